This is an optimization exercise on Yosys and OpenROAD, whose aim is small area and a short achievable clock period, not a production implementation.
The RTL was checked by simulation tests, not by an equivalence proof against the original design.
Runs are listed by start time; runs that overlapped did not see each other's results, and the first one shown may already differ from the original design.
The series may have gaps, and a smaller design here may also do less where the tests do not look.
No activity file was given, so power comes from the tool's default toggle rates.

==> design/flow/design.v <==
`default_nettype none
`default_nettype none
`default_nettype none
module alu
  ( 
   alu_data_out, alu_flags_out,
   alu_data0_in, alu_data1_in, alu_op, alu_flags_in, alu_size
   );
   parameter
     F_Z = 3, F_N = 2, F_H = 1, F_C = 0;
   output reg [7:0] alu_data_out;
   output reg [3:0] alu_flags_out;
   input [7:0]      alu_data0_in, alu_data1_in;
   input [4:0]      alu_op;
   input [3:0]      alu_flags_in;
   input [1:0]      alu_size;
   reg [8:0]        intermediate_result1, intermediate_result2;
   reg [4:0]        result_low;
   reg [4:0]        result_high;
   wire [2:0]       bit_index;
   reg              carry;
   assign bit_index = alu_data0_in[5:3];
   always @(*) begin
      alu_flags_out = 4'd0;
      carry = 1'b0;
      result_low = 5'd0;
      result_high = 5'd0;
      intermediate_result1 = 9'd0;
      intermediate_result2 = 9'd0;
      case (alu_op)
        5'd0, 5'd1: begin
           carry = (alu_op == 5'd1) ? alu_flags_in[F_C] : 1'b0;
           result_low = {1'b0, alu_data1_in[3:0]} + {1'b0, alu_data0_in[3:0]} + 
                        {4'b0, carry};
           alu_flags_out[F_H] = result_low[4];
           result_high = {1'b0, alu_data1_in[7:4]} + 
                         {1'b0, alu_data0_in[7:4]} + 
                         result_low[4];
           alu_flags_out[F_C] = result_high[4];
           alu_data_out = {result_high[3:0], result_low[3:0]};
           if (alu_size == 2'd1) begin
              alu_flags_out[F_Z] = alu_flags_in[F_Z];
           end else if (alu_size == 2'd2) begin
              alu_flags_out[F_Z] = 1'b0;
           end else begin
              alu_flags_out[F_Z] = (alu_data_out == 8'd0) ? 1'b1 : 1'b0;
           end
        end
        5'd2, 5'd3: begin
           alu_flags_out[F_N] = 1'b1;
           carry = (alu_op == 5'd3) ? alu_flags_in[F_C] : 1'b0;
           result_low = {1'b0, alu_data1_in[3:0]} + 
                        ~({1'b0, alu_data0_in[3:0]} + 
                          {4'b0, carry}) + 5'b1;
           alu_flags_out[F_H] = result_low[4];
           result_high = {1'b0, alu_data1_in[7:4]} + 
                         ~({1'b0, alu_data0_in[7:4]}) +
                         {4'b0, ~result_low[4]};
           alu_flags_out[F_C] = result_high[4];
           alu_data_out = {result_high[3:0], result_low[3:0]};
           alu_flags_out[F_Z] = (alu_data_out == 8'd0) ? 1'b1 : 1'b0;
        end
        5'd4: begin
           alu_flags_out[F_H] = 1'b1;
           alu_data_out = alu_data1_in & alu_data0_in;
           alu_flags_out[F_Z] = (alu_data_out == 8'd0) ? 1'b1 : 1'b0;
        end
        5'd5: begin
           alu_data_out = alu_data1_in | alu_data0_in;
           alu_flags_out[F_Z] = (alu_data_out == 8'd0) ? 1'b1 : 1'b0;
        end
        5'd6: begin
           alu_data_out = alu_data1_in ^ alu_data0_in;
           alu_flags_out[F_Z] = (alu_data_out == 8'd0) ? 1'b1 : 1'b0;
        end
        5'd8: begin
           alu_flags_out[F_C] = alu_flags_in[F_C];
           result_low = {1'b0, alu_data1_in[3:0]} + 5'd1;
           alu_flags_out[F_H] = result_low[4];
           result_high = {1'b0, alu_data1_in[7:4]} + result_low[4];
           alu_data_out = {result_high[3:0], result_low[3:0]};
           if (alu_size == 2'd1) begin
              alu_flags_out = alu_flags_in;
           end else begin
              alu_flags_out[F_Z] = (alu_data_out == 8'd0) ? 1'b1 : 1'b0;
           end
        end  
        5'd7: begin
           alu_flags_out[F_C] = alu_flags_in[F_C];
           result_low = {1'b0, alu_data1_in[3:0]} + 
                        ~({1'b0, 4'd1}) + 5'b1;
           alu_flags_out[F_H] = result_low[4];
           result_high = {1'b0, alu_data1_in[7:4]} + 
                         ~({1'b0, 4'd0}) +
                         {4'b0, ~result_low[4]};
           alu_flags_out[F_N] = 1'b1;
           alu_data_out = {result_high[3:0], result_low[3:0]};
           if (alu_size == 2'd1) begin
              alu_flags_out = alu_flags_in;
           end else begin
              alu_flags_out[F_Z] = (alu_data_out == 8'd0) ? 1'b1 : 1'b0;
           end
        end  
        5'd9: begin
           if (~alu_flags_in[F_N]) begin
              if (alu_flags_in[F_H] | 
                  ((alu_data1_in & 8'h0f) > 8'h9)) begin
                 intermediate_result1 = {1'b0, alu_data1_in} + 9'h6;
              end
              else begin
                 intermediate_result1 = {1'b0, alu_data1_in};
              end
              if (alu_flags_in[F_C] | (intermediate_result1 > 9'h9f)) begin
                 intermediate_result2 = intermediate_result1 + 9'h60;
              end
              else begin
                 intermediate_result2 = intermediate_result1;
              end
           end
           else begin
              if (alu_flags_in[F_H]) begin
                 intermediate_result1 = {1'b0, (alu_data1_in - 8'h6)};
              end
              else begin
                 intermediate_result1 = {1'b0, alu_data1_in};
              end
              if (alu_flags_in[F_C]) begin
                 intermediate_result2 = intermediate_result1 - 9'h60;
              end
              else begin
                 intermediate_result2 = intermediate_result1;
              end
           end  
           alu_data_out = intermediate_result2[7:0];
           alu_flags_out[F_N] = alu_flags_in[F_N];
           alu_flags_out[F_H] = 1'b0;
           alu_flags_out[F_C] = intermediate_result2[8] ? 1'b1 : 
                                alu_flags_in[F_C];
           alu_flags_out[F_Z] = (intermediate_result2[7:0] == 8'd0) ? 
                                1'b1 : 1'b0;
        end
        5'd10: begin
           alu_flags_out[F_Z] = alu_flags_in[F_Z];
           alu_flags_out[F_N] = 1'b1;
           alu_flags_out[F_H] = 1'b1;
           alu_flags_out[F_C] = alu_flags_in[F_C];
           alu_data_out = ~alu_data1_in;
        end
        5'd11: begin
           alu_flags_out[F_Z] = alu_flags_in[F_Z];
           alu_flags_out[F_C] = ~alu_flags_in[F_C];
           alu_data_out = alu_data0_in;
        end
        5'd12: begin
           alu_flags_out[F_Z] = alu_flags_in[F_Z];
           alu_flags_out[F_C] = 1'b1;
           alu_data_out = alu_data0_in;
        end
        5'd13: begin
           alu_data_out[0] = alu_data1_in[7];
           alu_data_out[7:1] = alu_data1_in[6:0];
           alu_flags_out[F_C] = alu_data1_in[7];
           if (alu_size == 2'd2) begin
              alu_flags_out[F_Z] = 1'b0;
           end else begin
              alu_flags_out[F_Z] = (alu_data_out == 8'd0) ? 1'b1 : 1'b0;
           end
        end
        5'd14: begin
           alu_data_out[0] = alu_flags_in[F_C];
           alu_data_out[7:1] = alu_data1_in[6:0];
           alu_flags_out[F_C] = alu_data1_in[7];
           if (alu_size == 2'd2) begin
              alu_flags_out[F_Z] = 1'b0;
           end else begin
              alu_flags_out[F_Z] = (alu_data_out == 8'd0) ? 1'b1 : 1'b0;
           end
        end
        5'd15: begin
           alu_data_out[7] = alu_data1_in[0];
           alu_data_out[6:0] = alu_data1_in[7:1];
           alu_flags_out[F_C] = alu_data1_in[0];
           if (alu_size == 2'd2) begin
              alu_flags_out[F_Z] = 1'b0;
           end else begin
              alu_flags_out[F_Z] = (alu_data_out == 8'd0) ? 1'b1 : 1'b0;
           end
        end
        5'd16: begin
           alu_data_out[7] = alu_flags_in[F_C];
           alu_data_out[6:0] = alu_data1_in[7:1];
           alu_flags_out[F_C] = alu_data1_in[0];
           if (alu_size == 2'd2) begin
              alu_flags_out[F_Z] = 1'b0;
           end else begin
              alu_flags_out[F_Z] = (alu_data_out == 8'd0) ? 1'b1 : 1'b0;
           end
        end
        5'd17: begin
           alu_data_out[7:1] = alu_data1_in[6:0];
           alu_data_out[0] = 1'b0;
           alu_flags_out[F_C] = alu_data1_in[7];
           alu_flags_out[F_Z] = (alu_data_out == 8'd0) ? 1'b1 : 1'b0;
        end
        5'd18: begin
           alu_data_out[7] = alu_data1_in[7];
           alu_data_out[6:0] = alu_data1_in[7:1];
           alu_flags_out[F_C] = alu_data1_in[0];
           alu_flags_out[F_Z] = (alu_data_out == 8'd0) ? 1'b1 : 1'b0;
        end
        5'd19: begin
           alu_data_out[7] = 1'b0;
           alu_data_out[6:0] = alu_data1_in[7:1];
           alu_flags_out[F_C] = alu_data1_in[0];
           alu_flags_out[F_Z] = (alu_data_out == 8'd0) ? 1'b1 : 1'b0;
        end
        5'd20: begin
           alu_data_out = alu_data0_in;
           alu_flags_out = alu_flags_in;
        end
        5'd21: begin
           alu_data_out = alu_data1_in;
           alu_flags_out = alu_flags_in;
        end
        5'd22: begin
           alu_data_out = alu_data0_in;
           alu_flags_out = alu_data0_in[7:4];
        end
        5'd23: begin
           alu_flags_out[F_C] = alu_flags_in[F_C];
           alu_flags_out[F_H] = 1'b1;
           alu_flags_out[F_N] = 1'b0;
           alu_flags_out[F_Z] = ~alu_data1_in[bit_index];
           alu_data_out = alu_data0_in;
        end
        5'd24: begin
           alu_flags_out = alu_flags_in;
           alu_data_out = alu_data1_in;
           alu_data_out[bit_index] = 1'b1;
        end
        5'd25: begin
           alu_flags_out = alu_flags_in;
           alu_data_out = alu_data1_in;
           alu_data_out[bit_index] = 1'b0;
        end
        5'd26: begin
           alu_flags_out[F_Z] = (alu_data_out == 8'd0) ? 1'd1: 1'd0;
           alu_flags_out[F_H] = 1'b0;
           alu_flags_out[F_C] = 1'b0;
           alu_flags_out[F_N] = 1'b0;
           alu_data_out = {alu_data1_in[3:0], alu_data1_in[7:4]};
        end
        default: begin
           alu_data_out = alu_data0_in;
           alu_flags_out = alu_flags_in;
        end
      endcase
   end
endmodule  
`default_nettype none
`default_nettype none
module regfile( 
   regs_data, regfile_data_out,
   regfile_data_in, regfile_rn_in, regfile_rn_out, regfile_we,
   regfile_change16, regfile_inc, regfile_jp_hl, reset, clock, halt
   );
   output wire [79:0] regs_data;
   output wire [15:0] regfile_data_out;
   input [7:0]        regfile_data_in;
   input [4:0]        regfile_rn_in, regfile_rn_out;
   input              regfile_we, regfile_change16, regfile_inc, regfile_jp_hl;
   input              reset, clock;
   input              halt;
   reg [15:0]         mem[0:4];
   integer            i;
   wire [2:0]         ri_in, ri_out;
   wire               full_in, hi_in, full_out, hi_out;
   wire [7:0]         data_out8;
   assign regs_data[79:64] = mem[0];
   assign regs_data[63:48] = mem[1];
   assign regs_data[47:32] = mem[2];
   assign regs_data[31:16] = mem[3];
   assign regs_data[15:0] = mem[4];
   assign full_out = regfile_rn_out[4];
   assign hi_out = regfile_rn_out[3];
   assign ri_out = regfile_rn_out[2:0];
   assign full_in = regfile_rn_in[4];
   assign hi_in = regfile_rn_in[3];
   assign ri_in = regfile_rn_in[2:0];
   always @(posedge clock or posedge reset) begin
      if (reset) begin
         mem[0] <= 16'h0013;  
         mem[1] <= 16'h00D8;  
         mem[2] <= 16'h014D;  
         mem[3] <= 16'hFFFE;  
         mem[4] <= 16'h0100;  
      end
      else if (regfile_we) begin
         if (regfile_jp_hl) begin
            mem[4] <= mem[2];
         end else if (full_in & regfile_change16 & regfile_inc) begin
            mem[ri_in] <= mem[ri_in] + 16'd1;
         end else if (full_in & regfile_change16 & ~regfile_inc) begin
            mem[ri_in] <= mem[ri_in] - 16'd1;
         end else if (hi_in) begin
            mem[ri_in][15:8] <= regfile_data_in;
         end else begin
            mem[ri_in][7:0] <= regfile_data_in;
         end
      end
   end
   assign data_out8 = (hi_out) ? mem[ri_out][15:8] : mem[ri_out][7:0];
   assign regfile_data_out = (full_out) ? mem[ri_out] : {8'd0, data_out8};
endmodule  
`default_nettype none
`default_nettype none
module decode( 
   regfile_rn_in, regfile_rn_out, regfile_we, regfile_change16,
   regfile_inc, regfile_jp_hl, addr_buf_load, addr_buf_write,
   data_buf_load, data_buf_write, addr_buf_load_ext,
   addr_buf_write_ext, data_buf_load_ext, data_buf_write_ext,
   inst_reg_load, A_load, F_load, temp1_load, temp0_load, IF_load_l,
   IME_set, IME_reset, regfile_data_gate, A_data_gate, F_data_gate,
   alu_data_gate, regfile_addr_gate, interrupt_data_gate,
   alu_data1_in_sel, alu_data0_in_sel, addr_ff00_sel, alu_op,
   alu_size, halt, debug_halt,
   bp_step, bp_continue, bp_pc, instruction, taken, interrupt,
   IME_data, clock, reset, ext_halt
   );
   parameter
     F_Z = 3, F_N = 2, F_H = 1, F_C = 0;
   output wire [4:0]  regfile_rn_in, regfile_rn_out;
   output wire        regfile_we;
   output wire        regfile_change16, regfile_inc;
   output reg         regfile_jp_hl;
   output reg         addr_buf_load, addr_buf_write;
   output reg         data_buf_load, data_buf_write;
   output reg         addr_buf_load_ext, addr_buf_write_ext;
   output reg         data_buf_load_ext, data_buf_write_ext;
   output reg         inst_reg_load, A_load, F_load, temp1_load, temp0_load;
   output reg         IF_load_l, IME_set, IME_reset;
   output reg         regfile_data_gate, A_data_gate, F_data_gate;
   output reg         alu_data_gate;
   output reg         regfile_addr_gate, interrupt_data_gate;
   output reg [1:0]   alu_data1_in_sel, alu_data0_in_sel;
   output reg         addr_ff00_sel;
   output reg [4:0]   alu_op;
   output reg [1:0]   alu_size;
   output reg         halt;
   output reg         debug_halt;        
   input              bp_step, bp_continue, bp_pc;
   input [7:0]        instruction;
   input              taken, interrupt, IME_data;
   input              clock, reset;
   input              ext_halt;
   reg                 next_debug_halt;
   reg                step_inst, next_step_inst;
   reg                step_pressed, next_step_pressed;
   reg                continue_pressed, next_continue_pressed;
   reg                cb, next_cb;
   reg                branch_taken, next_branch_taken;
   reg [4:0]          cycle, next_cycle;
   reg [3:0]          m_cycles;
   wire [2:0]         m_cycle;
   wire [1:0]         t_cycle;
   reg                halted;
   reg                interrupt_handle, next_interrupt_handle;
   assign m_cycle = cycle[4:2];
   assign t_cycle = cycle[1:0];
   reg [4:0]          rn_in, rn_out;
   reg [2:0]          nin_rn_in, nin_rn_out;
   reg                rn16_in, rn16_out, rn16_in_lo, rn16_in_hi, rn16_out_lo;
   reg                rn16_out_hi;
   wire [4:0]         rn_in_inter;
   rn_decode rgf_in_decoder(.rgf_rn_out(regfile_rn_in),
                            .rgf_rn_in(rn_in_inter),
                            .rn(nin_rn_in),
                            .rn16(rn16_in),
                            .hi(rn16_in_hi),
                            .lo(rn16_in_lo));
   rn_decode rgf_out_decoder(.rgf_rn_out(regfile_rn_out),
                             .rgf_rn_in(rn_out),
                             .rn(nin_rn_out),
                             .rn16(rn16_out),
                             .hi(rn16_out_hi),
                             .lo(rn16_out_lo));
   reg                regfile_change16_l, regfile_inc_l, regfile_inc_pc;
   reg                regfile_we_l;
   assign rn_in_inter = (regfile_inc_pc) ? 5'b10_100 : rn_in;
   assign regfile_we = regfile_inc_pc | regfile_we_l;
   assign regfile_change16 = regfile_inc_pc | regfile_change16_l;
   assign regfile_inc = regfile_inc_pc | regfile_inc_l;
   wire [5:0]         next_cycle_high;
   assign next_cycle_high = {1'b0, cycle} + 6'b1;
   always @(posedge clock or posedge reset) begin
      if (reset) begin
         cycle <= 5'd0;
         cb <= 1'b0;
         branch_taken <= 1'b0;
         halted <= 1'd0;
         interrupt_handle <= 1'b0;
         debug_halt <= 1'b0;
         step_inst <= 1'b0;
         step_pressed <= 1'b0;
         continue_pressed <= 1'b0;
      end else if (ext_halt) begin
      end else begin
         cycle <= next_cycle;
         cb <= next_cb;
         branch_taken <= next_branch_taken;
         interrupt_handle <= next_interrupt_handle;
         halted <= halt;
         debug_halt <= next_debug_halt;
         step_inst <= next_step_inst;
         step_pressed <= next_step_pressed;
         continue_pressed <= next_continue_pressed;
      end
   end
   always @(*) begin
      {regfile_we_l, regfile_change16_l, regfile_inc_l, regfile_inc_pc} = 4'd0;
      regfile_jp_hl = 1'd0;
      {addr_buf_load, addr_buf_write} = 2'd0;
      {data_buf_load, data_buf_write} = 2'd0;
      {addr_buf_load_ext, addr_buf_write_ext} = 2'd0;
      {data_buf_load_ext, data_buf_write_ext} = 2'd0;
      {inst_reg_load, A_load, F_load, temp1_load, temp0_load} = 5'd0;
      {regfile_data_gate, A_data_gate, F_data_gate, alu_data_gate} = 4'd0;
      regfile_addr_gate = 1'd0;
      alu_data1_in_sel = 2'd0;
      {alu_data0_in_sel, addr_ff00_sel} = 2'd0;
      alu_op = 5'd0;
      alu_size = 2'd0;
      next_cb = cb;
      m_cycles = 4'd1;
      next_interrupt_handle = interrupt_handle;
      next_branch_taken = branch_taken;
      rn_in = 5'b11_111;
      rn_out = 5'b11_111;
      nin_rn_in = 3'd0;
      nin_rn_out = 3'd0;
      {rn16_in, rn16_out} = 2'd0;
      {rn16_in_hi, rn16_in_lo, rn16_out_hi, rn16_out_lo} = 4'd0;
      {IF_load_l, interrupt_data_gate, IME_set, IME_reset} = 4'd0;
      halt = halted;
      next_step_pressed = step_pressed | bp_step;
      next_continue_pressed = continue_pressed | bp_continue;
      next_debug_halt = debug_halt;
      next_step_inst = step_inst;
      if (cycle == 5'd0 & bp_pc & ~debug_halt & ~ext_halt) begin
         m_cycles = 4'd1;
         next_debug_halt = 1'b1;
      end else if (ext_halt | ( debug_halt & ~step_inst)) begin
         m_cycles = 4'd1;
      end else if (~debug_halt & interrupt & IME_data & cycle == 5'd0) begin
         m_cycles = 4'd5;
         next_interrupt_handle = 1'b1;
         if (halted) begin
            halt = 1'b0;
         end
         IME_reset = 1'b1;
         regfile_we_l = 1'b1;
         regfile_change16_l = 1'b1;
         regfile_inc_l = 1'b0;
         rn_in = 5'b10_011;
         interrupt_data_gate = 1'b1;
         temp1_load = 1'b1;
      end else if (interrupt_handle) begin
         m_cycles = 4'd5;
         case (cycle)
           5'd1: begin
              rn_out = 5'b01_100;
              regfile_data_gate = 1'b1;
              data_buf_load = 1'b1;
           end
           5'd2: begin
              rn_out = 5'b10_011;
              regfile_addr_gate = 1'b1;
              addr_buf_load = 1'b1;
           end
           5'd3: begin
              addr_buf_write_ext = 1'b1;
              data_buf_write_ext = 1'b1;
              rn_in = 5'b10_011;
              regfile_we_l = 1'b1;
              regfile_change16_l = 1'b1;
              regfile_inc_l = 1'b0;
           end
           5'd4: begin
              rn_out = 5'b00_100;
              regfile_data_gate = 1'b1;
              data_buf_load = 1'b1;
           end
           5'd5: begin
              rn_out = 5'b10_011;
              regfile_addr_gate = 1'b1;
              addr_buf_load = 1'b1;
           end
           5'd6: begin
              addr_buf_write_ext = 1'b1;
              data_buf_write_ext = 1'b1;
              alu_data1_in_sel = 2'd3;
              alu_op = 5'd21;
              alu_data_gate = 1'b1;
              data_buf_load = 1'b1;
              temp0_load = 1'b1;
           end
           5'd7: begin
              alu_data1_in_sel = 2'd3;
              alu_data0_in_sel = 2'd1;
              alu_op = 5'd6;
              alu_data_gate = 1'b1;
              temp1_load = 1'b1;
           end
           5'd8: begin
              alu_data1_in_sel = 2'd3;
              alu_op = 5'd21;
              alu_data_gate = 1'b1;
              regfile_we_l = 1'b1;
              rn_in = 5'b01_100;
           end
           5'd9: begin
              data_buf_write = 1'b1;
              regfile_we_l = 1'b1;
              rn_in = 5'b00_100;
              IF_load_l = 1'b1;
           end
         endcase
      end else if ((halted) & ~(~IME_data & interrupt)) begin
         m_cycles = 4'd1;
         halt = 1'b1;
      end else if (cycle == 5'd0) begin
         m_cycles = 4'd1;
         rn_out = 5'b10_100;
         regfile_addr_gate = 1'b1;
         addr_buf_load = 1'b1;
      end else if (cycle == 5'd1) begin
         m_cycles = 4'd1;
         if (halted & ~IME_data & interrupt) begin
            halt = 1'b0;
         end else begin
            regfile_inc_pc = 1'b1;
         end
         addr_buf_write_ext = 1'b1;
         data_buf_load_ext = 1'b1;
      end else if (cycle == 5'd2) begin
         m_cycles = 4'd1;
         data_buf_write = 1'b1;
         inst_reg_load = 1'b1;
         rn_out = 5'b10_100;
         regfile_addr_gate = 1'b1;
         addr_buf_load = 1'b1;
      end else if ((cycle == 5'd3) && (instruction == 8'hCB)) begin
         m_cycles = 4'd2;
         next_cb = 1'b1;
         regfile_inc_pc = 1'b1;
         addr_buf_write_ext = 1'b1;
         data_buf_load_ext = 1'b1;
      end else if ((cycle == 5'd4) && (cb)) begin
         m_cycles = 4'd2;
         data_buf_write = 1'b1;
         inst_reg_load = 1'b1;
      end
      else if (~cb) begin
         casex (instruction)
           8'b0: begin
              m_cycles = 4'd1;
           end
           8'b01_110_110: begin
              halt = 1'b1;
           end
           8'b01_xxx_xxx: begin
              if (instruction[2:0] == 3'b110) begin
                 m_cycles = 4'd2;
                 case (cycle)
                   5'd3: begin
                      rn_out = 5'b10_010;
                      regfile_addr_gate = 1'b1;
                      addr_buf_load = 1'b1;
                   end
                   5'd4: begin
                      addr_buf_write_ext = 1'b1;
                      data_buf_load_ext = 1'b1;
                   end
                   5'd5: begin
                      data_buf_write = 1'b1;
                      nin_rn_in = instruction[5:3];
                      if (nin_rn_in == 3'b111) begin
                         A_load = 1'b1;
                         alu_op = 5'd20;
                      end else begin
                         regfile_we_l = 1'b1;
                      end
                   end
                 endcase
              end else if (instruction[5:3] == 3'b110) begin
                 m_cycles = 4'd2;
                 case (cycle)
                   5'd3: begin
                      rn_out = 5'b10_010;
                      regfile_addr_gate = 1'b1;
                      addr_buf_load = 1'b1;
                   end
                   5'd4: begin
                      nin_rn_out = instruction[2:0];
                      if (nin_rn_out == 3'b111) begin
                         A_data_gate = 1'b1;
                      end else begin
                         regfile_data_gate = 1'b1;
                      end
                      data_buf_load = 1'b1;
                   end
                   5'd5: begin
                      addr_buf_write_ext = 1'b1;
                      data_buf_write_ext = 1'b1;
                   end
                 endcase
              end else begin
                 m_cycles = 4'd1;
                 if (cycle == 5'd3) begin
                    nin_rn_in = instruction[5:3];
                    nin_rn_out = instruction[2:0];
                    if (nin_rn_in == 3'b111) begin
                       A_load = 1'b1;
                       alu_op = 5'd20;
                    end else begin
                       regfile_we_l = 1'b1;
                    end
                    if (nin_rn_out == 3'b111) begin
                       A_data_gate = 1'b1;
                    end else begin
                       regfile_data_gate = 1'b1;
                    end
                 end
              end
           end  
           8'b00_xxx_110: begin
              if (instruction[5:3] == 3'b110) begin
                 m_cycles = 4'd3;
                 case (cycle)
                   5'd3: begin
                      regfile_inc_pc = 1'b1;
                      addr_buf_write_ext = 1'b1;
                      data_buf_load_ext = 1'b1;
                      regfile_addr_gate = 1'b1;
                      rn_out = 5'b10_010;
                      addr_buf_load = 1'b1;
                   end
                   5'd4: begin
                      addr_buf_write_ext = 1'b1;
                      data_buf_write_ext = 1'b1;
                   end
                 endcase
              end else begin
                 m_cycles = 4'd2;
                 case (cycle)
                   5'd3: begin
                      rn_out = 5'b10_100;
                      regfile_addr_gate = 1'b1;
                      addr_buf_load = 1'b1;
                   end
                   5'd4: begin
                      regfile_inc_pc = 1'b1;
                      addr_buf_write_ext = 1'b1;
                      data_buf_load_ext = 1'b1;
                   end
                   5'd5: begin
                      data_buf_write = 1'b1;
                      nin_rn_in = instruction[5:3];
                      if (nin_rn_in == 3'b111) begin
                         A_load = 1'b1;
                         alu_op = 5'd20;
                      end else begin
                         regfile_we_l = 1'b1;
                      end
                   end
                 endcase
              end
           end  
           8'b00_001_010: begin
              m_cycles = 4'd2;
              case (cycle)
                5'd3: begin
                   regfile_addr_gate = 1'b1;
                   rn_out = 5'b10_000;
                   addr_buf_load = 1'b1;
                end
                5'd4: begin
                   data_buf_load_ext = 1'b1;
                   addr_buf_write_ext = 1'b1;
                end
                5'd5: begin
                   data_buf_write = 1'b1;
                   A_load = 1'b1;
                   alu_op = 5'd20;
                end
              endcase
           end
           8'b00_011_010: begin
              m_cycles = 4'd2;
              case (cycle)
                5'd3: begin
                   regfile_addr_gate = 1'b1;
                   rn_out = 5'b10_001;
                   addr_buf_load = 1'b1;
                end
                5'd4: begin
                   data_buf_load_ext = 1'b1;
                   addr_buf_write_ext = 1'b1;
                end
                5'd5: begin
                   data_buf_write = 1'b1;
                   A_load = 1'b1;
                   alu_op = 5'd20;
                end
              endcase
           end
           8'b11_110_010: begin
              m_cycles = 4'd2;
              case (cycle)
                5'd3: begin
                   rn_out = 5'b00_000;
                   addr_ff00_sel = 1'b1;
                   regfile_addr_gate = 1'b1;
                   addr_buf_load = 1'b1;
                end
                5'd4: begin
                   addr_buf_write_ext = 1'b1;
                   data_buf_load_ext = 1'b1;
                end
                5'd5: begin
                   data_buf_write = 1'b1;
                   A_load = 1'b1;
                   alu_op = 5'd20;
                end
              endcase
           end
           8'b11_100_010: begin
              m_cycles = 4'd2;
              case (cycle)
                5'd3: begin
                   rn_out = 5'b00_000;
                   addr_ff00_sel = 1'b1;
                   regfile_addr_gate = 1'b1;
                   addr_buf_load = 1'b1;
                end
                5'd4: begin
                   A_data_gate = 1'b1;
                   data_buf_load = 1'b1;
                end
                5'd5: begin
                   addr_buf_write_ext = 1'b1;
                   data_buf_write_ext = 1'b1;
                end
              endcase
           end
           8'b11_110_000, 8'b11_100_000: begin
              m_cycles = 4'd3;
              case (cycle)
                5'd3: begin
                   addr_buf_write_ext = 1'b1;
                   data_buf_load_ext = 1'b1;
                   rn_out = 5'b00_000;
                   regfile_data_gate = 1'b1;
                   temp0_load = 1'b1;
                end
                5'd4: begin
                   rn_in = 5'b00_000;
                   regfile_we_l = 1'b1;
                   data_buf_write = 1'b1;
                end
                5'd5: begin
                   rn_out = 5'b00_000;
                   regfile_addr_gate = 1'b1;
                   addr_buf_load = 1'b1;
                   addr_ff00_sel = 1'b1;
                   rn_in = 5'b00_000;
                   regfile_we_l = 1'b1;
                   alu_data0_in_sel = 2'd1;
                   alu_op = 5'd20;
                   alu_data_gate = 1'b1;
                end  
                5'd6: begin
                   if (instruction[4]) begin
                      addr_buf_write_ext = 1'b1;
                      data_buf_load_ext = 1'b1;
                   end else begin
                      A_data_gate = 1'b1;
                      data_buf_load = 1'b1;
                   end
                   regfile_inc_pc = 1'b1;
                end
                5'd7: begin
                   if (instruction[4]) begin
                      data_buf_write = 1'b1;
                      alu_op = 5'd20;
                      A_load = 1'b1;
                   end else begin
                      addr_buf_write_ext = 1'b1;
                      data_buf_write_ext = 1'b1;
                   end
                end
              endcase
           end
           8'b11_111_010, 8'b11_101_010: begin
              m_cycles = 4'd4;
              case (cycle)
                5'd3: begin
                   addr_buf_write_ext = 1'b1;
                   data_buf_load_ext = 1'b1;
                   regfile_inc_pc = 1'b1;
                end
                5'd4: begin
                   rn_out = 5'b10_100;
                   regfile_addr_gate = 1'b1;
                   addr_buf_load = 1'b1;
                   data_buf_write = 1'b1;
                   temp0_load = 1'b1;
                end
                5'd5: begin
                   addr_buf_write_ext = 1'b1;
                   data_buf_load_ext = 1'b1;
                   regfile_inc_pc = 1'b1;
                end
                5'd6: begin
                   data_buf_write = 1'b1;
                   temp1_load = 1'b1;
                end
                5'd7: begin
                   rn_out = 5'b00_000;
                   regfile_data_gate = 1'b1;
                   data_buf_load = 1'b1;
                end
                5'd8: begin
                   alu_data0_in_sel = 2'd1;
                   alu_op = 5'd20;
                   alu_data_gate = 1'b1;
                   rn_in = 5'b00_000;
                   regfile_we_l = 1'b1;
                end
                5'd9: begin
                   rn_out = 5'b01_000;
                   regfile_data_gate = 1'b1;
                   temp0_load = 1'b1;
                end
                5'd10: begin
                   alu_data1_in_sel = 2'd3;
                   alu_op = 5'd21;
                   alu_data_gate = 1'd1;
                   rn_in = 5'b01_000;
                   regfile_we_l = 1'b1;
                end
                5'd11: begin
                   rn_out = 5'b10_000;
                   regfile_addr_gate = 1'b1;
                   addr_buf_load = 1'b1;
                   data_buf_write = 1'b1;
                   rn_in = 5'b00_000;
                   regfile_we_l = 1'b1;
                end
                5'd12: begin
                   alu_data0_in_sel = 2'd1;
                   alu_op = 5'd20;
                   alu_data_gate = 1'b1;
                   rn_in = 5'b01_000;
                   regfile_we_l = 1'b1;
                   if (instruction[4]) begin
                      addr_buf_write_ext = 1'b1;
                      data_buf_load_ext = 1'b1;
                   end
                end
                5'd13: begin
                   if (instruction[4]) begin
                      data_buf_write = 1'b1;
                      alu_op = 5'd20;
                      A_load = 1'b1;
                   end else begin
                      A_data_gate = 1'b1;
                      data_buf_load = 1'b1;
                   end
                end  
                5'd14: begin
                   if (~instruction[4]) begin
                      addr_buf_write_ext = 1'b1;
                      data_buf_write_ext = 1'b1;
                   end
                end
              endcase
           end
           8'b00_101_010, 8'b00_111_010: begin
              m_cycles = 4'd2;
              case (cycle)
                5'd3: begin
                   regfile_addr_gate = 1'b1;
                   rn_out = 5'b10_010;
                   addr_buf_load = 1'b1;
                end
                5'd4: begin
                   data_buf_load_ext = 1'b1;
                   addr_buf_write_ext = 1'b1;
                   regfile_we_l = 1'b1;
                   regfile_change16_l = 1'b1;
                   if (instruction[4]) begin
                      regfile_inc_l = 1'b0;
                   end else begin
                      regfile_inc_l = 1'b1;
                   end
                   rn_in = 5'b10_010;
                end
                5'd5: begin
                   A_load = 1'b1;
                   alu_op = 5'd20;
                   data_buf_write = 1'b1;
                end
              endcase
           end
           8'b00_000_010: begin
              m_cycles = 4'd2;
              case (cycle)
                5'd3: begin
                   rn_out = 5'b10_000;
                   regfile_addr_gate = 1'b1;
                   addr_buf_load = 1'b1;
                end
                5'd4: begin
                   A_data_gate = 1'b1;
                   data_buf_load = 1'b1;
                end
                5'd5: begin
                   data_buf_write_ext = 1'b1;
                   addr_buf_write_ext = 1'b1;
                end
              endcase
           end
           8'b00_010_010: begin
              m_cycles = 4'd2;
              case (cycle)
                5'd3: begin
                   rn_out = 5'b10_001;
                   regfile_addr_gate = 1'b1;
                   addr_buf_load = 1'b1;
                end
                5'd4: begin
                   A_data_gate = 1'b1;
                   data_buf_load = 1'b1;
                end
                5'd5: begin
                   data_buf_write_ext = 1'b1;
                   addr_buf_write_ext = 1'b1;
                end
              endcase
           end  
           8'b00_100_010, 8'b00_110_010: begin
              m_cycles = 4'd2;
              case (cycle)
                5'd3: begin
                   rn_out = 5'b10_010;
                   regfile_addr_gate = 1'b1;
                   addr_buf_load = 1'b1;
                   A_data_gate = 1'b1;
                   data_buf_load = 1'b1;
                end
                5'd4: begin
                   data_buf_write_ext = 1'b1;
                   addr_buf_write_ext = 1'b1;
                   regfile_we_l = 1'b1;
                   regfile_change16_l = 1'b1;
                   if (instruction[4]) begin
                      regfile_inc_l = 1'b0;
                   end else begin
                      regfile_inc_l = 1'b1;
                   end
                   rn_in = 5'b10_010;
                end
              endcase
           end
           8'b00_xx0_001: begin
              m_cycles = 4'd3;
              case (cycle)
                5'd3: begin
                   addr_buf_write_ext = 1'b1;
                   data_buf_load_ext = 1'b1;
                   regfile_inc_pc = 1'b1;
                end
                5'd4: begin
                   regfile_we_l = 1'b1;
                   nin_rn_in = instruction[5:4];
                   rn16_in = 1'b1;
                   rn16_in_lo = 1'b1;
                   data_buf_write = 1'b1;
                   regfile_addr_gate = 1'b1;
                   rn_out = 5'b10_100;
                   addr_buf_load = 1'b1;
                end
                5'd5: begin
                   addr_buf_write_ext = 1'b1;
                   data_buf_load_ext = 1'b1;
                   regfile_inc_pc = 1'b1;
                end
                5'd6: begin
                   data_buf_write = 1'b1;
                   regfile_we_l = 1'b1;
                   nin_rn_in = instruction[5:4];
                   rn16_in = 1'b1;
                   rn16_in_hi = 1'b1;
                end
              endcase
           end
           8'b11_111_001: begin
              m_cycles = 4'd2;
              case (cycle)
                5'd3: begin
                   regfile_data_gate = 1'b1;
                   regfile_we_l = 1'b1;
                   rn_in = 5'b01_011;
                   rn_out = 5'b01_010;
                end
                5'd4: begin
                   regfile_data_gate = 1'b1;
                   regfile_we_l = 1'b1;
                   rn_in = 5'b00_011;
                   rn_out = 5'b00_010;
                end
              endcase
           end
           8'b11_xx0_101: begin
              m_cycles = 4'd4;
              case (cycle)
                5'd3: begin
                   regfile_we_l = 1'b1;
                   regfile_change16_l = 1'b1;
                   rn_in = 5'b10_011;
                   if (instruction[5:4] == 2'b11) begin
                      A_data_gate = 1'b1;
                   end else begin
                      regfile_data_gate = 1'b1;
                      nin_rn_out = instruction[5:4];
                      rn16_out = 1'b1;
                      rn16_out_hi = 1'b1;
                   end
                   data_buf_load = 1'b1;
                end
                5'd4: begin
                   rn_out = 5'b10_011;
                   regfile_addr_gate = 1'b1;
                   addr_buf_load = 1'b1;
                   regfile_we_l = 1'b1;
                   regfile_change16_l = 1'b1;
                   rn_in = 5'b10_011;
                end
                5'd5: begin
                   addr_buf_write_ext = 1'b1;
                   data_buf_write_ext = 1'b1;
                   addr_buf_load = 1'b1;
                   rn_out = 5'b10_011;
                   regfile_addr_gate = 1'b1;
                end
                5'd6: begin
                   if (instruction[5:4] == 2'b11) begin
                      F_data_gate = 1'b1;
                   end else begin
                      regfile_data_gate = 1'b1;
                      nin_rn_out = instruction[5:4];
                      rn16_out = 1'b1;
                      rn16_out_lo = 1'b1;
                   end
                   data_buf_load = 1'b1;
                end
                5'd7: begin
                   addr_buf_write_ext = 1'b1;
                   data_buf_write_ext = 1'b1;
                end
              endcase
           end
           8'b11_xx0_001: begin
              m_cycles = 4'd3;
              case (cycle)
                5'd3: begin
                   rn_out = 5'b10_011;
                   regfile_addr_gate = 1'b1;
                   addr_buf_load = 1'b1;
                   rn_in = 5'b10_011;
                   regfile_we_l = 1'b1;
                   regfile_change16_l = 1'b1;
                   regfile_inc_l = 1'b1;
                end
                5'd4: begin
                   data_buf_load_ext = 1'b1;
                   addr_buf_write_ext = 1'b1;
                   rn_out = 5'b10_011;
                   regfile_addr_gate = 1'b1;
                   addr_buf_load = 1'b1;
                   rn_in = 5'b10_011;
                   regfile_we_l = 1'b1;
                   regfile_change16_l = 1'b1;
                   regfile_inc_l = 1'b1;
                end  
                5'd5: begin
                   data_buf_write = 1'b1;
                   if (instruction[5:4] == 2'b11) begin
                      alu_data0_in_sel = 2'd0;
                      alu_op = 5'd22;
                      F_load = 1'b1;
                   end else begin
                      nin_rn_in = instruction[5:4];
                      rn16_in = 1'b1;
                      rn16_in_lo = 1'b1;
                      regfile_we_l = 1'b1;
                   end
                   data_buf_load_ext = 1'b1;
                   addr_buf_write_ext = 1'b1;
                end
                5'd6: begin
                   data_buf_write = 1'b1;
                   if (instruction[5:4] == 2'b11) begin
                      alu_data0_in_sel = 2'd0;
                      alu_op = 5'd20;
                      A_load = 1'b1;
                   end else begin
                      nin_rn_in = instruction[5:4];
                      rn16_in = 1'b1;
                      rn16_in_hi = 1'b1;
                      regfile_we_l = 1'b1;
                   end
                end
              endcase
           end  
           8'b11_111_000: begin
              m_cycles = 4'd3;
              case (cycle)
                5'd3: begin
                   addr_buf_write_ext = 1'b1;
                   data_buf_load_ext = 1'b1;
                   regfile_inc_pc = 1'b1;
                end
                5'd4: begin
                   data_buf_write = 1'b1;
                   temp0_load = 1'b1;
                end
                5'd5: begin
                   rn_out = 5'b00_011;
                   regfile_data_gate = 1'b1;
                   temp1_load = 1'b1;
                end
                5'd6: begin
                   alu_data1_in_sel = 2'd3;
                   alu_data0_in_sel = 2'd1;
                   alu_op = 5'd0;
                   alu_data_gate = 1'b1;
                   F_load = 1'b1;
                   alu_size = 2'd2;
                   rn_in = 5'b00_010;
                   regfile_we_l = 1'b1;
                end
                5'd7: begin
                   rn_out = 5'b01_011;
                   regfile_data_gate = 1'b1;
                   temp1_load = 1'b1;
                end
                5'd8: begin
                   alu_data1_in_sel = 2'd3;
                   alu_data0_in_sel = 2'd3;
                   alu_op = 5'd1;
                   alu_data_gate = 1'b1;
                   alu_size = 2'd1;
                   rn_in = 5'b01_010;
                   regfile_we_l = 1'b1;
                end
              endcase
           end
           8'b00_001_000: begin
              m_cycles = 4'd5;
              case (cycle)
                5'd3: begin
                   regfile_data_gate = 1'b1;
                   temp0_load = 1'b1;
                   rn_out = 5'b00_000;
                   addr_buf_write_ext = 1'b1;
                   data_buf_load_ext = 1'b1;
                   regfile_inc_pc = 1'b1;
                end
                5'd4: begin
                   regfile_data_gate = 1'b1;
                   temp1_load = 1'b1;
                   rn_out = 5'b01_000;
                end
                5'd5: begin
                   regfile_we_l = 1'b1;
                   rn_in = 5'b00_000;
                   data_buf_write = 1'b1;
                end
                5'd6: begin
                   addr_buf_load = 1'b1;
                   regfile_addr_gate = 1'b1;
                   rn_out = 5'b10_100;
                   regfile_inc_pc = 1'b1;
                end
                5'd7: begin
                   addr_buf_write_ext = 1'b1;
                   data_buf_load_ext = 1'b1;
                end
                5'd8: begin
                   data_buf_write = 1'b1;
                   regfile_we_l = 1'b1;
                   rn_in = 5'b01_000;
                end
                5'd9: begin
                   regfile_addr_gate = 1'b1;
                   addr_buf_load = 1'b1;
                   rn_out = 5'b10_000;
                end
                5'd10: begin
                   regfile_data_gate = 1'b1;
                   data_buf_load = 1'b1;
                   rn_out = 5'b00_011;
                   regfile_we_l = 1'b1;
                   regfile_change16_l = 1'b1;
                   regfile_inc_l = 1'b1;
                   rn_in = 5'b10_000;
                end  
                5'd11: begin
                   data_buf_write_ext = 1'b1;
                   addr_buf_write_ext = 1'b1;
                   addr_buf_load = 1'b1;
                   regfile_addr_gate = 1'b1;
                   rn_out = 5'b10_000;
                end
                5'd12: begin
                   regfile_data_gate = 1'b1;
                   data_buf_load = 1'b1;
                   rn_out = 5'b01_011;
                end
                5'd13: begin
                   data_buf_write_ext = 1'b1;
                   addr_buf_write_ext = 1'b1;
                   alu_data_gate = 1'b1;
                   alu_op = 5'd21;
                   alu_data1_in_sel = 2'd3;
                   regfile_we_l = 1'b1;
                   rn_in = 5'b01_000;
                end
                5'd14: begin
                   alu_data_gate = 1'b1;
                   alu_op = 5'd20;
                   alu_data0_in_sel = 2'd1;
                   regfile_we_l = 1'b1;
                   rn_in = 5'b00_000;
                end
              endcase
           end
           8'b10_xxx_xxx: begin
              if (instruction[2:0] == 3'b110) begin
                 m_cycles = 4'd2;
                 case (cycle)
                   5'd3: begin
                      rn_out = 5'b10_010;
                      regfile_addr_gate = 1'b1;
                      addr_buf_load = 1'b1;
                   end
                   5'd4: begin
                      addr_buf_write_ext = 1'b1;
                      data_buf_load_ext = 1'b1;
                   end
                   5'd5: begin
                      data_buf_write = 1'b1;
                      if (instruction[5:3] != 3'b111) begin
                         A_load = 1'b1;
                      end
                      F_load = 1'b1;
                      case (instruction[5:3])
                        3'b000: alu_op = 5'd0;
                        3'b001: alu_op = 5'd1;
                        3'b010: alu_op = 5'd2;
                        3'b011: alu_op = 5'd3;
                        3'b100: alu_op = 5'd4;
                        3'b110: alu_op = 5'd5;
                        3'b101: alu_op = 5'd6;
                        3'b111: alu_op = 5'd2;
                      endcase  
                   end
                 endcase
              end else begin
                 m_cycles = 4'd1;
                 if (cycle == 5'd3) begin
                    nin_rn_out = instruction[2:0];
                    if (nin_rn_out == 3'b111) begin
                       A_data_gate = 1'b1;
                    end else begin
                       regfile_data_gate = 1'b1;
                    end
                    if (instruction[5:3] != 3'b111) begin
                       A_load = 1'b1;
                    end
                    F_load = 1'b1;
                    case (instruction[5:3])
                      3'b000: alu_op = 5'd0;
                      3'b001: alu_op = 5'd1;
                      3'b010: alu_op = 5'd2;
                      3'b011: alu_op = 5'd3;
                      3'b100: alu_op = 5'd4;
                      3'b110: alu_op = 5'd5;
                      3'b101: alu_op = 5'd6;
                      3'b111: alu_op = 5'd2;
                    endcase  
                 end
              end
           end
           8'b11_xxx_110: begin
              m_cycles = 4'd2;
              case (cycle)
                5'd3: begin
                   addr_buf_write_ext = 1'b1;
                   data_buf_load_ext = 1'b1;
                   regfile_inc_pc = 1'b1;
                end
                5'd4: begin
                   data_buf_write = 1'b1;
                   if (instruction[5:3] != 3'b111) begin
                      A_load = 1'b1;
                   end
                   F_load = 1'b1;
                   case (instruction[5:3])
                     3'b000: alu_op = 5'd0;
                     3'b001: alu_op = 5'd1;
                     3'b010: alu_op = 5'd2;
                     3'b011: alu_op = 5'd3;
                     3'b100: alu_op = 5'd4;
                     3'b110: alu_op = 5'd5;
                     3'b101: alu_op = 5'd6;
                     3'b111: alu_op = 5'd2;
                   endcase  
                end
              endcase  
           end
           8'b00_xxx_10x: begin
              if (instruction[5:3] == 3'b110) begin
                 m_cycles = 4'd3;
                 case (cycle)
                   5'd3: begin
                      rn_out = 5'b10_010;
                      regfile_addr_gate = 1'b1;
                      addr_buf_load = 1'b1;
                   end
                   5'd4: begin
                      addr_buf_write_ext = 1'b1;
                      data_buf_load_ext = 1'b1;
                   end
                   5'd5: begin
                      data_buf_write = 1'b1;
                      temp1_load = 1'b1;
                   end
                   5'd6: begin
                      alu_data1_in_sel = 2'd3;
                      if (instruction[0]) begin
                         alu_op = 5'd7;
                      end else begin
                         alu_op = 5'd8;
                      end
                      F_load = 1'b1;
                      alu_data_gate = 1'b1;
                      data_buf_load = 1'b1;
                   end
                   5'd7: begin
                      addr_buf_write_ext = 1'b1;
                      data_buf_write_ext = 1'b1;
                   end
                 endcase
              end else begin
                 m_cycles = 4'd1;
                 case (cycle)
                   5'd3: begin
                      nin_rn_in = instruction[5:3];
                      nin_rn_out = instruction[5:3];
                      if (instruction[5:3] == 3'b111) begin
                         A_load = 1'b1;
                         alu_data1_in_sel = 2'd0;
                      end else begin
                         regfile_we_l = 1'b1;
                         alu_data1_in_sel = 2'd2;
                         alu_data_gate = 1'b1;
                      end
                      if (instruction[0]) begin
                         alu_op = 5'd7;
                      end else begin
                         alu_op = 5'd8;
                      end
                      F_load = 1'b1;
                   end
                 endcase  
              end
           end
           8'b00_xx1_001: begin
              m_cycles = 4'd2;
              case (cycle)
                5'd3: begin
                   nin_rn_out = instruction[5:4];
                   rn16_out = 1'b1;
                   rn16_out_lo = 1'b1;
                   regfile_data_gate = 1'b1;
                   temp1_load = 1'b1;
                end
                5'd4: begin
                   rn_out = 5'b00_010;
                   regfile_data_gate = 1'b1;
                   temp0_load = 1'b1;
                end
                5'd5: begin
                   alu_data0_in_sel = 2'd1;
                   alu_data1_in_sel = 2'd3;
                   alu_op = 5'd0;
                   alu_size = 2'd1;
                   F_load = 1'b1;
                   alu_data_gate = 1'b1;
                   regfile_we_l = 1'b1;
                   rn_in = 5'b00_010;
                end
                5'd6: begin
                   nin_rn_out = instruction[5:4];
                   rn16_out = 1'b1;
                   rn16_out_hi = 1'b1;
                   regfile_data_gate = 1'b1;
                   temp0_load = 1'b1;
                end
                5'd7: begin
                   rn_out = 5'b01_010;
                   alu_data0_in_sel = 2'd1;
                   alu_data1_in_sel = 2'd2;
                   alu_op = 5'd1;
                   alu_size = 2'd1;
                   F_load = 1'b1;
                   alu_data_gate = 1'b1;
                   regfile_we_l = 1'b1;
                   rn_in = 5'b01_010;
                end
              endcase
           end
           8'b11_101_000: begin
              m_cycles = 4'd4;
              case (cycle)
                5'd3: begin
                   addr_buf_write_ext = 1'b1;
                   data_buf_load_ext = 1'b1;
                   regfile_inc_pc = 1'b1;
                end
                5'd4: begin
                   data_buf_write = 1'b1;
                   temp0_load = 1'b1;
                end
                5'd5: begin
                   rn_out = 5'b00_011;
                   regfile_data_gate = 1'b1;
                   temp1_load = 1'b1;
                end
                5'd6: begin
                   alu_data1_in_sel = 2'd3;
                   alu_data0_in_sel = 2'd1;
                   alu_op = 5'd0;
                   F_load = 1'b1;
                   alu_size = 2'd2;
                   alu_data_gate = 1'b1;
                   rn_in = 5'b00_011;
                   regfile_we_l = 1'b1;
                end
                5'd7: begin
                   rn_out = 5'b01_011;
                   regfile_data_gate = 1'b1;
                   temp1_load = 1'b1;
                end
                5'd8: begin
                   alu_data1_in_sel = 2'd3;
                   alu_data0_in_sel = 2'd3;
                   alu_op = 5'd1;
                   alu_size = 2'd1;
                   alu_data_gate = 1'b1;
                   rn_in = 5'b01_011;
                   regfile_we_l = 1'b1;
                end
              endcase
           end
           8'b00_xx0_011, 8'b00_xx1_011: begin
              m_cycles = 4'd2;
              case (cycle)
                5'd3: begin
                   regfile_we_l = 1'b1;
                   regfile_change16_l = 1'b1;
                   if (instruction[3]) begin
                      regfile_inc_l = 1'b0;
                   end else begin
                      regfile_inc_l = 1'b1;
                   end
                   rn16_in = 1'b1;
                   nin_rn_in = instruction[5:4];
                end
              endcase
           end
           8'b00_000_111, 8'b00_010_111, 8'b00_001_111, 8'b00_011_111: begin
              m_cycles = 4'd1;
              case (cycle)
                5'd3: begin
                   case (instruction[4:3])
                     2'b00: alu_op = 5'd13;
                     2'b01: alu_op = 5'd15;
                     2'b10: alu_op = 5'd14;
                     2'b11: alu_op = 5'd16;
                   endcase  
                   alu_data1_in_sel = 2'd0;
                   alu_size = 2'd2;
                   A_load = 1'b1;
                   F_load = 1'b1;
                end  
              endcase
           end
           8'b11_000_011, 8'b11_0xx_010: begin
              if (instruction[0] | taken | branch_taken) begin
                 m_cycles = 4'd3;
                 case (cycle)
                   5'd3: begin
                      next_branch_taken = 1'b1;
                      regfile_inc_pc = 1'b1;
                      addr_buf_write_ext = 1'b1;
                      data_buf_load_ext = 1'b1;
                   end
                   5'd4: begin
                      data_buf_write = 1'b1;
                      temp0_load = 1'b1;
                      rn_out = 5'b10_100;
                      regfile_addr_gate = 1'b1;
                      addr_buf_load = 1'b1;
                   end
                   5'd5: begin
                      addr_buf_write_ext = 1'b1;
                      data_buf_load_ext = 1'b1;
                      A_data_gate = 1'b1;
                      temp1_load = 1'b1;
                   end
                   5'd6: begin
                      A_load = 1'b1;
                      alu_op = 5'd20;
                      alu_data0_in_sel = 2'd1;
                      data_buf_write = 1'b1;
                      regfile_we_l = 1'b1;
                      rn_in = 5'b01_100;
                   end
                   5'd7: begin
                      A_data_gate = 1'b1;
                      regfile_we_l = 1'b1;
                      rn_in = 5'b00_100;
                      A_load = 1'b1;
                      alu_data1_in_sel = 2'd3;
                      alu_op = 5'd21;
                   end
                 endcase  
              end else begin  
                 m_cycles = 4'd2;
                 case (cycle)
                   5'd3: begin
                      regfile_inc_pc = 1'b1;
                   end
                   5'd4: begin
                      regfile_inc_pc = 1'b1;
                   end
                 endcase
              end
           end
           8'b00_011_000, 8'b00_1xx_000: begin
              if ((~instruction[5]) | taken | branch_taken) begin
                 m_cycles = 4'd3;
                 case (cycle)
                   5'd3: begin
                      next_branch_taken = 1'b1;
                      data_buf_load_ext = 1'b1;
                      addr_buf_write_ext = 1'b1;
                      regfile_inc_pc = 1'b1;
                   end
                   5'd4: begin
                      data_buf_write = 1'b1;
                      temp0_load = 1'b1;
                   end
                   5'd5: begin
                      F_data_gate = 1'b1;
                      data_buf_load = 1'b1;
                   end
                   5'd6: begin
                      rn_out = 5'b00_100;
                      regfile_data_gate = 1'b1;
                      temp1_load = 1'b1;                   
                   end
                   5'd7: begin
                      alu_data1_in_sel = 2'd3;
                      alu_data0_in_sel = 2'd1;
                      alu_op = 5'd0;
                      F_load = 1'b1;
                      alu_data_gate = 1'b1;
                      regfile_we_l = 1'b1;
                      rn_in = 5'b00_100;
                   end
                   5'd8: begin
                      rn_out = 5'b01_100;
                      regfile_data_gate = 1'b1;
                      temp1_load = 1'b1;
                   end
                   5'd9: begin
                      alu_data1_in_sel = 2'd3;
                      alu_data0_in_sel = 2'd3;
                      alu_op = 5'd1;
                      rn_in = 5'b01_100;
                      alu_data_gate = 1'b1;
                      regfile_we_l = 1'b1;
                   end
                   5'd10: begin
                      data_buf_write = 1'b1;
                      alu_data0_in_sel = 2'd0;
                      alu_op = 5'd22;
                      F_load = 1'b1;
                   end
                 endcase  
              end else begin  
                 m_cycles = 4'd2;
                 case (cycle)
                   5'd3: begin
                      regfile_inc_pc = 1'b1;
                   end
                 endcase
              end
           end
           8'b11_101_001: begin
              m_cycles = 4'd1;
              if (cycle == 5'd3) begin
                 regfile_we_l = 1'b1;
                 regfile_jp_hl = 1'b1;
              end
           end
           8'b11_001_101, 8'b11_0xx_100: begin
              if (instruction[0] | taken | branch_taken) begin
                 m_cycles = 4'd6;
                 case (cycle)
                   5'd3: begin
                      next_branch_taken = 1'b1;
                      regfile_inc_pc = 1'b1;
                      data_buf_load_ext = 1'b1;
                      addr_buf_write_ext = 1'b1;
                   end
                   5'd4: begin
                      rn_out = 5'b10_100;
                      regfile_addr_gate = 1'b1;
                      addr_buf_load = 1'b1;
                      data_buf_write = 1'b1;
                      temp0_load = 1'b1;
                   end
                   5'd5: begin
                      regfile_inc_pc = 1'b1;
                      data_buf_load_ext = 1'b1;
                      addr_buf_write_ext = 1'b1;
                   end
                   5'd6: begin
                      data_buf_write = 1'b1;
                      temp1_load = 1'b1;
                      regfile_we_l = 1'b1;
                      regfile_change16_l = 1'b1;
                      rn_in = 5'b10_011;
                   end
                   5'd7: begin
                      regfile_we_l = 1'b1;
                      regfile_change16_l = 1'b1;
                      rn_in = 5'b10_011;
                      addr_buf_load = 1'b1;
                      regfile_addr_gate = 1'b1;
                      rn_out = 5'b10_011;
                   end
                   5'd8: begin
                      data_buf_load = 1'b1;
                      regfile_data_gate = 1'b1;
                      rn_out = 5'b01_100;
                   end
                   5'd9: begin
                      addr_buf_write_ext = 1'b1;
                      data_buf_write_ext = 1'b1;
                   end
                   5'd10: begin
                      data_buf_load = 1'b1;
                      regfile_data_gate = 1'b1;
                      rn_out = 5'b00_100;
                   end
                   5'd11: begin
                      addr_buf_load = 1'b1;
                      regfile_addr_gate = 1'b1;
                      rn_out = 5'b10_011;
                   end
                   5'd12: begin
                      addr_buf_write_ext = 1'b1;
                      data_buf_write_ext = 1'b1;
                   end
                   5'd13: begin
                      alu_data1_in_sel = 2'd3;
                      alu_op = 5'd21;
                      alu_data_gate = 1'b1;
                      regfile_we_l = 1'b1;
                      rn_in = 5'b01_100;
                   end
                   5'd14: begin
                      alu_data0_in_sel = 2'd1;
                      alu_op = 5'd20;
                      alu_data_gate = 1'b1;
                      regfile_we_l = 1'b1;
                      rn_in = 5'b00_100;
                   end
                 endcase  
              end else begin  
                 m_cycles = 4'd3;
                 case (cycle)
                   5'd3: begin
                      regfile_inc_pc = 1'b1;
                   end
                   5'd4: begin
                      regfile_inc_pc = 1'b1;
                   end
                 endcase
              end
           end  
           8'b11_001_001, 8'b11_011_001, 8'b11_0xx_000: begin
              if (instruction[0] | taken | branch_taken) begin
                 if(instruction != 8'b11_001_001 && instruction != 8'b11_011_001)
                   m_cycles = 4'd5;
                 else
                   m_cycles = 4'd4;
                 case (cycle)
                   5'd3: begin
                      next_branch_taken = 1'b1;
                      rn_out = 5'b10_011;
                      regfile_addr_gate = 1'b1;
                      addr_buf_load = 1'b1;
                      rn_in = 5'b10_011;
                      regfile_change16_l = 1'b1;
                      regfile_inc_l = 1'b1;
                      regfile_we_l = 1'b1;
                   end
                   5'd4: begin
                      addr_buf_write_ext = 1'b1;
                      data_buf_load_ext = 1'b1;
                      rn_out = 5'b10_011;
                      regfile_addr_gate = 1'b1;
                      addr_buf_load = 1'b1;
                   end
                   5'd5: begin
                      data_buf_write = 1'b1;
                      regfile_we_l = 1'b1;
                      rn_in = 5'b00_100;
                      addr_buf_write_ext = 1'b1;
                      data_buf_load_ext = 1'b1;
                   end
                   5'd6: begin
                      data_buf_write = 1'b1;
                      regfile_we_l = 1'b1;
                      rn_in = 5'b01_100;
                   end
                   5'd7: begin
                      rn_in = 5'b10_011;
                      regfile_change16_l = 1'b1;
                      regfile_inc_l = 1'b1;
                      regfile_we_l = 1'b1;
                      if (instruction[0] & instruction[4]) begin
                         IME_set = 1'b1;
                      end
                   end
                 endcase  
              end else begin
                 m_cycles = 4'd2;
              end
           end
           8'b11_xxx_111: begin
              m_cycles = 4'd4;
              case (cycle)
                5'd3: begin
                   regfile_we_l = 1'b1;
                   regfile_change16_l = 1'b1;
                   rn_in = 5'b10_011;
                   data_buf_write = 1'b1;
                   temp1_load = 1'b1;
                end
                5'd4: begin
                   regfile_addr_gate = 1'b1;
                   rn_out = 5'b10_011;
                   addr_buf_load = 1'b1;
                   regfile_we_l = 1'b1;
                   rn_in = 5'b10_011;
                   regfile_change16_l = 1'b1;
                   alu_data0_in_sel = 2'd2;
                   alu_op = 5'd20;
                   alu_data_gate = 1'b1;
                   temp1_load = 1'b1;
                end
                5'd5: begin
                   data_buf_load = 1'b1;
                   rn_out = 5'b01_100;
                   regfile_data_gate = 1'b1;
                end
                5'd6: begin
                   data_buf_write_ext = 1'b1;
                   addr_buf_write_ext = 1'b1;
                   data_buf_load = 1'b1;
                   rn_out = 5'b00_100;
                   regfile_data_gate = 1'b1;
                end
                5'd7: begin
                   addr_buf_load = 1'b1;
                   regfile_addr_gate = 1'b1;
                   rn_out = 5'b10_011;
                   rn_in = 5'b00_100;
                   alu_data1_in_sel = 2'd3;
                   alu_op = 5'd21;
                   alu_data_gate = 1'b1;
                   regfile_we_l = 1'b1;
                end
                5'd8: begin
                   alu_data_gate = 1'b1;
                   alu_op = 5'd21;
                   alu_data1_in_sel = 2'd3;
                   temp0_load = 1'b1;
                   addr_buf_write_ext = 1'b1;
                   data_buf_write_ext = 1'b1;
                end
                5'd9: begin
                   alu_data_gate = 1'b1;
                   alu_op = 5'd6;
                   alu_data1_in_sel = 2'd3;
                   alu_data0_in_sel = 2'd1;
                   temp1_load = 1'b1;
                end
                5'd10: begin
                   regfile_we_l = 1'b1;
                   rn_in = 5'b01_100;
                   alu_op = 5'd21;
                   alu_data1_in_sel = 2'd3;
                   alu_data_gate = 1'b1;
                end
              endcase
           end  
           8'b00_100_111: begin
              m_cycles = 4'd1;
              case(cycle)
                5'd3: begin
                   alu_data1_in_sel = 2'd0;
                   alu_op = 5'd9;
                   A_load = 1'b1;
                   F_load = 1'b1;
                end
              endcase
           end
           8'b00_101_111: begin
              m_cycles = 4'd1;
              case(cycle)
                5'd3: begin
                   alu_data1_in_sel = 2'd0;
                   alu_op = 5'd10;
                   A_load = 1'b1;
                   F_load = 1'b1;
                end
              endcase
           end
           8'b00_111_111: begin
              m_cycles = 4'd1;
              case(cycle)
                5'd3: begin
                   alu_op = 5'd11;
                   F_load = 1'b1;
                end
              endcase
           end
           8'b00_110_111: begin
              m_cycles = 4'd1;
              case(cycle)
                5'd3: begin
                   alu_op = 5'd12;
                   F_load = 1'b1;
                end
              endcase
           end
           8'b11_110_011: begin
              m_cycles = 4'd1;
              case(cycle)
                 5'd3: begin
                    IME_reset = 1'b1;
                 end
              endcase
           end
           8'b11_111_011: begin
              m_cycles = 4'd1;
              case(cycle)
                 5'd3: begin
                    IME_set = 1'b1;
                 end
              endcase
           end
         endcase  
      end else begin
         casex (instruction)
           8'b00_xxx_xxx: begin
              case (instruction[5:3])
                3'b000: alu_op = 5'd13;
                3'b001: alu_op = 5'd15;
                3'b010: alu_op = 5'd14;
                3'b011: alu_op = 5'd16;
                3'b100: alu_op = 5'd17;
                3'b101: alu_op = 5'd18;
                3'b110: alu_op = 5'd26;
                3'b111: alu_op = 5'd19;
              endcase
              if (instruction[2:0] == 3'b110) begin
                 m_cycles = 4'd4;
                 case (cycle)
                   5'd5: begin
                      rn_out = 5'b10_010;
                      regfile_addr_gate = 1'b1;
                      addr_buf_load = 1'b1;
                   end
                   5'd6: begin
                      addr_buf_write_ext = 1'b1;
                      data_buf_load_ext = 1'b1;
                   end
                   5'd7: begin
                      data_buf_write = 1'b1;
                      temp1_load = 1'b1;
                   end
                   5'd8: begin
                      alu_data1_in_sel = 2'd3;
                      alu_data_gate = 1'b1;
                      data_buf_load = 1'b1;
                      F_load = 1'b1;
                   end
                   5'd9: begin
                      addr_buf_write_ext = 1'b1;
                      data_buf_write_ext = 1'b1;
                   end
                 endcase
              end else begin
                 m_cycles = 4'd2;
                 case (cycle)
                   5'd5: begin
                      if (instruction[2:0] == 3'b111) begin
                         A_data_gate = 1'b1;
                      end else begin
                         nin_rn_out = instruction[2:0];
                         regfile_data_gate = 1'b1;
                      end
                      temp1_load = 1'b1;
                   end
                   5'd6: begin
                      alu_data1_in_sel = 2'd3;
                      if (instruction[2:0] == 3'b111) begin
                         A_load = 1'b1;
                      end else begin
                         alu_data_gate = 1'b1;
                         nin_rn_in = instruction[2:0];
                         regfile_we_l = 1'b1;
                      end
                      F_load = 1'b1;
                   end
                 endcase
              end
           end
           8'b01_xxx_xxx, 8'b11_xxx_xxx, 8'b10_xxx_xxx: begin
              if (instruction[2:0] == 3'b110) begin
                 m_cycles = 4'd3;
                 case (cycle)
                   5'd5: begin
                      data_buf_write = 1'b1;
                      temp0_load = 1'b1;
                   end
                   5'd6: begin
                      rn_out = 5'b10_010;
                      regfile_addr_gate = 1'b1;
                      addr_buf_load = 1'b1;
                   end
                   5'd7: begin
                      addr_buf_write_ext = 1'b1;
                      data_buf_load_ext = 1'b1;
                   end
                   5'd8: begin
                      data_buf_write = 1'b1;
                      temp1_load = 1'b1;
                   end
                   5'd9: begin
                      alu_data1_in_sel = 2'd3;
                      alu_data0_in_sel = 2'd1;
                      if (instruction[7:6] == 2'b01) begin
                         alu_op = 5'd23;
                         F_load = 1'b1;
                      end else begin
                         alu_data_gate = 1'b1;
                         data_buf_load = 1'b1;
                         if (instruction[7:6] == 2'b11) begin
                            alu_op = 5'd24;
                         end else begin
                            alu_op = 5'd25;
                         end
                      end
                   end  
                   5'd10: begin
                      if (instruction[7:6] != 2'b01) begin
                         addr_buf_write_ext = 1'b1;
                         data_buf_write_ext = 1'b1;
                      end
                   end
                 endcase
              end else begin
                 m_cycles = 4'd2;
                 case (cycle)
                   5'd5: begin
                      data_buf_write = 1'b1;
                      temp0_load = 1'b1;
                   end
                   5'd6: begin
                      nin_rn_out = instruction[2:0];
                      if (nin_rn_out == 3'b111) begin
                         A_data_gate = 1'b1;
                      end else begin
                         regfile_data_gate = 1'b1;
                      end
                      temp1_load = 1'b1;
                   end
                   5'd7: begin
                      alu_data0_in_sel = 2'd1;
                      alu_data1_in_sel = 2'd3;
                      nin_rn_in = instruction[2:0];
                      if (instruction[7:6] == 2'b01) begin
                         alu_op = 5'd23;
                         F_load = 1'b1;
                      end else begin
                         if (nin_rn_in == 3'b111) begin
                            A_load = 1'b1;
                         end else begin
                            regfile_we_l = 1'b1;
                         end
                         alu_data_gate = 1'b1;
                         if (instruction[7:6] == 2'b11) begin
                            alu_op = 5'd24;
                         end else begin
                            alu_op = 5'd25;
                         end
                      end
                   end
                 endcase
              end  
           end  
         endcase  
      end  
      if (next_cycle_high[5:2] == m_cycles) begin
         next_cycle = 5'b0;
         next_cb = 1'b0;
         next_interrupt_handle = 1'b0;
         next_branch_taken = 1'b0;
         if (step_pressed | bp_step) begin
            next_step_inst = 1'b1;
         end else begin
            next_step_inst = 1'b0;
         end
         if (continue_pressed | bp_continue) begin
            next_debug_halt = 1'b0;
         end else begin
            next_debug_halt = debug_halt;
         end
         next_step_pressed = 1'b0;
         next_continue_pressed = 1'b0;
      end else begin
         next_cycle = next_cycle_high[4:0];
      end
   end
endmodule  
`default_nettype none
`default_nettype none
module gb80_cpu(
   F_data, A_data, instruction, IF_data,
   IE_data, regs_data, mem_we_l, mem_re_l, halt, debug_halt,
   cpu_addr_out, data_out,
   data_in,
   IF_in, IE_in, IF_load, IE_load, cpu_mem_disable, clock, reset,
   bp_addr, bp_step, bp_continue, ext_halt
   );
   output wire [15:0] cpu_addr_out;
   output wire [7:0]  data_out;
   input [7:0]        data_in;
   output wire [7:0] F_data;
   output wire [7:0] A_data, instruction;
   output wire [79:0] regs_data;
   output wire [4:0] IF_data, IE_data;
   output wire  mem_we_l, mem_re_l;
   output wire  halt;
   output wire  debug_halt;
   input [4:0]  IF_in, IE_in;
   input        IF_load, IE_load;
   input        cpu_mem_disable;
   input        clock, reset, ext_halt;
   input [15:0] bp_addr;
   input        bp_step, bp_continue;
   parameter
     F_Z = 3, F_N = 2, F_H = 1, F_C = 0,
     I_HILO = 4, I_SERIAL = 3, I_TIMA = 2, I_LCDC = 1, I_VBLANK = 0;
   wire [15:0]  addr_bus;
   wire [7:0]   data_bus;
   wire         bp_pc;
   assign bp_pc = regs_data[15:0] == bp_addr;
   wire        addr_buf_load_ext, addr_buf_write_ext;
   wire        data_buf_load_ext, data_buf_write_ext;
   wire [7:0]   data_ext_out, data_ext_in;
   wire [15:0]  addr_ext_out, addr_ext_in;
	assign cpu_addr_out = addr_ext_out; 
   wire         high_mem = (16'hff80 <= addr_ext_out) & 
                (addr_ext_out <= 16'hfffe); 
   wire [7:0]   high_mem_data, high_mem_rdata;
   wire [15:0]  high_mem_addr;
   assign high_mem_addr = addr_ext_out - 16'hff80;
   assign high_mem_data = (data_buf_write_ext & high_mem) ? data_ext_out :
                          high_mem_rdata;
   assign data_ext_in = (high_mem) ? high_mem_data :
                        (cpu_mem_disable) ? 8'h0 : data_in;
   assign addr_ext_in = 16'h0;
   assign data_out = data_ext_out;
   hram #(127) high_mmmod(.rdata(high_mem_rdata),
                          .wdata(high_mem_data),
                          .addr(high_mem_addr[6:0]),
                          .mem_we(addr_buf_write_ext & high_mem & ~ext_halt),
                          .reset(reset),
                          .clock(clock));
   wire [7:0]    temp1_data, temp0_data;
   wire [4:0]   IF_in_l, IE_in_l;
   wire         IME_data;
   wire         IE_load_l;
   reg [4:0]   interrupt_mask;  
   reg [2:0]   interrupt_sel;  
   reg [3:0]   interrupt_addr_bits;  
   wire         IF_load_l;  
   wire         interrupt_data_gate;  
   wire         interrupt;  
   assign interrupt = ~((IF_data & IE_data) == 5'd0);
   assign IF_in_l = (IF_load_l) ? IF_in | (IF_data & interrupt_mask) : IF_in;
   assign IE_load_l = (~mem_we_l) ? addr_ext_out == 16'hffff : 1'b0;
   assign IE_in_l = (IE_load_l) ? data_ext_out[4:0] : IE_in;
   always @(*) begin
      casex (IF_data & IE_data)
        5'bxx_xx1: begin
           interrupt_sel = 3'd0;
           interrupt_mask = 5'b11_110;
        end
        5'bxx_x10: begin
           interrupt_sel = 3'd1;
           interrupt_mask = 5'b11_101;
        end
        5'bxx_100: begin
           interrupt_sel = 3'd2;
           interrupt_mask = 5'b11_011;
        end
        5'bx1_000: begin
           interrupt_sel = 3'd3;
           interrupt_mask = 5'b10_111;
        end
        5'b10_000: begin
           interrupt_sel = 3'd4;
           interrupt_mask = 5'b01_111;
        end
        5'b00_000: begin
           interrupt_sel = 3'd0;
           interrupt_mask = 5'b11_111;
        end
      endcase  
      case (interrupt_sel)
        3'd0: interrupt_addr_bits = 4'b1000;
        3'd1: interrupt_addr_bits = 4'b1001;
        3'd2: interrupt_addr_bits = 4'b1010;
        3'd3: interrupt_addr_bits = 4'b1011;
        3'd4: interrupt_addr_bits = 4'b1100;
        default: interrupt_addr_bits = 4'd0;
      endcase  
   end
   wire [7:0]   alu_data_out;
   reg [7:0]    alu_data1_in, alu_data0_in;
   wire [3:0]   alu_flags_in, alu_flags_out;
   assign alu_flags_in = F_data[7:4];
   wire [15:0]  regfile_data_out, regfile_data_addr;
   wire [7:0]   regfile_data_in;
   wire        addr_buf_load, addr_buf_write;
   wire        data_buf_load, data_buf_write;
   assign mem_we_l = ~(data_buf_write_ext & ~high_mem & ~cpu_mem_disable & ~ext_halt);
   assign mem_re_l = ~(data_buf_load_ext & ~high_mem & ~cpu_mem_disable & ~ext_halt);
   wire        inst_reg_load, A_load, F_load, temp1_load, temp0_load;
   wire        IME_set, IME_reset;
   wire        regfile_data_gate, A_data_gate, F_data_gate, regfile_addr_gate;
   wire        alu_data_gate;
   wire [1:0]  alu_data1_in_sel, alu_data0_in_sel;
   wire        addr_ff00_sel;
   wire [4:0]  alu_op;
   wire [1:0]  alu_size;
   wire [4:0]  regfile_rn_in, regfile_rn_out;
   wire        regfile_we, regfile_change16, regfile_inc, regfile_jp_hl;
   reg         taken;
   wire [3:0]  flags;
   assign flags = F_data[7:4];
   always @(*) begin
      case (instruction[4:3])
        2'b00: taken = ~flags[F_Z];
        2'b01: taken = flags[F_Z];
        2'b10: taken = ~flags[F_C];
        2'b11: taken = flags[F_C];
      endcase
   end
   assign regfile_data_addr = (addr_ff00_sel) ? {8'hff, regfile_data_out[7:0]} :
                              regfile_data_out;
   always @(*) begin
      case (alu_data0_in_sel)
         2'd0: alu_data0_in = data_bus_src;
         2'd1: alu_data0_in = temp0_data;
         2'd2: alu_data0_in = {2'd0, instruction[5:3], 3'd0};
         2'd3: alu_data0_in = (temp0_data[7]) ? 8'hff : 8'h00;
      endcase
   end
   always @(*) begin
      case (alu_data1_in_sel)
        2'd0: alu_data1_in = A_data;
        2'd1: alu_data1_in = data_bus_src;
        2'd2: alu_data1_in = regfile_data_out;
        2'd3: alu_data1_in = temp1_data;
      endcase
   end
   assign regfile_data_in = data_bus;
   nobus_buffer #(8, 0) data_buf(.bus_in(data_bus),
                                 .bus_out(data_buf_q),
                                 .bus_ext_out(data_ext_out),
                                 .bus_ext_in(data_ext_in),
                                 .bus_read(data_buf_load & ~ext_halt),
                                 .bus_write(data_buf_write),
                                 .bus_ext_read(data_buf_load_ext & ~ext_halt),
                                 .clock(clock),
                                 .reset(reset));
   nobus_buffer #(16, 0) addr_buf(.bus_in(addr_bus),
                                  .bus_out(addr_buf_q),
                                  .bus_ext_out(addr_ext_out),
                                  .bus_ext_in(addr_ext_in),
                                  .bus_read(addr_buf_load & ~ext_halt),
                                  .bus_write(addr_buf_write),
                                  .bus_ext_read(addr_buf_load_ext & ~ext_halt),
                                  .clock(clock),
                                  .reset(reset));
   register #(8, 0) inst_reg(.q(instruction),
                             .d(data_bus),
                             .load(inst_reg_load & ~ext_halt),
                             .clock(clock),
                             .reset(reset));
   register #(8, 8'h11) A_reg(.q(A_data),
                          .d(alu_data_out),
                          .load(A_load & ~ext_halt),
                          .clock(clock),
                          .reset(reset));
   register #(8, 8'hB0) F_reg(.q(F_data),
                          .d({alu_flags_out, 4'b0}),
                          .load(F_load & ~ext_halt),
                          .clock(clock),
                          .reset(reset));
   register #(8, 0) temp1_reg(.q(temp1_data),
                              .d(data_bus),
                              .load(temp1_load & ~ext_halt),
                              .clock(clock),
                              .reset(reset));
   register #(8, 0) temp0_reg(.q(temp0_data),
                              .d(data_bus),
                              .load(temp0_load & ~ext_halt),
                              .clock(clock),
                              .reset(reset));
   register #(5, 0) IF_reg(.q(IF_data),
                           .d(IF_in_l),
                           .load(IF_load_l | IF_load),
                           .clock(clock),
                           .reset(reset));
   register #(5, 0) IE_reg(.q(IE_data),
                           .d(IE_in_l),
                           .load((IE_load_l | IE_load) & ~ext_halt),
                           .clock(clock),
                           .reset(reset));
   register #(1, 1) IME_reg(.q(IME_data),
                            .d(IME_set),
                            .load((IME_set | IME_reset) & ~ext_halt),
                            .clock(clock),
                            .reset(reset));
   wire [7:0]   data_buf_q;
   wire [15:0]  addr_buf_q;
   wire [7:0]   data_bus_src;
   assign data_bus_src = ({8{data_buf_write}} & data_buf_q) |
                         ({8{regfile_data_gate}} & regfile_data_out[7:0]) |
                         ({8{A_data_gate}} & A_data) |
                         ({8{F_data_gate}} & F_data) |
                         ({8{interrupt_data_gate}} &
                          {1'd0, interrupt_addr_bits, 3'd0});
   assign data_bus = data_bus_src | ({8{alu_data_gate}} & alu_data_out);
   assign addr_bus = ({16{addr_buf_write}} & addr_buf_q) |
                     ({16{regfile_addr_gate}} & regfile_data_addr[15:0]);
   alu gb80_alu( 
                .alu_data_out           (alu_data_out[7:0]),
                .alu_flags_out          (alu_flags_out[3:0]),
                .alu_data0_in           (alu_data0_in[7:0]),
                .alu_data1_in           (alu_data1_in[7:0]),
                .alu_op                 (alu_op[4:0]),
                .alu_flags_in           (alu_flags_in[3:0]),
                .alu_size               (alu_size[1:0]));
   regfile gb80_regfile( 
                        .regs_data      (regs_data[79:0]),
                        .regfile_data_out(regfile_data_out[15:0]),
                        .regfile_data_in(regfile_data_in[7:0]),
                        .regfile_rn_in  (regfile_rn_in[4:0]),
                        .regfile_rn_out (regfile_rn_out[4:0]),
                        .regfile_we     (regfile_we & ~ext_halt),
                        .regfile_change16(regfile_change16),
                        .regfile_inc    (regfile_inc),
                        .regfile_jp_hl  (regfile_jp_hl),
                        .reset          (reset),
                        .clock          (clock),
                        .halt           (halt));
   decode gb80_decode( 
                      .regfile_rn_in    (regfile_rn_in[4:0]),
                      .regfile_rn_out   (regfile_rn_out[4:0]),
                      .regfile_we       (regfile_we),
                      .regfile_change16 (regfile_change16),
                      .regfile_inc      (regfile_inc),
                      .regfile_jp_hl    (regfile_jp_hl),
                      .addr_buf_load    (addr_buf_load),
                      .addr_buf_write   (addr_buf_write),
                      .data_buf_load    (data_buf_load),
                      .data_buf_write   (data_buf_write),
                      .addr_buf_load_ext(addr_buf_load_ext),
                      .addr_buf_write_ext(addr_buf_write_ext),
                      .data_buf_load_ext(data_buf_load_ext),
                      .data_buf_write_ext(data_buf_write_ext),
                      .inst_reg_load    (inst_reg_load),
                      .A_load           (A_load),
                      .F_load           (F_load),
                      .temp1_load       (temp1_load),
                      .temp0_load       (temp0_load),
                      .IF_load_l        (IF_load_l),
                      .IME_set          (IME_set),
                      .IME_reset        (IME_reset),
                      .regfile_data_gate(regfile_data_gate),
                      .A_data_gate      (A_data_gate),
                      .F_data_gate      (F_data_gate),
                      .alu_data_gate    (alu_data_gate),
                      .regfile_addr_gate(regfile_addr_gate),
                      .interrupt_data_gate(interrupt_data_gate),
                      .alu_data1_in_sel (alu_data1_in_sel[1:0]),
                      .alu_data0_in_sel (alu_data0_in_sel[1:0]),
                      .addr_ff00_sel    (addr_ff00_sel),
                      .alu_op           (alu_op[4:0]),
                      .alu_size         (alu_size[1:0]),
                      .halt             (halt),
                      .ext_halt         (ext_halt),
                      .debug_halt       (debug_halt),
                      .bp_step          (bp_step),
                      .bp_continue      (bp_continue),
                      .bp_pc            (bp_pc), 
                      .instruction      (instruction[7:0]),
                      .taken            (taken),
                      .interrupt        (interrupt),
                      .IME_data         (IME_data),
                      .clock            (clock),
                      .reset            (reset));
endmodule  
module rn_decode( 
   rgf_rn_out,
   rgf_rn_in, rn, rn16, lo, hi
   );
   output reg [4:0]   rgf_rn_out;
   input [4:0]        rgf_rn_in;
   input [2:0]        rn;
   input              rn16, lo, hi;
   always @(*) begin
      if (rgf_rn_in == 5'b11_111) begin
         if (~rn16) begin
            case (rn)
              3'b000: rgf_rn_out = 5'b01_000;
              3'b001: rgf_rn_out = 5'b00_000;
              3'b010: rgf_rn_out = 5'b01_001;
              3'b011: rgf_rn_out = 5'b00_001;
              3'b100: rgf_rn_out = 5'b01_010;
              3'b101: rgf_rn_out = 5'b00_010;
              default: rgf_rn_out = 5'b01_000;
            endcase
         end else if (hi) begin
            case (rn)
              3'b000: rgf_rn_out = 5'b01_000;
              3'b001: rgf_rn_out = 5'b01_001;
              3'b010: rgf_rn_out = 5'b01_010;
              3'b011: rgf_rn_out = 5'b01_011;
              default: rgf_rn_out = 5'b01_000;
            endcase
         end else if (lo) begin
            case (rn)
              3'b000: rgf_rn_out = 5'b00_000;
              3'b001: rgf_rn_out = 5'b00_001;
              3'b010: rgf_rn_out = 5'b00_010;
              3'b011: rgf_rn_out = 5'b00_011;
              default: rgf_rn_out = 5'b01_000;
            endcase
         end else begin
            case(rn)
              3'b000: rgf_rn_out = 5'b10_000;
              3'b001: rgf_rn_out = 5'b10_001;
              3'b010: rgf_rn_out = 5'b10_010;
              3'b011: rgf_rn_out = 5'b10_011;
              default: rgf_rn_out = 5'b01_000;
            endcase
         end
      end else begin
         rgf_rn_out = rgf_rn_in;
      end
   end
endmodule  
module register( 
   q,
   d, load, clock, reset
   );
   parameter
     width = 8,
     reset_value = 0;
   output reg [(width - 1):0] q;
   input [(width - 1):0]      d;
   input                      load;
   input                      clock, reset;
   always @(posedge clock or posedge reset) begin
      if (reset) begin
         q <= reset_value;
      end
      else if (load) begin
         q <= d;
      end
   end
endmodule  
module nobus_buffer(
   bus_out, bus_ext_out,
   bus_in, bus_ext_in, bus_read, bus_write, bus_ext_read, clock, reset
   );
   parameter
     width = 8,
     reset_value = 0;
   input [width-1:0]         bus_in;
   output wire [width-1:0]   bus_out;
   output wire [(width-1):0] bus_ext_out;
   input [(width-1):0]       bus_ext_in;
   input                     bus_read, bus_write, bus_ext_read;
   input                     clock, reset;
   reg [(width - 1):0] q;
   assign bus_out = q;
   assign bus_ext_out = q;
   always @(posedge clock or posedge reset) begin
      if (reset) begin
         q <= reset_value;
      end
      else if (bus_read) begin
         q <= bus_in;
      end
      else if (bus_ext_read) begin
         q <= bus_ext_in;
      end
   end
endmodule
module hram(
   rdata,
   wdata, addr, mem_we, reset, clock
   );
   parameter size = 127;  
   output wire [7:0] rdata;
   input [7:0]       wdata;
   input [6:0]       addr;
   input             mem_we;
   input             reset, clock;
   reg [7:0]         data[0:size-1];
   integer           i;
   always @(posedge clock or posedge reset) begin
      if (reset) begin
         for (i = 0; i < size; i = i + 1) begin
            data[i] <= 8'hee;
         end
      end else if (mem_we && addr < size) begin
         data[addr] <= wdata;
      end
   end
   assign rdata = (addr < size) ? data[addr] : 8'h00;
endmodule
==> design/flow/run.sh <==
#!/bin/bash
# synth_recipe.tcl (not shown) runs the flow's synth.tcl, then flattens the netlist and writes it again
# the make line also repeats each setting of config.mk as NAME=value (left out here)
make -C /OpenROAD-flow-scripts/flow DESIGN_CONFIG=/design/flow/config.mk WORK_HOME=/design/flow/orfs CLKGATE_MAP_FILE= SYNTH_SCRIPT=/design/flow/synth_recipe.tcl finish
==> design/flow/config.mk <==
export PLATFORM = sky130hd
export DESIGN_NAME = gb80_cpu
export DESIGN_NICKNAME = gb80_cpu
export VERILOG_FILES = /design/flow/design.v
export SDC_FILE = /design/flow/constraint.sdc
export NUM_CORES = 4
export LEC_CHECK = 0
export CAP_MARGIN = 20
export CORE_MARGIN = 2
export CORE_UTILIZATION = 40
export PLACE_DENSITY = 0.55
export SLEW_MARGIN = 20
==> design/flow/constraint.sdc <==
create_clock -name core_clock -period 10.0 [get_ports {clock}]
set_input_delay 2.0000 -clock core_clock [delete_from_list [all_inputs] [get_ports {clock}]]
set_output_delay 2.0000 -clock core_clock [all_outputs]
set_load 0.01 [all_outputs]
==> results of run 1 <==
## worst max-delay path, delay by kind of cell (launching register included)
| family | cells | cell delay, ns |
|---|---|---|
| AO/OA/AOI/OAI | 16 | 4.00 |
| adder cells (fa/ha/maj) | 6 | 1.91 |
| multiplexers | 1 | 0.32 |
| buffers and inverters | 10 | 1.66 |
| XOR/XNOR | 1 | 0.12 |
| flip-flops | 1 | 0.46 |
| AND/OR/NAND/NOR | 8 | 1.18 |
## Yosys cell counts (29+ instances only)
master,n,share of area (%)
a221oi_1,159,2.2
clkbuf_1,366,2.2
a22oi_1,246,2.9
nand2_1,1420,8.4
inv_1,70,0.41
nand3_1,126,0.99
a31oi_1,45,0.44
dfstp_2,796,33
dfrtp_1,384,15
nand4_1,124,1.2
nor3_1,104,0.82
nor4_1,77,0.76
mux2_2,97,1.7
nor2_1,379,2.2
o31ai_1,29,0.34
a22o_1,175,2.4
ha_1,60,1.2
o22ai_1,40,0.39
a211oi_1,36,0.42
a21o_1,34,0.40
a21oi_1,190,1.5
buf_2,49,0.39
xnor2_1,36,0.50
o211ai_1,36,0.42
mux2i_1,53,0.83
o21ai_0,1184,9.3
## repair_timing
| item | 4_1_cts | 5_1_grt |
|---|---|---|
| setup endpoints to repair | 32 | 52 |
| endpoints found under the hold margin | 0 | 0 |
| buffers inserted | 0 | 5 |
| resized for setup | 3 | 34 |
| pin swaps | 0 | 15 |
| hold buffers | 0 | 0 |
## final cells by class
cell class | count | share of cell area (%)
tap | 2072 | 3.33
inverter | 84 | 0.417
sequential | 1180 | 39.3
clock inverter | 46 | 0.729
timing repair buffer | 1016 | 10.8
clock buffer | 202 | 5.02
antenna | 8 | 0.0257
multi-input combinational | 5315 | 40.4
## cell usage in the layout, fill, tap and decap left out, types with 25 or more instances in the layout
cell and count:
a22oi_1 245, nand2_1 1418, nor2_2 37, or3_1 28
a22o_1 175, o21ai_0 1183, dfrtp_1 383, o211ai_1 36
nor2_1 342, clkdlybuf4s50_1 179, o31ai_1 28, a21oi_1 187
mux2i_1 45, nand4_1 124, dfstp_2 796, o22ai_1 39
ha_1 60, mux2_2 95, a221oi_1 154, nand3_1 126
inv_1 69, a31oi_1 44, buf_4 804, clkbuf_8 27
clkbuf_16 135, xnor2_1 35, xor2_1 25, nor4_1 72
clkbuf_1 40, a211oi_1 33, a21o_1 34, nor3_1 102
## how the worst max path moves through the flow
stage                               to  depth (start not counted)     startpoint  slack [ns]
2_1_floorplan               A_reg.q[1]                          1          reset       -7.65
3_3_place_gp   gb80_regfile.mem[1][13]                         37    bp_addr[11]       -1.05
3_5_place_dp    gb80_regfile.mem[0][6]                         37    bp_addr[11]       -1.02
4_1_cts        gb80_regfile.mem[0][13]                         39     bp_addr[4]        0.04
5_1_grt         gb80_regfile.mem[1][5]                         38     bp_addr[4]       0.001
6_report        gb80_regfile.mem[0][6]                         42  inst_reg.q[6]        0.21
## state kept, by name, summed over array words and instances, names as in the netlist
name                          cells
gb80_regfile.mem                 80
gb80_decode.interrupt_handle      1
inst_reg.q                        8
gb80_decode.step_inst             1
temp1_reg.q                       8
gb80_decode.cycle                 5
gb80_decode.step_pressed          1
IME_reg.q                         1
IE_reg.q                          5
gb80_decode.cb                    1
gb80_decode.halted                1
gb80_decode.branch_taken          1
gb80_decode.debug_halt            1
addr_buf.q                       16
data_buf.q                        8
gb80_decode.continue_pressed      1
A_reg.q                           8
IF_reg.q                          5
F_reg.q                           4
high_mmmod.data                1016
temp0_reg.q                       8
## kinds of logic after synthesis
logic type,Yosys count
AO/OA/AOI/OAI,2524
AND/OR/NAND/NOR,2504
flip-flops,1180
buffers and inverters,542
multiplexers,150
adder cells (fa/ha/maj),67
XOR/XNOR,66
other,1
## layer usage
metal	track usage, %	up-vias	wire length [um]
met4	19.3	12	19800
met1	64.7	33493	159000
met5	0.922	-	508
met2	60.4	4861	146000
met3	19.8	945	55900
li1	-	27361	-
## per-stage QoR
step,std cells,cell area [um^2]
6_report,9923,77800
5_1_grt,9916,77700
4_1_cts,9903,77400
3_5_place_dp,9655,72900
3_3_place_gp,9652,72900
2_1_floorplan,7037,63700
## report_power, final
part	switching [W]	internal, W	total [W]
clock	0.00224	0.00282	0.00506
combinational	0.00505	0.00296	0.00801
sequential	0.000363	0.00495	0.00531
total	0.00764	0.0107	0.0184
==> out/metrics.cfg, run 1 <==
[grt]
grt_usage_pct=45.9
grt_pass1_wl_um=519000
overflow=0
grt_pass1_vias=61618
antenna_found_initial=23
grt_max_degree=160

[logic_synthesis]
syn_avg_cell_area_um2=9.05
synthMuxAreaShare_pct=2.55
async_flop_share_pct=100
yosysSeqAreaShare_pct=47.9
synth_cell_type_count=134
syn_area_um2=63700
synth_compound_area_share_pct=25.9
syn_inst=7034
synth_fa_ha_area_share_pct=1.40
yosys.area_share.simple_pct=17.7
synth-xor-area-share_pct=0.943
ys.flop_type=dfstp_2
ys_ff_latch=1180
yosysWarnings=15
synth_top_family_by_area=compound AO/OA/AOI/OAI gates
synth_edf_count=0

[timing]
tightest_slew_ns=1.29
fin_skew_ns=0.0783
timing.setup.tns_ns=0
fin_crit_ns=9.79
hold_ws_ns=0.476
setup_viol=0
fin_crit_sh_pct=97.9
hold_viol_final=0
slew_headroom_pct=14.0
worst_slack_ns=0.213
rsz0062_at_grt=false
drv_slew=0
fmax_mhz=102

[drt]
post_drt_wl_per_cell_um=38.4
drc_errors=0
viasPerCell=6.72
drt_iter0_markers=10472
drtPass1Iterations=9
ant_nets=0
vias=66672
wirelength_um=381000

[floorplan]
ios=184
fp.coreArea_um2=158000
die_w_um=403
die_h_um=403
rows=146
die_area_um2=162000
initial_core_util_pct=40.2

[setup_path]
startpoint_type=flip-flop
cp_max_fo=12
arrival_ns=10.47
worst_path_most_repeated_cell=buf_4
reg2reg_slack_ns=0.21
regToRegStartpoint=inst_reg.q[6]
criticalPathCategory=reg2reg
required_ns=10.69
rr_endpoint=gb80_regfile.mem[0][6]
critPathSlowestCell=o41ai_1
rr_worst_depth=42
crit_path_end_kind=flip-flop
cpPeakStageDelay_ns=0.67

[pwr]
power.density_nw_per_um2=236
total_power_w=0.0184
p_leak_nw=30.0
max-vdd-ir-drop_uv=179

[clock_network]
path_clk_slew_ns=0.07
cts_sinks=1180
clkLatencyLatePin_ns=0.82
cts_root_buf=clkbuf_16
clk_path_buf_depth=3
cts_tree=done
htree_num_levels=4
numCtsBuffers=134

[final_layout]
multiInputGateArea_um2=31400
nets=7840
layout-area-overhead-vs-synth_pct=22.1
final_layout_size_suffix_gt1_share_pct=27.4
fillers=15243
final_util_pct=49.2
seq_area_um2=30500

[placed_design]
hpwl_um=286000
gp_congestion=1.10
place_ws_ns=-1.02
port-buffer-count=179

[run_status]
status=no timing/DRC/antenna violations

[min_path]
hold_start=high_mmmod.data[85][6]
min_path_cells=2
hp-class=reg2reg
hold_end=high_mmmod.data[85][6]

[flow_run]
drv_cap=0

==> run 2: changes to the inputs <==
--- a/design/flow/design.v
+++ b/design/flow/design.v
@@ -323,7 +323,7 @@
    IME_set, IME_reset, regfile_data_gate, A_data_gate, F_data_gate,
    alu_data_gate, regfile_addr_gate, interrupt_data_gate,
    alu_data1_in_sel, alu_data0_in_sel, addr_ff00_sel, alu_op,
-   alu_size, halt, debug_halt,
+   alu_size, halt, debug_halt, bp_hit,
    bp_step, bp_continue, bp_pc, instruction, taken, interrupt,
    IME_data, clock, reset, ext_halt
    );
@@ -346,8 +346,9 @@
    output reg         addr_ff00_sel;
    output reg [4:0]   alu_op;
    output reg [1:0]   alu_size;
-   output reg         halt;
-   output reg         debug_halt;        
+   output wire        halt;
+   output reg         debug_halt;
+   output wire        bp_hit;        
    input              bp_step, bp_continue, bp_pc;
    input [7:0]        instruction;
    input              taken, interrupt, IME_data;
@@ -390,6 +391,9 @@
    assign regfile_we = regfile_inc_pc | regfile_we_l;
    assign regfile_change16 = regfile_inc_pc | regfile_change16_l;
    assign regfile_inc = regfile_inc_pc | regfile_inc_l;
+   reg                halt_d;
+   assign halt = ext_halt ? halted : halt_d;
+   assign bp_hit = (cycle == 5'd0) & bp_pc & ~debug_halt;
    wire [5:0]         next_cycle_high;
    assign next_cycle_high = {1'b0, cycle} + 6'b1;
    always @(posedge clock or posedge reset) begin
@@ -409,7 +413,7 @@
          cb <= next_cb;
          branch_taken <= next_branch_taken;
          interrupt_handle <= next_interrupt_handle;
-         halted <= halt;
+         halted <= halt_d;
          debug_halt <= next_debug_halt;
          step_inst <= next_step_inst;
          step_pressed <= next_step_pressed;
@@ -441,21 +445,18 @@
       {rn16_in, rn16_out} = 2'd0;
       {rn16_in_hi, rn16_in_lo, rn16_out_hi, rn16_out_lo} = 4'd0;
       {IF_load_l, interrupt_data_gate, IME_set, IME_reset} = 4'd0;
-      halt = halted;
+      halt_d = halted;
       next_step_pressed = step_pressed | bp_step;
       next_continue_pressed = continue_pressed | bp_continue;
       next_debug_halt = debug_halt;
       next_step_inst = step_inst;
-      if (cycle == 5'd0 & bp_pc & ~debug_halt & ~ext_halt) begin
-         m_cycles = 4'd1;
-         next_debug_halt = 1'b1;
-      end else if (ext_halt | ( debug_halt & ~step_inst)) begin
+      if (debug_halt & ~step_inst) begin
          m_cycles = 4'd1;
       end else if (~debug_halt & interrupt & IME_data & cycle == 5'd0) begin
          m_cycles = 4'd5;
          next_interrupt_handle = 1'b1;
          if (halted) begin
-            halt = 1'b0;
+            halt_d = 1'b0;
          end
          IME_reset = 1'b1;
          regfile_we_l = 1'b1;
@@ -527,7 +528,7 @@
          endcase
       end else if ((halted) & ~(~IME_data & interrupt)) begin
          m_cycles = 4'd1;
-         halt = 1'b1;
+         halt_d = 1'b1;
       end else if (cycle == 5'd0) begin
          m_cycles = 4'd1;
          rn_out = 5'b10_100;
@@ -536,7 +537,7 @@
       end else if (cycle == 5'd1) begin
          m_cycles = 4'd1;
          if (halted & ~IME_data & interrupt) begin
-            halt = 1'b0;
+            halt_d = 1'b0;
          end else begin
             regfile_inc_pc = 1'b1;
          end
@@ -566,7 +567,7 @@
               m_cycles = 4'd1;
            end
            8'b01_110_110: begin
-              halt = 1'b1;
+              halt_d = 1'b1;
            end
            8'b01_xxx_xxx: begin
               if (instruction[2:0] == 3'b110) begin
@@ -2043,6 +2044,14 @@
            end  
          endcase  
       end  
+      if (bp_hit) begin
+         m_cycles = 4'd1;
+         next_debug_halt = 1'b1;
+         next_interrupt_handle = interrupt_handle;
+         next_branch_taken = branch_taken;
+         next_cb = cb;
+         halt_d = halted;
+      end
       if (next_cycle_high[5:2] == m_cycles) begin
          next_cycle = 5'b0;
          next_cb = 1'b0;
@@ -2105,19 +2114,18 @@
 	assign cpu_addr_out = addr_ext_out; 
    wire         high_mem = (16'hff80 <= addr_ext_out) & 
                 (addr_ext_out <= 16'hfffe); 
-   wire [7:0]   high_mem_data, high_mem_rdata;
-   wire [15:0]  high_mem_addr;
-   assign high_mem_addr = addr_ext_out - 16'hff80;
-   assign high_mem_data = (data_buf_write_ext & high_mem) ? data_ext_out :
-                          high_mem_rdata;
-   assign data_ext_in = (high_mem) ? high_mem_data :
+   wire         bp_hit;
+   wire         kill = ext_halt | bp_hit;
+   wire [7:0]   high_mem_rdata;
+   assign data_ext_in = (high_mem) ? high_mem_rdata :
                         (cpu_mem_disable) ? 8'h0 : data_in;
    assign addr_ext_in = 16'h0;
    assign data_out = data_ext_out;
    hram #(127) high_mmmod(.rdata(high_mem_rdata),
-                          .wdata(high_mem_data),
-                          .addr(high_mem_addr[6:0]),
-                          .mem_we(addr_buf_write_ext & high_mem & ~ext_halt),
+                          .wdata(data_ext_out),
+                          .addr(addr_ext_out[6:0]),
+                          .mem_we(addr_buf_write_ext & data_buf_write_ext &
+                                  high_mem & ~kill),
                           .reset(reset),
                           .clock(clock));
    wire [7:0]    temp1_data, temp0_data;
@@ -2131,7 +2139,7 @@
    wire         interrupt_data_gate;  
    wire         interrupt;  
    assign interrupt = ~((IF_data & IE_data) == 5'd0);
-   assign IF_in_l = (IF_load_l) ? IF_in | (IF_data & interrupt_mask) : IF_in;
+   assign IF_in_l = (IF_load_l & ~kill) ? IF_in | (IF_data & interrupt_mask) : IF_in;
    assign IE_load_l = (~mem_we_l) ? addr_ext_out == 16'hffff : 1'b0;
    assign IE_in_l = (IE_load_l) ? data_ext_out[4:0] : IE_in;
    always @(*) begin
@@ -2178,8 +2186,8 @@
    wire [7:0]   regfile_data_in;
    wire        addr_buf_load, addr_buf_write;
    wire        data_buf_load, data_buf_write;
-   assign mem_we_l = ~(data_buf_write_ext & ~high_mem & ~cpu_mem_disable & ~ext_halt);
-   assign mem_re_l = ~(data_buf_load_ext & ~high_mem & ~cpu_mem_disable & ~ext_halt);
+   assign mem_we_l = ~(data_buf_write_ext & ~high_mem & ~cpu_mem_disable & ~kill);
+   assign mem_re_l = ~(data_buf_load_ext & ~high_mem & ~cpu_mem_disable & ~kill);
    wire        inst_reg_load, A_load, F_load, temp1_load, temp0_load;
    wire        IME_set, IME_reset;
    wire        regfile_data_gate, A_data_gate, F_data_gate, regfile_addr_gate;
@@ -2224,48 +2232,48 @@
                                  .bus_out(data_buf_q),
                                  .bus_ext_out(data_ext_out),
                                  .bus_ext_in(data_ext_in),
-                                 .bus_read(data_buf_load & ~ext_halt),
+                                 .bus_read(data_buf_load & ~kill),
                                  .bus_write(data_buf_write),
-                                 .bus_ext_read(data_buf_load_ext & ~ext_halt),
+                                 .bus_ext_read(data_buf_load_ext & ~kill),
                                  .clock(clock),
                                  .reset(reset));
    nobus_buffer #(16, 0) addr_buf(.bus_in(addr_bus),
                                   .bus_out(addr_buf_q),
                                   .bus_ext_out(addr_ext_out),
                                   .bus_ext_in(addr_ext_in),
-                                  .bus_read(addr_buf_load & ~ext_halt),
+                                  .bus_read(addr_buf_load & ~kill),
                                   .bus_write(addr_buf_write),
-                                  .bus_ext_read(addr_buf_load_ext & ~ext_halt),
+                                  .bus_ext_read(addr_buf_load_ext & ~kill),
                                   .clock(clock),
                                   .reset(reset));
    register #(8, 0) inst_reg(.q(instruction),
                              .d(data_bus),
-                             .load(inst_reg_load & ~ext_halt),
+                             .load(inst_reg_load & ~kill),
                              .clock(clock),
                              .reset(reset));
    register #(8, 8'h11) A_reg(.q(A_data),
                           .d(alu_data_out),
-                          .load(A_load & ~ext_halt),
+                          .load(A_load & ~kill),
                           .clock(clock),
                           .reset(reset));
    register #(8, 8'hB0) F_reg(.q(F_data),
                           .d({alu_flags_out, 4'b0}),
-                          .load(F_load & ~ext_halt),
+                          .load(F_load & ~kill),
                           .clock(clock),
                           .reset(reset));
    register #(8, 0) temp1_reg(.q(temp1_data),
                               .d(data_bus),
-                              .load(temp1_load & ~ext_halt),
+                              .load(temp1_load & ~kill),
                               .clock(clock),
                               .reset(reset));
    register #(8, 0) temp0_reg(.q(temp0_data),
                               .d(data_bus),
-                              .load(temp0_load & ~ext_halt),
+                              .load(temp0_load & ~kill),
                               .clock(clock),
                               .reset(reset));
    register #(5, 0) IF_reg(.q(IF_data),
                            .d(IF_in_l),
-                           .load(IF_load_l | IF_load),
+                           .load((IF_load_l & ~kill) | IF_load),
                            .clock(clock),
                            .reset(reset));
    register #(5, 0) IE_reg(.q(IE_data),
@@ -2275,7 +2283,7 @@
                            .reset(reset));
    register #(1, 1) IME_reg(.q(IME_data),
                             .d(IME_set),
-                            .load((IME_set | IME_reset) & ~ext_halt),
+                            .load((IME_set | IME_reset) & ~kill),
                             .clock(clock),
                             .reset(reset));
    wire [7:0]   data_buf_q;
@@ -2304,7 +2312,7 @@
                         .regfile_data_in(regfile_data_in[7:0]),
                         .regfile_rn_in  (regfile_rn_in[4:0]),
                         .regfile_rn_out (regfile_rn_out[4:0]),
-                        .regfile_we     (regfile_we & ~ext_halt),
+                        .regfile_we     (regfile_we & ~kill),
                         .regfile_change16(regfile_change16),
                         .regfile_inc    (regfile_inc),
                         .regfile_jp_hl  (regfile_jp_hl),
@@ -2348,6 +2356,7 @@
                       .halt             (halt),
                       .ext_halt         (ext_halt),
                       .debug_halt       (debug_halt),
+                      .bp_hit           (bp_hit),
                       .bp_step          (bp_step),
                       .bp_continue      (bp_continue),
                       .bp_pc            (bp_pc), 
@@ -2467,15 +2476,18 @@
    input             mem_we;
    input             reset, clock;
    reg [7:0]         data[0:size-1];
-   integer           i;
+   reg [size-1:0]    written;
+   always @(posedge clock) begin
+      if (mem_we) begin
+         data[addr] <= wdata;
+      end
+   end
    always @(posedge clock or posedge reset) begin
       if (reset) begin
-         for (i = 0; i < size; i = i + 1) begin
-            data[i] <= 8'hee;
-         end
-      end else if (mem_we && addr < size) begin
-         data[addr] <= wdata;
+         written <= {size{1'b0}};
+      end else if (mem_we) begin
+         written[addr] <= 1'b1;
       end
    end
-   assign rdata = (addr < size) ? data[addr] : 8'h00;
+   assign rdata = written[addr] ? data[addr] : 8'hee;
 endmodule
--- a/design/flow/config.mk
+++ b/design/flow/config.mk
@@ -9,4 +9,5 @@
 export CORE_MARGIN = 2
 export CORE_UTILIZATION = 40
 export PLACE_DENSITY = 0.55
+export SETUP_SLACK_MARGIN = 1.5
 export SLEW_MARGIN = 20
==> run 2 against run 1 <==
Combinational power up 49%. Power up 32%. Critical path depth down 5. Final cell count down 20%. First-iteration DRC count down 42%. Highest routed layer unchanged. Critical path type unchanged. Largest cell class is now registers. Via count down 22%.
==> out/metrics.cfg, run 2 <==
[grt]
grt_pass1_wl_um=412000
grt_usage_pct=36.0
grt_max_degree=118
grt_pass1_vias=50533
overflow=0
antenna_found_initial=13

[final_layout]
fillers=14232
largest_registers=high_mmmod.data (1016), high_mmmod.written (127), gb80_regfile.mem (80)
nets=5862
final_layout_size_suffix_gt1_share_pct=20.2
largest_reg_flops=1016
layout-area-overhead-vs-synth_pct=20.7
largest_register=high_mmmod.data
final_area_um2=76700
final_cell_mix=edfxtp_1, buf_4, a22oi_1
layout_commonest_cell=edfxtp_1
final_util_pct=48.5

[setup_path]
crit_path_end_kind=flip-flop
cp_max_fo=19
required_ns=10.67
crit_buf_inv=5
cpPeakStageDelay_ns=0.67
critical-path-top-delay-family=compound AO/OA/AOI/OAI gates
worst_path_most_repeated_cell=a21oi_2
criticalPathCategory=reg2reg
reg2reg_slack_ns=1.16
arrival_ns=9.51
startpoint_type=flip-flop
critPathSlowestCell=or4_4

[min_path]
hp-class=reg2reg

[clock_network]
cts_sinks=1307
cts_tree=done
clk_path_buf_depth=3
htree_num_levels=4
numCtsBuffers=143
path_clk_slew_ns=0.07
cts_root_buf=clkbuf_16
clkLatencyLatePin_ns=0.82
holdBufCountCts=0

[drt]
viasPerCell=6.59
vias=52327
drc_errors=0
post_drt_wl_per_cell_um=37.4
ant_nets=0
wirelength_um=297000
drt_iter0_markers=6069
drtPass1Iterations=6

[floorplan]
fp.coreArea_um2=158000
initial_core_util_pct=40.2
rows=146
die_h_um=402
die_area_um2=162000
die_w_um=402
ios=184

[placed_design]
gp_congestion=1.04
hpwl_um=208000
port-buffer-count=179
placed_area_um2=70000

[pwr]
p_int_w=0.0135
clkPwrFrac_pct=22.1
seq_power_share_pct=29.0
combPwrFrac_pct=48.9
max-vdd-ir-drop_uv=260
p_leak_nw=26.6
power.density_nw_per_um2=316
swShare_pct=44.3
p_sw_w=0.0108

[timing]
hold_ws_ns=0.468
slew_headroom_pct=15.7
tightest_slew_ns=1.26
fin_crit_ns=8.84
fmax_mhz=113
timing.setup.tns_ns=0
drv_slew=0
setup_viol=0
hold_viol_final=0
fin_crit_sh_pct=88.4
rsz0062_at_grt=true
fin_skew_ns=0.0709

[run_status]
status=no timing/DRC/antenna violations

[logic_synthesis]
syn_avg_cell_area_um2=12.0
synth_cell_type_count=131
syn_area_um2=63500
synthTopCellsByCount=edfxtp_1, a22oi_1, nand2_1, nor2_1, dfrtp_1
yosysTopAreaCell=edfxtp_1
ys_ff_latch=1307
syn_inst=5289
yosysSeqAreaShare_pct=59.6
ys.flop_type=edfxtp_1
synth_edf_count=1016
synth_top_area_share_pct=48.0
async_flop_share_pct=22.3
synthTopCellsByArea=edfxtp_1, dfrtp_1, a22oi_1, nand2_1, nor2_1
synth_most_common_cell=edfxtp_1
yosysWarnings=14

[flow_run]
drv_cap=0

-- run 2: cell count changes after synthesis, sizes merged, moves of 127 or more --
cell / previous run / this run
dfstp: 796 / 34
dfrtp: 384 / 257
nand2: 1423 / 393
edfxtp: 0 / 1016
o21ai: 1203 / 251
a22oi: 249 / 398
-- run 2: stage by stage --
stage,total power (W),cells,setup WS [ns]
3_3_place_gp,0.0178,7583,-0.0925
6_report,0.0242,7943,1.16
5_1_grt,0.0249,7939,0.946
4_1_cts,0.0236,7919,1.28
2_1_floorplan,0.0124,5292,1.50
3_5_place_dp,0.0177,7585,0.00461
-- run 2: cells by family after synthesis --
kind of cell               Yosys count  synth area share [%]
other                                1               0.00591
DFF                               1307                  59.6
xor gates and xnor gates            71                  1.00
muxes                              172                  3.02
and+or+nand+nor                   1396                  10.9
adders and majority gates           71                  1.48
AOI/OAI and AO/OA                 1798                  21.0
buffers and inverters              473                  3.06
-- run 2: area by class of cell --
class / instances / area (um^2) / area share [%]
sequential: 1307 / 37900 / 49.4
multi-input combinational: 3512 / 25000 / 32.6
timing repair buffer: 693 / 6100 / 7.95
clock buffer: 178 / 3830 / 5.00
tap: 2072 / 2590 / 3.38
clock inverter: 84 / 887 / 1.16
inverter: 92 / 353 / 0.460
antenna: 5 / 12.5 / 0.0163
-- run 2: final timing paths --
check                                  startpoint                       to  cells after the start
hold / removal             high_mmmod.written[53]   high_mmmod.written[53]                      1
setup reg to reg                    inst_reg.q[3]  gb80_regfile.mem[2][14]                     37
max in group asynchronous                   reset            data_buf.q[1]                      4
setup / recovery                    inst_reg.q[3]  gb80_regfile.mem[2][14]                     37
hold reg to reg            high_mmmod.written[53]   high_mmmod.written[53]                      1
min in group asynchronous                   reset     gb80_decode.cycle[0]                      2
-- run 2: power by group through the flow --
| stage | Sequential (W) | Combinational (W) | Clock (W) |
|---|---|---|---|
| after floorplan | 0.00715 | 0.00524 | 0 |
| after global placement | 0.00713 | 0.0107 | 0 |
| after detailed placement | 0.00714 | 0.0106 | 0 |
| after CTS | 0.00701 | 0.0112 | 0.00540 |
| after global routing | 0.00703 | 0.0122 | 0.00562 |
| final | 0.00704 | 0.0119 | 0.00535 |
-- run 2: layer usage --
layer  up-vias  track usage (%)  share of wire, %
li1      21945                -                 -
met1     26819             45.1                38
met2      2760             58.2                47
met3       789             6.41               7.4
met4        14             21.9               7.1
met5         -                0             0.031
-- run 2: repair_timing --
action,4_1_cts,5_1_grt
cloned,2,0
pin swaps,67,26
buffers inserted,70,18
endpoints found under the setup margin,91,82
resized for setup,166,111
==> run 3: changes to the inputs <==
--- a/design/flow/design.v
+++ b/design/flow/design.v
@@ -15,50 +15,66 @@
    input [3:0]      alu_flags_in;
    input [1:0]      alu_size;
    reg [8:0]        intermediate_result1, intermediate_result2;
-   reg [4:0]        result_low;
-   reg [4:0]        result_high;
    wire [2:0]       bit_index;
-   reg              carry;
    assign bit_index = alu_data0_in[5:3];
+   wire             op_add = (alu_op == 5'd0) | (alu_op == 5'd1);
+   wire             op_sub = (alu_op == 5'd2) | (alu_op == 5'd3);
+   wire             op_carry = (alu_op == 5'd1) | (alu_op == 5'd3);
+   wire             op_inc = (alu_op == 5'd8);
+   wire             op_dec = (alu_op == 5'd7);
+   wire             sub = op_sub | op_dec;
+   wire [7:0]       add_b = op_inc ? 8'h00 : op_dec ? 8'hff :
+                    (sub ? ~alu_data0_in : alu_data0_in);
+   wire             add_cin = op_inc ? 1'b1 : op_dec ? 1'b0 :
+                    (op_carry ? alu_flags_in[F_C] : 1'b0) ^ sub;
+   wire [7:0]       add_a = alu_data1_in;
+   wire [7:0]       g = add_a & add_b;
+   wire [7:0]       p = add_a | add_b;
+   wire [7:0]       x = add_a ^ add_b;
+   wire [8:0]       c;
+   assign c[0] = add_cin;
+   genvar           i, j;
+   generate
+      for (i = 0; i < 8; i = i + 1) begin : carry
+         wire [i:0] terms;
+         for (j = 0; j <= i; j = j + 1) begin : term
+            if (j == i) begin : last
+               assign terms[j] = g[j];
+            end else begin : chain
+               assign terms[j] = g[j] & (&p[i:j+1]);
+            end
+         end
+         assign c[i+1] = (|terms) | (add_cin & (&p[i:0]));
+      end
+   endgenerate
+   wire [7:0]       sum = x ^ c[7:0];
+   wire             half = c[4] ^ sub;
+   wire             full = c[8] ^ sub;
+   wire             sum_zero = (sum == 8'd0);
    always @(*) begin
       alu_flags_out = 4'd0;
-      carry = 1'b0;
-      result_low = 5'd0;
-      result_high = 5'd0;
+      alu_data_out = alu_data0_in;
       intermediate_result1 = 9'd0;
       intermediate_result2 = 9'd0;
       case (alu_op)
         5'd0, 5'd1: begin
-           carry = (alu_op == 5'd1) ? alu_flags_in[F_C] : 1'b0;
-           result_low = {1'b0, alu_data1_in[3:0]} + {1'b0, alu_data0_in[3:0]} + 
-                        {4'b0, carry};
-           alu_flags_out[F_H] = result_low[4];
-           result_high = {1'b0, alu_data1_in[7:4]} + 
-                         {1'b0, alu_data0_in[7:4]} + 
-                         result_low[4];
-           alu_flags_out[F_C] = result_high[4];
-           alu_data_out = {result_high[3:0], result_low[3:0]};
+           alu_flags_out[F_H] = half;
+           alu_flags_out[F_C] = full;
+           alu_data_out = sum;
            if (alu_size == 2'd1) begin
               alu_flags_out[F_Z] = alu_flags_in[F_Z];
            end else if (alu_size == 2'd2) begin
               alu_flags_out[F_Z] = 1'b0;
            end else begin
-              alu_flags_out[F_Z] = (alu_data_out == 8'd0) ? 1'b1 : 1'b0;
+              alu_flags_out[F_Z] = sum_zero;
            end
         end
         5'd2, 5'd3: begin
            alu_flags_out[F_N] = 1'b1;
-           carry = (alu_op == 5'd3) ? alu_flags_in[F_C] : 1'b0;
-           result_low = {1'b0, alu_data1_in[3:0]} + 
-                        ~({1'b0, alu_data0_in[3:0]} + 
-                          {4'b0, carry}) + 5'b1;
-           alu_flags_out[F_H] = result_low[4];
-           result_high = {1'b0, alu_data1_in[7:4]} + 
-                         ~({1'b0, alu_data0_in[7:4]}) +
-                         {4'b0, ~result_low[4]};
-           alu_flags_out[F_C] = result_high[4];
-           alu_data_out = {result_high[3:0], result_low[3:0]};
-           alu_flags_out[F_Z] = (alu_data_out == 8'd0) ? 1'b1 : 1'b0;
+           alu_flags_out[F_H] = half;
+           alu_flags_out[F_C] = full;
+           alu_data_out = sum;
+           alu_flags_out[F_Z] = sum_zero;
         end
         5'd4: begin
            alu_flags_out[F_H] = 1'b1;
@@ -74,31 +90,24 @@
            alu_flags_out[F_Z] = (alu_data_out == 8'd0) ? 1'b1 : 1'b0;
         end
         5'd8: begin
-           alu_flags_out[F_C] = alu_flags_in[F_C];
-           result_low = {1'b0, alu_data1_in[3:0]} + 5'd1;
-           alu_flags_out[F_H] = result_low[4];
-           result_high = {1'b0, alu_data1_in[7:4]} + result_low[4];
-           alu_data_out = {result_high[3:0], result_low[3:0]};
+           alu_data_out = sum;
            if (alu_size == 2'd1) begin
               alu_flags_out = alu_flags_in;
            end else begin
-              alu_flags_out[F_Z] = (alu_data_out == 8'd0) ? 1'b1 : 1'b0;
+              alu_flags_out[F_C] = alu_flags_in[F_C];
+              alu_flags_out[F_H] = half;
+              alu_flags_out[F_Z] = sum_zero;
            end
         end  
         5'd7: begin
-           alu_flags_out[F_C] = alu_flags_in[F_C];
-           result_low = {1'b0, alu_data1_in[3:0]} + 
-                        ~({1'b0, 4'd1}) + 5'b1;
-           alu_flags_out[F_H] = result_low[4];
-           result_high = {1'b0, alu_data1_in[7:4]} + 
-                         ~({1'b0, 4'd0}) +
-                         {4'b0, ~result_low[4]};
-           alu_flags_out[F_N] = 1'b1;
-           alu_data_out = {result_high[3:0], result_low[3:0]};
+           alu_data_out = sum;
            if (alu_size == 2'd1) begin
               alu_flags_out = alu_flags_in;
            end else begin
-              alu_flags_out[F_Z] = (alu_data_out == 8'd0) ? 1'b1 : 1'b0;
+              alu_flags_out[F_C] = alu_flags_in[F_C];
+              alu_flags_out[F_H] = half;
+              alu_flags_out[F_N] = 1'b1;
+              alu_flags_out[F_Z] = sum_zero;
            end
         end  
         5'd9: begin
@@ -244,11 +253,11 @@
            alu_data_out[bit_index] = 1'b0;
         end
         5'd26: begin
+           alu_data_out = {alu_data1_in[3:0], alu_data1_in[7:4]};
            alu_flags_out[F_Z] = (alu_data_out == 8'd0) ? 1'd1: 1'd0;
            alu_flags_out[F_H] = 1'b0;
            alu_flags_out[F_C] = 1'b0;
            alu_flags_out[F_N] = 1'b0;
-           alu_data_out = {alu_data1_in[3:0], alu_data1_in[7:4]};
         end
         default: begin
            alu_data_out = alu_data0_in;
@@ -324,8 +333,211 @@
    alu_data_gate, regfile_addr_gate, interrupt_data_gate,
    alu_data1_in_sel, alu_data0_in_sel, addr_ff00_sel, alu_op,
    alu_size, halt, debug_halt, bp_hit,
-   bp_step, bp_continue, bp_pc, instruction, taken, interrupt,
-   IME_data, clock, reset, ext_halt
+   bp_step, bp_continue, bp_pc, instruction, next_instruction, flags,
+   interrupt, IME_data, clock, reset, ext_halt
+   );
+   output wire [4:0]  regfile_rn_in, regfile_rn_out;
+   output wire        regfile_we;
+   output wire        regfile_change16, regfile_inc;
+   output wire        regfile_jp_hl;
+   output wire        addr_buf_load, addr_buf_write;
+   output wire        data_buf_load, data_buf_write;
+   output wire        addr_buf_load_ext, addr_buf_write_ext;
+   output wire        data_buf_load_ext, data_buf_write_ext;
+   output wire        inst_reg_load, A_load, F_load, temp1_load, temp0_load;
+   output wire        IF_load_l, IME_set, IME_reset;
+   output wire        regfile_data_gate, A_data_gate, F_data_gate;
+   output wire        alu_data_gate;
+   output wire        regfile_addr_gate, interrupt_data_gate;
+   output wire [1:0]  alu_data1_in_sel, alu_data0_in_sel;
+   output wire        addr_ff00_sel;
+   output wire [4:0]  alu_op;
+   output wire [1:0]  alu_size;
+   output wire        halt;
+   output reg         debug_halt;
+   output wire        bp_hit;
+   input              bp_step, bp_continue, bp_pc;
+   input [7:0]        instruction;
+   input [7:0]        next_instruction;
+   input [3:0]        flags;
+   input              interrupt, IME_data;
+   input              clock, reset;
+   input              ext_halt;
+   reg                step_inst, step_pressed, continue_pressed;
+   reg                cb, branch_taken, halted, interrupt_handle;
+   reg [4:0]          cycle;
+   localparam CW_W = 55;
+   reg [CW_W-1:0]     cw;
+   wire [4:0]         cw_rn_in, cw_rn_out;
+   wire               cw_we, cw_change16, cw_inc, cw_jp_hl;
+   wire               cw_addr_buf_load, cw_addr_buf_write;
+   wire               cw_data_buf_load, cw_data_buf_write;
+   wire               cw_addr_buf_load_ext, cw_addr_buf_write_ext;
+   wire               cw_data_buf_load_ext, cw_data_buf_write_ext;
+   wire               cw_inst_reg_load, cw_A_load, cw_F_load;
+   wire               cw_temp1_load, cw_temp0_load;
+   wire               cw_IF_load_l, cw_IME_set, cw_IME_reset;
+   wire               cw_regfile_data_gate, cw_A_data_gate, cw_F_data_gate;
+   wire               cw_alu_data_gate, cw_regfile_addr_gate;
+   wire               cw_interrupt_data_gate;
+   wire [1:0]         cw_alu_data1_in_sel, cw_alu_data0_in_sel;
+   wire               cw_addr_ff00_sel;
+   wire [4:0]         cw_alu_op;
+   wire [1:0]         cw_alu_size;
+   wire [3:0]         cw_m_cycles;
+   wire               cw_set_cb, cw_set_bt, cw_halt_set;
+   assign {cw_rn_in, cw_rn_out, cw_we, cw_change16, cw_inc, cw_jp_hl, cw_addr_buf_load, cw_addr_buf_write, cw_data_buf_load, cw_data_buf_write, cw_addr_buf_load_ext, cw_addr_buf_write_ext, cw_data_buf_load_ext, cw_data_buf_write_ext, cw_inst_reg_load, cw_A_load, cw_F_load, cw_temp1_load, cw_temp0_load, cw_IF_load_l, cw_IME_set, cw_IME_reset, cw_regfile_data_gate, cw_A_data_gate, cw_F_data_gate, cw_alu_data_gate, cw_regfile_addr_gate, cw_interrupt_data_gate, cw_alu_data1_in_sel, cw_alu_data0_in_sel, cw_addr_ff00_sel, cw_alu_op, cw_alu_size, cw_m_cycles, cw_set_cb, cw_set_bt, cw_halt_set} = cw;
+   wire               stall = debug_halt & ~step_inst;
+   wire               int_entry = ~debug_halt & interrupt & IME_data &
+                                  (cycle == 5'd0);
+   wire               idle = ~stall & ~int_entry & ~interrupt_handle &
+                             halted & ~(~IME_data & interrupt);
+   wire               run = ~stall & ~int_entry & ~idle;
+   wire               halt_bug = run & ~interrupt_handle & (cycle == 5'd1) &
+                                 halted & ~IME_data & interrupt;
+   assign bp_hit = (cycle == 5'd0) & bp_pc & ~debug_halt;
+   assign regfile_rn_in = cw_rn_in;
+   assign regfile_rn_out = cw_rn_out;
+   assign regfile_we = (run & cw_we & ~halt_bug) | int_entry;
+   assign regfile_change16 = cw_change16;
+   assign regfile_inc = cw_inc;
+   assign regfile_jp_hl = cw_jp_hl;
+   assign addr_buf_load = run & cw_addr_buf_load;
+   assign addr_buf_write = cw_addr_buf_write;
+   assign data_buf_load = run & cw_data_buf_load;
+   assign data_buf_write = cw_data_buf_write;
+   assign addr_buf_load_ext = run & cw_addr_buf_load_ext;
+   assign addr_buf_write_ext = run & cw_addr_buf_write_ext;
+   assign data_buf_load_ext = run & cw_data_buf_load_ext;
+   assign data_buf_write_ext = run & cw_data_buf_write_ext;
+   assign inst_reg_load = run & cw_inst_reg_load;
+   assign A_load = run & cw_A_load;
+   assign F_load = run & cw_F_load;
+   assign temp1_load = (run & cw_temp1_load) | int_entry;
+   assign temp0_load = run & cw_temp0_load;
+   assign IF_load_l = run & cw_IF_load_l;
+   assign IME_set = run & cw_IME_set;
+   assign IME_reset = (run & cw_IME_reset) | int_entry;
+   assign regfile_data_gate = cw_regfile_data_gate;
+   assign A_data_gate = cw_A_data_gate;
+   assign F_data_gate = cw_F_data_gate;
+   assign alu_data_gate = cw_alu_data_gate;
+   assign regfile_addr_gate = cw_regfile_addr_gate;
+   assign interrupt_data_gate = cw_interrupt_data_gate;
+   assign alu_data1_in_sel = cw_alu_data1_in_sel;
+   assign alu_data0_in_sel = cw_alu_data0_in_sel;
+   assign addr_ff00_sel = cw_addr_ff00_sel;
+   assign alu_op = cw_alu_op;
+   assign alu_size = cw_alu_size;
+   wire               halt_d = (halted & ~int_entry & ~halt_bug) |
+                               (run & cw_halt_set);
+   assign halt = (ext_halt | bp_hit) ? halted : halt_d;
+   wire [3:0]         m_cycles = (stall | idle) ? 4'd1 : cw_m_cycles;
+   wire [5:0]         next_cycle_high = {1'b0, cycle} + 6'b1;
+   wire               last = next_cycle_high[5:2] == m_cycles;
+   wire [4:0]         next_cycle = last ? 5'd0 : next_cycle_high[4:0];
+   wire               next_cb = ~last & (cb | (run & cw_set_cb));
+   wire               next_branch_taken = ~last &
+                                          (branch_taken | (run & cw_set_bt));
+   wire               next_interrupt_handle = ~last & interrupt_handle;
+   wire               entering = int_entry & ~bp_hit;
+   wire [7:0]         next_inst = (run & cw_inst_reg_load) ? next_instruction :
+                      instruction;
+   always @(posedge clock or posedge reset) begin
+      if (reset) begin
+         cycle <= 5'd0;
+         cb <= 1'b0;
+         branch_taken <= 1'b0;
+         halted <= 1'd0;
+         interrupt_handle <= 1'b0;
+         debug_halt <= 1'b0;
+         step_inst <= 1'b0;
+         step_pressed <= 1'b0;
+         continue_pressed <= 1'b0;
+      end else if (ext_halt) begin
+      end else begin
+         cycle <= next_cycle;
+         cb <= next_cb;
+         branch_taken <= next_branch_taken;
+         interrupt_handle <= next_interrupt_handle | entering;
+         halted <= halt;
+         if (last) begin
+            step_inst <= step_pressed | bp_step;
+            debug_halt <= (continue_pressed | bp_continue) ? 1'b0 : debug_halt;
+            step_pressed <= 1'b0;
+            continue_pressed <= 1'b0;
+         end else begin
+            debug_halt <= debug_halt | bp_hit;
+            step_pressed <= step_pressed | bp_step;
+            continue_pressed <= continue_pressed | bp_continue;
+         end
+      end
+   end
+   wire [CW_W-1:0]    cw_next, cw_int1, cw_reset;
+   ucode ucode_next(
+      .regfile_rn_in(cw_next[54:50]),
+      .regfile_rn_out(cw_next[49:45]),
+      .regfile_we(cw_next[44]),
+      .regfile_change16(cw_next[43]),
+      .regfile_inc(cw_next[42]),
+      .regfile_jp_hl(cw_next[41]),
+      .addr_buf_load(cw_next[40]),
+      .addr_buf_write(cw_next[39]),
+      .data_buf_load(cw_next[38]),
+      .data_buf_write(cw_next[37]),
+      .addr_buf_load_ext(cw_next[36]),
+      .addr_buf_write_ext(cw_next[35]),
+      .data_buf_load_ext(cw_next[34]),
+      .data_buf_write_ext(cw_next[33]),
+      .inst_reg_load(cw_next[32]),
+      .A_load(cw_next[31]),
+      .F_load(cw_next[30]),
+      .temp1_load(cw_next[29]),
+      .temp0_load(cw_next[28]),
+      .IF_load_l(cw_next[27]),
+      .IME_set(cw_next[26]),
+      .IME_reset(cw_next[25]),
+      .regfile_data_gate(cw_next[24]),
+      .A_data_gate(cw_next[23]),
+      .F_data_gate(cw_next[22]),
+      .alu_data_gate(cw_next[21]),
+      .regfile_addr_gate(cw_next[20]),
+      .interrupt_data_gate(cw_next[19]),
+      .alu_data1_in_sel(cw_next[18:17]),
+      .alu_data0_in_sel(cw_next[16:15]),
+      .addr_ff00_sel(cw_next[14]),
+      .alu_op(cw_next[13:9]),
+      .alu_size(cw_next[8:7]),
+      .m_cycles(cw_next[6:3]),
+      .set_cb(cw_next[2]),
+      .set_bt(cw_next[1]),
+      .halt_set(cw_next[0]),
+      .regfile_inc_pc(),
+      .cycle(next_cycle), .instruction(next_inst), .cb(next_cb),
+      .branch_taken(next_branch_taken),
+      .interrupt_handle(next_interrupt_handle),
+      .flags(flags));
+   localparam [CW_W-1:0] CW_INT1 = 55'h21804001000028;
+   localparam [CW_W-1:0] CW_RESET = 55'h4e890000180008;
+   always @(posedge clock or posedge reset) begin
+      if (reset) begin
+         cw <= CW_RESET;
+      end else if (~ext_halt) begin
+         cw <= entering ? CW_INT1 : cw_next;
+      end
+   end
+endmodule  
+module ucode(
+   regfile_rn_in, regfile_rn_out, regfile_we, regfile_change16,
+   regfile_inc, regfile_jp_hl, addr_buf_load, addr_buf_write,
+   data_buf_load, data_buf_write, addr_buf_load_ext,
+   addr_buf_write_ext, data_buf_load_ext, data_buf_write_ext,
+   inst_reg_load, A_load, F_load, temp1_load, temp0_load, IF_load_l,
+   IME_set, IME_reset, regfile_data_gate, A_data_gate, F_data_gate,
+   alu_data_gate, regfile_addr_gate, interrupt_data_gate,
+   alu_data1_in_sel, alu_data0_in_sel, addr_ff00_sel, alu_op,
+   alu_size, m_cycles, set_cb, set_bt, halt_set, regfile_inc_pc,
+   cycle, instruction, cb, branch_taken, interrupt_handle, flags
    );
    parameter
      F_Z = 3, F_N = 2, F_H = 1, F_C = 0;
@@ -346,28 +558,22 @@
    output reg         addr_ff00_sel;
    output reg [4:0]   alu_op;
    output reg [1:0]   alu_size;
-   output wire        halt;
-   output reg         debug_halt;
-   output wire        bp_hit;        
-   input              bp_step, bp_continue, bp_pc;
+   output reg [3:0]   m_cycles;
+   output reg         set_cb, set_bt, halt_set;
+   output reg         regfile_inc_pc;
+   input [4:0]        cycle;
    input [7:0]        instruction;
-   input              taken, interrupt, IME_data;
-   input              clock, reset;
-   input              ext_halt;
-   reg                 next_debug_halt;
-   reg                step_inst, next_step_inst;
-   reg                step_pressed, next_step_pressed;
-   reg                continue_pressed, next_continue_pressed;
-   reg                cb, next_cb;
-   reg                branch_taken, next_branch_taken;
-   reg [4:0]          cycle, next_cycle;
-   reg [3:0]          m_cycles;
-   wire [2:0]         m_cycle;
-   wire [1:0]         t_cycle;
-   reg                halted;
-   reg                interrupt_handle, next_interrupt_handle;
-   assign m_cycle = cycle[4:2];
-   assign t_cycle = cycle[1:0];
+   input              cb, branch_taken, interrupt_handle;
+   input [3:0]        flags;
+   reg                taken;
+   always @(*) begin
+      case (instruction[4:3])
+        2'b00: taken = ~flags[F_Z];
+        2'b01: taken = flags[F_Z];
+        2'b10: taken = ~flags[F_C];
+        2'b11: taken = flags[F_C];
+      endcase
+   end
    reg [4:0]          rn_in, rn_out;
    reg [2:0]          nin_rn_in, nin_rn_out;
    reg                rn16_in, rn16_out, rn16_in_lo, rn16_in_hi, rn16_out_lo;
@@ -385,41 +591,12 @@
                              .rn16(rn16_out),
                              .hi(rn16_out_hi),
                              .lo(rn16_out_lo));
-   reg                regfile_change16_l, regfile_inc_l, regfile_inc_pc;
+   reg                regfile_change16_l, regfile_inc_l;
    reg                regfile_we_l;
    assign rn_in_inter = (regfile_inc_pc) ? 5'b10_100 : rn_in;
    assign regfile_we = regfile_inc_pc | regfile_we_l;
    assign regfile_change16 = regfile_inc_pc | regfile_change16_l;
    assign regfile_inc = regfile_inc_pc | regfile_inc_l;
-   reg                halt_d;
-   assign halt = ext_halt ? halted : halt_d;
-   assign bp_hit = (cycle == 5'd0) & bp_pc & ~debug_halt;
-   wire [5:0]         next_cycle_high;
-   assign next_cycle_high = {1'b0, cycle} + 6'b1;
-   always @(posedge clock or posedge reset) begin
-      if (reset) begin
-         cycle <= 5'd0;
-         cb <= 1'b0;
-         branch_taken <= 1'b0;
-         halted <= 1'd0;
-         interrupt_handle <= 1'b0;
-         debug_halt <= 1'b0;
-         step_inst <= 1'b0;
-         step_pressed <= 1'b0;
-         continue_pressed <= 1'b0;
-      end else if (ext_halt) begin
-      end else begin
-         cycle <= next_cycle;
-         cb <= next_cb;
-         branch_taken <= next_branch_taken;
-         interrupt_handle <= next_interrupt_handle;
-         halted <= halt_d;
-         debug_halt <= next_debug_halt;
-         step_inst <= next_step_inst;
-         step_pressed <= next_step_pressed;
-         continue_pressed <= next_continue_pressed;
-      end
-   end
    always @(*) begin
       {regfile_we_l, regfile_change16_l, regfile_inc_l, regfile_inc_pc} = 4'd0;
       regfile_jp_hl = 1'd0;
@@ -434,10 +611,9 @@
       {alu_data0_in_sel, addr_ff00_sel} = 2'd0;
       alu_op = 5'd0;
       alu_size = 2'd0;
-      next_cb = cb;
+      set_cb = 1'b0;
       m_cycles = 4'd1;
-      next_interrupt_handle = interrupt_handle;
-      next_branch_taken = branch_taken;
+      set_bt = 1'b0;
       rn_in = 5'b11_111;
       rn_out = 5'b11_111;
       nin_rn_in = 3'd0;
@@ -445,27 +621,8 @@
       {rn16_in, rn16_out} = 2'd0;
       {rn16_in_hi, rn16_in_lo, rn16_out_hi, rn16_out_lo} = 4'd0;
       {IF_load_l, interrupt_data_gate, IME_set, IME_reset} = 4'd0;
-      halt_d = halted;
-      next_step_pressed = step_pressed | bp_step;
-      next_continue_pressed = continue_pressed | bp_continue;
-      next_debug_halt = debug_halt;
-      next_step_inst = step_inst;
-      if (debug_halt & ~step_inst) begin
-         m_cycles = 4'd1;
-      end else if (~debug_halt & interrupt & IME_data & cycle == 5'd0) begin
-         m_cycles = 4'd5;
-         next_interrupt_handle = 1'b1;
-         if (halted) begin
-            halt_d = 1'b0;
-         end
-         IME_reset = 1'b1;
-         regfile_we_l = 1'b1;
-         regfile_change16_l = 1'b1;
-         regfile_inc_l = 1'b0;
-         rn_in = 5'b10_011;
-         interrupt_data_gate = 1'b1;
-         temp1_load = 1'b1;
-      end else if (interrupt_handle) begin
+      halt_set = 1'b0;
+      if (interrupt_handle) begin
          m_cycles = 4'd5;
          case (cycle)
            5'd1: begin
@@ -526,21 +683,18 @@
               IF_load_l = 1'b1;
            end
          endcase
-      end else if ((halted) & ~(~IME_data & interrupt)) begin
-         m_cycles = 4'd1;
-         halt_d = 1'b1;
       end else if (cycle == 5'd0) begin
          m_cycles = 4'd1;
          rn_out = 5'b10_100;
          regfile_addr_gate = 1'b1;
          addr_buf_load = 1'b1;
+         regfile_change16_l = 1'b1;
+         regfile_inc_l = 1'b0;
+         rn_in = 5'b10_011;
+         interrupt_data_gate = 1'b1;
       end else if (cycle == 5'd1) begin
          m_cycles = 4'd1;
-         if (halted & ~IME_data & interrupt) begin
-            halt_d = 1'b0;
-         end else begin
-            regfile_inc_pc = 1'b1;
-         end
+         regfile_inc_pc = 1'b1;
          addr_buf_write_ext = 1'b1;
          data_buf_load_ext = 1'b1;
       end else if (cycle == 5'd2) begin
@@ -552,7 +706,7 @@
          addr_buf_load = 1'b1;
       end else if ((cycle == 5'd3) && (instruction == 8'hCB)) begin
          m_cycles = 4'd2;
-         next_cb = 1'b1;
+         set_cb = 1'b1;
          regfile_inc_pc = 1'b1;
          addr_buf_write_ext = 1'b1;
          data_buf_load_ext = 1'b1;
@@ -567,7 +721,7 @@
               m_cycles = 4'd1;
            end
            8'b01_110_110: begin
-              halt_d = 1'b1;
+              halt_set = 1'b1;
            end
            8'b01_xxx_xxx: begin
               if (instruction[2:0] == 3'b110) begin
@@ -1515,7 +1669,7 @@
                  m_cycles = 4'd3;
                  case (cycle)
                    5'd3: begin
-                      next_branch_taken = 1'b1;
+                      set_bt = 1'b1;
                       regfile_inc_pc = 1'b1;
                       addr_buf_write_ext = 1'b1;
                       data_buf_load_ext = 1'b1;
@@ -1567,7 +1721,7 @@
                  m_cycles = 4'd3;
                  case (cycle)
                    5'd3: begin
-                      next_branch_taken = 1'b1;
+                      set_bt = 1'b1;
                       data_buf_load_ext = 1'b1;
                       addr_buf_write_ext = 1'b1;
                       regfile_inc_pc = 1'b1;
@@ -1635,7 +1789,7 @@
                  m_cycles = 4'd6;
                  case (cycle)
                    5'd3: begin
-                      next_branch_taken = 1'b1;
+                      set_bt = 1'b1;
                       regfile_inc_pc = 1'b1;
                       data_buf_load_ext = 1'b1;
                       addr_buf_write_ext = 1'b1;
@@ -1725,7 +1879,7 @@
                    m_cycles = 4'd4;
                  case (cycle)
                    5'd3: begin
-                      next_branch_taken = 1'b1;
+                      set_bt = 1'b1;
                       rn_out = 5'b10_011;
                       regfile_addr_gate = 1'b1;
                       addr_buf_load = 1'b1;
@@ -2044,34 +2198,6 @@
            end  
          endcase  
       end  
-      if (bp_hit) begin
-         m_cycles = 4'd1;
-         next_debug_halt = 1'b1;
-         next_interrupt_handle = interrupt_handle;
-         next_branch_taken = branch_taken;
-         next_cb = cb;
-         halt_d = halted;
-      end
-      if (next_cycle_high[5:2] == m_cycles) begin
-         next_cycle = 5'b0;
-         next_cb = 1'b0;
-         next_interrupt_handle = 1'b0;
-         next_branch_taken = 1'b0;
-         if (step_pressed | bp_step) begin
-            next_step_inst = 1'b1;
-         end else begin
-            next_step_inst = 1'b0;
-         end
-         if (continue_pressed | bp_continue) begin
-            next_debug_halt = 1'b0;
-         end else begin
-            next_debug_halt = debug_halt;
-         end
-         next_step_pressed = 1'b0;
-         next_continue_pressed = 1'b0;
-      end else begin
-         next_cycle = next_cycle_high[4:0];
-      end
    end
 endmodule  
 `default_nettype none
@@ -2198,17 +2324,6 @@
    wire [1:0]  alu_size;
    wire [4:0]  regfile_rn_in, regfile_rn_out;
    wire        regfile_we, regfile_change16, regfile_inc, regfile_jp_hl;
-   reg         taken;
-   wire [3:0]  flags;
-   assign flags = F_data[7:4];
-   always @(*) begin
-      case (instruction[4:3])
-        2'b00: taken = ~flags[F_Z];
-        2'b01: taken = flags[F_Z];
-        2'b10: taken = ~flags[F_C];
-        2'b11: taken = flags[F_C];
-      endcase
-   end
    assign regfile_data_addr = (addr_ff00_sel) ? {8'hff, regfile_data_out[7:0]} :
                               regfile_data_out;
    always @(*) begin
@@ -2361,7 +2476,8 @@
                       .bp_continue      (bp_continue),
                       .bp_pc            (bp_pc), 
                       .instruction      (instruction[7:0]),
-                      .taken            (taken),
+                      .next_instruction (data_buf_q),
+                      .flags            (F_data[7:4]),
                       .interrupt        (interrupt),
                       .IME_data         (IME_data),
                       .clock            (clock),
--- a/design/flow/config.mk
+++ b/design/flow/config.mk
@@ -9,5 +9,5 @@
 export CORE_MARGIN = 2
 export CORE_UTILIZATION = 40
 export PLACE_DENSITY = 0.55
-export SETUP_SLACK_MARGIN = 1.5
+export SETUP_SLACK_MARGIN = 4.5
 export SLEW_MARGIN = 20
==> run 3 against run 2 <==
Largest cell class unchanged. Final area up 1.1%. Utilization down 0.92 points. Critical path depth down 27. Worst hold slack worse by 0.012 ns. Sequential share of layout area up 1.1 points. Synthesized cell count up 7.1%. Clock-buffer cell count up 31. Clock power up 2%. First-iteration DRC count up 20%. Sequential power up 9.7%. Non-clock buffer count down 213. Wire length down 8.0%. Highest routed layer unchanged.
==> out/metrics.cfg, run 3 <==
[run_status]
status=no timing/DRC/antenna violations

[drt]
viasPerCell=6.56
vias=53769
wirelength_um=273000
drt_iter0_markers=7259
drc_errors=0
drtPass1Iterations=9
ant_nets=0
post_drt_wl_per_cell_um=33.4

[setup_path]
required_ns=8.00
arrival_ns=3.76
criticalPathCategory=in2out
crit_path_end_kind=output port
cp_max_fo=6
startpoint_type=primary input

[timing]
rsz0062_at_grt=true
tightest_slew_ns=1.20
timing.setup.tns_ns=0
fin_crit_sh_pct=57.6
slew_headroom_pct=19.1
fin_crit_ns=5.76
worst_slack_ns=4.24
setup_viol=0
hold_viol_final=0
fin_skew_ns=0.0584
drv_slew=0
fmax_mhz=174

[logic_synthesis]
synth_cell_type_count=123
synth_top_family_by_area=compound AO/OA/AOI/OAI gates
yosysSeqAreaShare_pct=59.7
syn_inst=5664
synth_top_area_share_pct=46.6
synth_fa_ha_area_share_pct=1.25
yosysTopAreaCell=edfxtp_1
synth_edf_count=1016
synth_most_common_cell=edfxtp_1
async_flop_share_pct=25.2
synthTopCellsByCount=edfxtp_1, nor2_1, a22oi_1, nand2_1, o21ai_0
syn_avg_cell_area_um2=11.6
ys.flop_type=edfxtp_1
yosysWarnings=15
synth_compound_area_share_pct=21.1
synthTopCellsByArea=edfxtp_1, dfrtp_1, a22oi_1, nor2_1, nand2_1
syn_area_um2=65500
ys_ff_latch=1358
yosys.area_share.simple_pct=11.4
synth-xor-area-share_pct=0.962
synthMuxAreaShare_pct=2.62

[floorplan]
fp.coreArea_um2=163000
ios=184
die_h_um=409
initial_core_util_pct=40.3
rows=148
die_area_um2=167000
die_w_um=409

[grt]
grt_pass1_wl_um=387000
antenna_found_initial=5
grt_pass1_vias=50901
grt_max_degree=128
overflow=0
grt_usage_pct=31.7

[clock_network]
htree_num_levels=4
path_clk_slew_ns=0.06
cts_tree=done
cts_root_buf=clkbuf_16
clk_path_buf_depth=3
cts_sinks=1358
numCtsBuffers=148
clkLatencyLatePin_ns=0.81

[min_path]
hp-class=reg2reg

[final_layout]
final_util_pct=47.6
fillers=14673
final_layout_size_suffix_gt1_share_pct=16.2
largest_registers=high_mmmod.data (1016), high_mmmod.written (127), gb80_regfile.mem (80)
nets=6010
largest_register=high_mmmod.data
final_cell_mix=edfxtp_1, a22oi_1, nor2_1
largest_reg_flops=1016
final_area_um2=77500
layout-area-overhead-vs-synth_pct=18.2
layout_commonest_cell=edfxtp_1
layout.cells.non_filler=8195

[placed_design]
gp_congestion=1.06
port-buffer-count=179
hpwl_um=182000
placed_area_um2=70000
place_ws_ns=2.03
placedCellCount=7792

[pwr]
max-vdd-ir-drop_uv=362
power.density_nw_per_um2=341
p_leak_nw=26.7

[flow_run]
drv_cap=0

-- run 3: power by group --
part,switching (W),internal [W],leakage [nW],total [W]
Combinational,0.00893,0.00428,10.7,0.0132
Sequential,0.000773,0.00694,13.6,0.00772
Clock,0.00233,0.00313,2.35,0.00545
-- run 3: critical path: stages --
cell,delay [ns]
clkdlybuf4s15_1,0.18
xor2_1,0.19
nor4_4,0.47
nand3_2,0.20
o21ai_4,0.20
nor2_4,0.07
buf_12,0.16
nand2_8,0.08
nand2_4,0.06
buf_6,0.13
-- run 3: area by class of cell --
cell class | count | area, um^2 | area share [%]
clock inverter | 55 | 601 | 0.775
timing repair buffer | 480 | 4380 | 5.65
sequential | 1358 | 39200 | 50.6
clock buffer | 209 | 4210 | 5.43
tap | 2175 | 2720 | 3.51
inverter | 88 | 369 | 0.476
multi-input combinational | 3827 | 26000 | 33.6
antenna | 3 | 7.51 | 0.00969
-- run 3: final timing paths --
check	from	slack, ns	cells past startpoint	to
min reg2reg	high_mmmod.written[77]	0.46	1	high_mmmod.written[77]
max reg2reg	gb80_decode.cw[47]	4.48	22	data_buf.q[6]
max	bp_addr[1]	4.24	10	halt
min in group asynchronous	reset	1.73	2	high_mmmod.written[22]
max in group asynchronous	reset	6.07	4	gb80_decode.cycle[3]
min	high_mmmod.written[77]	0.46	1	high_mmmod.written[77]
-- run 3: repair_timing --
action                                  in CTS  in global routing
hold endpoints to repair                     0                  0
endpoints found under the setup margin    1048                118
hold buffers                                 0                  0
pin swaps                                   56                 69
resized for setup                          268                148
cloned                                       4                  2
buffers inserted                            70                 60
-- run 3: stage by stage --
step / total power [W] / hold WS [ns]
final: 0.0264 / 0.455
after floorplan: 0.0140 / 0.422
after global routing: 0.0272 / 0.467
after detailed placement: 0.0191 / 0.444
after CTS: 0.0253 / 0.456
after global placement: 0.0192 / 0.438
-- run 3: routing by layer --
metal	up-vias	track usage [%]	share of wire, %
met1	27211	45.5	42
met4	8	10.9	3.8
met5	-	0	0.022
li1	22675	-	-
met3	565	7.80	10
met2	3310	46.6	43
-- run 3: kinds of logic after synthesis --
kind of cell | Yosys count
and+or+nand+nor | 1590
other | 1
DFF | 1358
adders and majority gates | 65
muxes | 150
buffers and inverters | 483
AOI/OAI and AO/OA | 1949
xor gates and xnor gates | 68
==> run 4: changes to the inputs <==
--- a/design/flow/design.v
+++ b/design/flow/design.v
@@ -2605,5 +2605,30 @@
          written[addr] <= 1'b1;
       end
    end
-   assign rdata = written[addr] ? data[addr] : 8'hee;
+   wire [3:0]        lsel;
+   wire [31:0]       hsel;
+   genvar            k;
+   generate
+      for (k = 0; k < 4; k = k + 1) begin : ldec
+         assign lsel[k] = (addr[1:0] == k);
+      end
+      for (k = 0; k < 32; k = k + 1) begin : hdec
+         assign hsel[k] = (addr[6:2] == k);
+      end
+   endgenerate
+   reg [8:0]         grp, rd;
+   integer           h, l;
+   always @(*) begin
+      rd = 9'd0;
+      for (h = 0; h < 32; h = h + 1) begin
+         grp = 9'd0;
+         for (l = 0; l < 4; l = l + 1) begin
+            if (h * 4 + l < size) begin
+               grp = grp | ({9{lsel[l]}} & {written[h*4+l], data[h*4+l]});
+            end
+         end
+         rd = rd | ({9{hsel[h]}} & grp);
+      end
+   end
+   assign rdata = rd[8] ? rd[7:0] : 8'hee;
 endmodule
--- a/design/flow/config.mk
+++ b/design/flow/config.mk
@@ -7,7 +7,8 @@
 export LEC_CHECK = 0
 export CAP_MARGIN = 20
 export CORE_MARGIN = 2
-export CORE_UTILIZATION = 40
-export PLACE_DENSITY = 0.55
+export CORE_UTILIZATION = 55
+export CTS_BUF_LIST = sky130_fd_sc_hd__clkbuf_4 sky130_fd_sc_hd__clkbuf_8
+export PLACE_DENSITY = 0.65
 export SETUP_SLACK_MARGIN = 4.5
 export SLEW_MARGIN = 20
==> run 4 against run 3 <==
Register-to-register slack got worse by 0.51 ns. Sequential power increased by 0.8%. Non-clock buffer count increased by 128. Sequential share of layout area decreased by 1.7 points. Largest cell class unchanged. First-iteration DRC count increased by 36%. Highest routed layer unchanged. Worst setup slack got worse by 0.33 ns. Still clean. Critical path depth unchanged. Worst hold slack improved by 0.0034 ns. Final area increased by 3.5%.
==> out/metrics.cfg, run 4 <==
[run_status]
status=no timing/DRC/antenna violations

[setup_path]
crit_buf_inv=3
arrival_ns=4.08
cp_max_fo=3
worst_path_most_repeated_cell=or3_4
criticalPathCategory=in2out
required_ns=8.00
path_cells=buf_8 -> xnor2_4 -> nand4_1 -> or3_4 -> or3_4 -> nor2_4 -> nor3_4 -> buf_6 -> a22o_1 -> buf_2
critical-path-top-delay-family=simple AND/OR/NAND/NOR gates
critPathSlowestCell=or3_4
startpoint_type=primary input
crit_path_end_kind=output port
cpPeakStageDelay_ns=0.44

[logic_synthesis]
yosysSeqAreaShare_pct=59.0
synth_most_common_cell=edfxtp_1
syn_inst=5644
syn_area_um2=66300
yosysWarnings=15
synth_edf_count=1016
synth_top_area_share_pct=46.0
synthTopCellsByCount=edfxtp_1, nand2_1, nor2_1, clkbuf_1, a22o_1
ys.flop_type=edfxtp_1
synthTopCellsByArea=edfxtp_1, dfrtp_1, a22o_1, a221oi_1, nand2_1
yosysTopAreaCell=edfxtp_1
syn_avg_cell_area_um2=11.7
synth_cell_type_count=119
async_flop_share_pct=25.2
ys_ff_latch=1358

[flow_run]
drv_cap=0

[floorplan]
rows=127
die_area_um2=123000
die_w_um=351
ios=184
initial_core_util_pct=55.4
fp.coreArea_um2=120000
die_h_um=351

[grt]
grt_pass1_vias=53181
grt_usage_pct=43.3
antenna_found_initial=11
grt_max_degree=152
overflow=0
grt_pass1_wl_um=384000
grt_util_met2_pct=60.8
grt_util_met1_pct=60.6
met3_usage_pct=16.0
grt-busiest-layer=met2

[final_layout]
final_layout_size_suffix_gt1_share_pct=23.2
final_cell_mix=edfxtp_1, nand2_1, nor2_1
layout_commonest_cell=edfxtp_1
nets=6189
layout-area-overhead-vs-synth_pct=20.9
largest_reg_flops=1016
largest_registers=high_mmmod.data (1016), high_mmmod.written (127), gb80_regfile.mem (80)
layout.cells.non_filler=7870
largest_register=high_mmmod.data

[drt]
ant_nets=0
post_drt_wl_per_cell_um=34.8
viasPerCell=7.29
wirelength_um=274000
vias=57370
drtPass1Iterations=9
drc_errors=0
drt_iter0_markers=9850

[clock_network]
cts_root_buf=clkbuf_8
clkLatencyLatePin_ns=0.97
path_clk_slew_ns=0.06
clk_path_buf_depth=3
htree_num_levels=4
holdBufCountCts=0
numCtsBuffers=210
cts_tree=done
cts_sinks=1358

[placed_design]
hpwl_um=182000
gp_congestion=1.07
place_ws_ns=1.87
port-buffer-count=179
placedCellCount=7184

[pwr]
p_leak_nw=28.3
power.density_nw_per_um2=360
max-vdd-ir-drop_uv=237

[timing]
hold_viol_final=0
tightest_slew_ns=1.34
setup_viol=0
fin_crit_sh_pct=60.8
timing.setup.tns_ns=0
fin_crit_ns=6.08
fmax_mhz=164
slew_headroom_pct=10.6
drv_slew=0
rsz0062_at_grt=true
fin_skew_ns=0.0785
worst_slack_ns=3.92

[min_path]
hp-class=reg2reg

[run 4: where the power goes]
part / total (W) / switching [W] / internal (W)
clock: 0.00485 / 0.00232 / 0.00252
combinational: 0.0162 / 0.0106 / 0.00566
sequential: 0.00778 / 0.000746 / 0.00704
total: 0.0289 / 0.0136 / 0.0152
[run 4: metrics by stage]
| step | total power, W | hold slack (ns) | area, um^2 | utilization (%) |
|---|---|---|---|---|
| after global placement | 0.0202 | 0.438 | 70000 | 58.5 |
| after global routing | 0.0295 | 0.470 | 80100 | 67.0 |
| after floorplan | 0.0150 | 0.428 | 66700 | - |
| final | 0.0289 | 0.459 | 80100 | 67.0 |
| after CTS | 0.0267 | 0.460 | 77900 | 65.1 |
| after detailed placement | 0.0202 | 0.446 | 70000 | 58.5 |
[run 4: final timing paths]
check	startpoint	end	slack [ns]	cells after the start
max reg2reg	gb80_decode.cycle[3]	gb80_decode.cw[17]	3.97	26
min	high_mmmod.written[8]	high_mmmod.written[8]	0.46	1
min in group asynchronous	reset	high_mmmod.written[59]	1.46	2
max	bp_addr[3]	halt	3.92	10
max in group asynchronous	reset	gb80_decode.cw[46]	6.55	4
min reg2reg	high_mmmod.written[8]	high_mmmod.written[8]	0.46	1
[run 4: cell families (layout without fill, tap and decap cells)]
family | Yosys count | in the layout | synth area share (%)
adders and majority gates | 66 | 66 | 1.26
other | 1 | 8 | 0.00566
xor gates and xnor gates | 69 | 69 | 0.933
and+or+nand+nor | 1544 | 1544 | 11.2
AOI/OAI and AO/OA | 1964 | 1966 | 22.0
DFF | 1358 | 1358 | 59.0
buffers and inverters | 487 | 1092 | 3.03
muxes | 155 | 155 | 2.55
[run 4: per-layer routing]
layer	share of wire, %	vias to the layer above
li1	-	23420
met1	38	28309
met2	42	4695
met3	15	932
met4	5.2	14
met5	0.047	-
[run 4: worst register-to-register path: stages, from the launching register on]
cell and delay [ns]:
dfrtp_2 0.43, buf_12 0.13, or4b_4 0.55, buf_6 0.16, a311oi_4 0.33, buf_4 0.19
a2111o_2 0.25, buf_6 0.14, buf_6 0.09, mux2i_4 0.29, inv_4 0.08, ha_4 0.17
mux2_2 0.27, a211oi_2 0.27, a21oi_4 0.10, a221oi_4 0.24, buf_12 0.18, o31ai_4 0.09
o21ai_4 0.19, buf_4 0.14, buf_6 0.10, a21oi_1 0.06, a31oi_1 0.26, o22ai_2 0.18
nand4b_1 0.31, a221o_1 0.40, a221o_1 0.32
[run 4: repair_timing]
item                                     CTS  global route
pin swaps                                111           152
gates resized for setup                  442           357
cloned                                     6             0
endpoints found under the setup margin  1242           692
hold endpoints to repair                   0             0
setup buffers                            209            81
[run 4: final cells by class]
class                      count  area, um^2
fill                        8809       39500
antenna                        4        10.0
timing repair buffer         608        5600
tap                         1612        2020
sequential                  1358       39200
clock inverter                99         880
clock buffer                 286        3540
inverter                      99         418
multi-input combinational   3804       28500
==> run 5: changes to the inputs <==
--- a/design/flow/design.v
+++ b/design/flow/design.v
@@ -429,9 +429,9 @@
    assign addr_ff00_sel = cw_addr_ff00_sel;
    assign alu_op = cw_alu_op;
    assign alu_size = cw_alu_size;
-   wire               halt_d = (halted & ~int_entry & ~halt_bug) |
-                               (run & cw_halt_set);
-   assign halt = (ext_halt | bp_hit) ? halted : halt_d;
+   assign halt = ext_halt ? halted :
+                 ((halted & ~(int_entry & ~bp_pc) & ~halt_bug) |
+                  (run & cw_halt_set));
    wire [3:0]         m_cycles = (stall | idle) ? 4'd1 : cw_m_cycles;
    wire [5:0]         next_cycle_high = {1'b0, cycle} + 6'b1;
    wire               last = next_cycle_high[5:2] == m_cycles;
@@ -2251,7 +2251,7 @@
                           .wdata(data_ext_out),
                           .addr(addr_ext_out[6:0]),
                           .mem_we(addr_buf_write_ext & data_buf_write_ext &
-                                  high_mem & ~kill),
+                                  high_mem & ~ext_halt),
                           .reset(reset),
                           .clock(clock));
    wire [7:0]    temp1_data, temp0_data;
@@ -2265,7 +2265,7 @@
    wire         interrupt_data_gate;  
    wire         interrupt;  
    assign interrupt = ~((IF_data & IE_data) == 5'd0);
-   assign IF_in_l = (IF_load_l & ~kill) ? IF_in | (IF_data & interrupt_mask) : IF_in;
+   assign IF_in_l = (IF_load_l & ~ext_halt) ? IF_in | (IF_data & interrupt_mask) : IF_in;
    assign IE_load_l = (~mem_we_l) ? addr_ext_out == 16'hffff : 1'b0;
    assign IE_in_l = (IE_load_l) ? data_ext_out[4:0] : IE_in;
    always @(*) begin
@@ -2312,8 +2312,8 @@
    wire [7:0]   regfile_data_in;
    wire        addr_buf_load, addr_buf_write;
    wire        data_buf_load, data_buf_write;
-   assign mem_we_l = ~(data_buf_write_ext & ~high_mem & ~cpu_mem_disable & ~kill);
-   assign mem_re_l = ~(data_buf_load_ext & ~high_mem & ~cpu_mem_disable & ~kill);
+   assign mem_we_l = ~(data_buf_write_ext & ~high_mem & ~cpu_mem_disable & ~ext_halt);
+   assign mem_re_l = ~(data_buf_load_ext & ~high_mem & ~cpu_mem_disable & ~ext_halt);
    wire        inst_reg_load, A_load, F_load, temp1_load, temp0_load;
    wire        IME_set, IME_reset;
    wire        regfile_data_gate, A_data_gate, F_data_gate, regfile_addr_gate;
@@ -2347,9 +2347,9 @@
                                  .bus_out(data_buf_q),
                                  .bus_ext_out(data_ext_out),
                                  .bus_ext_in(data_ext_in),
-                                 .bus_read(data_buf_load & ~kill),
+                                 .bus_read(data_buf_load & ~ext_halt),
                                  .bus_write(data_buf_write),
-                                 .bus_ext_read(data_buf_load_ext & ~kill),
+                                 .bus_ext_read(data_buf_load_ext & ~ext_halt),
                                  .clock(clock),
                                  .reset(reset));
    nobus_buffer #(16, 0) addr_buf(.bus_in(addr_bus),
@@ -2358,22 +2358,22 @@
                                   .bus_ext_in(addr_ext_in),
                                   .bus_read(addr_buf_load & ~kill),
                                   .bus_write(addr_buf_write),
-                                  .bus_ext_read(addr_buf_load_ext & ~kill),
+                                  .bus_ext_read(addr_buf_load_ext & ~ext_halt),
                                   .clock(clock),
                                   .reset(reset));
    register #(8, 0) inst_reg(.q(instruction),
                              .d(data_bus),
-                             .load(inst_reg_load & ~kill),
+                             .load(inst_reg_load & ~ext_halt),
                              .clock(clock),
                              .reset(reset));
    register #(8, 8'h11) A_reg(.q(A_data),
                           .d(alu_data_out),
-                          .load(A_load & ~kill),
+                          .load(A_load & ~ext_halt),
                           .clock(clock),
                           .reset(reset));
    register #(8, 8'hB0) F_reg(.q(F_data),
                           .d({alu_flags_out, 4'b0}),
-                          .load(F_load & ~kill),
+                          .load(F_load & ~ext_halt),
                           .clock(clock),
                           .reset(reset));
    register #(8, 0) temp1_reg(.q(temp1_data),
@@ -2383,12 +2383,12 @@
                               .reset(reset));
    register #(8, 0) temp0_reg(.q(temp0_data),
                               .d(data_bus),
-                              .load(temp0_load & ~kill),
+                              .load(temp0_load & ~ext_halt),
                               .clock(clock),
                               .reset(reset));
    register #(5, 0) IF_reg(.q(IF_data),
                            .d(IF_in_l),
-                           .load((IF_load_l & ~kill) | IF_load),
+                           .load((IF_load_l & ~ext_halt) | IF_load),
                            .clock(clock),
                            .reset(reset));
    register #(5, 0) IE_reg(.q(IE_data),
@@ -2605,30 +2605,5 @@
          written[addr] <= 1'b1;
       end
    end
-   wire [3:0]        lsel;
-   wire [31:0]       hsel;
-   genvar            k;
-   generate
-      for (k = 0; k < 4; k = k + 1) begin : ldec
-         assign lsel[k] = (addr[1:0] == k);
-      end
-      for (k = 0; k < 32; k = k + 1) begin : hdec
-         assign hsel[k] = (addr[6:2] == k);
-      end
-   endgenerate
-   reg [8:0]         grp, rd;
-   integer           h, l;
-   always @(*) begin
-      rd = 9'd0;
-      for (h = 0; h < 32; h = h + 1) begin
-         grp = 9'd0;
-         for (l = 0; l < 4; l = l + 1) begin
-            if (h * 4 + l < size) begin
-               grp = grp | ({9{lsel[l]}} & {written[h*4+l], data[h*4+l]});
-            end
-         end
-         rd = rd | ({9{hsel[h]}} & grp);
-      end
-   end
-   assign rdata = rd[8] ? rd[7:0] : 8'hee;
+   assign rdata = written[addr] ? data[addr] : 8'hee;
 endmodule
==> design/flow/config.mk (replaced) <==
export PLATFORM = sky130hd
export DESIGN_NAME = gb80_cpu
export DESIGN_NICKNAME = gb80_cpu
export VERILOG_FILES = /design/flow/design.v
export SDC_FILE = /design/flow/constraint.sdc
export NUM_CORES = 4
export LEC_CHECK = 0
export CAP_MARGIN = 20
export CORE_MARGIN = 2
export CORE_UTILIZATION = 40
export PLACE_DENSITY = 0.55
export SETUP_SLACK_MARGIN = 4.5
export SLEW_MARGIN = 20
==> run 5 against run 4 <==
Final cell count rose by 5.5%. Clock power up 9.7%. Fmax is 10% higher. Still clean. Non-clock buffer count is 52 lower. Flip-flop and latch count did not move.
==> out/metrics.cfg, run 5 <==
[pwr]
p_leak_nw=27.3
max-vdd-ir-drop_uv=243
power.density_nw_per_um2=356

[clock_network]
cts_root_buf=clkbuf_16
numCtsBuffers=147
htree_num_levels=4
cts_sinks=1358
clk_path_buf_depth=3
cts_tree=done
clkLatencyLatePin_ns=0.82
path_clk_slew_ns=0.05

[flow_run]
drv_cap=0

[timing]
fmax_mhz=181
drv_slew=0
timing.setup.tns_ns=0
setup_viol=0
tightest_slew_ns=1.27
fin_crit_sh_pct=55.2
hold_viol_final=0
rsz0062_at_grt=true
fin_skew_ns=0.0556
hold_ws_ns=0.455
worst_slack_ns=4.48
slew_headroom_pct=15.3
fin_crit_ns=5.52

[logic_synthesis]
ys_ff_latch=1358
yosysTopAreaCell=edfxtp_1
yosysWarnings=15
syn_area_um2=65800
synthTopCellsByArea=edfxtp_1, dfrtp_1, a22oi_1, nor2_1, nand2_1
yosysSeqAreaShare_pct=59.5
synthTopCellsByCount=edfxtp_1, nor2_1, nand2_1, a22oi_1, a21oi_1
synth_top_area_share_pct=46.4
syn_inst=5714
synth_cell_type_count=115
ys.flop_type=edfxtp_1
syn_avg_cell_area_um2=11.5
synth_most_common_cell=edfxtp_1
synth_edf_count=1016
async_flop_share_pct=25.2

[floorplan]
fp.coreArea_um2=163000
ios=184
rows=148
initial_core_util_pct=40.4
die_h_um=409
die_w_um=409
die_area_um2=168000

[final_layout]
layout_commonest_cell=edfxtp_1
final_area_um2=79000
largest_registers=high_mmmod.data (1016), high_mmmod.written (127), gb80_regfile.mem (80)
largest_reg_flops=1016
antenna_cells=0
nets=6123
final_layout_size_suffix_gt1_share_pct=18.5
final_cell_mix=edfxtp_1, nor2_1, nand2_1
layout-area-overhead-vs-synth_pct=20.1
largest_register=high_mmmod.data

[min_path]
hp-class=reg2reg

[placed_design]
placed_area_um2=70400
place_ws_ns=2.45
port-buffer-count=179
gp_congestion=1.02
hpwl_um=190000

[grt]
antenna_found_initial=9
overflow=0
grt_max_degree=158
grt_usage_pct=33.3
grt_pass1_wl_um=402000
grt_pass1_vias=51521

[setup_path]
cp_max_fo=2
criticalPathCategory=in2out
worst_path_most_repeated_cell=buf_6
critPathSlowestCell=nor4_4
crit_path_end_kind=output port
path_cells=clkbuf_2 -> xor2_2 -> nor4_4 -> nand4_1 -> buf_6 -> and2_4 -> nor2_4 -> o21ai_2 -> nand2_2 -> buf_6
required_ns=8.00
startpoint_type=primary input
cpPeakStageDelay_ns=0.43
arrival_ns=3.52

[drt]
drt_iter0_markers=7260
wirelength_um=286000
drtPass1Iterations=8
post_drt_wl_per_cell_um=34.5
viasPerCell=6.57
ant_nets=0
drc_errors=0
vias=54541

[run_status]
status=no timing/DRC/antenna violations

## run 5: area by class of cell
cell class	count	area, um^2
Timing Repair Buffer	556	5100
Clock inverter	62	703
Inverter	95	397
Clock buffer	202	3980
Tap cell	2175	2720
Sequential cell	1358	39200
Fill cell	14721	84000
Multi-Input combinational cell	3858	26900
## run 5: path summary, 6_finish.rpt
kind	start	slack (ns)	end	depth (start not counted)
worst max register to register	gb80_decode.cycle[1]	4.51	gb80_decode.cw[44]	22
worst min register to register	high_mmmod.written[118]	0.45	high_mmmod.written[118]	1
worst max-delay path	bp_addr[8]	4.48	halt	10
min in group asynchronous	reset	1.74	high_mmmod.written[8]	2
max in group asynchronous	reset	6.76	data_buf.q[4]	3
worst min-delay path	high_mmmod.written[118]	0.45	high_mmmod.written[118]	1
## run 5: power by group
group	internal [W]	switching, W	total [W]
clock	0.00298	0.00234	0.00532
combinational	0.00486	0.0100	0.0149
sequential	0.00710	0.000800	0.00789
total	0.0149	0.0131	0.0281
## run 5: through the flow
stage,cells,power [W],utilization [%]
floorplan,5717,0.0146,-
global placement,7850,0.0205,43.2
detailed placement,7850,0.0204,43.2
CTS,8233,0.0269,47.6
global route,8306,0.0289,48.5
finish,8306,0.0281,48.5
## run 5: cells by family (layout without fill, tap and decap cells)
| family | count (synthesis) | after routing | share of synthesized area (%) |
|---|---|---|---|
| other cells | 1 | 4 | 0.00570 |
| xor+xnor | 64 | 64 | 0.873 |
| fa+ha+maj | 65 | 65 | 1.25 |
| buf+inv | 504 | 915 | 3.10 |
| compound gates | 1942 | 1943 | 20.9 |
| flops | 1358 | 1358 | 59.5 |
| mux | 160 | 160 | 2.74 |
| simple gates | 1620 | 1622 | 11.7 |
## run 5: what timing repair did
action,CTS,global route
setup endpoints to repair,1230,126
pin swaps,76,95
buffers inserted,113,73
hold endpoints to repair,0,0
cloned,6,0
resized for setup,385,184
hold buffers,0,0
## run 5: layer usage
metal  part of all wire (%)  GRT usage, %
met5                  0.056             0
met1                     43          48.4
met3                     10          8.50
met2                     43          48.0
met4                    3.8          11.4
## run 5: critical path: cells and delay by family
kind | cells | cell delay, ns
AOI/OAI and AO/OA | 1 | 0.07
and+or+nand+nor | 5 | 0.92
buffers and inverters | 3 | 0.38
xor gates and xnor gates | 1 | 0.15
==> run 6: changes to the inputs <==
--- a/design/flow/design.v
+++ b/design/flow/design.v
@@ -332,7 +332,7 @@
    IME_set, IME_reset, regfile_data_gate, A_data_gate, F_data_gate,
    alu_data_gate, regfile_addr_gate, interrupt_data_gate,
    alu_data1_in_sel, alu_data0_in_sel, addr_ff00_sel, alu_op,
-   alu_size, halt, debug_halt, bp_hit,
+   alu_size, halt, debug_halt, bp_hit, regfile_byte_sel,
    bp_step, bp_continue, bp_pc, instruction, next_instruction, flags,
    interrupt, IME_data, clock, reset, ext_halt
    );
@@ -356,6 +356,7 @@
    output wire        halt;
    output reg         debug_halt;
    output wire        bp_hit;
+   output reg [9:0]   regfile_byte_sel;
    input              bp_step, bp_continue, bp_pc;
    input [7:0]        instruction;
    input [7:0]        next_instruction;
@@ -519,11 +520,20 @@
       .flags(flags));
    localparam [CW_W-1:0] CW_INT1 = 55'h21804001000028;
    localparam [CW_W-1:0] CW_RESET = 55'h4e890000180008;
+   wire [CW_W-1:0]    cw_load = entering ? CW_INT1 : cw_next;
+   function [9:0] byte_sel;
+      input [4:0] rn;
+      begin
+         byte_sel = 10'd1 << {rn[2:0], rn[3] & ~rn[4]};
+      end
+   endfunction
    always @(posedge clock or posedge reset) begin
       if (reset) begin
          cw <= CW_RESET;
+         regfile_byte_sel <= 10'b01_0000_0000;  
       end else if (~ext_halt) begin
-         cw <= entering ? CW_INT1 : cw_next;
+         cw <= cw_load;
+         regfile_byte_sel <= byte_sel(cw_load[49:45]);
       end
    end
 endmodule  
@@ -2324,6 +2334,16 @@
    wire [1:0]  alu_size;
    wire [4:0]  regfile_rn_in, regfile_rn_out;
    wire        regfile_we, regfile_change16, regfile_inc, regfile_jp_hl;
+   wire [9:0]   regfile_byte_sel;
+   reg [7:0]    regfile_byte;
+   integer      rb;
+   always @(*) begin
+      regfile_byte = 8'd0;
+      for (rb = 0; rb < 10; rb = rb + 1) begin
+         regfile_byte = regfile_byte |
+                        ({8{regfile_byte_sel[rb]}} & regs_data[(79 - 16 * (rb / 2) - 8 * (1 - rb % 2)) -: 8]);
+      end
+   end
    assign regfile_data_addr = (addr_ff00_sel) ? {8'hff, regfile_data_out[7:0]} :
                               regfile_data_out;
    always @(*) begin
@@ -2338,7 +2358,7 @@
       case (alu_data1_in_sel)
         2'd0: alu_data1_in = A_data;
         2'd1: alu_data1_in = data_bus_src;
-        2'd2: alu_data1_in = regfile_data_out;
+        2'd2: alu_data1_in = regfile_byte;
         2'd3: alu_data1_in = temp1_data;
       endcase
    end
@@ -2405,7 +2425,7 @@
    wire [15:0]  addr_buf_q;
    wire [7:0]   data_bus_src;
    assign data_bus_src = ({8{data_buf_write}} & data_buf_q) |
-                         ({8{regfile_data_gate}} & regfile_data_out[7:0]) |
+                         ({8{regfile_data_gate}} & regfile_byte) |
                          ({8{A_data_gate}} & A_data) |
                          ({8{F_data_gate}} & F_data) |
                          ({8{interrupt_data_gate}} &
@@ -2472,6 +2492,7 @@
                       .ext_halt         (ext_halt),
                       .debug_halt       (debug_halt),
                       .bp_hit           (bp_hit),
+                      .regfile_byte_sel (regfile_byte_sel),
                       .bp_step          (bp_step),
                       .bp_continue      (bp_continue),
                       .bp_pc            (bp_pc), 
==> run 6 against run 5 <==
Critical endpoint unchanged. Clock-buffer cell count shrank 14. First-iteration DRC count grew 11%. Critical path depth grew 1. Die area is 2.5% higher. Largest cell class unchanged.
==> out/metrics.cfg, run 6 <==
[clock_network]
numCtsBuffers=149
clkLatencyLatePin_ns=0.80
cts_tree=done
clk_path_buf_depth=3
cts_root_buf=clkbuf_16
path_clk_slew_ns=0.06
cts_sinks=1368
htree_num_levels=4

[floorplan]
die_w_um=415
die_h_um=415
initial_core_util_pct=40.3
fp.coreArea_um2=167000
rows=150
ios=184
die_area_um2=172000

[drt]
vias=56995
viasPerCell=6.74
drt_iter0_markers=8087
wl_met3_um=34100
post_drt_wl_per_cell_um=35.8
highest_layer=met5
drc_errors=0
wl_met2_um=128000
ant_nets=0
wl_met1_um=130000
drtPass1Iterations=7
wirelength_um=303000

[timing]
rsz0062_at_grt=true
tightest_slew_ns=1.32
hold_ws_ns=0.455
worst_slack_ns=4.11
fin_skew_ns=0.0459
setup_viol=0
fin_crit_ns=5.89
drv_slew=0
fmax_mhz=170
timing.setup.tns_ns=0
fin_crit_sh_pct=58.9
hold_viol_final=0
slew_headroom_pct=11.6

[logic_synthesis]
syn_area_um2=67400
synth_cell_type_count=121
yosysWarnings=15
syn_avg_cell_area_um2=11.4
ys.flop_type=edfxtp_1
synthTopCellsByCount=edfxtp_1, nor2_1, nand2_1, a22oi_1, clkbuf_1
syn_inst=5930
synth_most_common_cell=edfxtp_1
ys_ff_latch=1368
synth_top_area_share_pct=45.3
synthTopCellsByArea=edfxtp_1, dfrtp_1, a22oi_1, nor2_1, nand2_1
synth_edf_count=1016
yosysSeqAreaShare_pct=58.4
yosysTopAreaCell=edfxtp_1
async_flop_share_pct=25.7

[pwr]
clkPwrFrac_pct=24.3
seq_power_share_pct=32.4
p_int_w=0.0134
p_sw_w=0.0103
combPwrFrac_pct=43.3
swShare_pct=43.5
p_leak_nw=27.2
max-vdd-ir-drop_uv=347
power.density_nw_per_um2=299

[final_layout]
largest_registers=high_mmmod.data (1016), high_mmmod.written (127), gb80_regfile.mem (80)
layout-area-overhead-vs-synth_pct=17.5
nets=6234
largest_register=high_mmmod.data
final_layout_size_suffix_gt1_share_pct=15.8
final_cell_mix=edfxtp_1, nor2_1, nand2_1
fillers=15256
layout_commonest_cell=edfxtp_1
largest_reg_flops=1016

[setup_path]
crit_path_end_kind=output port
cpPeakStageDelay_ns=0.42
critical-path-top-delay-family=simple AND/OR/NAND/NOR gates
regToRegStartpoint=IF_reg.q[0]
reg2reg_slack_ns=4.27
crit_end=halt
required_ns=8.00
path_cells=buf_8 -> xor2_4 -> nor4_4 -> nand2_2 -> nor4_4 -> nor2_1 -> a31oi_1 -> o21ai_1 -> buf_4 -> nand2_2 -> buf_6
rr_endpoint=gb80_decode.regfile_byte_sel[1]
startpoint=bp_addr[6]
arrival_ns=3.89
crit_cells=11
startpoint_type=primary input
cp_max_fo=2
rr_worst_depth=16
crit_buf_inv=3
criticalPathCategory=in2out
critPathSlowestCell=nor4_4

[grt]
grt_pass1_vias=53314
grt_pass1_wl_um=424000
overflow=0
grt_max_degree=130
antenna_found_initial=15
grt_usage_pct=34.2

[run_status]
status=no timing/DRC/antenna violations

[placed_design]
port-buffer-count=179
gp_congestion=1.05
place_ws_ns=2.17
hpwl_um=208000

[flow_run]
drv_cap=0

[min_path]
hp-class=reg2reg

## run 6: worst min-delay path by stage
stage                         endpoint  depth (start not counted)                    start
6_report       high_mmmod.written[122]                          1  high_mmmod.written[122]
5_1_grt         high_mmmod.written[61]                          1   high_mmmod.written[61]
4_1_cts         high_mmmod.written[58]                          1   high_mmmod.written[58]
3_5_place_dp    high_mmmod.written[58]                          1   high_mmmod.written[58]
3_3_place_gp    high_mmmod.written[93]                          1   high_mmmod.written[93]
2_1_floorplan  high_mmmod.written[125]                          1  high_mmmod.written[125]
## run 6: metal layers
metal / vias up / GRT usage, %
met1: 28991 / 50.7
met5: - / 0.167
met4: 16 / 11.2
li1: 23655 / -
met3: 649 / 8.19
met2: 3684 / 48.9
## run 6: per-stage QoR
| step | cells | instance area [um^2] | power, W | utilization (%) |
|---|---|---|---|---|
| after floorplan | 5933 | 67500 | 0.0127 | - |
| after global placement | 8073 | 71900 | 0.0170 | 43.0 |
| after detailed placement | 8074 | 71900 | 0.0170 | 43.0 |
| after CTS | 8434 | 78500 | 0.0232 | 46.9 |
| after global routing | 8457 | 79200 | 0.0243 | 47.4 |
| final | 8458 | 79200 | 0.0237 | 47.4 |
## run 6: cells by family after synthesis
family                     share of synthesized area [%]
muxes                                               3.19
other                                            0.00556
buffers and inverters                               3.14
adders and majority gates                           1.20
xor gates and xnor gates                           0.792
and+or+nand+nor                                     11.6
AOI/OAI and AO/OA                                   21.7
DFF                                                 58.4
## run 6: power by group through the flow
stage	clock (W)	combinational [W]	sequential [W]
floorplan	0	0.00498	0.00768
global placement	0	0.00923	0.00776
detailed placement	0	0.00922	0.00776
CTS	0.00584	0.00970	0.00763
global route	0.00605	0.0106	0.00768
finish	0.00577	0.0103	0.00768
## run 6: layout make-up
type	count	area (um^2)	area share [%]
clock inverter	88	1120	1.42
sequential	1368	39400	49.8
inverter	104	400	0.505
antenna	1	2.50	0.00316
clock buffer	188	4030	5.09
timing repair buffer	468	4120	5.20
tap	2204	2760	3.48
multi-input combinational	4037	27400	34.5
## run 6: worst reg2reg max path: cells and delay by family (launching register included)
kind / cells / cell delay [ns]
AO/OA/AOI/OAI: 8 / 2.89
buffers and inverters: 4 / 0.86
AND/OR/NAND/NOR: 3 / 0.81
multiplexers: 1 / 0.58
flip-flops: 1 / 0.44
## run 6: timing repair
| item | 4_1_cts | 5_1_grt |
|---|---|---|
| gates resized for setup | 241 | 112 |
| buffers inserted | 83 | 23 |
| gates cloned | 1 | 0 |
| pin swaps | 44 | 26 |
| endpoints found under the setup margin | 147 | 104 |
| hold buffers | 0 | 0 |
==> run 7: changes to the inputs <==
--- a/design/flow/config.mk
+++ b/design/flow/config.mk
@@ -8,6 +8,7 @@
 export CAP_MARGIN = 20
 export CORE_MARGIN = 2
 export CORE_UTILIZATION = 40
+export CTS_CLUSTER_SIZE = 28
 export PLACE_DENSITY = 0.55
 export SETUP_SLACK_MARGIN = 4.5
 export SLEW_MARGIN = 20
==> run 7 against run 6 <==
Still clean on timing, DRC and antenna. Synthesized area did not move. Final cell count did not move. Power did not move. Wire length did not move. Critical path type unchanged. Highest routed layer unchanged.
==> out/metrics.cfg, run 7 <==
[drt]
vias=56995
drtPass1Iterations=7
drt_iter0_markers=8087
viasPerCell=6.74
drc_errors=0
ant_nets=0
wirelength_um=303000
post_drt_wl_per_cell_um=35.8

[timing]
fmax_mhz=170
setup_viol=0
fin_crit_sh_pct=58.9
rsz0062_at_grt=true
tightest_slew_ns=1.32
fin_crit_ns=5.89
timing.setup.tns_ns=0
worst_slack_ns=4.11
fin_skew_ns=0.0459
drv_slew=0
slew_headroom_pct=11.6
hold_viol_final=0

[floorplan]
rows=150
fp.coreArea_um2=167000
ios=184
initial_core_util_pct=40.3
die_h_um=415
die_w_um=415
die_area_um2=172000

[min_path]
hp-class=reg2reg
hold_start=high_mmmod.written[122]
min_path_cells=1
hold_end=high_mmmod.written[122]

[logic_synthesis]
yosysTopAreaCell=edfxtp_1
syn_area_um2=67400
synthTopCellsByCount=edfxtp_1, nor2_1, nand2_1, a22oi_1, clkbuf_1
synth_cell_type_count=121
synth_edf_count=1016
ys_ff_latch=1368
yosysSeqAreaShare_pct=58.4
syn_avg_cell_area_um2=11.4
synth_most_common_cell=edfxtp_1
ys.flop_type=edfxtp_1
syn_inst=5930
synth_top_area_share_pct=45.3
async_flop_share_pct=25.7
synthTopCellsByArea=edfxtp_1, dfrtp_1, a22oi_1, nor2_1, nand2_1
yosysWarnings=15

[grt]
grt_usage_pct=34.2
grt_pass1_wl_um=424000
grt_max_degree=130
overflow=0
grt_pass1_vias=53314
antenna_found_initial=15

[placed_design]
gp_congestion=1.05
hpwl_um=208000
port-buffer-count=179
placed_area_um2=71900
place_ws_ns=2.17

[final_layout]
final_cell_mix=edfxtp_1, nor2_1, nand2_1
layout_commonest_cell=edfxtp_1
fillers=15256
layout-area-overhead-vs-synth_pct=17.5
largest_registers=high_mmmod.data (1016), high_mmmod.written (127), gb80_regfile.mem (80)
largest_register=high_mmmod.data
final_area_um2=79200
final_layout_size_suffix_gt1_share_pct=15.8
nets=6234
largest_reg_flops=1016
final_util_pct=47.4

[setup_path]
regToRegStartpoint=IF_reg.q[0]
critPathSlowestCell=nor4_4
rr_endpoint=gb80_decode.regfile_byte_sel[1]
crit_path_end_kind=output port
criticalPathCategory=in2out
startpoint_type=primary input
reg2reg_slack_ns=4.27
arrival_ns=3.89
rr_worst_depth=16
required_ns=8.00
path_cells=buf_8 -> xor2_4 -> nor4_4 -> nand2_2 -> nor4_4 -> nor2_1 -> a31oi_1 -> o21ai_1 -> buf_4 -> nand2_2 -> buf_6
cp_max_fo=2
cpPeakStageDelay_ns=0.42

[pwr]
total_power_w=0.0237
max-vdd-ir-drop_uv=347
power.density_nw_per_um2=299
p_leak_nw=27.2

[clock_network]
numCtsBuffers=149
cts_sinks=1368
clk_path_buf_depth=3
cts_tree=done
clkLatencyLatePin_ns=0.80
path_clk_slew_ns=0.06
holdBufCountCts=0
htree_num_levels=4
cts_root_buf=clkbuf_16

[flow_run]
drv_cap=0

[run_status]
status=no timing/DRC/antenna violations

[run 7: power breakdown]
group          internal, W  switching [W]
combinational      0.00305        0.00722
sequential         0.00698       0.000703
clock              0.00336        0.00240
[run 7: repair_timing]
action,CTS,global route
buffers inserted,83,23
gates cloned,1,0
setup endpoints to repair,147,104
resized for setup,241,112
pin swaps,44,26
[run 7: logic make-up after synthesis]
| group | after synthesis | share of synthesized area, % |
|---|---|---|
| xor gates and xnor gates | 61 | 0.792 |
| DFF | 1368 | 58.4 |
| muxes | 195 | 3.19 |
| other | 1 | 0.00556 |
| adders and majority gates | 64 | 1.20 |
| AOI/OAI and AO/OA | 2044 | 21.7 |
| and+or+nand+nor | 1669 | 11.6 |
| buffers and inverters | 528 | 3.14 |
[run 7: cell type report]
type                    count  area [um^2]  area share [%]
diodes                      1         2.50         0.00316
clock buffers             188         4030            5.09
clock inverters            88         1120            1.42
inverters                 104          400           0.505
multi-input cells        4037        27400            34.5
flip-flops and latches   1368        39400            49.8
well taps                2204         2760            3.48
repair buffers            468         4120            5.20
[run 7: critical path, delay by kind of cell]
| family | cells | cell delay [ns] |
|---|---|---|
| XOR/XNOR | 1 | 0.18 |
| AND/OR/NAND/NOR | 5 | 1.04 |
| buffers and inverters | 3 | 0.35 |
| AO/OA/AOI/OAI | 2 | 0.31 |
[run 7: how the worst max path moves through the flow]
stage,from,end,slack [ns]
floorplan,reset,A_reg.q[1],3.32
global placement,gb80_decode.cycle[0],gb80_decode.regfile_byte_sel[5],2.41
detailed placement,gb80_decode.cycle[0],gb80_decode.regfile_byte_sel[2],2.17
CTS,bp_addr[15],halt,4.26
global route,bp_addr[6],gb80_decode.halted,4.05
finish,bp_addr[6],halt,4.11
[run 7: per-stage QoR]
stage	hold WS (ns)	std cells
after floorplan	0.422	5933
after global placement	0.438	8073
after detailed placement	0.444	8074
after CTS	0.457	8434
after global routing	0.472	8457
final	0.455	8458
[run 7: layer usage]
metal / track usage (%) / wire [um]
met1: 50.7 / 130000
met2: 48.9 / 128000
met3: 8.19 / 34100
met4: 11.2 / 11200
met5: 0.167 / 101
==> run 8: changes to the inputs <==
--- a/design/flow/design.v
+++ b/design/flow/design.v
@@ -433,9 +433,8 @@
    assign halt = ext_halt ? halted :
                  ((halted & ~(int_entry & ~bp_pc) & ~halt_bug) |
                   (run & cw_halt_set));
-   wire [3:0]         m_cycles = (stall | idle) ? 4'd1 : cw_m_cycles;
    wire [5:0]         next_cycle_high = {1'b0, cycle} + 6'b1;
-   wire               last = next_cycle_high[5:2] == m_cycles;
+   wire               last = (stall | idle) ? cw_last1 : cw_last;
    wire [4:0]         next_cycle = last ? 5'd0 : next_cycle_high[4:0];
    wire               next_cb = ~last & (cb | (run & cw_set_cb));
    wire               next_branch_taken = ~last &
@@ -521,6 +520,8 @@
    localparam [CW_W-1:0] CW_INT1 = 55'h21804001000028;
    localparam [CW_W-1:0] CW_RESET = 55'h4e890000180008;
    wire [CW_W-1:0]    cw_load = entering ? CW_INT1 : cw_next;
+   reg                cw_last, cw_last1;
+   wire [5:0]         next_cycle_high2 = {1'b0, next_cycle} + 6'b1;
    function [9:0] byte_sel;
       input [4:0] rn;
       begin
@@ -530,9 +531,13 @@
    always @(posedge clock or posedge reset) begin
       if (reset) begin
          cw <= CW_RESET;
+         cw_last <= 1'b0;
+         cw_last1 <= 1'b0;
          regfile_byte_sel <= 10'b01_0000_0000;  
       end else if (~ext_halt) begin
          cw <= cw_load;
+         cw_last <= next_cycle_high2[5:2] == cw_load[6:3];
+         cw_last1 <= next_cycle_high2[5:2] == 4'd1;
          regfile_byte_sel <= byte_sel(cw_load[49:45]);
       end
    end
--- a/design/flow/config.mk
+++ b/design/flow/config.mk
@@ -8,7 +8,6 @@
 export CAP_MARGIN = 20
 export CORE_MARGIN = 2
 export CORE_UTILIZATION = 40
-export CTS_CLUSTER_SIZE = 28
 export PLACE_DENSITY = 0.55
 export SETUP_SLACK_MARGIN = 4.5
 export SLEW_MARGIN = 20
==> run 8 against run 7 <==
Still clean on timing, DRC and antenna. Clock-buffer cell count increased by 1. Sequential power increased by 4.2%. Combinational power increased by about 50%. First-iteration DRC count is 8.8% lower. Critical path depth up 7. Worst setup slack improved by 0.28 ns. Critical endpoint is now gb80_decode.regfile_byte_sel[7]. Largest cell class unchanged. Highest routed layer unchanged.
==> out/metrics.cfg, run 8 <==
[run_status]
status=no timing/DRC/antenna violations

[logic_synthesis]
synth_edf_count=1016
yosysWarnings=15
ys_ff_latch=1367
syn_area_um2=66700
synthTopCellsByArea=edfxtp_1, dfrtp_1, a22oi_1, nor2_1, nand2_1
yosysSeqAreaShare_pct=59.0
async_flop_share_pct=25.7
yosysTopAreaCell=edfxtp_1
synth_most_common_cell=edfxtp_1
synth_top_area_share_pct=45.8
ys.flop_type=edfxtp_1
syn_avg_cell_area_um2=11.5
syn_inst=5782
synth_cell_type_count=110
synthTopCellsByCount=edfxtp_1, nor2_1, nand2_1, a22oi_1, clkbuf_1

[placed_design]
port-buffer-count=179
gp_congestion=1.04
hpwl_um=193000
place_ws_ns=2.00

[timing]
drv_slew=0
hold_viol_final=0
fmax_mhz=179
slew_headroom_pct=19.3
fin_crit_ns=5.60
fin_skew_ns=0.0371
fin_crit_sh_pct=56.0
hold_ws_ns=0.454
setup_viol=0
worst_slack_ns=4.40
tightest_slew_ns=1.20
timing.setup.tns_ns=0
rsz0062_at_grt=true

[floorplan]
die_area_um2=170000
die_h_um=412
die_w_um=412
fp.coreArea_um2=165000
rows=149
ios=184
initial_core_util_pct=40.4

[clock_network]
cts_root_buf=clkbuf_16
clk_path_buf_depth=3
numCtsBuffers=147
cts_tree=done
path_clk_slew_ns=0.07
cts_sinks=1367
clkLatencyLatePin_ns=0.80
htree_num_levels=4

[final_layout]
layout-area-overhead-vs-synth_pct=18.6
largest_register=high_mmmod.data
largest_registers=high_mmmod.data (1016), high_mmmod.written (127), gb80_regfile.mem (80)
layout_commonest_cell=edfxtp_1
nets=6145
final_layout_size_suffix_gt1_share_pct=16.8
largest_reg_flops=1016
final_cell_mix=edfxtp_1, nor2_1, nand2_1

[grt]
overflow=0
grt_max_degree=170
antenna_found_initial=14
grt_usage_pct=33.1
grt_pass1_wl_um=404000
grt_pass1_vias=51833

[drt]
vias=56071
drt_iter0_markers=7378
wirelength_um=290000
post_drt_wl_per_cell_um=34.7
ant_nets=0
viasPerCell=6.72
drc_errors=0
drtPass1Iterations=8

[setup_path]
critPathSlowestCell=and3_1
crit_path_end_kind=flip-flop
arrival_ns=6.25
criticalPathCategory=reg2reg
path_cells=inv_4 -> ha_4 -> nor4b_4 -> o311ai_4 -> o2111a_2 -> buf_12 -> buf_4 -> o22ai_2 -> buf_4 -> and3_1 -> o21ai_0 -> nand3_1 -> and4bb_2 -> a211o_4 -> o31ai_4 -> o21bai_4 -> buf_4 -> o31ai_2
cp_max_fo=36
required_ns=10.65
cpPeakStageDelay_ns=0.80
worst_path_most_repeated_cell=buf_4
startpoint_type=flip-flop
reg2reg_slack_ns=4.40

[flow_run]
drv_cap=0

[min_path]
hp-class=reg2reg

[pwr]
power.density_nw_per_um2=364
p_leak_nw=27.9
max-vdd-ir-drop_uv=239

## run 8: cells by family (layout without fill, tap and decap cells)
family                     Yosys count  count (layout)  share of synthesized area (%)
AOI/OAI and AO/OA                 2025            2027                           21.7
buffers and inverters              510             866                           2.98
muxes                              178             178                           2.97
xor gates and xnor gates            68              68                          0.914
DFF                               1367            1367                           59.0
other                                1              10                        0.00562
and+or+nand+nor                   1564            1564                           11.1
adders and majority gates           69              69                           1.31
## run 8: layout make-up
type	count	area, um^2
clock buffers	189	3980
flip-flops and latches	1367	39400
inverters	94	419
well taps	2189	2740
multi-input cells	3910	27100
clock inverters	69	701
diodes	6	15.0
repair buffers	514	4720
fillers	15121	86100
## run 8: final timing paths
kind | cells past startpoint | startpoint | endpoint
worst max-delay path | 18 | gb80_decode.cycle[0] | gb80_decode.regfile_byte_sel[7]
worst min-delay path | 1 | high_mmmod.written[13] | high_mmmod.written[13]
worst max register to register | 18 | gb80_decode.cycle[0] | gb80_decode.regfile_byte_sel[7]
worst min register to register | 1 | high_mmmod.written[13] | high_mmmod.written[13]
max in group asynchronous | 4 | reset | data_buf.q[1]
min in group asynchronous | 3 | reset | high_mmmod.written[74]
## run 8: critical path: cells and delay by family, from the launching register on
| kind | cells | cell delay (ns) |
|---|---|---|
| buf+inv | 5 | 1.06 |
| flops | 1 | 0.50 |
| fa+ha+maj | 1 | 0.12 |
| simple gates | 4 | 1.64 |
| compound gates | 8 | 2.09 |
## run 8: stage by stage
stage	cell area, um^2	total power [W]	utilization, %	cells
finish	79100	0.0288	47.9	8338
global route	79100	0.0296	47.9	8332
CTS	77800	0.0274	47.1	8261
detailed placement	71300	0.0209	43.2	7921
global placement	71300	0.0209	43.2	7921
floorplan	66900	0.0151	-	5785
## run 8: where the power goes
part           total (W)  leakage (nW)  switching, W  internal, W
Combinational     0.0155          11.9        0.0104      0.00509
Sequential       0.00800          13.7      0.000883      0.00711
Clock            0.00535          2.27       0.00234      0.00301
## run 8: what timing repair did
item                                   in CTS  in global routing
setup endpoints to repair                 166                130
hold buffers                                0                  0
resized for setup                         312                161
pin swaps                                  59                 56
gates cloned                                4                  4
endpoints found under the hold margin       0                  0
setup buffers                              78                 67
## run 8: layer usage
layer / global-route usage [%] / part of all wire (%)
met3: 7.72 / 11
met4: 10.7 / 3.9
met2: 48.7 / 43
met1: 48.0 / 42
met5: 0 / 0.027
==> run 9: changes to the inputs <==
==> design/flow/design.v: back to that of run 5 <==
--- a/design/flow/config.mk
+++ b/design/flow/config.mk
@@ -9,5 +9,5 @@
 export CORE_MARGIN = 2
 export CORE_UTILIZATION = 40
 export PLACE_DENSITY = 0.55
-export SETUP_SLACK_MARGIN = 4.5
+export SETUP_SLACK_MARGIN = 5.0
 export SLEW_MARGIN = 20
==> run 9 against run 8 <==
Synthesized cell count is 1.2% lower. Fmax is 0.74% higher. Highest routed layer unchanged. Via count is 0.19% lower. Clock power hardly changed. Clock skew is 0.050 ns higher. Still clean. Worst hold slack worse by 0.0016 ns.
==> out/metrics.cfg, run 9 <==
[run_status]
status=no timing/DRC/antenna violations

[grt]
overflow=0
grt_pass1_wl_um=403000
grt_pass1_vias=52323
grt_max_degree=143
antenna_found_initial=7
grt_usage_pct=33.2

[floorplan]
initial_core_util_pct=40.4
die_w_um=409
die_h_um=409
rows=148
ios=184
fp.coreArea_um2=163000
die_area_um2=168000

[setup_path]
criticalPathCategory=in2out
crit_path_end_kind=output port
arrival_ns=3.56
cp_max_fo=2
required_ns=8.00
startpoint_type=primary input

[final_layout]
final_layout_size_suffix_gt1_share_pct=22.1
largest_register=high_mmmod.data
layout_commonest_cell=edfxtp_1
largest_reg_flops=1016
final_util_pct=49.8
nets=6199
final_cell_mix=edfxtp_1, nor2_1, a22oi_1
layout-area-overhead-vs-synth_pct=23.5
largest_registers=high_mmmod.data (1016), high_mmmod.written (127), gb80_regfile.mem (80)

[pwr]
p_leak_nw=28.1
total_power_w=0.0293
max-vdd-ir-drop_uv=245
power.density_nw_per_um2=361

[timing]
drv_slew=0
timing.setup.tns_ns=0
rsz0062_at_grt=true
fin_crit_ns=5.56
tightest_slew_ns=1.28
setup_viol=0
fin_skew_ns=0.0867
hold_viol_final=0
fin_crit_sh_pct=55.6
fmax_mhz=180
slew_headroom_pct=13.9

[clock_network]
clkLatencyLatePin_ns=0.82
cts_sinks=1358
holdBufCountCts=0
clk_path_buf_depth=3
cts_tree=done
cts_root_buf=clkbuf_16
numCtsBuffers=147
htree_num_levels=4
path_clk_slew_ns=0.06

[drt]
viasPerCell=6.67
wirelength_um=288000
post_drt_wl_per_cell_um=34.3
drtPass1Iterations=8
drt_iter0_markers=7808
ant_nets=0
vias=55965
drc_errors=0

[placed_design]
hpwl_um=187000
port-buffer-count=179
gp_congestion=1.04

[logic_synthesis]
syn_avg_cell_area_um2=11.5
syn_area_um2=65800
synthTopCellsByArea=edfxtp_1, dfrtp_1, a22oi_1, nor2_1, nand2_1
ys_ff_latch=1358
yosysTopAreaCell=edfxtp_1
yosysWarnings=15
synthTopCellsByCount=edfxtp_1, nor2_1, nand2_1, a22oi_1, a21oi_1
syn_inst=5714
synth_top_area_share_pct=46.4
synth_edf_count=1016
async_flop_share_pct=25.2
synth_cell_type_count=115
synth_most_common_cell=edfxtp_1
yosysSeqAreaShare_pct=59.5
ys.flop_type=edfxtp_1

[min_path]
hp-class=reg2reg

[flow_run]
drv_cap=0

[run 9: per-stage QoR]
step | setup WS (ns) | hold WS (ns) | cells | cell area (um^2)
3_3_place_gp | 2.66 | 0.437 | 7822 | 70300
2_1_floorplan | 3.46 | 0.428 | 5717 | 66100
6_report | 4.44 | 0.453 | 8388 | 81200
3_5_place_dp | 2.56 | 0.444 | 7822 | 70300
5_1_grt | 4.36 | 0.466 | 8386 | 81200
4_1_cts | 4.39 | 0.457 | 8290 | 79000
[run 9: area by class of cell]
class                      instances  area [um^2]
clock inverter                    78          865
tap                             2175         2720
antenna                            2         5.00
fill                           14588        81800
timing repair buffer             630         5940
inverter                          95          437
multi-input combinational       3860        28200
clock buffer                     190         3900
sequential                      1358        39200
[run 9: timing repair]
| item | in CTS | in global routing |
|---|---|---|
| gates cloned | 7 | 4 |
| endpoints found under the hold margin | 0 | 0 |
| resized for setup | 546 | 310 |
| buffers inserted | 193 | 90 |
| pin swaps | 148 | 150 |
| setup endpoints to repair | 1289 | 323 |
[run 9: final timing paths]
kind,slack [ns],cells past startpoint,to,start
max in group asynchronous,6.34,4,gb80_decode.cw[46],reset
min in group asynchronous,1.52,2,high_mmmod.written[28],reset
hold / removal,0.45,1,high_mmmod.written[18],high_mmmod.written[18]
hold reg to reg,0.45,1,high_mmmod.written[18],high_mmmod.written[18]
setup / recovery,4.44,10,halt,bp_addr[1]
setup reg to reg,4.50,27,gb80_decode.cw[49],gb80_decode.cycle[1]
[run 9: cells by family (layout without fill, tap and decap cells)]
| kind of cell | Yosys count | count (layout) | synth area share (%) |
|---|---|---|---|
| AO/OA/AOI/OAI | 1942 | 1943 | 20.9 |
| adder cells (fa/ha/maj) | 65 | 65 | 1.25 |
| multiplexers | 160 | 160 | 2.74 |
| flip-flops | 1358 | 1358 | 59.5 |
| XOR/XNOR | 64 | 64 | 0.873 |
| buffers and inverters | 504 | 993 | 3.10 |
| other | 1 | 6 | 0.00570 |
| AND/OR/NAND/NOR | 1620 | 1624 | 11.7 |
[run 9: per-layer routing]
metal	up-vias	share of wire, %	track usage [%]
li1	23125	-	-
met3	718	11	7.81
met5	-	0.0045	0
met2	3623	42	47.5
met1	28497	42	48.7
met4	2	4.5	12.1
[run 9: critical path: stages]
cell and delay [ns]:
buf_2 0.11, xor2_1 0.16, nor4_2 0.41, nand4_1 0.17, buf_6 0.18, and2_4 0.15, nor2_4 0.07, o21ai_2 0.06
nand2_1 0.11, buf_2 0.14
[run 9: power breakdown]
group / leakage, nW / internal, W / switching, W
clock network: 2.29 / 0.00298 / 0.00237
logic: 12.2 / 0.00558 / 0.0104
registers: 13.6 / 0.00709 / 0.000941
total: 28.1 / 0.0157 / 0.0137
==> run 10: changes to the inputs <==
==> design/flow/design.v: back to that of run 8 <==
==> run 10 against run 9 <==
Final area increased by 0.24%. Worst setup slack got worse by 0.16 ns. Critical path depth increased by 10. Wire length increased by 3.2%. Register-to-register slack got worse by 0.22 ns. Synthesized cell count increased by 1.2%.
==> out/metrics.cfg, run 10 <==
[timing]
tightest_slew_ns=1.20
hold_viol_final=0
fin_skew_ns=0.0461
slew_headroom_pct=20.1
drv_slew=0
setup_viol=0
rsz0062_at_grt=true
fin_crit_sh_pct=57.2
timing.setup.tns_ns=0
worst_slack_ns=4.28
hold_ws_ns=0.455
fin_crit_ns=5.72
fmax_mhz=175

[logic_synthesis]
synth_edf_count=1016
ys_ff_latch=1367
synth_top_area_share_pct=45.8
synthTopCellsByCount=edfxtp_1, nor2_1, nand2_1, a22oi_1, clkbuf_1
async_flop_share_pct=25.7
yosysTopAreaCell=edfxtp_1
yosysSeqAreaShare_pct=59.0
syn_area_um2=66700
synth_most_common_cell=edfxtp_1
synth_cell_type_count=110
synthTopCellsByArea=edfxtp_1, dfrtp_1, a22oi_1, nor2_1, nand2_1
syn_inst=5782
yosysWarnings=15
syn_avg_cell_area_um2=11.5
ys.flop_type=edfxtp_1

[setup_path]
path_cells=inv_2 -> ha_4 -> or4b_4 -> o22ai_4 -> buf_12 -> o2111ai_4 -> buf_12 -> buf_4 -> buf_4 -> mux2i_2 -> and3_2 -> o21ai_0 -> nand3_1 -> and4bb_2 -> a211o_4 -> buf_12 -> nor3_4 -> o21bai_4 -> buf_4 -> o41ai_2
critPathSlowestCell=mux2i_2
regToRegStartpoint=gb80_decode.cycle[0]
rr_endpoint=gb80_decode.regfile_byte_sel[1]
reg2reg_slack_ns=4.28
criticalPathCategory=reg2reg
cpPeakStageDelay_ns=0.64
cp_max_fo=31
startpoint_type=flip-flop
arrival_ns=6.40
required_ns=10.68
crit_path_end_kind=flip-flop
rr_worst_depth=20

[clock_network]
holdBufCountCts=0
clk_path_buf_depth=3
numCtsBuffers=147
cts_tree=done
path_clk_slew_ns=0.06
cts_root_buf=clkbuf_16
cts_sinks=1367
clkLatencyLatePin_ns=0.80
htree_num_levels=4

[pwr]
p_leak_nw=28.6
max-vdd-ir-drop_uv=247
p_int_w=0.0160
power.density_nw_per_um2=371
seq_power_share_pct=26.5
swShare_pct=47.1
combPwrFrac_pct=56.1
p_sw_w=0.0142
clkPwrFrac_pct=17.3

[min_path]
hold_start=high_mmmod.written[119]
min_path_cells=1
hold_end=high_mmmod.written[119]
hp-class=reg2reg

[floorplan]
die_w_um=412
rows=149
ios=184
die_area_um2=170000
initial_core_util_pct=40.4
fp.coreArea_um2=165000
die_h_um=412

[final_layout]
largest_reg_flops=1016
final_layout_size_suffix_gt1_share_pct=21.5
final_cell_mix=edfxtp_1, nor2_1, nand2_1
largest_registers=high_mmmod.data (1016), high_mmmod.written (127), gb80_regfile.mem (80)
layout-area-overhead-vs-synth_pct=22.1
layout.cells.non_filler=8438
nets=6238
fillers=14772
layout_commonest_cell=edfxtp_1
largest_register=high_mmmod.data

[grt]
antenna_found_initial=11
grt_pass1_wl_um=415000
grt_usage_pct=34.0
grt_max_degree=150
grt_pass1_vias=52969
overflow=0

[flow_run]
drv_cap=0

[placed_design]
placedCellCount=7907
place_ws_ns=2.25
gp_congestion=1.03
port-buffer-count=179
hpwl_um=196000

[drt]
post_drt_wl_per_cell_um=35.2
drt_iter0_markers=7719
viasPerCell=6.67
vias=56323
wirelength_um=297000
drc_errors=0
drtPass1Iterations=6
ant_nets=0

[run_status]
status=no timing/DRC/antenna violations

## run 10: cell count changes after synthesis, sizes merged, moves of 33 or more
cell / before / now
a22oi: 412 / 349
o21bai: 107 / 46
a22o: 85 / 144
a221oi: 98 / 156
a21o: 53 / 105
nand3: 101 / 146
o21ai: 267 / 303
a21oi: 321 / 288
## run 10: kinds of logic (layout without fill, tap and decap cells)
kind of cell / after synthesis / after routing / share of synthesized area, %
buffers and inverters: 510 / 968 / 2.98
multiplexers: 178 / 178 / 2.97
AO/OA/AOI/OAI: 2025 / 2025 / 21.7
flip-flops: 1367 / 1367 / 59.0
adder cells (fa/ha/maj): 69 / 69 / 1.31
XOR/XNOR: 68 / 68 / 0.914
other: 1 / 10 / 0.00562
AND/OR/NAND/NOR: 1564 / 1564 / 11.1
## run 10: how the worst max path moves through the flow
| stage | slack, ns | cells past startpoint | end | start |
|---|---|---|---|---|
| after floorplan | 3.33 | 1 | A_reg.q[1] | reset |
| after global placement | 2.34 | 18 | gb80_decode.regfile_byte_sel[3] | gb80_decode.cycle[0] |
| after detailed placement | 2.25 | 18 | gb80_decode.regfile_byte_sel[9] | gb80_decode.cycle[0] |
| after CTS | 4.42 | 11 | halt | bp_addr[15] |
| after global routing | 4.27 | 28 | gb80_decode.regfile_byte_sel[8] | gb80_decode.cycle[0] |
| final | 4.28 | 20 | gb80_decode.regfile_byte_sel[1] | gb80_decode.cycle[0] |
## run 10: final cells by class
type                    count  area, um^2  area share (%)
diodes                      6        15.0          0.0184
clock buffers             188        3900            4.79
clock inverters            77         694           0.853
inverters                  94         415           0.510
multi-input cells        3908       28400            34.9
flip-flops and latches   1367       39400            48.4
well taps                2189        2740            3.37
repair buffers            609        5780            7.10
## run 10: stage by stage
step           utilization [%]  power, W  cell area (um^2)
6_report                  49.3    0.0302             81400
5_1_grt                   49.3    0.0310             81400
4_1_cts                   48.3    0.0287             79900
3_5_place_dp              43.3    0.0211             71500
3_3_place_gp              43.2    0.0212             71400
2_1_floorplan                -    0.0152             67000
## run 10: power by group through the flow
stage	Clock, W	Combinational [W]	Sequential (W)
floorplan	0	0.00728	0.00793
detailed placement	0	0.0130	0.00811
CTS	0.00529	0.0154	0.00798
global route	0.00551	0.0175	0.00801
finish	0.00523	0.0169	0.00800
global placement	0	0.0131	0.00811
## run 10: worst max-delay path, delay by kind of cell (launching register included)
| family | cells | cell delay (ns) |
|---|---|---|
| and+or+nand+nor | 5 | 1.78 |
| AOI/OAI and AO/OA | 6 | 1.40 |
| buffers and inverters | 7 | 1.15 |
| muxes | 1 | 0.64 |
| DFF | 1 | 0.49 |
| adders and majority gates | 1 | 0.12 |
## run 10: metal layers
layer	wire (um)	share of wire (%)	vias up	GRT usage, %
met5	147	0.050	-	0
met4	11100	3.8	12	11.3
met3	30600	10	622	8.37
met2	126000	43	3351	49.3
met1	129000	43	28818	49.6
li1	-	-	23520	-
## run 10: what timing repair did
item	CTS	global route
setup endpoints to repair	878	143
endpoints found under the hold margin	0	0
pin swaps	129	111
resized for setup	604	177
buffers inserted	175	80
cloned	4	0
==> run 11: changes to the inputs <==
==> design/flow/design.v: back to that of run 5 <==
--- a/design/flow/config.mk
+++ b/design/flow/config.mk
@@ -9,5 +9,5 @@
 export CORE_MARGIN = 2
 export CORE_UTILIZATION = 40
 export PLACE_DENSITY = 0.55
-export SETUP_SLACK_MARGIN = 5.0
+export SETUP_SLACK_MARGIN = 4.0
 export SLEW_MARGIN = 20
==> run 11 against run 10 <==
Clock skew grew 0.0097 ns. Worst hold slack lost 0.0019 ns. Sequential share of layout area grew 2.5 points. Worst setup slack lost 0.32 ns. Final area shrank 5.5%. Critical path depth grew 1. Clock power grew 3%. Final cell count shrank 2.9%. Register-to-register slack lost 0.32 ns. Combinational power shrank about 20%. Flip-flop and latch count shrank 9. Largest cell class unchanged. Highest routed layer unchanged.
==> out/metrics.cfg, run 11 <==
[run_status]
status=no timing/DRC/antenna violations

[clock_network]
path_clk_slew_ns=0.06
holdBufCountCts=0
htree_num_levels=4
numCtsBuffers=148
cts_sinks=1358
cts_tree=done
cts_root_buf=clkbuf_16
clk_path_buf_depth=3
clkLatencyLatePin_ns=0.81

[drt]
viasPerCell=6.62
ant_nets=0
drc_errors=0
drt_iter0_markers=8178
post_drt_wl_per_cell_um=34.8
vias=54236
wirelength_um=285000
drtPass1Iterations=9

[grt]
grt_pass1_vias=50958
grt_max_degree=145
grt-busiest-layer=met1
grt_pass1_wl_um=399000
met3_usage_pct=6.44
grt_util_met1_pct=49.1
overflow=0
grt_util_met2_pct=48.0
grt_usage_pct=33.0
antenna_found_initial=14

[logic_synthesis]
syn_avg_cell_area_um2=11.5
synth-xor-area-share_pct=0.873
yosys.area_share.simple_pct=11.7
synth_cell_type_count=115
syn_area_um2=65800
async_flop_share_pct=25.2
synth_fa_ha_area_share_pct=1.25
yosysSeqAreaShare_pct=59.5
ys.flop_type=edfxtp_1
yosysWarnings=15
synthTopCellsByCount=edfxtp_1, nor2_1, nand2_1, a22oi_1, a21oi_1
synth_top_family_by_area=compound AO/OA/AOI/OAI gates
syn_inst=5714
yosysTopAreaCell=edfxtp_1
synth_edf_count=1016
synth_top_area_share_pct=46.4
synthTopCellsByArea=edfxtp_1, dfrtp_1, a22oi_1, nor2_1, nand2_1
synth_compound_area_share_pct=20.9
synth_most_common_cell=edfxtp_1
synthMuxAreaShare_pct=2.74
ys_ff_latch=1358

[pwr]
p_leak_nw=26.4
power.density_nw_per_um2=351
total_power_w=0.0270
max-vdd-ir-drop_uv=257

[final_layout]
layout-area-overhead-vs-synth_pct=16.9
final_cell_mix=edfxtp_1, nor2_1, nand2_1
largest_registers=high_mmmod.data (1016), high_mmmod.written (127), gb80_regfile.mem (80)
layout_commonest_cell=edfxtp_1
nets=6009
final_util_pct=47.2
seq_area_um2=39200
final_layout_size_suffix_gt1_share_pct=14.3
multiInputGateArea_um2=25800
largest_reg_flops=1016
largest_register=high_mmmod.data
fillers=14935
layout.cells.non_filler=8194

[timing]
fin_crit_sh_pct=60.5
slew_headroom_pct=19.4
hold_viol_final=0
setup_viol=0
timing.setup.tns_ns=0
fin_crit_ns=6.05
tightest_slew_ns=1.18
rsz0062_at_grt=true
drv_slew=0
fin_skew_ns=0.0558
fmax_mhz=165

[placed_design]
placedCellCount=7854
port-buffer-count=179
hpwl_um=192000
gp_congestion=1.02

[setup_path]
crit_path_end_kind=flip-flop
startpoint_type=flip-flop
arrival_ns=6.71
cp_max_fo=14
criticalPathCategory=reg2reg
required_ns=10.67

[floorplan]
initial_core_util_pct=40.4
die_area_um2=168000
ios=184
die_w_um=409
die_h_um=409
rows=148
fp.coreArea_um2=163000

[min_path]
hp-class=reg2reg

[flow_run]
drv_cap=0

## run 11: changes by cell type after synthesis, moves of 42 or more
cell / delta
o21bai_1: +62
a22oi_1: +64
a21o_1: -52
o21ai_0: -42
a221oi_1: -58
nand3_1: -45
a22o_1: -59
## run 11: metal layers
metal  vias to the layer above  share of wire [%]
li1                      22760                  -
met1                     27597                 44
met2                      3348                 43
met3                       529                 10
met4                         2                3.7
met5                         -             0.0046
## run 11: metrics by stage
stage / hold slack (ns) / area (um^2) / setup slack, ns
2_1_floorplan: 0.428 / 65800 / 3.46
3_3_place_gp: 0.438 / 70300 / 2.31
3_5_place_dp: 0.444 / 70300 / 2.36
4_1_cts: 0.456 / 75900 / 4.01
5_1_grt: 0.462 / 76900 / 3.96
6_report: 0.453 / 76900 / 3.95
## run 11: cells by family after synthesis
logic type               Yosys count
AO/OA/AOI/OAI                   1942
XOR/XNOR                          64
adder cells (fa/ha/maj)           65
buffers and inverters            504
flip-flops                      1358
multiplexers                     160
other                              1
AND/OR/NAND/NOR                 1620
## run 11: area by class of cell
type,instances,share of cell area (%)
flip-flops and latches,1358,50.9
clock inverters,71,1.04
repair buffers,442,5.28
clock buffers,192,5.17
multi-input cells,3857,33.5
inverters,95,0.498
diodes,4,0.0130
well taps,2175,3.54
## run 11: critical path, cell delays in order (launching register included)
cell,delay (ns)
dfrtp_2,0.43
inv_1,0.13
ha_1,0.18
or4b_4,0.50
a311oi_4,0.22
buf_4,0.20
nand2_2,0.11
nor2_4,0.20
buf_12,0.17
mux2i_4,0.25
inv_1,0.14
ha_4,0.25
nor4bb_1,0.16
nand2_1,0.15
mux2_2,0.40
nand2_1,0.33
nor2_1,0.31
and3_1,0.21
nand4_1,0.18
o21ai_0,0.85
a21oi_1,0.28
a21o_1,0.23
## run 11: power by group
group          total, W  internal (W)  switching [W]
registers       0.00801       0.00709       0.000920
logic            0.0136       0.00418        0.00942
clock network   0.00539       0.00305        0.00235
total            0.0270        0.0143         0.0127
## run 11: path summary, 6_finish.rpt
check	startpoint	depth (start not counted)	slack [ns]	endpoint
setup / recovery	gb80_decode.cycle[0]	21	3.95	gb80_decode.cw[4]
hold / removal	high_mmmod.written[82]	1	0.45	high_mmmod.written[82]
setup reg to reg	gb80_decode.cycle[0]	21	3.95	gb80_decode.cw[4]
hold reg to reg	high_mmmod.written[82]	1	0.45	high_mmmod.written[82]
max in group asynchronous	reset	4	6.63	gb80_regfile.mem[2][1]
min in group asynchronous	reset	3	1.85	high_mmmod.written[43]
## run 11: timing repair
item	4_1_cts	5_1_grt
buffers inserted	25	42
gates resized for setup	143	99
endpoints found under the setup margin	195	112
cloned	2	2
pin swaps	14	26
==> run 12: changes to the inputs <==
==> design/flow/design.v: back to that of run 8 <==
==> run 12 against run 11 <==
Fmax hardly changed. Clock skew increased by 0.021 ns. Final area grew 0.88%. Critical endpoint is now gb80_decode.cw[33].
==> out/metrics.cfg, run 12 <==
[final_layout]
largest_registers=high_mmmod.data (1016), high_mmmod.written (127), gb80_regfile.mem (80)
final_util_pct=47.0
nets=6058
final_layout_size_suffix_gt1_share_pct=13.4
layout.cells.non_filler=8259
seq_area_um2=39400
layout_commonest_cell=edfxtp_1
largest_reg_flops=1016
final_cell_mix=edfxtp_1, nor2_1, nand2_1
fillers=15177
layout-area-overhead-vs-synth_pct=16.3
largest_register=high_mmmod.data
multiInputGateArea_um2=26200

[timing]
drv_slew=0
timing.setup.tns_ns=0
worst_slack_ns=3.96
fin_skew_ns=0.0763
hold_viol_final=0
fin_crit_ns=6.04
fin_crit_sh_pct=60.4
slew_headroom_pct=20.2
setup_viol=0
fmax_mhz=165
rsz0062_at_grt=true
tightest_slew_ns=1.19

[logic_synthesis]
synthTopCellsByCount=edfxtp_1, nor2_1, nand2_1, a22oi_1, clkbuf_1
async_flop_share_pct=25.7
syn_avg_cell_area_um2=11.5
synth_top_family_by_area=compound AO/OA/AOI/OAI gates
synth_top_area_share_pct=45.8
synth_edf_count=1016
yosysSeqAreaShare_pct=59.0
syn_inst=5782
yosysTopAreaCell=edfxtp_1
synthTopCellsByArea=edfxtp_1, dfrtp_1, a22oi_1, nor2_1, nand2_1
synth_compound_area_share_pct=21.7
ys.flop_type=edfxtp_1
synth_most_common_cell=edfxtp_1
yosys.area_share.simple_pct=11.1
syn_area_um2=66700
ys_ff_latch=1367
synth-xor-area-share_pct=0.914
yosysWarnings=15
synth_cell_type_count=110
synth_fa_ha_area_share_pct=1.31
synthMuxAreaShare_pct=2.97

[floorplan]
initial_core_util_pct=40.4
ios=184
die_area_um2=170000
die_h_um=412
fp.coreArea_um2=165000
rows=149
die_w_um=412

[clock_network]
numCtsBuffers=149
path_clk_slew_ns=0.05
clk_path_buf_depth=3
holdBufCountCts=0
htree_num_levels=4
cts_tree=done
cts_root_buf=clkbuf_16
cts_sinks=1367
clkLatencyLatePin_ns=0.80

[grt]
grt_usage_pct=32.7
grt_pass1_wl_um=400000
overflow=0
antenna_found_initial=15
grt_pass1_vias=51487
grt_max_degree=130

[drt]
wirelength_um=286000
drt_iter0_markers=8254
ant_nets=0
vias=55262
drtPass1Iterations=11
viasPerCell=6.69
post_drt_wl_per_cell_um=34.6
drc_errors=0

[placed_design]
placedCellCount=7922
port-buffer-count=179
place_ws_ns=2.43
gp_congestion=1.05
hpwl_um=191000

[pwr]
power.density_nw_per_um2=356
p_leak_nw=27.3
max-vdd-ir-drop_uv=208

[flow_run]
drv_cap=0

[run_status]
status=no timing/DRC/antenna violations

[setup_path]
startpoint_type=flip-flop
required_ns=10.67
cp_max_fo=9
crit_path_end_kind=flip-flop
arrival_ns=6.72
criticalPathCategory=reg2reg

[min_path]
hp-class=reg2reg

[run 12: timing repair]
item,in CTS,in global routing
hold endpoints to repair,0,0
endpoints found under the setup margin,135,99
pin swaps,19,22
resized for setup,121,83
gates cloned,0,1
setup buffers,28,32
[run 12: cells by family (layout without fill, tap and decap cells)]
kind of cell	Yosys count	count (layout)
muxes	178	178
buffers and inverters	510	789
other	1	10
and+or+nand+nor	1564	1564
xor gates and xnor gates	68	68
AOI/OAI and AO/OA	2025	2025
DFF	1367	1367
adders and majority gates	69	69
[run 12: layout make-up]
cell class,instances,area share [%]
sequential,1367,50.8
clock inverter,84,1.30
timing repair buffer,427,4.98
multi-input combinational,3908,33.8
inverter,94,0.494
clock buffer,184,5.07
tap,2189,3.53
antenna,6,0.0194
[run 12: worst paths after layout]
path,start,to,slack (ns),cells past startpoint
min,high_mmmod.written[119],high_mmmod.written[119],0.46,1
min in group asynchronous,reset,high_mmmod.written[10],1.67,2
max reg2reg,gb80_decode.cycle[1],gb80_decode.cw[33],3.96,22
min reg2reg,high_mmmod.written[119],high_mmmod.written[119],0.46,1
max in group asynchronous,reset,gb80_decode.cycle[0],6.06,4
max,gb80_decode.cycle[1],gb80_decode.cw[33],3.96,22
[run 12: worst max-delay path, stage by stage, from the launching register on]
cell	delay, ns
dfrtp_2	0.47
inv_1	0.13
ha_1	0.19
or4b_4	0.50
o22ai_4	0.26
o2111a_2	0.41
nand2_1	0.14
o21ai_4	0.18
ha_2	0.30
a22o_1	0.18
a211oi_2	0.05
a21oi_2	0.13
buf_4	0.19
a21o_1	0.24
a21oi_4	0.11
buf_12	0.15
a2111oi_0	0.57
a311oi_1	0.13
o2111ai_2	0.20
a221oi_1	0.11
o311ai_0	0.98
o2111ai_1	0.22
nand2_1	0.11
[run 12: layer usage]
metal  vias up  track usage [%]  wire (um)  share of wire, %
met5         -                0         72             0.025
met4        12             9.96       9570               3.3
met3       581             8.56      31200                11
met2      3474             47.5     122000                43
met1     28052             47.7     123000                43
li1      23143                -          -                 -
[run 12: power by group]
| part | internal [W] | total [W] | switching [W] |
|---|---|---|---|
| clock network | 0.00320 | 0.00558 | 0.00238 |
| logic | 0.00434 | 0.0139 | 0.00961 |
| registers | 0.00711 | 0.00810 | 0.000994 |
| total | 0.0146 | 0.0276 | 0.0130 |
[run 12: through the flow]
step           instance area (um^2)  total power (W)  hold slack (ns)
6_report                      77600           0.0276            0.455
5_1_grt                       77500           0.0285            0.467
4_1_cts                       76900           0.0267            0.458
3_5_place_dp                  71300           0.0207            0.444
3_3_place_gp                  71200           0.0207            0.438
2_1_floorplan                 66700           0.0150            0.428

## what the ideal ports hide
No port has a modelled driver above. Below, the same layouts with a new extraction and two added sets of constraints.
Step 1 assumes that a clkbuf_16 drives the clock port and a buf_2 every other input.
Step 2 also shifts input and output timing later by t, the mid clock arrival at the registers, as if the neighbouring blocks saw the same clock.
Three values: ideal, step 1, step 2; two values: the first two.
run	t, ns	slack for setup (ns)	worst data-port slew with drivers (ns)
run 1	0.865	0.213 / 0.213 / -0.501	0.12
run 2	0.873	1.158 / 1.158 / 1.158	0.09
run 3	0.865	4.241 / 4.215 / 3.779	0.07
run 4	1.010	3.916 / 3.878 / 2.960	0.05
run 5	0.887	4.476 / 4.444 / 4.444	0.06
run 6	0.857	4.114 / 4.070 / 3.286	0.06
run 7	0.857	4.114 / 4.070 / 3.286	0.06
run 8	0.856	4.398 / 4.398 / 4.398	0.16
run 9	0.854	4.439 / 4.407 / 4.333	0.05
run 10	0.861	4.279 / 4.279 / 4.279	0.17
run 11	0.880	3.955 / 3.955 / 3.955	0.06
run 12	0.845	3.956 / 3.956 / 3.956	0.14
With both steps, setup timing fails in run 1, where it was met with ideal ports. For run 4, which loses most, drivers alone change the setup slack by -0.038 ns; drivers and shift together by -0.956 ns.
